What follows belongs to an exercise in optimizing a design on an open flow for small area; a production flow would make more cautious choices.
RTL that was checked went through simulation tests only; none was proved equivalent to the original.
The runs stand in the order in which they began. Some may have run side by side, so a run need not build on the results above it, and the first need not be the original design.
Not every run is shown, and edits may drop behaviour that the tests do not exercise.
No functional check of the RTL was part of runs 20, 21 and 24.
Power and IR drop assume default switching activity.

==> flow/design.v <==
module KF6845_Bus_Control_Logic (
    input   logic           clock,
    input   logic           reset,
    input   logic           CS_N,
    input   logic           RS,
    input   logic           ENABLE,
    input   logic           R_OR_W,
    input   logic   [7:0]   D_IN,
    output  logic   [7:0]   internal_data_bus,
    output  logic           write_horizontal_total_register,
    output  logic           write_horizontal_displayed_register,
    output  logic           write_horizontal_sync_position_register,
    output  logic           write_horizontal_sync_width_register,
    output  logic           write_vertical_total_register,
    output  logic           write_vertical_total_adjust_register,
    output  logic           write_vertical_displayed_register,
    output  logic           write_vertical_sync_position_register,
    output  logic           write_interlace_mode_register,
    output  logic           write_maximum_scan_line_register,
    output  logic           write_cursor_start_register,
    output  logic           write_cursor_end_register,
    output  logic           write_start_address_h_register,
    output  logic           write_start_address_l_register,
    output  logic           write_cursor_h_register,
    output  logic           write_cursor_l_register,
    output  logic           write_light_pen_h_register,
    output  logic           write_light_pen_l_register,
    output  logic           read_cursor_h_register,
    output  logic           read_cursor_l_register,
    output  logic           read_light_pen_h_register,
    output  logic           read_light_pen_l_register
);
    logic           latch_chip_select_n;
    logic           latch_r_or_s;
    logic           latch_read_or_write;
    logic   [7:0]   latch_data;
    always_ff @(posedge clock, posedge reset) begin
        if (reset) begin
            latch_chip_select_n <= 1'b1;
            latch_r_or_s        <= 1'b1;
            latch_read_or_write <= 1'b1;
            latch_data          <= 8'hFF;
        end
        else begin
            latch_chip_select_n <= CS_N;
            latch_r_or_s        <= RS;
            latch_read_or_write <= R_OR_W;
            latch_data          <= D_IN;
        end
    end
    logic           prev_enable;
    logic           strobe;
    always_ff @(posedge clock, posedge reset) begin
        if (reset)
            prev_enable         <= 1'b0;
        else
            prev_enable         <= ENABLE;
    end
    assign  strobe  = prev_enable & ~ENABLE;
    wire    write   = strobe      & ~latch_chip_select_n & ~latch_read_or_write;
    wire    read    = prev_enable & ~latch_chip_select_n &  latch_read_or_write;
    logic   [4:0]   address;
    always_ff @(posedge clock, posedge reset) begin
        if (reset)
            address             <= 5'h00;
        else if (write & ~latch_r_or_s)
            address             <= latch_data;
        else
            address             <= address;
    end
    assign  internal_data_bus   =  latch_data;
    wire    write_register  = write & latch_r_or_s;
    assign  write_horizontal_total_register         = (write_register & (address == 5'h00));
    assign  write_horizontal_displayed_register     = (write_register & (address == 5'h01));
    assign  write_horizontal_sync_position_register = (write_register & (address == 5'h02));
    assign  write_horizontal_sync_width_register    = (write_register & (address == 5'h03));
    assign  write_vertical_total_register           = (write_register & (address == 5'h04));
    assign  write_vertical_total_adjust_register    = (write_register & (address == 5'h05));
    assign  write_vertical_displayed_register       = (write_register & (address == 5'h06));
    assign  write_vertical_sync_position_register   = (write_register & (address == 5'h07));
    assign  write_interlace_mode_register           = (write_register & (address == 5'h08));
    assign  write_maximum_scan_line_register        = (write_register & (address == 5'h09));
    assign  write_cursor_start_register             = (write_register & (address == 5'h0A));
    assign  write_cursor_end_register               = (write_register & (address == 5'h0B));
    assign  write_start_address_h_register          = (write_register & (address == 5'h0C));
    assign  write_start_address_l_register          = (write_register & (address == 5'h0D));
    assign  write_cursor_h_register                 = (write_register & (address == 5'h0E));
    assign  write_cursor_l_register                 = (write_register & (address == 5'h0F));
    assign  write_light_pen_h_register              = (write_register & (address == 5'h10));
    assign  write_light_pen_l_register              = (write_register & (address == 5'h11));
    wire    read_register   = read & latch_r_or_s;
    assign  read_cursor_h_register                  = (read_register  & (address == 5'h0E));
    assign  read_cursor_l_register                  = (read_register  & (address == 5'h0F));
    assign  read_light_pen_h_register               = (read_register  & (address == 5'h10));
    assign  read_light_pen_l_register               = (read_register  & (address == 5'h11));
endmodule
module KF6845_Horizontal_Control (
    input   logic           clock,
    input   logic           video_clock_enable,
    input   logic           reset,
    input   logic   [7:0]   internal_data_bus,
    input   logic           write_horizontal_total_register,
    input   logic           write_horizontal_displayed_register,
    input   logic           write_horizontal_sync_position_register,
    input   logic           write_horizontal_sync_width_register,
    output  logic           Horizontal,
    output  logic           Horizontal_Half,
    output  logic           Horizontal_End,
    output  logic           H_Display,
    output  logic           HSYNC
);
    logic   [7:0]   horizontal_total;
    always_ff @(posedge clock, posedge reset) begin
        if (reset)
            horizontal_total                    <= 8'h00;
        else if (write_horizontal_total_register)
            horizontal_total                    <= internal_data_bus;
        else
            horizontal_total                    <= horizontal_total;
    end
    logic   [7:0]   horizontal_displayed;
    always_ff @(posedge clock, posedge reset) begin
        if (reset)
            horizontal_displayed                <= 8'h00;
        else if (write_horizontal_displayed_register)
            horizontal_displayed                <= internal_data_bus;
        else
            horizontal_displayed                <= horizontal_displayed;
    end
    logic   [7:0]   horizontal_sync_position;
    always_ff @(posedge clock, posedge reset) begin
        if (reset)
            horizontal_sync_position            <= 8'h00;
        else if (write_horizontal_sync_position_register)
            horizontal_sync_position            <= internal_data_bus;
        else
            horizontal_sync_position            <= horizontal_sync_position;
    end
    logic   [3:0]   horizontal_sync_width;
    always_ff @(posedge clock, posedge reset) begin
        if (reset)
            horizontal_sync_width               <= 4'h0;
        else if (write_horizontal_sync_width_register)
            horizontal_sync_width               <= internal_data_bus;
        else
            horizontal_sync_width               <= horizontal_sync_width;
    end
    logic   [7:0]   horizontal_counter;
    logic   [7:0]   next_horizontal_counter;
    always_comb begin
        if (Horizontal)
            next_horizontal_counter             = 8'h00;
        else
            next_horizontal_counter             = horizontal_counter + 8'h01;
    end
    always_ff @(posedge clock, posedge reset) begin
        if (reset)
            horizontal_counter                  <= 8'hFF;
        else if (video_clock_enable)
            horizontal_counter                  <= next_horizontal_counter;
        else
            horizontal_counter                  <= horizontal_counter;
    end
    logic   [3:0]   horizontal_sync_width_counter;
    logic   [3:0]   next_horizontal_sync_width_counter;
    logic           wire_reset_horizontal_sync_width;
    logic           reset_horizontal_sync_width;
    always_comb begin
        if (reset_horizontal_sync_width)
            next_horizontal_sync_width_counter  = 4'h0;
        else if (HSYNC)
            next_horizontal_sync_width_counter  = horizontal_sync_width_counter + 4'h1;
        else
            next_horizontal_sync_width_counter  = horizontal_sync_width_counter;
    end
    always_ff @(posedge clock, posedge reset) begin
        if (reset)
            horizontal_sync_width_counter       <= 4'h0;
        else if (video_clock_enable)
            horizontal_sync_width_counter       <= next_horizontal_sync_width_counter;
        else
            horizontal_sync_width_counter       <= horizontal_sync_width_counter;
    end
    assign  wire_reset_horizontal_sync_width = (next_horizontal_sync_width_counter == horizontal_sync_width);
    always_ff @(posedge clock, posedge reset) begin
        if (reset)
            reset_horizontal_sync_width         <= 1'b0;
        else if (video_clock_enable)
            reset_horizontal_sync_width         <= wire_reset_horizontal_sync_width;
        else
            reset_horizontal_sync_width         <= reset_horizontal_sync_width;
    end
    wire    wire_Horizontal         = (next_horizontal_counter == horizontal_total);
    wire    wire_Horizontal_Half    = (next_horizontal_counter == {1'b0, horizontal_total[7:1]});
    wire    wire_Horizontal_End     = (next_horizontal_counter == horizontal_displayed);
    always_ff @(posedge clock, posedge reset) begin
        if (reset)
            Horizontal      <= 1'b0;
        else if (video_clock_enable)
            Horizontal      <= wire_Horizontal;
        else
            Horizontal      <= Horizontal;
    end
    always_ff @(posedge clock, posedge reset) begin
        if (reset)
            Horizontal_Half <= 1'b0;
        else if (video_clock_enable)
            Horizontal_Half <= wire_Horizontal_Half;
        else
            Horizontal_Half <= Horizontal_Half;
    end
    always_ff @(posedge clock, posedge reset) begin
        if (reset)
            Horizontal_End  <= 1'b0;
        else if (video_clock_enable)
            Horizontal_End  <= wire_Horizontal_End;
        else
            Horizontal_End  <= Horizontal_End;
    end
    always_ff @(posedge clock, posedge reset) begin
        if (reset)
            H_Display       <= 1'b0;
        else if ((video_clock_enable) && (wire_Horizontal_End))
            H_Display       <= 1'b0;
        else if ((video_clock_enable) && (wire_Horizontal))
            H_Display       <= 1'b1;
        else
            H_Display       <= H_Display;
    end
    always_ff @(posedge clock, posedge reset) begin
        if (reset)
            HSYNC           <= 1'b0;
        else if ((video_clock_enable) && (wire_reset_horizontal_sync_width))
            HSYNC           <= 1'b0;
        else if ((video_clock_enable) && (next_horizontal_counter == horizontal_sync_position))
            HSYNC           <= 1'b1;
        else
            HSYNC           <= HSYNC;
    end
endmodule
module KF6845_Vertical_Control (
    input   logic           clock,
    input   logic           video_clock_enable,
    input   logic           reset,
    input   logic   [7:0]   internal_data_bus,
    input   logic           write_vertical_total_register,
    input   logic           write_vertical_total_adjust_register,
    input   logic           write_vertical_displayed_register,
    input   logic           write_vertical_sync_position_register,
    input   logic           write_interlace_mode_register,
    input   logic           write_maximum_scan_line_register,
    input   logic           Horizontal,
    input   logic           Horizontal_Half,
    output  logic   [1:0]   interlace,
    output  logic           V_total,
    output  logic           V_Display,
    output  logic           Scanline_End,
    output  logic   [4:0]   RA,
    output  logic           VSYNC
);
    logic   [6:0]   vertical_total;
    always_ff @(posedge clock, posedge reset) begin
        if (reset)
            vertical_total              <= 7'h00;
        else if (write_vertical_total_register)
            vertical_total              <= internal_data_bus[6:0];
        else
            vertical_total              <= vertical_total;
    end
    logic   [4:0]   vertical_total_adjust;
    always_ff @(posedge clock, posedge reset) begin
        if (reset)
            vertical_total_adjust       <= 5'h00;
        else if (write_vertical_total_adjust_register)
            vertical_total_adjust       <= internal_data_bus[4:0];
        else
            vertical_total_adjust       <= vertical_total_adjust;
    end
    logic   [6:0]   vertical_displayed;
    always_ff @(posedge clock, posedge reset) begin
        if (reset)
            vertical_displayed          <= 7'h00;
        else if (write_vertical_displayed_register)
            vertical_displayed          <= internal_data_bus[6:0];
        else
            vertical_displayed          <= vertical_displayed;
    end
    logic   [6:0]   vertical_sync_position;
    always_ff @(posedge clock, posedge reset) begin
        if (reset)
            vertical_sync_position      <= 7'h3F;
        else if (write_vertical_sync_position_register)
            vertical_sync_position      <= internal_data_bus[6:0];
        else
            vertical_sync_position      <= vertical_sync_position;
    end
    logic   [1:0]   interlace_mode;
    always_ff @(posedge clock, posedge reset) begin
        if (reset)
            interlace_mode              <= 2'b00;
        else if (write_interlace_mode_register)
            interlace_mode              <= internal_data_bus[1:0];
        else
            interlace_mode              <= interlace_mode;
    end
    logic   [4:0]   maximum_scan_line;
    always_ff @(posedge clock, posedge reset) begin
        if (reset)
            maximum_scan_line           <= 5'h00;
        else if (write_maximum_scan_line_register)
            maximum_scan_line           <= internal_data_bus[4:0];
        else
            maximum_scan_line           <= maximum_scan_line;
    end
    logic   [4:0]   scan_line_counter;
    always_ff @(posedge clock, posedge reset) begin
        if (reset)
            scan_line_counter           <= 5'h00;
        else if ((video_clock_enable) && (Horizontal))
            if (V_total || Scanline_End)
                scan_line_counter       <= 5'h00;
            else
                scan_line_counter       <= scan_line_counter + 5'h01;
        else
            scan_line_counter           <= scan_line_counter;
    end
    assign  Scanline_End    = video_clock_enable & Horizontal & (scan_line_counter == maximum_scan_line);
    logic   [6:0]   next_character_row_counter;
    logic   [6:0]   character_row_counter;
    always_comb begin
        if (V_total)
            next_character_row_counter  = 8'h00;
        else if (Scanline_End)
            next_character_row_counter  = character_row_counter + 8'h01;
        else
            next_character_row_counter  = character_row_counter;
    end
    always_ff @(posedge clock, posedge reset) begin
        if (reset)
            character_row_counter       <= 8'h00;
        else
            character_row_counter       <= next_character_row_counter;
    end
    logic           odd_or_even;
    always_ff @(posedge clock, posedge reset) begin
        if (reset) begin
            interlace                   <= 2'b00;
            odd_or_even                 <= 1'b1;
        end
        else if (V_total) begin
            interlace                   <= interlace_mode[1:0];
            if (~interlace_mode[0])
                odd_or_even             <= 1'b1;
            else
                odd_or_even             <= ~odd_or_even;
        end
        else begin
            interlace                   <= interlace;
            odd_or_even                 <= odd_or_even;
        end
    end
    logic   Vadjust;
    always_ff @(posedge clock, posedge reset) begin
        if (reset)
            Vadjust                     <= 1'b0;
        else if (V_total)
            Vadjust                     <= 1'b0;
        else if (Scanline_End && (character_row_counter == vertical_total))
            Vadjust                     <= 1'b1;
        else
            Vadjust                     <= Vadjust;
    end
    always_comb begin
        if (odd_or_even)     
            if (~|vertical_total_adjust)     
                V_total = (character_row_counter == vertical_total);
            else                             
                V_total = (Vadjust & scan_line_counter == (vertical_total_adjust-5'h01));
        else                 
            V_total = (Vadjust & (scan_line_counter == vertical_total_adjust));
        V_total = video_clock_enable & Horizontal & V_total;
    end
    wire wire_Vertical_End  = (next_character_row_counter == vertical_displayed);
    always_ff @(posedge clock, posedge reset) begin
        if (reset)
            V_Display                   <= 1'b0;
        else if (wire_Vertical_End)
            V_Display                   <= 1'b0;
        else if (V_total)
            V_Display                   <= 1'b1;
        else
            V_Display                   <= V_Display;
    end
    wire    update_ra_timing = video_clock_enable & Horizontal;
    always_ff @(posedge clock, posedge reset) begin
        if (reset)
            RA                          <= 5'h00;
        else if (V_total || Scanline_End)
            if (~interlace[0] || ~interlace[1] || ~odd_or_even)  
                RA                      <= 5'h00;
            else                                                 
                RA                      <= 5'h01;
        else if (update_ra_timing)
            if (~interlace[0] || ~interlace[1])                  
                RA                      <= RA + 5'h01;
            else                                                 
                RA                      <= RA + 5'h02;
        else
            RA                          <= RA;
    end
    logic   [4:0]   Vsync_counter;
    logic   [4:0]   increment_Vsync_counter;
    logic           Vsync_odd;
    logic           Vsync_even;
    assign  increment_Vsync_counter = Vsync_counter + 5'h1;
    always_ff @(posedge clock, posedge reset) begin
        if (reset) begin
            Vsync_odd                   <= 1'b0;
            Vsync_counter               <= 5'h0;
        end
        else if (update_ra_timing)
            if ((Scanline_End) && (next_character_row_counter == vertical_sync_position)) begin
                Vsync_odd               <= 1'b1;
                Vsync_counter           <= 5'h0;
            end
            else if (increment_Vsync_counter == 5'h10) begin
                Vsync_odd               <= 1'b0;
                Vsync_counter           <= 5'h0;
            end
            else begin
                Vsync_odd               <= Vsync_odd;
                Vsync_counter           <= increment_Vsync_counter;
            end
        else begin
            Vsync_odd                   <= Vsync_odd;
            Vsync_counter               <= Vsync_counter;
        end
    end
    always_ff @(posedge clock, posedge reset) begin
        if (reset)
            Vsync_even                  <= 1'b0;
        else if (video_clock_enable & Horizontal_Half)
            Vsync_even                  <= Vsync_odd;
        else
            Vsync_even                  <= Vsync_even;
    end
    assign  VSYNC   = (odd_or_even) ? Vsync_odd : Vsync_even;
endmodule
module KF6845_Linear_Address_Generator (
    input   logic           clock,
    input   logic           video_clock_enable,
    input   logic           reset,
    input   logic   [7:0]   internal_data_bus,
    input   logic           write_start_address_h_register,
    input   logic           write_start_address_l_register,
    input   logic           Horizontal,
    input   logic           Horizontal_End,
    input   logic           V_total,
    input   logic           Scanline_End,
    output  logic   [13:0]  MA
);
    logic   [13:0]  start_address;
    always_ff @(posedge clock, posedge reset) begin
        if (reset)
            start_address   <= 14'h0;
        else if (write_start_address_h_register)
            start_address   <= {internal_data_bus[5:0], start_address[7:0]};
        else if (write_start_address_l_register)
            start_address   <= {start_address[13:8],    internal_data_bus };
        else
            start_address   <= start_address;
    end
    wire    [13:0]  increment_ma = MA + 14'h1;
    logic   [13:0]  retrace_ma;
    logic   [13:0]  next_line_ma;
    always_ff @(posedge clock, posedge reset) begin
        if (reset)
            retrace_ma      <= 14'h0;
        else if (video_clock_enable)
            if (V_total)
                retrace_ma  <= start_address;
            else if (Scanline_End)
                retrace_ma  <= next_line_ma;
            else
                retrace_ma  <= retrace_ma;
        else
            retrace_ma      <= retrace_ma;
    end
    always_ff @(posedge clock, posedge reset) begin
        if (reset)
            next_line_ma    <= 14'h0;
        else if (video_clock_enable && Horizontal_End)
            next_line_ma    <= increment_ma;
        else
            next_line_ma    <= next_line_ma;
    end
    always_ff @(posedge clock, posedge reset) begin
        if (reset)
            MA              <= 14'h0;
        else if (video_clock_enable)
            if (V_total)
                MA          <= start_address;
            else if (Scanline_End)
                MA          <= next_line_ma;
            else if (Horizontal)
                MA          <= retrace_ma;
            else
                MA          <= increment_ma;
        else
            MA              <= MA;
    end
endmodule
module KF6845_Cursor (
    input   logic           clock,
    input   logic           video_clock_enable,
    input   logic           reset,
    input   logic   [7:0]   internal_data_bus_in,
    output  logic   [7:0]   internal_data_bus_out,
    input   logic           write_cursor_start_register,
    input   logic           write_cursor_end_register,
    input   logic           write_cursor_h_register,
    input   logic           write_cursor_l_register,
    input   logic           read_cursor_h_register,
    input   logic           read_cursor_l_register,
    input   logic           V_total,
    input   logic   [4:0]   RA,
    input   logic   [13:0]  MA,
    output  logic           CURSOR
);
    logic   [1:0]   blink_config;
    logic   [4:0]   cursor_start;
    always_ff @(posedge clock, posedge reset) begin
        if (reset) begin
            blink_config            <= 2'h1;
            cursor_start            <= 5'h0;
        end
        else if (write_cursor_start_register) begin
            blink_config            <= internal_data_bus_in[6:5];
            cursor_start            <= internal_data_bus_in[4:0];
        end
        else begin
            blink_config            <= blink_config;
            cursor_start            <= cursor_start;
        end
    end
    logic   [4:0]   cursor_end;
    always_ff @(posedge clock, posedge reset) begin
        if (reset)
            cursor_end              <= 5'h0;
        else if (write_cursor_end_register)
            cursor_end              <= internal_data_bus_in[4:0];
        else
            cursor_end              <= cursor_end;
    end
    logic   [13:0]  cursor_address;
    always_ff @(posedge clock, posedge reset) begin
        if (reset)
            cursor_address          <= 14'h0;
        else if (write_cursor_h_register)
            cursor_address          <= {internal_data_bus_in[5:0], cursor_address[7:0]};
        else if (write_cursor_l_register)
            cursor_address          <= {cursor_address[13:8], internal_data_bus_in};
        else
            cursor_address          <= cursor_address;
    end
    always_comb begin
        if (read_cursor_h_register)
            internal_data_bus_out   = {2'b00, cursor_address[13:8]};
        else if (read_cursor_l_register)
            internal_data_bus_out   = cursor_address[7:0];
        else
            internal_data_bus_out   = 8'hFF;
    end
    logic   [4:0]   field_rate_counter;
    logic           cursor_on;
    always_ff @(posedge clock, posedge reset) begin
        if (reset)
            field_rate_counter      <= 5'h0;
        else if (V_total)
            field_rate_counter      <= field_rate_counter + 5'h1;
        else
            field_rate_counter      <= field_rate_counter;
    end
    always_ff @(posedge clock, posedge reset) begin
        if (reset)
            cursor_on               <= 1'b0;
        else
            casez (blink_config)
                2'b00:  cursor_on   <= 1'b1;
                2'b01:  cursor_on   <= 1'b0;
                2'b10:  if (V_total)
                            cursor_on   <= (~|field_rate_counter[3:0]) ? ~cursor_on : cursor_on;
                        else
                            cursor_on   <= cursor_on;
                2'b11:  if (V_total)
                            cursor_on   <= (~|field_rate_counter[4:0]) ? ~cursor_on : cursor_on;
                        else
                            cursor_on   <= cursor_on;
            endcase
    end
    wire    cursor_character = (cursor_address == MA);
    wire    cursor_scanline  = (cursor_start <= RA) && (RA <= cursor_end);
    assign  CURSOR  = cursor_character & cursor_scanline & cursor_on;
endmodule
module KF6845_Light_Pen (
    input   logic           clock,
    input   logic           video_clock_enable,
    input   logic           reset,
    output  logic   [7:0]   internal_data_bus_out,
    input   logic           read_light_pen_h_register,
    input   logic           read_light_pen_l_register,
    input   logic   [13:0]  MA,
    input   logic           LPSTB
);
    logic   prev_lpstb;
    always_ff @(posedge clock, posedge reset) begin
        if (reset)
            prev_lpstb              <= 1'b1;
        else if (video_clock_enable)
            prev_lpstb              <= LPSTB;
        else
            prev_lpstb              <= prev_lpstb;
    end
    wire    lpstb_edge  = ~prev_lpstb & LPSTB;
    logic   [13:0]  light_pen;
    always_ff @(posedge clock, posedge reset) begin
        if (reset)
            light_pen               <= 14'h0;
        else if (video_clock_enable & lpstb_edge)
            light_pen               <= MA;
        else
            light_pen               <= light_pen;
    end
    always_comb begin
        if (read_light_pen_h_register)
            internal_data_bus_out   = {2'b00, light_pen[13:8]};
        else if (read_light_pen_l_register)
            internal_data_bus_out   = light_pen[7:0];
        else
            internal_data_bus_out   = 8'hFF;
    end
endmodule
module KF6845 (
    input   logic           clock,
    input   logic           video_clock_enable,
    input   logic           reset,
    input   logic           CS_N,
    input   logic           RS,
    input   logic           ENABLE,
    input   logic           R_OR_W,
    input   logic   [7:0]   D_IN,
    output  logic   [7:0]   D_OUT,
    input   logic           LPSTB,
    output  logic           CURSOR,
    output  logic           HSYNC,
    output  logic           VSYNC,
    output  logic   [4:0]   RA,
    output  logic   [13:0]  MA,
    output  logic           DE
);
    logic   [7:0]   internal_data_bus;
    logic   [7:0]   internal_data_bus_out_cursor;
    logic   [7:0]   internal_data_bus_out_light_pen;
    logic           write_horizontal_total_register;
    logic           write_horizontal_displayed_register;
    logic           write_horizontal_sync_position_register;
    logic           write_horizontal_sync_width_register;
    logic           write_vertical_total_register;
    logic           write_vertical_total_adjust_register;
    logic           write_vertical_displayed_register;
    logic           write_vertical_sync_position_register;
    logic           write_interlace_mode_register;
    logic           write_maximum_scan_line_register;
    logic           write_cursor_start_register;
    logic           write_cursor_end_register;
    logic           write_start_address_h_register;
    logic           write_start_address_l_register;
    logic           write_cursor_h_register;
    logic           write_cursor_l_register;
    logic           write_light_pen_h_register;
    logic           write_light_pen_l_register;
    logic           read_cursor_h_register;
    logic           read_cursor_l_register;
    logic           read_light_pen_h_register;
    logic           read_light_pen_l_register;
    logic           Horizontal;
    logic           Horizontal_Half;
    logic           Horizontal_End;
    logic           H_Display;
    logic           V_Display;
    logic   [1:0]   interlace;
    logic           V_total;
    logic           Scanline_End;
    logic           CURSOR_Buffer;
    logic           HSYNC_Buffer;
    logic           VSYNC_Buffer;
    logic   [4:0]   RA_Buffer;
    logic   [13:0]  MA_Buffer;
    logic           DE_Buffer;
    KF6845_Bus_Control_Logic u_Bus_Control_Logic (
        .clock                                      (clock),
        .reset                                      (reset),
        .CS_N                                       (CS_N),
        .RS                                         (RS),
        .ENABLE                                     (ENABLE),
        .R_OR_W                                     (R_OR_W),
        .D_IN                                       (D_IN),
        .internal_data_bus                          (internal_data_bus),
        .write_horizontal_total_register            (write_horizontal_total_register),
        .write_horizontal_displayed_register        (write_horizontal_displayed_register),
        .write_horizontal_sync_position_register    (write_horizontal_sync_position_register),
        .write_horizontal_sync_width_register       (write_horizontal_sync_width_register),
        .write_vertical_total_register              (write_vertical_total_register),
        .write_vertical_total_adjust_register       (write_vertical_total_adjust_register),
        .write_vertical_displayed_register          (write_vertical_displayed_register),
        .write_vertical_sync_position_register      (write_vertical_sync_position_register),
        .write_interlace_mode_register              (write_interlace_mode_register),
        .write_maximum_scan_line_register           (write_maximum_scan_line_register),
        .write_cursor_start_register                (write_cursor_start_register),
        .write_cursor_end_register                  (write_cursor_end_register),
        .write_start_address_h_register             (write_start_address_h_register),
        .write_start_address_l_register             (write_start_address_l_register),
        .write_cursor_h_register                    (write_cursor_h_register),
        .write_cursor_l_register                    (write_cursor_l_register),
        .write_light_pen_h_register                 (write_light_pen_h_register),
        .write_light_pen_l_register                 (write_light_pen_l_register),
        .read_cursor_h_register                     (read_cursor_h_register),
        .read_cursor_l_register                     (read_cursor_l_register),
        .read_light_pen_h_register                  (read_light_pen_h_register),
        .read_light_pen_l_register                  (read_light_pen_l_register)
    );
    KF6845_Horizontal_Control u_Horizontal_Control (
        .clock                                      (clock),
        .video_clock_enable                         (video_clock_enable),
        .reset                                      (reset),
        .internal_data_bus                          (internal_data_bus),
        .write_horizontal_total_register            (write_horizontal_total_register),
        .write_horizontal_displayed_register        (write_horizontal_displayed_register),
        .write_horizontal_sync_position_register    (write_horizontal_sync_position_register),
        .write_horizontal_sync_width_register       (write_horizontal_sync_width_register),
        .Horizontal                                 (Horizontal),
        .Horizontal_Half                            (Horizontal_Half),
        .Horizontal_End                             (Horizontal_End),
        .H_Display                                  (H_Display),
        .HSYNC                                      (HSYNC_Buffer)
    );
    KF6845_Vertical_Control u_Vertical_Control (
        .clock                                      (clock),
        .video_clock_enable                         (video_clock_enable),
        .reset                                      (reset),
        .internal_data_bus                          (internal_data_bus),
        .write_vertical_total_register              (write_vertical_total_register),
        .write_vertical_total_adjust_register       (write_vertical_total_adjust_register),
        .write_vertical_displayed_register          (write_vertical_displayed_register),
        .write_vertical_sync_position_register      (write_vertical_sync_position_register),
        .write_interlace_mode_register              (write_interlace_mode_register),
        .write_maximum_scan_line_register           (write_maximum_scan_line_register),
        .Horizontal                                 (Horizontal),
        .Horizontal_Half                            (Horizontal_Half),
        .interlace                                  (interlace),
        .V_total                                    (V_total),
        .V_Display                                  (V_Display),
        .Scanline_End                               (Scanline_End),
        .RA                                         (RA_Buffer),
        .VSYNC                                      (VSYNC_Buffer)
    );
    assign  DE_Buffer   = H_Display & V_Display;
    KF6845_Linear_Address_Generator u_Linear_Address_Generator (
        .clock                                      (clock),
        .video_clock_enable                         (video_clock_enable),
        .reset                                      (reset),
        .internal_data_bus                          (internal_data_bus),
        .write_start_address_h_register             (write_start_address_h_register),
        .write_start_address_l_register             (write_start_address_l_register),
        .Horizontal                                 (Horizontal),
        .Horizontal_End                             (Horizontal_End),
        .V_total                                    (V_total),
        .Scanline_End                               (Scanline_End),
        .MA                                         (MA_Buffer)
    );
    KF6845_Cursor u_Cursor (
        .clock                                      (clock),
        .video_clock_enable                         (video_clock_enable),
        .reset                                      (reset),
        .internal_data_bus_in                       (internal_data_bus),
        .internal_data_bus_out                      (internal_data_bus_out_cursor),
        .write_cursor_start_register                (write_cursor_start_register),
        .write_cursor_end_register                  (write_cursor_end_register),
        .write_cursor_h_register                    (write_cursor_h_register),
        .write_cursor_l_register                    (write_cursor_l_register),
        .read_cursor_h_register                     (read_cursor_h_register),
        .read_cursor_l_register                     (read_cursor_l_register),
        .V_total                                    (V_total),
        .RA                                         (RA_Buffer),
        .MA                                         (MA_Buffer),
        .CURSOR                                     (CURSOR_Buffer)
    );
    KF6845_Light_Pen u_Light_Pen (
        .clock                                      (clock),
        .video_clock_enable                         (video_clock_enable),
        .reset                                      (reset),
        .internal_data_bus_out                      (internal_data_bus_out_light_pen),
        .read_light_pen_h_register                  (read_light_pen_h_register),
        .read_light_pen_l_register                  (read_light_pen_l_register),
        .MA                                         (MA),
        .LPSTB                                      (LPSTB)
    );
    always_comb begin
        if (read_cursor_h_register)
            D_OUT   = internal_data_bus_out_cursor;
        else if (read_cursor_l_register)
            D_OUT   = internal_data_bus_out_cursor;
        else if (read_light_pen_h_register)
            D_OUT   = internal_data_bus_out_light_pen;
        else if (read_light_pen_l_register)
            D_OUT   = internal_data_bus_out_light_pen;
        else
            D_OUT   = 8'hFF;
    end
    always_ff @(posedge clock, posedge reset) begin
        if (reset) begin
            CURSOR  <= 1'b0;
            HSYNC   <= 1'b0;
            VSYNC   <= 1'b0;
            RA      <= 5'h0;
            MA      <= 14'h0;
            DE      <= 1'b0;
        end
        else begin
            CURSOR  <= CURSOR_Buffer;
            HSYNC   <= HSYNC_Buffer;
            VSYNC   <= VSYNC_Buffer;
            RA      <= RA_Buffer;
            MA      <= MA_Buffer;
            DE      <= DE_Buffer;
        end
    end
endmodule
==> flow/run.sh <==
#!/bin/bash
# synth_recipe.tcl (not shown) runs the flow's synth.tcl, then flattens the netlist and writes it again
# the make line also repeats each setting of config.mk as NAME=value (left out here)
make -C /OpenROAD-flow-scripts/flow DESIGN_CONFIG=/design/flow/config.mk WORK_HOME=/design/flow/orfs CLKGATE_MAP_FILE= SYNTH_SCRIPT=/design/flow/synth_recipe.tcl finish
==> flow/config.mk <==
export PLATFORM = sky130hd
export DESIGN_NAME = KF6845
export DESIGN_NICKNAME = KF6845
export VERILOG_FILES = /design/flow/design.v
export SDC_FILE = /design/flow/constraint.sdc
export NUM_CORES = 4
export LEC_CHECK = 0
export CAP_MARGIN = 20
export CORE_MARGIN = 2
export CORE_UTILIZATION = 40
export SLEW_MARGIN = 20
==> flow/constraint.sdc <==
create_clock -name core_clock -period 5.0 [get_ports {clock}]
set_input_delay 1.0000 -clock core_clock [delete_from_list [all_inputs] [get_ports {clock}]]
set_output_delay 1.0000 -clock core_clock [all_outputs]
set_load 0.01 [all_outputs]
==> key figures, run 1 <==
Logic synthesis
  • Post-Synthesis Cells: 1080
  • Ys async rst share: 1.00
  • Synthesized flop and latch total: 251
  • Mapped Avg Cell Area: 11.1 um2
  • Sequential fraction of the synthesis area: 0.526
  • Yosys cell types: 64
  • Syn_nets: 1117
  • Mapped Area: 0.0120 mm2
  • Main synth FF type: dfrtp_1
  • Post-synth EDFFs: 0
  • YS warnings: 7

Worst setup path
  • Max Fanout on Critical Path: 12
  • Critical path startpoint: u_Bus_Control_Logic.address[1]
  • Critical path class: register to output port
  • CP Data Required Time: 4.00 ns
  • Reg2reg path depth: 10
  • Worst EP arrival: 2.82 ns
  • CP Launch Type: register
  • Reg2reg end: u_Linear_Address_Generator.MA[3]
  • Crit end category: output port
  • Reg-to-Reg Start: u_Vertical_Control.vertical_total_adjust[1]
  • CP endpoint: D_OUT[3]
  • Reg2Reg Setup Slack: 2.07 ns

Route
  • Final ANT Viol Nets: 0
  • Overall routed net length: 27.8 mm
  • Via density: 5.31
  • Via count: 8141
  • Drt first-iter violations: 444
  • DRC: 0
  • Wire length per cell: 18.1 um
  • 1st-pass router iterations: 4

Global routing
  • Total gr overflow: 0
  • Initial antenna violation count: 0
  • Gr usage total: 0.180
  • Global-route wire length before repair: 44.7 mm
  • Largest net degree at the start of global routing: 132
  • Vias in the first global route: 7976

Timing
  • Highest Clock Rate: 0.262 GHz
  • Setup-failing EPs final: 0
  • Final hold violation count: 0
  • Max-slew violations: 0
  • Clock Skews: 0.0222 ns
  • Min Tclk post-route: 3.82 ns
  • Crit share post-route: 0.764
  • Rel. slew slack: 0.348
  • Setup_tns: 0 ns
  • RSZ-0062 raised after global routing: false
  • Worst Max-Slew Pin Slew: 0.977 ns

Floorplan
  • Die span in y: 177 um
  • Ports: 47
  • Core Region: 0.0296 mm2
  • Die area: 0.0314 mm2
  • Starting density of the core: 0.406
  • Die width: 177 um
  • Rows: 63

Pwr
  • Total power: 7.14 mW
  • Peak VDD IR: 0.000327 V
  • Pleak: 6.41 nW
  • Power per cell area: 514 mW/mm2

Clock tree
  • CTS tree: built
  • H-tree levels: 1
  • CTS Buffer Depth: 3
  • Clock root cell: clkbuf_16
  • CTS buffer count: 28
  • CTS resizes: 0
  • Setup bufs post-CTS: 0
  • Clk sinks: 251
  • Clk slew on worst S/H paths: 0.05 ns
  • Hold Buf Count CTS: 0
  • Clock Latency Late Sink: 0.54 ns

Layout
  • Area Growth Syn to Fin: 15.7%
  • Final core utilization: 0.470
  • Nets@finish: 1157
  • Antenna cell count: 0
  • Fraction of layout cells with a size suffix above 1: 0.207
  • Design area: 0.0139 mm2

Place
  • Placed cell areas: 0.0128 mm2
  • GPL Wtd Cong: 0.823
  • HPWL after DPL: 18.0 mm
  • Port bufs: 46

Worst hold path
  • Hold crit path type: register to register

Job
  • Max-cap violations: 0

Run status
  • Status: finished clean
-- where the power goes --
group	total (mW)	internal (mW)	leakage, nW	switching [mW]
clock network	2.30	1.45	0.489	0.851
registers	3.01	2.52	3.27	0.492
logic	1.82	0.906	2.65	0.918
-- critical path, stage by stage (launching register included) --
cell             delay [ns]
dfrtp_1                0.51
nor4b_1                0.47
nand2_1                0.38
o221ai_1               0.27
o21ai_0                0.13
clkdlybuf4s50_1        0.53
-- how the worst min path moves through the flow --
stage                       end  cells past startpoint                     start  slack [ns]
after floorplan           RA[3]                      0  u_Vertical_Control.RA[3]        0.38
after global placement    RA[3]                      0  u_Vertical_Control.RA[3]        0.41
after detailed placement  RA[3]                      0  u_Vertical_Control.RA[3]        0.40
after CTS                 RA[3]                      0  u_Vertical_Control.RA[3]        0.42
after global routing      RA[3]                      0  u_Vertical_Control.RA[3]        0.44
final                     RA[3]                      0  u_Vertical_Control.RA[3]        0.42
-- logic make-up (layout without fill, tap and decap cells) --
| kind of cell | count (synthesis) | after routing | share of synthesized area |
|---|---|---|---|
| flip-flops | 251 | 251 | 0.526 |
| multiplexers | 133 | 133 | 0.125 |
| buffers and inverters | 83 | 145 | 0.0284 |
| XOR/XNOR | 109 | 109 | 0.0795 |
| AND/OR/NAND/NOR | 296 | 296 | 0.120 |
| adder cells (fa/ha/maj) | 21 | 21 | 0.0219 |
| AO/OA/AOI/OAI | 187 | 187 | 0.0985 |
-- cell type report --
class / count / area [um2]
inverters: 37 / 143
repair buffers: 56 / 548
clock inverters: 16 / 270
fillers: 2706 / 15700
well taps: 390 / 488
multi-input cells: 746 / 5350
flip-flops and latches: 251 / 6320
clock buffers: 36 / 772
-- through the flow --
step / setup WS (ns) / instances / hold slack (ns)
6_report: 1.18 / 1532 / 0.415
3_3_place_gp: 1.10 / 1480 / 0.410
3_5_place_dp: 1.06 / 1480 / 0.402
5_1_grt: 0.989 / 1532 / 0.438
2_1_floorplan: 0.721 / 1080 / 0.380
4_1_cts: 1.14 / 1532 / 0.415
-- synth_stat cells, types with 9 or more instances --
| master | instances | area, um2 |
|---|---|---|
| a21o_1 | 9 | 67.6 |
| a21oi_1 | 45 | 225 |
| a31oi_1 | 10 | 62.6 |
| and3_1 | 14 | 87.6 |
| buf_2 | 11 | 55.1 |
| clkbuf_1 | 31 | 116 |
| dfrtp_1 | 223 | 5580 |
| dfstp_2 | 28 | 736 |
| ha_1 | 21 | 263 |
| inv_1 | 37 | 139 |
| mux2_2 | 132 | 1490 |
| nand2_1 | 127 | 477 |
| nand3_1 | 30 | 150 |
| nand4_1 | 15 | 93.8 |
| nor2_1 | 50 | 188 |
| nor3_1 | 9 | 45.0 |
| nor4_1 | 9 | 56.3 |
| o21ai_0 | 59 | 295 |
| xnor2_1 | 55 | 482 |
| xor2_1 | 54 | 473 |
-- sequential cells by signal (all words and copies together) (netlist names), 8 cells and up --
name and count:
u_Light_Pen.light_pen 14, u_Linear_Address_Generator.retrace_ma 14, MA 14, u_Horizontal_Control.horizontal_displayed 8, u_Horizontal_Control.horizontal_counter 8, u_Cursor.cursor_address 14
u_Linear_Address_Generator.next_line_ma 14, u_Horizontal_Control.horizontal_sync_position 8, u_Linear_Address_Generator.start_address 14, u_Linear_Address_Generator.MA 14, u_Bus_Control_Logic.latch_data 8, u_Horizontal_Control.horizontal_total 8
-- cell usage in the layout, fill, tap and decap left out, types with 28 or more instances in the layout --
cell and n:
nand2_1 127, mux2_2 132, xor2_1 54, clkdlybuf4s50_1 46, xnor2_1 55, inv_1 36, a21oi_1 45, o21ai_0 59
nand3_1 30, clkbuf_16 29, dfrtp_1 223, dfstp_2 28, nor2_1 50
-- metal layers --
layer,up-vias,global-route usage,wire length [um]
met5,-,0,0
met2,149,0.288,12900
li1,3866,-,-
met3,29,0.0253,1210
met1,4097,0.263,13400
met4,0,0.0310,320
==> run 2, diff against run 1 <==
--- a/flow/config.mk
+++ b/flow/config.mk
@@ -7,2 +7,3 @@
 export LEC_CHECK = 0
+export ABC_AREA = 1
 export CAP_MARGIN = 20
@@ -10,2 +11,3 @@
 export CORE_UTILIZATION = 40
+export CTS_BUF_LIST = sky130_fd_sc_hd__clkbuf_4
 export SLEW_MARGIN = 20
==> run 2 against run 1 <==
Net effect:
- clock skew up 0.017 ns
- core utilization fell by 0.65 points
- non-clock buffer count decreased by 4
- cell count up 25%
- flip-flop and latch count stayed put
- area after synthesis decreased by 1.1%
- routed wire length increased by 3.6%
==> key figures, run 2 <==
Logic synthesis
  • Post-synth top cells: nand2_1 (366), dfrtp_1 (223), o21ai_0 (187)
  • Syn_nets: 1424
  • Sequential fraction of the synthesis area: 0.532
  • Main synth FF type: dfrtp_1
  • Synthesized flop and latch total: 251
  • Synth top area cells: dfrtp_1 (47%), nand2_1 (12%), o21ai_0 (7.9%)
  • Ys async rst share: 1.00
  • Post-Synthesis Cells: 1387
  • Top cell type's share of synthesized area: 0.470
  • Area leader, netlist: dfrtp_1
  • Cell with the most instances after synthesis: nand2_1
  • YS warnings: 7
  • Mapped Area: 0.0119 mm2
  • Post-synth EDFFs: 0
  • Mapped Avg Cell Area: 8.56 um2
  • Yosys cell types: 46

Clock tree
  • CTS buffer count: 68
  • Clock Latency Late Sink: 0.67 ns
  • Clk slew on worst S/H paths: 0.06 ns
  • CTS resizes: 0
  • CTS Buffer Depth: 3
  • Clk sinks: 251
  • CTS tree: built
  • Clock root cell: clkbuf_4
  • Setup bufs post-CTS: 0
  • H-tree levels: 3
  • Hold Buf Count CTS: 0

Pwr
  • Power per cell area: 466 mW/mm2
  • Sw Pwr: 2.15 mW
  • Switch share: 0.339
  • Total power: 6.35 mW
  • Clk network pwr share: 0.301
  • Seq pwr share: 0.451
  • Peak VDD IR: 0.000157 V
  • Combinational power share: 0.248
  • Pleak: 6.44 nW
  • Internal: 4.19 mW

Layout
  • Leading cell type in the layout, fill and taps excluded: nand2_1
  • Storage cell area: 0.00632 mm2
  • Nets@finish: 1502
  • Filler cells: 2853
  • Most frequent cells in the layout: nand2_1 (366), dfrtp_1 (223), o21ai_0 (187)
  • Area Growth Syn to Fin: 14.7%
  • Fraction of layout cells with a size suffix above 1: 0.123
  • Footprint of the multi-input gates: 0.00478 mm2

Floorplan
  • Core Region: 0.0294 mm2
  • Starting density of the core: 0.404
  • Die area: 0.0311 mm2
  • Ports: 47
  • Die span in y: 176 um
  • Rows: 63
  • Die width: 176 um

Worst setup path
  • Worst path bufs/invs: 5
  • CP Data Required Time: 4.00 ns
  • Crit end category: output port
  • Cell family with most CP delay: buffers and inverters
  • CP peak stage delay: 0.50 ns
  • Most frequent CP cell: inv_1
  • CP Launch Type: register
  • Critical path class: register to output port
  • Reg2Reg Setup Slack: 1.53 ns
  • Worst EP arrival: 3.13 ns
  • Crit-path cells: inv_1 > nor3_1 > inv_1 > nor2_1 > inv_1 > nor2_1 > inv_1 > o21ai_0 > o21ai_0 > clkdlybuf4s50_1
  • Slowest CP cell: clkdlybuf4s50_1
  • Max Fanout on Critical Path: 8

Global routing
  • Gr usage total: 0.192
  • Largest net degree at the start of global routing: 127
  • Initial antenna violation count: 1
  • Vias in the first global route: 9183
  • Total gr overflow: 0
  • Global-route wire length before repair: 47.5 mm

Route
  • DRC: 0
  • Via density: 4.94
  • 1st-pass router iterations: 7
  • Via count: 9432
  • Overall routed net length: 28.8 mm
  • Final ANT Viol Nets: 0
  • Wire length per cell: 15.1 um
  • Drt first-iter violations: 764

Place
  • Port bufs: 46
  • HPWL after DPL: 19.2 mm
  • GPL Wtd Cong: 0.849

Timing
  • Setup_tns: 0 ns
  • Rel. slew slack: 0.299
  • Final hold violation count: 0
  • Worst Max-Slew Pin Slew: 1.05 ns
  • Crit share post-route: 0.825
  • Setup-failing EPs final: 0
  • Max-slew violations: 0
  • Highest Clock Rate: 0.242 GHz
  • Min Tclk post-route: 4.13 ns
  • RSZ-0062 raised after global routing: false
  • Clock Skews: 0.0390 ns

Run status
  • Status: finished clean

Worst hold path
  • Hold crit path type: register to register

Job
  • Max-cap violations: 0
## run 2: per-layer routing
metal	part of all wire	global-route usage	routed length, um
met2	0.44	0.296	12600
met5	0	0	0
met4	0.028	0.0713	802
met1	0.49	0.271	14000
met3	0.046	0.0342	1320
## run 2: final timing paths
path	from	endpoint	cells past startpoint
max	u_Bus_Control_Logic.address[3]	D_OUT[2]	10
min	u_Vertical_Control.interlace_mode[1]	u_Vertical_Control.interlace[1]	2
max reg2reg	u_Horizontal_Control.Horizontal	u_Vertical_Control.Vsync_counter[3]	16
min reg2reg	u_Vertical_Control.interlace_mode[1]	u_Vertical_Control.interlace[1]	2
max in group asynchronous	reset	u_Horizontal_Control.horizontal_sync_width[3]	3
min in group asynchronous	reset	u_Vertical_Control.RA[0]	3
## run 2: layout make-up
| cell class | instances | area share |
|---|---|---|
| clock inverter | 12 | 0.00606 |
| timing repair buffer | 52 | 0.0389 |
| tap | 390 | 0.0358 |
| multi-input combinational | 934 | 0.351 |
| sequential | 251 | 0.464 |
| antenna | 1 | 0.000184 |
| inverter | 158 | 0.0438 |
| clock buffer | 110 | 0.0606 |
## run 2: metrics by stage
stage | instance area [um2] | util | worst slack (ns) | hold WS [ns] | instances
global route | 13600 | 0.463 | 0.609 | 0.471 | 1908
finish | 13600 | 0.463 | 0.875 | 0.461 | 1908
CTS | 13600 | 0.463 | 0.884 | 0.456 | 1907
floorplan | 11900 | - | 0.721 | 0.352 | 1387
global placement | 12700 | 0.432 | 0.985 | 0.441 | 1785
detailed placement | 12700 | 0.432 | 0.928 | 0.445 | 1785
## run 2: logic make-up after synthesis
group / share of synthesized area
AOI/OAI and AO/OA: 0.122
muxes: 0.00948
xor gates and xnor gates: 0.0529
DFF: 0.532
adders and majority gates: 0.0221
and+or+nand+nor: 0.195
buffers and inverters: 0.0663
## run 2: worst reg2reg max path: cells and delay by family (launching register included)
kind	cells	cell delay, ns
compound gates	2	0.32
buf+inv	3	0.84
simple gates	11	1.37
flops	1	0.84
## run 2: power by group through the flow
stage          Clock, mW  Combinational (mW)  Sequential, mW
4_1_cts             1.97                1.59            2.87
3_5_place_dp           0                1.58            2.90
6_report            1.91                1.58            2.86
5_1_grt             2.08                1.81            2.93
2_1_floorplan          0                1.14            2.79
3_3_place_gp           0                1.54            2.89
==> run 3, diff against run 2 <==
--- a/flow/config.mk
+++ b/flow/config.mk
@@ -10,4 +10,5 @@
 export CORE_MARGIN = 2
-export CORE_UTILIZATION = 40
-export CTS_BUF_LIST = sky130_fd_sc_hd__clkbuf_4
+export CORE_UTILIZATION = 60
+export CTS_BUF_LIST = sky130_fd_sc_hd__clkbuf_2
+export PLACE_DENSITY = 0.7
 export SLEW_MARGIN = 20
==> run 3 against run 2 <==
Net effect:
- die area down 33%
- global-route usage up 8.4 points
- cell count down 7.0%
- core utilization up 21 points
- final area down 3.8%
- flip-flop and latch count unchanged
- critical path depth unchanged
- combinational power about the same
- hold slack worse by 0.022 ns
- total power down 8.8%
==> key figures, run 3 <==
Clock tree
  • CTS tree: built
  • Setup bufs post-CTS: 0
  • Clock root cell: clkbuf_2
  • Clk sinks: 251
  • Hold Buf Count CTS: 0
  • Clock Latency Late Sink: 0.81 ns
  • CTS Buffer Depth: 3
  • CTS resizes: 0
  • Clk slew on worst S/H paths: 0.09 ns
  • CTS buffer count: 66
  • H-tree levels: 3

Worst setup path
  • Cell family with most CP delay: buffers and inverters
  • Worst path bufs/invs: 5
  • Crit end category: output port
  • Slowest CP cell: clkdlybuf4s50_1
  • CP Launch Type: register
  • Worst EP arrival: 3.16 ns
  • Max Fanout on Critical Path: 8
  • Most frequent CP cell: inv_1
  • Crit-path cells: inv_1 > nor3_1 > inv_1 > nor2_1 > inv_1 > nor2_1 > inv_1 > o21ai_0 > o21ai_0 > clkdlybuf4s50_1
  • CP peak stage delay: 0.51 ns
  • Critical path class: register to output port
  • CP Data Required Time: 4.00 ns

Place
  • HPWL after DPL: 18.3 mm
  • GPL Wtd Cong: 0.867
  • Placed cells: 1659
  • Port bufs: 46

Logic synthesis
  • Synth top area cells: dfrtp_1 (47%), nand2_1 (12%), o21ai_0 (7.9%)
  • Synthesized flop and latch total: 251
  • Syn_nets: 1424
  • Post-synth EDFFs: 0
  • Yosys cell types: 46
  • Top cell type's share of synthesized area: 0.470
  • Ys async rst share: 1.00
  • Cell with the most instances after synthesis: nand2_1
  • Sequential fraction of the synthesis area: 0.532
  • Main synth FF type: dfrtp_1
  • Mapped Area: 0.0119 mm2
  • Mapped Avg Cell Area: 8.56 um2
  • Area leader, netlist: dfrtp_1
  • Post-synth top cells: nand2_1 (366), dfrtp_1 (223), o21ai_0 (187)
  • YS warnings: 7
  • Post-Synthesis Cells: 1387

Layout
  • Leading cell type in the layout, fill and taps excluded: nand2_1
  • Filler cells: 1667
  • Footprint of the multi-input gates: 0.00477 mm2
  • Nets@finish: 1499
  • Final std cells w/o fill: 1775
  • Storage cell area: 0.00632 mm2
  • Fraction of layout cells with a size suffix above 1: 0.117
  • Most frequent cells in the layout: nand2_1 (366), dfrtp_1 (223), o21ai_0 (187)
  • Area Growth Syn to Fin: 10.4%

Route
  • Via density: 5.32
  • Overall routed net length: 27.4 mm
  • Via count: 9447
  • Drt first-iter violations: 656
  • DRC: 0
  • Final ANT Viol Nets: 0
  • 1st-pass router iterations: 7
  • Wire length per cell: 15.4 um

Timing
  • Setup_tns: 0 ns
  • Crit share post-route: 0.833
  • Highest Clock Rate: 0.240 GHz
  • Setup-failing EPs final: 0
  • Rel. slew slack: 0.358
  • Clock Skews: 0.0572 ns
  • RSZ-0062 raised after global routing: false
  • Final hold violation count: 0
  • Max-slew violations: 0
  • Worst Max-Slew Pin Slew: 0.960 ns
  • Min Tclk post-route: 4.16 ns

Pwr
  • Peak VDD IR: 0.000221 V
  • Pleak: 6.35 nW
  • Power per cell area: 442 mW/mm2

Job
  • Max-cap violations: 0

Global routing
  • Largest net degree at the start of global routing: 165
  • Gr usage total: 0.277
  • Vias in the first global route: 8967
  • Total gr overflow: 0
  • Global-route wire length before repair: 44.7 mm
  • Initial antenna violation count: 1

Run status
  • Status: finished clean

Floorplan
  • Rows: 51
  • Die area: 0.0209 mm2
  • Die width: 145 um
  • Starting density of the core: 0.610
  • Ports: 47
  • Die span in y: 145 um
  • Core Region: 0.0195 mm2

Worst hold path
  • Hold crit path type: register to register
-- run 3: changes by cell type in the layout (fill, tap and decap cells not counted), moves of 2 or more --
cell,change
clkbuf_4,-110
clkbuf_2,+105
clkinvlp_4,-3
clkinv_1,+2
clkinv_2,+2
inv_2,-2
-- run 3: through the flow --
step | instance area [um2] | hold WS [ns] | util | total power, mW | worst slack, ns
floorplan | 11900 | 0.352 | - | 3.93 | 0.721
global placement | 12500 | 0.428 | 0.644 | 4.42 | 1.07
detailed placement | 12500 | 0.436 | 0.644 | 4.46 | 0.944
CTS | 13100 | 0.443 | 0.673 | 5.84 | 0.765
global route | 13100 | 0.459 | 0.673 | 6.23 | 0.465
finish | 13100 | 0.440 | 0.673 | 5.79 | 0.837
-- run 3: path summary, 6_finish.rpt --
kind | startpoint | to | slack [ns] | cells after the start
setup / recovery | u_Bus_Control_Logic.address[3] | D_OUT[3] | 0.84 | 10
setup reg to reg | u_Horizontal_Control.Horizontal | u_Vertical_Control.Vsync_counter[1] | 1.46 | 16
hold / removal | u_Linear_Address_Generator.MA[3] | MA[3] | 0.44 | 0
max in group asynchronous | reset | MA[5] | 3.43 | 3
min in group asynchronous | reset | u_Vertical_Control.RA[1] | 0.71 | 3
hold reg to reg | u_Linear_Address_Generator.MA[3] | MA[3] | 0.44 | 0
-- run 3: cell type report --
class,count,share of cell area
Antenna cell,1,0.000191
Clock buffer,105,0.0401
Clock inverter,10,0.00305
Inverter,158,0.0455
Multi-Input combinational cell,934,0.364
Sequential cell,251,0.482
Tap cell,265,0.0253
Timing Repair Buffer,51,0.0399
-- run 3: cells by family after synthesis --
kind of cell,after synthesis,synth area share
buffers and inverters,202,0.0663
multiplexers,10,0.00948
XOR/XNOR,70,0.0529
AND/OR/NAND/NOR,563,0.195
adder cells (fa/ha/maj),21,0.0221
AO/OA/AOI/OAI,270,0.122
flip-flops,251,0.532
-- run 3: worst register-to-register path, cell delays in order, from the launching register on --
cell,delay [ns]
dfrtp_1,0.90
nand2_1,0.12
buf_4,0.23
inv_2,0.19
nand2_1,0.09
nor2_2,0.10
nand3_2,0.35
inv_2,0.41
nand2_1,0.08
o21ai_0,0.17
nand2_1,0.16
a21oi_1,0.19
nand2_1,0.10
nor2_1,0.12
nand2_2,0.11
nand2_1,0.08
nand2_1,0.05
-- run 3: where the power goes --
| group | switching, mW | internal [mW] |
|---|---|---|
| Clock | 0.811 | 0.546 |
| Sequential | 0.398 | 2.47 |
| Combinational | 0.889 | 0.678 |
| Total | 2.10 | 3.69 |
-- run 3: metal layers --
| layer | share of wire | GRT usage | vias to the layer above |
|---|---|---|---|
| li1 | - | - | 4679 |
| met1 | 0.46 | 0.387 | 4464 |
| met2 | 0.46 | 0.435 | 254 |
| met3 | 0.056 | 0.0586 | 50 |
| met4 | 0.019 | 0.0904 | 0 |
| met5 | 0 | 0 | - |
==> run 4, diff against run 3 <==
==> flow/design.v (replaced) <==
module KF6845 (
    input   logic           clock,
    input   logic           video_clock_enable,
    input   logic           reset,
    input   logic           CS_N,
    input   logic           RS,
    input   logic           ENABLE,
    input   logic           R_OR_W,
    input   logic   [7:0]   D_IN,
    output  logic   [7:0]   D_OUT,
    input   logic           LPSTB,
    output  logic           CURSOR,
    output  logic           HSYNC,
    output  logic           VSYNC,
    output  logic   [4:0]   RA,
    output  logic   [13:0]  MA,
    output  logic           DE
);
    logic   [1:0]   bus_state;
    logic           write_pending;
    logic           write_pending_rs;
    logic   [7:0]   bus_data;
    always_ff @(posedge clock, posedge reset) begin
        if (reset) begin
            bus_state       <= 2'b00;
            write_pending   <= 1'b0;
        end
        else begin
            bus_state[1]    <= ENABLE & ~CS_N & ~R_OR_W;
            bus_state[0]    <= ENABLE & ~CS_N & RS;
            write_pending   <= bus_state[1] & ~ENABLE;
        end
    end
    always_ff @(posedge clock) begin
        write_pending_rs    <= bus_state[0];
        if (ENABLE)
            bus_data        <= D_IN;
    end
    wire    read_cycle      = ~bus_state[1] & bus_state[0];
    logic           vce;
    always_ff @(posedge clock, posedge reset) begin
        if (reset)
            vce             <= 1'b0;
        else
            vce             <= video_clock_enable;
    end
    logic   [4:0]   address;
    always_ff @(posedge clock, posedge reset) begin
        if (reset)
            address         <= 5'h00;
        else if (write_pending & ~write_pending_rs)
            address         <= bus_data[4:0];
    end
    wire    write_register  = write_pending & write_pending_rs;
    wire    wr_h_total      = write_register & (address == 5'h00);
    wire    wr_h_disp       = write_register & (address == 5'h01);
    wire    wr_h_sync_pos   = write_register & (address == 5'h02);
    wire    wr_h_sync_width = write_register & (address == 5'h03);
    wire    wr_v_total      = write_register & (address == 5'h04);
    wire    wr_v_adjust     = write_register & (address == 5'h05);
    wire    wr_v_disp       = write_register & (address == 5'h06);
    wire    wr_v_sync_pos   = write_register & (address == 5'h07);
    wire    wr_interlace    = write_register & (address == 5'h08);
    wire    wr_max_scan     = write_register & (address == 5'h09);
    wire    wr_cursor_start = write_register & (address == 5'h0A);
    wire    wr_cursor_end   = write_register & (address == 5'h0B);
    wire    wr_start_h      = write_register & (address == 5'h0C);
    wire    wr_start_l      = write_register & (address == 5'h0D);
    wire    wr_cursor_h     = write_register & (address == 5'h0E);
    wire    wr_cursor_l     = write_register & (address == 5'h0F);
    logic   [7:0]   horizontal_total;
    logic   [7:0]   horizontal_displayed;
    logic   [7:0]   horizontal_sync_position;
    logic   [3:0]   horizontal_sync_width;
    logic   [6:0]   vertical_total;
    logic   [4:0]   vertical_total_adjust;
    logic   [6:0]   vertical_displayed;
    logic   [6:0]   vertical_sync_position;
    logic   [1:0]   interlace_mode;
    logic   [4:0]   maximum_scan_line;
    logic   [1:0]   blink_config;
    logic   [4:0]   cursor_start;
    logic   [4:0]   cursor_end;
    logic   [13:0]  start_address;
    logic   [13:0]  cursor_address;
    always_ff @(posedge clock, posedge reset) begin
        if (reset) begin
            horizontal_total            <= 8'h00;
            horizontal_displayed        <= 8'h00;
            horizontal_sync_position    <= 8'h00;
            horizontal_sync_width       <= 4'h0;
            vertical_total              <= 7'h00;
            vertical_total_adjust       <= 5'h00;
            vertical_displayed          <= 7'h00;
            vertical_sync_position      <= 7'h3F;
            interlace_mode              <= 2'b00;
            maximum_scan_line           <= 5'h00;
            blink_config                <= 2'h1;
            cursor_start                <= 5'h00;
            cursor_end                  <= 5'h00;
            start_address               <= 14'h0000;
            cursor_address              <= 14'h0000;
        end
        else begin
            if (wr_h_total)         horizontal_total            <= bus_data;
            if (wr_h_disp)          horizontal_displayed        <= bus_data;
            if (wr_h_sync_pos)      horizontal_sync_position    <= bus_data;
            if (wr_h_sync_width)    horizontal_sync_width       <= bus_data[3:0];
            if (wr_v_total)         vertical_total              <= bus_data[6:0];
            if (wr_v_adjust)        vertical_total_adjust       <= bus_data[4:0];
            if (wr_v_disp)          vertical_displayed          <= bus_data[6:0];
            if (wr_v_sync_pos)      vertical_sync_position      <= bus_data[6:0];
            if (wr_interlace)       interlace_mode              <= bus_data[1:0];
            if (wr_max_scan)        maximum_scan_line           <= bus_data[4:0];
            if (wr_cursor_start) begin
                blink_config        <= bus_data[6:5];
                cursor_start        <= bus_data[4:0];
            end
            if (wr_cursor_end)      cursor_end                  <= bus_data[4:0];
            if (wr_start_h)         start_address[13:8]         <= bus_data[5:0];
            if (wr_start_l)         start_address[7:0]          <= bus_data;
            if (wr_cursor_h)        cursor_address[13:8]        <= bus_data[5:0];
            if (wr_cursor_l)        cursor_address[7:0]         <= bus_data;
        end
    end
    logic   [7:0]   horizontal_counter;
    logic   [3:0]   horizontal_sync_width_counter;
    logic           reset_horizontal_sync_width;
    logic           Horizontal;
    logic           Horizontal_Half;
    logic           Horizontal_End;
    logic           H_Display;
    wire    [7:0]   next_horizontal_counter = Horizontal ? 8'h00 : horizontal_counter + 8'h01;
    wire    [3:0]   next_horizontal_sync_width_counter =
                        reset_horizontal_sync_width ? 4'h0 :
                        HSYNC ? horizontal_sync_width_counter + 4'h1 : horizontal_sync_width_counter;
    wire            wire_reset_horizontal_sync_width = (next_horizontal_sync_width_counter == horizontal_sync_width);
    wire            wire_Horizontal         = (next_horizontal_counter == horizontal_total);
    wire            wire_Horizontal_Half    = (next_horizontal_counter == {1'b0, horizontal_total[7:1]});
    wire            wire_Horizontal_End     = (next_horizontal_counter == horizontal_displayed);
    wire            wire_HSYNC_start        = (next_horizontal_counter == horizontal_sync_position);
    always_ff @(posedge clock, posedge reset) begin
        if (reset) begin
            horizontal_counter              <= 8'hFF;
            horizontal_sync_width_counter   <= 4'h0;
            reset_horizontal_sync_width     <= 1'b0;
            Horizontal                      <= 1'b0;
            Horizontal_Half                 <= 1'b0;
            Horizontal_End                  <= 1'b0;
            H_Display                       <= 1'b0;
            HSYNC                           <= 1'b0;
        end
        else if (vce) begin
            horizontal_counter              <= next_horizontal_counter;
            horizontal_sync_width_counter   <= next_horizontal_sync_width_counter;
            reset_horizontal_sync_width     <= wire_reset_horizontal_sync_width;
            Horizontal                      <= wire_Horizontal;
            Horizontal_Half                 <= wire_Horizontal_Half;
            Horizontal_End                  <= wire_Horizontal_End;
            if (wire_Horizontal_End)
                H_Display                   <= 1'b0;
            else if (wire_Horizontal)
                H_Display                   <= 1'b1;
            if (wire_reset_horizontal_sync_width)
                HSYNC                       <= 1'b0;
            else if (wire_HSYNC_start)
                HSYNC                       <= 1'b1;
        end
    end
    logic   [4:0]   scan_line_counter;
    logic   [6:0]   character_row_counter;
    logic           interlace_video;
    logic           odd_or_even;
    logic           Vadjust;
    logic           V_Display;
    logic   [3:0]   Vsync_counter;
    logic           Vsync_odd;
    logic           Vsync_even;
    logic           V_total;
    wire            line_end        = vce & Horizontal;
    wire    [4:0]   next_scan_line  = scan_line_counter + 5'h01;
    wire            Scanline_End    = line_end & (scan_line_counter == maximum_scan_line);
    always_comb begin
        if (odd_or_even)
            if (~|vertical_total_adjust)
                V_total = (character_row_counter == vertical_total);
            else
                V_total = Vadjust & (next_scan_line == vertical_total_adjust);
        else
            V_total = (Vadjust & (scan_line_counter == vertical_total_adjust));
        V_total = line_end & V_total;
    end
    wire    [6:0]   next_character_row_counter =
                        V_total ? 7'h00 : Scanline_End ? character_row_counter + 7'h01 : character_row_counter;
    always_ff @(posedge clock, posedge reset) begin
        if (reset) begin
            scan_line_counter       <= 5'h00;
            character_row_counter   <= 7'h00;
            interlace_video         <= 1'b0;
            odd_or_even             <= 1'b1;
            Vadjust                 <= 1'b0;
            V_Display               <= 1'b0;
            RA                      <= 5'h00;
            Vsync_odd               <= 1'b0;
            Vsync_even              <= 1'b0;
        end
        else begin
            if (line_end)
                scan_line_counter   <= (V_total | Scanline_End) ? 5'h00 : next_scan_line;
            character_row_counter   <= next_character_row_counter;
            if (V_total) begin
                interlace_video     <= &interlace_mode;
                odd_or_even         <= ~interlace_mode[0] | ~odd_or_even;
            end
            if (V_total)
                Vadjust             <= 1'b0;
            else if (Scanline_End && (character_row_counter == vertical_total))
                Vadjust             <= 1'b1;
            if (next_character_row_counter == vertical_displayed)
                V_Display           <= 1'b0;
            else if (V_total)
                V_Display           <= 1'b1;
            if (V_total | Scanline_End)
                RA                  <= {4'h0, interlace_video & odd_or_even};
            else if (line_end)
                RA                  <= RA + {3'h0, interlace_video, ~interlace_video};
            if (line_end) begin
                if (Scanline_End && (next_character_row_counter == vertical_sync_position))
                    Vsync_odd       <= 1'b1;
                else if (&Vsync_counter)
                    Vsync_odd       <= 1'b0;
            end
            if (vce & Horizontal_Half)
                Vsync_even          <= Vsync_odd;
        end
    end
    always_ff @(posedge clock) begin
        if (line_end)
            Vsync_counter   <= (Scanline_End && (next_character_row_counter == vertical_sync_position)) ? 4'h0 : Vsync_counter + 4'h1;
    end
    assign  VSYNC   = odd_or_even ? Vsync_odd : Vsync_even;
    assign  DE      = H_Display & V_Display;
    logic   [13:0]  retrace_ma;
    logic   [13:0]  next_line_ma;
    wire    [13:0]  increment_ma = MA + 14'h1;
    wire    [13:0]  next_retrace_ma = V_total ? start_address : Scanline_End ? next_line_ma : retrace_ma;
    always_ff @(posedge clock, posedge reset) begin
        if (reset) begin
            retrace_ma      <= 14'h0;
            next_line_ma    <= 14'h0;
            MA              <= 14'h0;
        end
        else if (vce) begin
            retrace_ma      <= next_retrace_ma;
            MA              <= Horizontal ? next_retrace_ma : increment_ma;
            if (Horizontal_End)
                next_line_ma <= increment_ma;
        end
    end
    logic   [4:0]   field_rate_counter;
    logic           cursor_on;
    always_ff @(posedge clock, posedge reset) begin
        if (reset) begin
            field_rate_counter      <= 5'h0;
            cursor_on               <= 1'b0;
        end
        else begin
            if (V_total)
                field_rate_counter  <= field_rate_counter + 5'h1;
            case (blink_config)
                2'b00:  cursor_on   <= 1'b1;
                2'b01:  cursor_on   <= 1'b0;
                2'b10:  if (V_total & ~|field_rate_counter[3:0]) cursor_on <= ~cursor_on;
                2'b11:  if (V_total & ~|field_rate_counter[4:0]) cursor_on <= ~cursor_on;
            endcase
        end
    end
    assign  CURSOR  = (cursor_address == MA) & (cursor_start <= RA) & (RA <= cursor_end) & cursor_on;
    logic           prev_lpstb;
    logic   [13:0]  light_pen;
    always_ff @(posedge clock, posedge reset) begin
        if (reset) begin
            prev_lpstb      <= 1'b1;
            light_pen       <= 14'h0;
        end
        else if (video_clock_enable) begin
            prev_lpstb      <= LPSTB;
            if (LPSTB & ~prev_lpstb)
                light_pen   <= MA;
        end
    end
    always_comb begin
        if (read_cycle && (address == 5'h0E))
            D_OUT   = {2'b00, cursor_address[13:8]};
        else if (read_cycle && (address == 5'h0F))
            D_OUT   = cursor_address[7:0];
        else if (read_cycle && (address == 5'h10))
            D_OUT   = {2'b00, light_pen[13:8]};
        else if (read_cycle && (address == 5'h11))
            D_OUT   = light_pen[7:0];
        else
            D_OUT   = 8'hFF;
    end
endmodule
--- a/flow/config.mk
+++ b/flow/config.mk
@@ -11,3 +11,5 @@
 export CORE_UTILIZATION = 60
-export CTS_BUF_LIST = sky130_fd_sc_hd__clkbuf_2
+export CTS_BUF_LIST = sky130_fd_sc_hd__clkbuf_4
+export CTS_CLUSTER_DIAMETER = 40
+export CTS_CLUSTER_SIZE = 10
 export PLACE_DENSITY = 0.7
==> run 4 against run 3 <==
Net effect:
- core utilization grew 0.22 points
- largest cell class unchanged
- highest routed layer unchanged
- maximum frequency rose by 6.1%
- critical path depth fell by 3
==> key figures, run 4 <==
Layout
  • Filler cells: 1540
  • Leading cell type in the layout, fill and taps excluded: nand2_1
  • Final core utilization: 0.676
  • Area Growth Syn to Fin: 10.7%
  • Final std cells w/o fill: 1581
  • Nets@finish: 1362
  • Most frequent cells in the layout: nand2_1 (322), dfrtp_1 (197), o21ai_0 (197)
  • Fraction of layout cells with a size suffix above 1: 0.0740

Global routing
  • Largest net degree at the start of global routing: 170
  • GR Layer Usage met3: 0.0435
  • Grt met1 use: 0.402
  • Met2 Resource Use GR: 0.442
  • Total gr overflow: 0
  • Global-route wire length before repair: 43.5 mm
  • Initial antenna violation count: 1
  • Vias in the first global route: 8313
  • Gr usage total: 0.282
  • Busiest layer in global routing: met2

Worst setup path
  • CP Data Required Time: 4.00 ns
  • Crit end category: output port
  • Most frequent CP cell: o22ai_1
  • Worst EP arrival: 2.92 ns
  • Max Fanout on Critical Path: 6
  • Crit-path cells: nor2_1 > nand2_1 > nor3_1 > inv_1 > o22ai_1 > o22ai_1 > clkdlybuf4s50_1
  • Critical path class: register to output port
  • CP peak stage delay: 0.50 ns
  • CP Launch Type: register
  • Slowest CP cell: clkdlybuf4s50_1

Clock tree
  • CTS buffer count: 35
  • CTS Buffer Depth: 3
  • Clk sinks: 227
  • Setup bufs post-CTS: 0
  • CTS tree: built
  • Clock Latency Late Sink: 0.64 ns
  • Clk slew on worst S/H paths: 0.11 ns
  • Hold Buf Count CTS: 0
  • H-tree levels: 2
  • Clock root cell: clkbuf_4
  • CTS resizes: 0

Route
  • Overall routed net length: 26.4 mm
  • DRC: 0
  • Via count: 8717
  • Wire length per cell: 16.7 um
  • Final ANT Viol Nets: 0
  • Drt first-iter violations: 648
  • Via density: 5.51
  • 1st-pass router iterations: 6

Floorplan
  • Die area: 0.0194 mm2
  • Rows: 49
  • Die width: 139 um
  • Ports: 47
  • Core Region: 0.0180 mm2
  • Die span in y: 139 um
  • Starting density of the core: 0.610

Logic synthesis
  • Mapped Avg Cell Area: 8.58 um2
  • Post-synth top cells: nand2_1 (322), dfrtp_1 (197), o21ai_0 (197)
  • Main synth FF type: dfrtp_1
  • Synthesized flop and latch total: 227
  • Mapped Area: 0.0110 mm2
  • Top cell type's share of synthesized area: 0.450
  • YS warnings: 1
  • Yosys cell types: 47
  • Sequential fraction of the synthesis area: 0.525
  • Ys async rst share: 0.943
  • Post-Synthesis Cells: 1277
  • Synth top area cells: dfrtp_1 (45%), nand2_1 (11%), o21ai_0 (9.0%)
  • Post-synth EDFFs: 12
  • Syn_nets: 1314
  • Cell with the most instances after synthesis: nand2_1
  • Area leader, netlist: dfrtp_1

Timing
  • Crit share post-route: 0.785
  • Rel. slew slack: 0.387
  • Min Tclk post-route: 3.92 ns
  • RSZ-0062 raised after global routing: false
  • Setup-failing EPs final: 0
  • Final hold violation count: 0
  • Highest Clock Rate: 0.255 GHz
  • Clock Skews: 0.0378 ns
  • Post-route setup slack: 1.08 ns
  • Worst Max-Slew Pin Slew: 0.920 ns
  • Worst-case hold slack: 0.434 ns
  • Max-slew violations: 0
  • Setup_tns: 0 ns

Place
  • Placed cells: 1517
  • Port bufs: 46
  • Pre-CTS WS: 1.40 ns
  • HPWL after DPL: 17.8 mm
  • GPL Wtd Cong: 0.910

Worst hold path
  • Hold crit path type: register to register

Job
  • Max-cap violations: 0

Pwr
  • Pleak: 5.62 nW
  • Power per cell area: 445 mW/mm2
  • Peak VDD IR: 0.000288 V

Run status
  • Status: finished clean
run 4: cell count changes in the layout (fill, tap and decap cells not counted), moves of 9 or more:
| cell | change |
|---|---|
| a21oi_1 | -16 |
| a31oi_1 | -12 |
| clkbuf_2 | -105 |
| clkbuf_4 | +42 |
| dfrtp_1 | -26 |
| dfstp_2 | -11 |
| edfxtp_1 | +12 |
| mux2_2 | -9 |
| nand2_1 | -44 |
| nor2_1 | -19 |
| o21ai_0 | +10 |
| o21ai_1 | +10 |
run 4: cell families (layout without fill, tap and decap cells):
logic type	Yosys count	after routing	synth area share
simple gates	503	503	0.193
mux	1	1	0.00103
xor+xnor	67	67	0.0535
fa+ha+maj	21	21	0.0247
flops	227	227	0.525
other cells	0	1	0
compound gates	273	273	0.135
buf+inv	185	259	0.0673
run 4: metal layers:
layer / vias to the layer above / routed length (um)
met4: 0 / 933
met3: 67 / 1620
met5: - / 0
li1: 4286 / -
met2: 272 / 11900
met1: 4092 / 12000
run 4: worst paths after layout:
path	cells after the start	slack (ns)	to	from
worst max-delay path	7	1.08	D_OUT[5]	address[0]
worst min-delay path	0	0.43	write_pending_rs	bus_state[0]
worst max register to register	15	1.37	Vsync_counter[0]	vce
worst min register to register	0	0.43	write_pending_rs	bus_state[0]
max in group asynchronous	3	3.33	HSYNC	reset
min in group asynchronous	3	0.91	light_pen[8]	reset
run 4: metrics by stage:
stage	total power [mW]	instance area [um2]
CTS	5.43	12100
global placement	3.97	11600
global route	5.74	12100
finish	5.40	12100
floorplan	3.45	11000
detailed placement	3.99	11600
run 4: where the power goes:
group	internal, mW	total (mW)	switching (mW)
clock network	0.726	1.42	0.698
registers	2.19	2.51	0.313
logic	0.581	1.47	0.887
total	3.50	5.40	1.90
run 4: final cells by class:
cell class                 instances  area, um2  share of cell area
sequential                       227       5760               0.474
multi-input combinational        865       4470               0.368
inverter                         147        557              0.0459
timing repair buffer              49        495              0.0408
clock buffer                      42        315              0.0260
tap                              229        287              0.0236
clock inverter                    21        256              0.0211
antenna                            1       2.50            0.000206
run 4: worst max-delay path, delay by kind of cell, from the launching register on:
family | cells | cell delay [ns]
buf+inv | 2 | 0.75
simple gates | 3 | 0.75
compound gates | 2 | 0.37
flops | 1 | 0.44
==> run 5, diff against run 4 <==
--- a/flow/config.mk
+++ b/flow/config.mk
@@ -11,5 +11,5 @@
 export CORE_UTILIZATION = 60
-export CTS_BUF_LIST = sky130_fd_sc_hd__clkbuf_4
-export CTS_CLUSTER_DIAMETER = 40
-export CTS_CLUSTER_SIZE = 10
+export CTS_BUF_LIST = sky130_fd_sc_hd__clkbuf_8
+export CTS_CLUSTER_DIAMETER = 60
+export CTS_CLUSTER_SIZE = 20
 export PLACE_DENSITY = 0.7
==> run 5 against run 4 <==
Net effect:
- routed wire length is 1.9% lower
- combinational power hardly changed
- die area stayed put
- maximum frequency is 3.2% higher
- setup slack better by 0.12 ns
- sequential power hardly changed
- largest cell class unchanged
==> key figures, run 5 <==
Route
  • Via density: 5.56
  • Drt first-iter violations: 640
  • Wire length per cell: 16.7 um
  • 1st-pass router iterations: 5
  • Via count: 8619
  • Final ANT Viol Nets: 0
  • Overall routed net length: 25.9 mm
  • DRC: 0

Logic synthesis
  • YS warnings: 1
  • Synthesized flop and latch total: 227
  • Ys async rst share: 0.943
  • Top cell type's share of synthesized area: 0.450
  • Area leader, netlist: dfrtp_1
  • Synth top area cells: dfrtp_1 (45%), nand2_1 (11%), o21ai_0 (9.0%)
  • Mapped Area: 0.0110 mm2
  • Post-Synthesis Cells: 1277
  • Post-synth EDFFs: 12
  • Sequential fraction of the synthesis area: 0.525
  • Post-synth top cells: nand2_1 (322), dfrtp_1 (197), o21ai_0 (197)
  • Yosys cell types: 47
  • Cell with the most instances after synthesis: nand2_1
  • Main synth FF type: dfrtp_1
  • Syn_nets: 1314
  • Mapped Avg Cell Area: 8.58 um2

Timing
  • Min Tclk post-route: 3.80 ns
  • Worst Max-Slew Pin Slew: 0.947 ns
  • Setup-failing EPs final: 0
  • Clock Skews: 0.0245 ns
  • Max-slew violations: 0
  • Rel. slew slack: 0.368
  • Setup_tns: 0 ns
  • Post-route setup slack: 1.20 ns
  • Crit share post-route: 0.760
  • Highest Clock Rate: 0.263 GHz
  • Final hold violation count: 0
  • RSZ-0062 raised after global routing: false
  • Worst-case hold slack: 0.434 ns

Pwr
  • Total power: 5.09 mW
  • Power per cell area: 426 mW/mm2
  • Pleak: 5.51 nW
  • Peak VDD IR: 0.000376 V

Worst setup path
  • Critical path class: register to output port
  • Worst path bufs/invs: 2
  • Cell family with most CP delay: simple AND/OR/NAND/NOR gates
  • Crit-path cells: nor2_1 > nand2_1 > nor3_1 > inv_1 > o22ai_1 > o21ai_0 > clkdlybuf4s50_1
  • Crit end category: output port
  • CP Launch Type: register
  • Critical path startpoint: address[0]
  • Slowest CP cell: clkdlybuf4s50_1
  • Worst EP arrival: 2.80 ns
  • Reg-to-Reg Start: vce
  • Max Fanout on Critical Path: 6
  • CP peak stage delay: 0.48 ns
  • CP Data Required Time: 4.00 ns

Layout
  • Antenna cell count: 0
  • Final std cells w/o fill: 1549
  • Nets@finish: 1345
  • Leading cell type in the layout, fill and taps excluded: nand2_1
  • Most frequent cells in the layout: nand2_1 (322), dfrtp_1 (197), o21ai_0 (197)
  • Area Growth Syn to Fin: 9.08%
  • Fraction of layout cells with a size suffix above 1: 0.0553
  • Final core utilization: 0.666
  • Design area: 0.0120 mm2

Clock tree
  • Hold Buf Count CTS: 0
  • H-tree levels: 1
  • Clk sinks: 227
  • CTS buffer count: 18
  • Clock root cell: clkbuf_8
  • Setup bufs post-CTS: 0
  • CTS Buffer Depth: 3
  • CTS resizes: 0
  • Clk slew on worst S/H paths: 0.11 ns
  • CTS tree: built
  • Clock Latency Late Sink: 0.53 ns

Floorplan
  • Starting density of the core: 0.610
  • Core Region: 0.0180 mm2
  • Ports: 47
  • Die span in y: 139 um
  • Rows: 49
  • Die width: 139 um
  • Die area: 0.0194 mm2

Run status
  • Status: finished clean

Global routing
  • Total gr overflow: 0
  • Met2 Resource Use GR: 0.438
  • Grt met1 use: 0.399
  • Vias in the first global route: 8137
  • Busiest layer in global routing: met2
  • Largest net degree at the start of global routing: 170
  • Global-route wire length before repair: 42.6 mm
  • GR Layer Usage met3: 0.0380
  • Initial antenna violation count: 0
  • Gr usage total: 0.275

Job
  • Max-cap violations: 0

Worst hold path
  • Hold Startpoint: bus_state[0]
  • Hold crit path type: register to register

Place
  • Pre-CTS WS: 1.40 ns
  • HPWL after DPL: 17.8 mm
  • GPL Wtd Cong: 0.910
  • Placed cells: 1517
  • Placed cell areas: 0.0116 mm2
  • Port bufs: 46
[run 5: worst register-to-register path, delay by kind of cell, from the launching register on]
| family | cells | cell delay [ns] |
|---|---|---|
| simple gates | 12 | 1.73 |
| buf+inv | 2 | 0.90 |
| flops | 1 | 0.63 |
| compound gates | 1 | 0.14 |
[run 5: cell families (layout without fill, tap and decap cells)]
group / count (synthesis) / count (layout) / synth area share
and+or+nand+nor: 503 / 503 / 0.193
AOI/OAI and AO/OA: 273 / 273 / 0.135
DFF: 227 / 227 / 0.525
buffers and inverters: 185 / 228 / 0.0673
xor gates and xnor gates: 67 / 67 / 0.0535
adders and majority gates: 21 / 21 / 0.0247
muxes: 1 / 1 / 0.00103
[run 5: metal layers]
layer | vias to the layer above | share of wire
li1 | 4230 | -
met1 | 4085 | 0.46
met2 | 257 | 0.45
met3 | 47 | 0.059
met4 | 0 | 0.028
met5 | - | 0
[run 5: cell type report]
cell class | count | area [um2]
multi-input cells | 865 | 4470
fillers | 1567 | 6000
clock inverters | 12 | 120
repair buffers | 49 | 495
flip-flops and latches | 227 | 5760
well taps | 229 | 287
clock buffers | 20 | 275
inverters | 147 | 557
[run 5: path summary, 6_finish.rpt]
kind,endpoint,slack [ns],cells after the start
worst max-delay path,D_OUT[3],1.20,7
worst min-delay path,write_pending_rs,0.43,0
worst max register to register,Vsync_counter[0],1.40,15
worst min register to register,write_pending_rs,0.43,0
max in group asynchronous,horizontal_total[4],3.22,3
min in group asynchronous,light_pen[2],1.02,3
[run 5: power breakdown]
group / switching (mW) / leakage [nW] / internal [mW] / total [mW]
sequential: 0.312 / 2.95 / 2.19 / 2.50
clock: 0.663 / 0.208 / 0.454 / 1.12
combinational: 0.886 / 2.36 / 0.581 / 1.47
==> run 6, diff against run 5 <==
==> flow/flow/run.sh (new file) <==
#!/bin/bash
# Own layout flow: the standard flow (standard.sh's make command and
# settings), with
#  - synthesis mapping the logic with an area-oriented abc script
#    (flow/abc_area.script, through flow/mysynth.tcl),
#  - the port buffers made of the smallest buffer cell,
#  - clock tree synthesis without dummy loads.
# Each step's full output is in orfs/logs/...; make's output is in make.log.
set -euo pipefail
HERE=$(pwd)
export MY_ABC_SCRIPT=$HERE/flow/abc_area.script
export BUFFER_PORTS_ARGS="-buffer_cell sky130_fd_sc_hd__buf_1"
export CTS_ARGS="-sink_clustering_enable -repair_clock_nets -sink_clustering_size 20 -sink_clustering_max_diameter 60 -buf_list sky130_fd_sc_hd__clkbuf_8 -dont_use_dummy_load"
sed "s#SYNTH_SCRIPT=[^ ]*#SYNTH_SCRIPT=$HERE/flow/mysynth.tcl#" standard.sh > my_standard.sh
grep -q "SYNTH_SCRIPT=$HERE/flow/mysynth.tcl" my_standard.sh
bash my_standard.sh finish > make.log 2>&1
test -f out/final.def
==> flow/flow/abc_area.script (new file) <==
strash
dch -f
amap
topo
==> flow/flow/mysynth.tcl (new file) <==
# The standard synthesis (synth_recipe.tcl), with one change: abc maps the
# combinational logic with the script in MY_ABC_SCRIPT instead of ORFS's.
# Flip-flop mapping, register names, flattening and renaming are unchanged.
proc synth {args} { yosys synth -nofsm -noshare {*}$args }
proc abc {args} {
  set i [lsearch -exact $args -script]
  if { $i >= 0 } { set args [lreplace $args $i [expr {$i+1}] -script $::env(MY_ABC_SCRIPT)] }
  set j [lsearch -exact $args -D]
  if { $j >= 0 } { set args [lreplace $args $j [expr {$j+1}]] }
  yosys abc {*}$args
}
source $::env(SCRIPTS_DIR)/synth.tcl
# left out here: clear keep_hierarchy, flatten, clean up, hide names made inside functions, write 1_2_yosys.v
==> flow/standard.sh (new file) <==
#!/bin/bash
# synth_recipe.tcl (not shown) runs the flow's synth.tcl, then flattens the netlist and writes it again
# the make line also repeats each setting of config.mk as NAME=value (left out here)
make -C /OpenROAD-flow-scripts/flow DESIGN_CONFIG=/design/flow/config.mk WORK_HOME=/design/flow/orfs CLKGATE_MAP_FILE= SYNTH_SCRIPT=/design/flow/synth_recipe.tcl "${@:-finish}"
--- a/flow/config.mk
+++ b/flow/config.mk
@@ -11,5 +11,2 @@
 export CORE_UTILIZATION = 60
-export CTS_BUF_LIST = sky130_fd_sc_hd__clkbuf_8
-export CTS_CLUSTER_DIAMETER = 60
-export CTS_CLUSTER_SIZE = 20
 export PLACE_DENSITY = 0.7
removed: flow/run.sh
==> run 6 against run 5 <==
Net effect:
- still clean
- clock power decreased by 25%
- die area decreased by 5.5%
- register-to-register slack got worse by 0.90 ns
- clock skew increased by 0.020 ns
- largest cell class unchanged
- highest routed layer is now met5
==> key figures, run 6 <==
Place
  • Port bufs: 46
  • HPWL after DPL: 17.6 mm
  • Pre-CTS WS: 0.423 ns
  • GPL Wtd Cong: 0.921

Worst setup path
  • Critical path class: register to register
  • Worst EP arrival: 4.89 ns
  • Reg2Reg Setup Slack: 0.50 ns
  • Max Fanout on Critical Path: 15
  • CP Data Required Time: 5.39 ns
  • CP Launch Type: register
  • Crit end category: register

Layout
  • Area Growth Syn to Fin: 8.05%
  • Leading cell type in the layout, fill and taps excluded: dfrtp_1
  • Nets@finish: 1179
  • Storage cell area: 0.00576 mm2
  • Fraction of layout cells with a size suffix above 1: 0.0491
  • Footprint of the multi-input gates: 0.00410 mm2
  • Final core utilization: 0.655
  • Filler cells: 1463
  • Most frequent cells in the layout: dfrtp_1 (196), nor2_1 (165), clkinv_1 (134)
  • Antenna cell count: 0

Logic synthesis
  • Mapped Area: 0.0103 mm2
  • Ys async rst share: 0.943
  • Syn_nets: 1099
  • Yosys cell types: 44
  • Post-Synthesis Cells: 1062
  • Mapped Avg Cell Area: 9.74 um2
  • Synth top area cells: dfrtp_1 (48%), o22a_1 (6.8%), nor2_1 (6.0%)
  • Post-synth top cells: dfrtp_1 (197), nor2_1 (166), clkinv_1 (136)
  • Sequential fraction of the synthesis area: 0.557
  • YS warnings: 1
  • Main synth FF type: dfrtp_1
  • Cell with the most instances after synthesis: dfrtp_1
  • Synthesized flop and latch total: 227
  • Area leader, netlist: dfrtp_1
  • Top cell type's share of synthesized area: 0.477
  • Post-synth EDFFs: 12

Global routing
  • Largest net degree at the start of global routing: 150
  • Busiest layer in global routing: met2
  • Global-route wire length before repair: 41.2 mm
  • Initial antenna violation count: 1
  • Vias in the first global route: 7733
  • Grt met1 use: 0.420
  • Gr usage total: 0.285
  • Total gr overflow: 0
  • GR Layer Usage met3: 0.0363
  • Met2 Resource Use GR: 0.452

Route
  • DRC: 0
  • Via count: 8390
  • Overall routed net length: 25.6 mm
  • 1st-pass router iterations: 4
  • Drt first-iter violations: 627
  • Wire length per cell: 18.8 um
  • Via density: 6.15
  • Final ANT Viol Nets: 0

Pwr
  • Peak VDD IR: 0.000257 V
  • Total power: 4.05 mW
  • Power per cell area: 362 mW/mm2
  • Pleak: 4.74 nW

Timing
  • Worst-case hold slack: 0.396 ns
  • Highest Clock Rate: 0.222 GHz
  • Worst Max-Slew Pin Slew: 1.06 ns
  • Setup_tns: 0 ns
  • Clock Skews: 0.0443 ns
  • Max-slew violations: 0
  • Rel. slew slack: 0.290
  • Setup-failing EPs final: 0
  • RSZ-0062 raised after global routing: false
  • Crit share post-route: 0.900
  • Final hold violation count: 0
  • Post-route setup slack: 0.499 ns
  • Min Tclk post-route: 4.50 ns

Clock tree
  • Clk sinks: 227
  • CTS buffer count: 16
  • CTS tree: built
  • Clk slew on worst S/H paths: 0.12 ns
  • H-tree levels: 1
  • Clock root cell: clkbuf_8
  • Clock Latency Late Sink: 0.52 ns
  • CTS Buffer Depth: 3
  • Setup bufs post-CTS: 0

Floorplan
  • Rows: 48
  • Die span in y: 135 um
  • Die area: 0.0183 mm2
  • Die width: 135 um
  • Core Region: 0.0171 mm2
  • Starting density of the core: 0.606
  • Ports: 47

Run status
  • Status: finished clean

Job
  • Max-cap violations: 0

Worst hold path
  • Hold crit path type: register to register
## run 6: changes by cell type in the layout (fill, tap and decap cells not counted), moves of 38 or more
| cell | before | now |
|---|---|---|
| nand2_1 | 322 | 75 |
| o21ai_0 | 197 | 34 |
| inv_1 | 143 | 0 |
| clkinv_1 | 1 | 134 |
| nor2_1 | 73 | 165 |
| a21oi_1 | 18 | 105 |
| o22a_1 | 0 | 80 |
| buf_1 | 0 | 46 |
| clkdlybuf4s50_1 | 46 | 0 |
| nand3_1 | 54 | 11 |
| o22ai_1 | 14 | 57 |
| xor2_1 | 42 | 4 |
## run 6: cells by family after synthesis
logic type	Yosys count	synth area share
fa+ha+maj	21	0.0261
simple gates	307	0.125
flops	227	0.557
buf+inv	136	0.0494
xor+xnor	5	0.00423
compound gates	366	0.239
## run 6: through the flow
stage / cell area (um2) / cells
after floorplan: 10400 / 1062
after global placement: 10900 / 1349
after detailed placement: 10900 / 1349
after CTS: 11200 / 1365
after global routing: 11200 / 1365
final: 11200 / 1365
## run 6: final cells by class
type | count | area share
sequential | 227 | 0.515
multi-input combinational | 699 | 0.367
inverter | 136 | 0.0469
timing repair buffer | 62 | 0.0262
tap | 225 | 0.0252
clock buffer | 16 | 0.0197
## run 6: metal layers
metal  wire length [um]  vias up
met5                 13        -
met3               1310       46
met4                608        2
li1                   -     4055
met2              11800      229
met1              11900     4058
## run 6: power breakdown
part | total (mW) | switching, mW | leakage, nW | internal (mW)
clock network | 0.841 | 0.550 | 0.115 | 0.291
registers | 2.30 | 0.207 | 2.96 | 2.09
logic | 0.907 | 0.556 | 1.66 | 0.351
## run 6: timing repair
item                       4_1_cts  5_1_grt
hold buffers                     0        0
resized for setup                0        2
setup endpoints to repair        0        5
## run 6: critical path, stage by stage (launching register included)
cell	delay (ns)
dfrtp_1	0.37
clkinv_1	0.12
nor2_4	0.37
clkinv_1	0.39
a2111oi_0	0.52
nand4_1	0.39
clkinv_1	0.14
nand2_1	0.10
nor4_1	0.39
nor2_1	0.10
a211oi_2	0.35
a21oi_1	0.13
a2111o_1	0.31
nor3_2	0.38
a31oi_1	0.06
o21ai_0	0.16
nand2b_1	0.08
## run 6: worst paths after layout
kind	start	end	cells after the start
hold reg to reg	bus_state[0]	write_pending_rs	0
setup / recovery	Horizontal	Vsync_odd	16
min in group asynchronous	reset	vertical_displayed[0]	2
setup reg to reg	Horizontal	Vsync_odd	16
hold / removal	bus_state[0]	write_pending_rs	0
max in group asynchronous	reset	prev_lpstb	3
==> run 7, diff against run 6 <==
--- a/flow/config.mk
+++ b/flow/config.mk
@@ -11,2 +11,3 @@
 export CORE_UTILIZATION = 60
+export GPL_TIMING_DRIVEN = 0
 export PLACE_DENSITY = 0.7
==> run 7 against run 6 <==
Net effect:
- largest power group unchanged
- clock skew rose by 0.0017 ns
- clock power is 3.3% higher
- still clean
- via count decreased by 0.88%
- combinational power grew 1%
- core utilization is 0.58 points higher
- routed wire length grew 1.2%
- hold slack worse by 0.019 ns
- critical path type unchanged
- highest routed layer is now met4
==> key figures, run 7 <==
Run status
  • Status: finished clean

Clock tree
  • CTS Buffer Depth: 3
  • Clk slew on worst S/H paths: 0.11 ns
  • H-tree levels: 1
  • Clock root cell: clkbuf_8
  • CTS buffer count: 17
  • Clock Latency Late Sink: 0.53 ns
  • CTS tree: built
  • Clk sinks: 227

Route
  • Via count: 8316
  • Final ANT Viol Nets: 0
  • Wire length per cell: 19.0 um
  • DRC: 0
  • Via density: 6.11
  • 1st-pass router iterations: 5
  • Overall routed net length: 25.9 mm
  • Drt first-iter violations: 551

Worst setup path
  • Worst path bufs/invs: 4
  • CP Launch Type: register
  • CP Data Required Time: 5.41 ns
  • Cell family with most CP delay: simple AND/OR/NAND/NOR gates
  • Worst EP arrival: 5.04 ns
  • Crit end category: register
  • CP Depth: 17
  • Max Fanout on Critical Path: 27
  • CP peak stage delay: 0.60 ns
  • Critical path class: register to register
  • Crit-path cells: clkinv_4 > nor2_4 > clkinvlp_4 > a2111oi_4 > nand4_1 > buf_4 > clkinv_2 > nand2_1 > nor4_1 > nor2_1 > a211oi_2 > a21oi_1 > a2111o_1 > nor3_4 > a31oi_1 > o21ai_0 > nand2b_1
  • Slowest CP cell: dfrtp_4
  • Reg2reg path depth: 17

Floorplan
  • Ports: 47
  • Die span in y: 135 um
  • Starting density of the core: 0.606
  • Die area: 0.0183 mm2
  • Rows: 48
  • Core Region: 0.0171 mm2
  • Die width: 135 um

Timing
  • RSZ-0062 raised after global routing: false
  • Clock Skews: 0.0460 ns
  • Crit share post-route: 0.926
  • Final hold violation count: 0
  • Highest Clock Rate: 0.216 GHz
  • Worst Max-Slew Pin Slew: 1.06 ns
  • Setup-failing EPs final: 0
  • Rel. slew slack: 0.295
  • Setup_tns: 0 ns
  • Min Tclk post-route: 4.63 ns
  • Max-slew violations: 0

Logic synthesis
  • Sequential fraction of the synthesis area: 0.557
  • Cell with the most instances after synthesis: dfrtp_1
  • Post-Synthesis Cells: 1062
  • Synth top area cells: dfrtp_1 (48%), o22a_1 (6.8%), nor2_1 (6.0%)
  • Synthesized flop and latch total: 227
  • Yosys cell types: 44
  • Main synth FF type: dfrtp_1
  • Ys async rst share: 0.943
  • Area leader, netlist: dfrtp_1
  • Post-synth top cells: dfrtp_1 (197), nor2_1 (166), clkinv_1 (136)
  • Top cell type's share of synthesized area: 0.477
  • Mapped Avg Cell Area: 9.74 um2
  • Post-synth EDFFs: 12
  • Syn_nets: 1099
  • YS warnings: 1
  • Mapped Area: 0.0103 mm2

Worst hold path
  • Hold path depth: 0
  • Hold crit path type: register to register

Global routing
  • Global-route wire length before repair: 41.2 mm
  • Vias in the first global route: 7833
  • Total gr overflow: 0
  • Gr usage total: 0.288
  • Initial antenna violation count: 0
  • Largest net degree at the start of global routing: 109

Place
  • Port bufs: 46
  • HPWL after DPL: 17.0 mm
  • GPL Wtd Cong: 0.822

Layout
  • Fraction of layout cells with a size suffix above 1: 0.0537
  • Final core utilization: 0.661
  • Nets@finish: 1175
  • Filler cells: 1418
  • Antenna cell count: 0
  • Leading cell type in the layout, fill and taps excluded: dfrtp_1
  • Area Growth Syn to Fin: 9.00%
  • Most frequent cells in the layout: dfrtp_1 (195), nor2_1 (163), clkinv_1 (131)

Pwr
  • Power per cell area: 363 mW/mm2
  • Peak VDD IR: 0.000363 V
  • Total power: 4.09 mW
  • Pleak: 4.74 nW

Job
  • Max-cap violations: 0
==> run 7: metal layers <==
metal,share of wire,wire [um],GRT usage,vias to the layer above
li1,-,-,-,4036
met4,0.023,595,0.0787,0
met5,0,0,0,-
met1,0.45,11600,0.406,3979
met2,0.47,12100,0.469,254
met3,0.064,1660,0.0468,47
==> run 7: repair_timing <==
action	in CTS	in global routing
gates cloned	1	0
setup buffers	5	1
pin swaps	2	0
resized for setup	10	5
hold buffers	0	0
setup endpoints to repair	53	5
==> run 7: cell families after synthesis <==
kind of cell / synth area share
AO/OA/AOI/OAI: 0.239
XOR/XNOR: 0.00423
buffers and inverters: 0.0494
flip-flops: 0.557
AND/OR/NAND/NOR: 0.125
adder cells (fa/ha/maj): 0.0261
==> run 7: metrics by stage <==
| stage | std cells | worst slack (ns) | hold slack [ns] | area (um2) |
|---|---|---|---|---|
| final | 1361 | 0.371 | 0.377 | 11300 |
| after global routing | 1361 | 0.00651 | 0.401 | 11300 |
| after CTS | 1359 | 0.00653 | 0.377 | 11200 |
| after detailed placement | 1336 | -2.57 | 0.352 | 10900 |
| after global placement | 1333 | -2.57 | 0.352 | 10800 |
| after floorplan | 1062 | 0.0436 | 0.347 | 10400 |
==> run 7: report_power, final <==
part / leakage (nW) / switching, mW / internal [mW]
sequential: 2.96 / 0.209 / 2.09
combinational: 1.66 / 0.565 / 0.352
clock: 0.122 / 0.561 / 0.308
==> run 7: final cells by class <==
| class | count | area (um2) | share of cell area |
|---|---|---|---|
| flip-flops and latches | 227 | 5760 | 0.511 |
| inverters | 136 | 538 | 0.0477 |
| well taps | 225 | 282 | 0.0250 |
| clock buffers | 17 | 234 | 0.0208 |
| multi-input cells | 700 | 4150 | 0.368 |
| repair buffers | 56 | 307 | 0.0272 |
==> run 7: path summary, 6_finish.rpt <==
| check | from | to | slack, ns |
|---|---|---|---|
| min | bus_state[0] | write_pending_rs | 0.38 |
| max in group asynchronous | reset | light_pen[7] | 3.50 |
| min in group asynchronous | reset | vertical_displayed[2] | 0.56 |
| max | vce | Vsync_odd | 0.37 |
| min reg2reg | bus_state[0] | write_pending_rs | 0.38 |
| max reg2reg | vce | Vsync_odd | 0.37 |
==> run 8, diff against run 7 <==
--- a/flow/config.mk
+++ b/flow/config.mk
@@ -10,5 +10,5 @@
 export CORE_MARGIN = 2
-export CORE_UTILIZATION = 60
+export CORE_UTILIZATION = 70
 export GPL_TIMING_DRIVEN = 0
-export PLACE_DENSITY = 0.7
+export PLACE_DENSITY = 0.8
 export SLEW_MARGIN = 20
==> run 8 against run 7 <==
Net effect:
- clock power fell by 3.6%
- global-route usage rose by 3.7 points
- clock skew rose by 0.0015 ns
- register-to-register slack barely moved
- critical path type unchanged
- largest cell class unchanged
- largest power group unchanged
==> key figures, run 8 <==
Worst setup path
  • CP peak stage delay: 0.62 ns
  • Critical path class: register to register
  • Worst path bufs/invs: 4
  • Most frequent CP cell: nand2_1
  • Slowest CP cell: dfrtp_4
  • CP endpoint: Vsync_odd
  • Reg2Reg Setup Slack: 0.36 ns
  • Crit end category: register
  • Reg-to-Reg Start: vce
  • Reg2reg path depth: 17
  • Max Fanout on Critical Path: 27
  • Cell family with most CP delay: compound AO/OA/AOI/OAI gates
  • CP Data Required Time: 5.40 ns
  • CP Depth: 17
  • CP Launch Type: register
  • Crit-path cells: clkinv_4 > nor2_4 > clkinv_2 > a2111oi_2 > nand4_1 > buf_4 > clkinvlp_4 > nand2_1 > nor2_1 > nand2_1 > a211oi_2 > a21oi_1 > a2111o_1 > nor3_2 > a31oi_1 > o21ai_0 > nand2b_1
  • Worst EP arrival: 5.04 ns
  • Critical path startpoint: vce
  • Reg2reg end: Vsync_odd

Clock tree
  • CTS buffer count: 16
  • Clk slew on worst S/H paths: 0.12 ns
  • Hold Buf Count CTS: 0
  • CTS tree: built
  • Clk sinks: 227
  • Clock root cell: clkbuf_8
  • Clock Latency Late Sink: 0.53 ns
  • CTS Buffer Depth: 3
  • H-tree levels: 1

Global routing
  • Gr usage total: 0.325
  • Global-route wire length before repair: 41.2 mm
  • Total gr overflow: 0
  • Vias in the first global route: 8199
  • Largest net degree at the start of global routing: 126
  • Initial antenna violation count: 0

Logic synthesis
  • Mapped Area: 0.0103 mm2
  • Synth top area cells: dfrtp_1 (48%), o22a_1 (6.8%), nor2_1 (6.0%)
  • Simple-gate share of the synthesized area: 0.125
  • Post-Synthesis Cells: 1062
  • Synthesized flop and latch total: 227
  • YS warnings: 1
  • Post-synth EDFFs: 12
  • Mapped Avg Cell Area: 9.74 um2
  • Main synth FF type: dfrtp_1
  • Yosys cell types: 44
  • Ys async rst share: 0.943
  • Syn_nets: 1099
  • Cell with the most instances after synthesis: dfrtp_1
  • Synth Area in Adders: 0.0261
  • Top cell type's share of synthesized area: 0.477
  • Area leader, netlist: dfrtp_1
  • Post-synth top cells: dfrtp_1 (197), nor2_1 (166), clkinv_1 (136)
  • Xor and xnor fraction of the mapped netlist area: 0.00423
  • Main combinational cell family by area after synthesis: compound AO/OA/AOI/OAI gates
  • Sequential fraction of the synthesis area: 0.557
  • Complex-gate fraction of the synthesized area: 0.239
  • Mux share of post-synthesis cell area: 0

Pwr
  • Power per cell area: 364 mW/mm2
  • Switch share: 0.326
  • Seq pwr share: 0.566
  • Pleak: 4.71 nW
  • Total power: 4.06 mW
  • Sw Pwr: 1.32 mW
  • Clk network pwr share: 0.207
  • Internal: 2.74 mW
  • Combinational power share: 0.227
  • Peak VDD IR: 0.000326 V

Floorplan
  • Die span in y: 126 um
  • Rows: 44
  • Core Region: 0.0145 mm2
  • Die width: 126 um
  • Starting density of the core: 0.714
  • Ports: 47
  • Die area: 0.0158 mm2

Place
  • GPL Wtd Cong: 0.949
  • Placed cell areas: 0.0108 mm2
  • HPWL after DPL: 16.5 mm
  • Placed cells: 1295
  • Pre-CTS WS: -2.55 ns
  • Port bufs: 46

Timing
  • Setup_tns: 0 ns
  • Worst Max-Slew Pin Slew: 1.04 ns
  • RSZ-0062 raised after global routing: false
  • Min Tclk post-route: 4.64 ns
  • Clock Skews: 0.0475 ns
  • Final hold violation count: 0
  • Max-slew violations: 0
  • Rel. slew slack: 0.306
  • Highest Clock Rate: 0.216 GHz
  • Setup-failing EPs final: 0
  • Crit share post-route: 0.928
  • Post-route setup slack: 0.362 ns

Layout
  • Fraction of layout cells with a size suffix above 1: 0.0521
  • Leading cell type in the layout, fill and taps excluded: dfrtp_1
  • Final std cells w/o fill: 1317
  • Filler cells: 1060
  • Area Growth Syn to Fin: 7.88%
  • Nets@finish: 1172
  • Antenna cell count: 0
  • Most frequent cells in the layout: dfrtp_1 (195), nor2_1 (163), clkinv_1 (131)
  • Design area: 0.0112 mm2

Route
  • Met2 wire length: 11.7 mm
  • Metal-1 WL: 11.0 mm
  • Wire length per cell: 19.3 um
  • Via count: 8545
  • DRC: 0
  • Final ANT Viol Nets: 0
  • DR top layer: met4
  • Drt first-iter violations: 807
  • Routed wl met3: 1.80 mm
  • 1st-pass router iterations: 5
  • Overall routed net length: 25.4 mm
  • Via density: 6.49

Run status
  • Status: finished clean

Job
  • Max-cap violations: 0

Worst hold path
  • Hold crit path type: register to register
[run 8: cell counts after synthesis]
No cell type changed its count.
[run 8: logic make-up after synthesis]
group | Yosys count
compound gates | 366
xor+xnor | 5
fa+ha+maj | 21
buf+inv | 136
flops | 227
simple gates | 307
[run 8: worst reg2reg max path, stage by stage (launching register included)]
cell and delay (ns):
dfrtp_4 0.62, clkinv_4 0.29, nor2_4 0.24, clkinv_2 0.20, a2111oi_2 0.45, nand4_1 0.14
buf_4 0.18, clkinvlp_4 0.30, nand2_1 0.17, nor2_1 0.15, nand2_1 0.11, a211oi_2 0.42
a21oi_1 0.15, a2111o_1 0.38, nor3_2 0.39, a31oi_1 0.07, o21ai_0 0.16, nand2b_1 0.07
[run 8: area by class of cell]
class	count	area (um2)	area share
clock buffer	16	220	0.0197
sequential	227	5760	0.517
tap	184	230	0.0206
inverter	136	538	0.0482
multi-input combinational	700	4140	0.371
timing repair buffer	54	268	0.0240
[run 8: worst min-delay path by stage]
stage	end	cells past startpoint	startpoint
3_3_place_gp	write_pending_rs	0	bus_state[0]
6_report	write_pending_rs	0	bus_state[0]
5_1_grt	write_pending_rs	0	bus_state[0]
3_5_place_dp	write_pending_rs	0	bus_state[0]
4_1_cts	write_pending_rs	0	bus_state[0]
2_1_floorplan	write_pending_rs	0	bus_state[0]
[run 8: what timing repair did]
action,CTS,global route
endpoints found under the setup margin,51,5
cloned,1,0
pin swaps,2,0
gates resized for setup,11,3
setup buffers,4,1
[run 8: power by group through the flow]
stage | sequential (mW) | combinational [mW] | clock (mW)
after floorplan | 2.28 | 0.665 | 0
after global placement | 2.32 | 0.858 | 0
after detailed placement | 2.33 | 0.894 | 0
after CTS | 2.29 | 0.908 | 0.853
after global routing | 2.33 | 1.03 | 0.908
final | 2.30 | 0.922 | 0.838
[run 8: metal layers]
metal / vias up / track usage
li1: 4027 / -
met1: 4114 / 0.473
met2: 342 / 0.503
met3: 62 / 0.0501
met4: 0 / 0.120
met5: - / 0
[run 8: per-stage QoR]
step / hold slack [ns] / util
finish: 0.379 / 0.771
global route: 0.411 / 0.771
CTS: 0.380 / 0.768
detailed placement: 0.354 / 0.748
global placement: 0.353 / 0.743
floorplan: 0.347 / -
==> run 9, diff against run 8 <==
--- a/flow/flow/run.sh
+++ b/flow/flow/run.sh
@@ -12,3 +12,3 @@
 export BUFFER_PORTS_ARGS="-buffer_cell sky130_fd_sc_hd__buf_1"
-export CTS_ARGS="-sink_clustering_enable -repair_clock_nets -sink_clustering_size 20 -sink_clustering_max_diameter 60 -buf_list sky130_fd_sc_hd__clkbuf_8 -dont_use_dummy_load"
+export CTS_ARGS="-sink_clustering_enable -repair_clock_nets -sink_clustering_size 30 -sink_clustering_max_diameter 80 -buf_list sky130_fd_sc_hd__clkbuf_16 -dont_use_dummy_load"
 sed "s#SYNTH_SCRIPT=[^ ]*#SYNTH_SCRIPT=$HERE/flow/mysynth.tcl#" standard.sh > my_standard.sh
==> flow/flow/abc_area.script (replaced) <==
strash
dc2
dch -f
amap
strash
dc2
dch -f
amap
topo
--- a/flow/config.mk
+++ b/flow/config.mk
@@ -10,5 +10,4 @@
 export CORE_MARGIN = 2
-export CORE_UTILIZATION = 70
-export GPL_TIMING_DRIVEN = 0
-export PLACE_DENSITY = 0.8
+export CORE_UTILIZATION = 60
+export PLACE_DENSITY = 0.7
 export SLEW_MARGIN = 20
==> run 9 against run 8 <==
Net effect:
- still clean
- total power grew 6.1%
- die area increased by 14%
- global-route usage down 2.6 points
- register-to-register slack better by 0.11 ns
- via count shrank 2.7%
- maximum frequency is 2.4% higher
- cell count up 2.1%
- hold slack improved by 0.0075 ns
- critical path type unchanged
- highest routed layer unchanged
==> key figures, run 9 <==
Route
  • Drt first-iter violations: 740
  • Via count: 8311
  • Wire length per cell: 19.2 um
  • Via density: 6.18
  • 1st-pass router iterations: 8
  • Final ANT Viol Nets: 0
  • Overall routed net length: 25.8 mm
  • DRC: 0

Clock tree
  • Setup bufs post-CTS: 0
  • Clk sinks: 227
  • CTS buffer count: 13
  • Clock root cell: clkbuf_16
  • CTS tree: built
  • H-tree levels: 1
  • Clk slew on worst S/H paths: 0.11 ns
  • CTS Buffer Depth: 3
  • Hold Buf Count CTS: 0
  • CTS resizes: 0
  • Clock Latency Late Sink: 0.48 ns

Pwr
  • Power per cell area: 388 mW/mm2
  • Peak VDD IR: 0.000264 V
  • Pleak: 4.49 nW

Global routing
  • Vias in the first global route: 7965
  • Gr usage total: 0.298
  • Total gr overflow: 0
  • Initial antenna violation count: 0
  • Global-route wire length before repair: 42.5 mm
  • Largest net degree at the start of global routing: 145

Logic synthesis
  • Post-synth top cells: dfrtp_1 (197), clkinv_1 (196), o22ai_1 (161)
  • Mapped Area: 0.0102 mm2
  • Sequential fraction of the synthesis area: 0.565
  • Post-synth EDFFs: 12
  • Synth Area in Adders: 0.0265
  • Top cell type's share of synthesized area: 0.484
  • Simple-gate share of the synthesized area: 0.0968
  • Cell with the most instances after synthesis: dfrtp_1
  • Synthesized flop and latch total: 227
  • YS warnings: 1
  • Yosys cell types: 42
  • Synth top area cells: dfrtp_1 (48%), o22ai_1 (9.9%), clkinv_1 (7.2%)
  • Xor and xnor fraction of the mapped netlist area: 0.000860
  • Area leader, netlist: dfrtp_1
  • Main synth FF type: dfrtp_1
  • Post-Synthesis Cells: 1053
  • Main combinational cell family by area after synthesis: compound AO/OA/AOI/OAI gates
  • Syn_nets: 1090
  • Complex-gate fraction of the synthesized area: 0.238
  • Mapped Avg Cell Area: 9.67 um2
  • Mux share of post-synthesis cell area: 0
  • Ys async rst share: 0.943

Timing
  • RSZ-0062 raised after global routing: false
  • Final hold violation count: 0
  • Worst-case hold slack: 0.387 ns
  • Worst Max-Slew Pin Slew: 0.900 ns
  • Highest Clock Rate: 0.221 GHz
  • Clock Skews: 0.0501 ns
  • Rel. slew slack: 0.396
  • Post-route setup slack: 0.470 ns
  • Min Tclk post-route: 4.53 ns
  • Setup-failing EPs final: 0
  • Crit share post-route: 0.906
  • Max-slew violations: 0

Place
  • GPL Wtd Cong: 0.936
  • Pre-CTS WS: 0.582 ns
  • Port bufs: 46
  • Placed cells: 1331
  • HPWL after DPL: 18.1 mm

Worst setup path
  • Worst EP arrival: 4.77 ns
  • Crit end category: register
  • CP Data Required Time: 5.24 ns
  • Critical path class: register to register
  • Max Fanout on Critical Path: 21
  • CP Launch Type: register

Floorplan
  • Die span in y: 134 um
  • Ports: 47
  • Die area: 0.0180 mm2
  • Die width: 134 um
  • Rows: 47
  • Core Region: 0.0166 mm2
  • Starting density of the core: 0.614

Layout
  • Fraction of layout cells with a size suffix above 1: 0.0409
  • Final std cells w/o fill: 1345
  • Area Growth Syn to Fin: 8.92%
  • Nets@finish: 1164
  • Antenna cell count: 0
  • Most frequent cells in the layout: dfrtp_1 (197), clkinv_1 (194), o22ai_1 (161)
  • Storage cell area: 0.00576 mm2
  • Filler cells: 1380
  • Footprint of the multi-input gates: 0.00370 mm2
  • Leading cell type in the layout, fill and taps excluded: dfrtp_1

Worst hold path
  • Hold crit path type: register to register

Job
  • Max-cap violations: 0

Run status
  • Status: finished clean
## run 9: routing by layer
metal | vias to the layer above | wire length, um | track usage | part of all wire
li1 | 3983 | - | - | -
met1 | 4019 | 11600 | 0.438 | 0.45
met2 | 275 | 12000 | 0.472 | 0.46
met3 | 34 | 1530 | 0.0423 | 0.059
met4 | 0 | 700 | 0.0807 | 0.027
met5 | - | 0 | 0 | 0
## run 9: cell families after synthesis
family,after synthesis
AOI/OAI and AO/OA,376
DFF,227
xor gates and xnor gates,1
and+or+nand+nor,232
buffers and inverters,196
adders and majority gates,21
## run 9: report_power, final
group | switching (mW) | internal, mW | total (mW)
Combinational | 0.658 | 0.361 | 1.02
Clock | 0.565 | 0.468 | 1.03
Sequential | 0.184 | 2.07 | 2.26
## run 9: cell type report
| class | instances | share of cell area |
|---|---|---|
| Sequential cell | 227 | 0.519 |
| Multi-Input combinational cell | 630 | 0.334 |
| Inverter | 196 | 0.0671 |
| Clock buffer | 13 | 0.0293 |
| Timing Repair Buffer | 59 | 0.0262 |
| Tap cell | 220 | 0.0248 |
## run 9: per-stage QoR
step	utilization	total power [mW]	instance area [um2]	setup TNS [ns]
2_1_floorplan	-	2.95	10200	-0.608
3_3_place_gp	0.648	3.26	10700	0
3_5_place_dp	0.648	3.29	10700	0
4_1_cts	0.667	4.32	11100	0
5_1_grt	0.669	4.55	11100	0
6_report	0.669	4.31	11100	0
## run 9: critical path: stages (launching register included)
cell	delay, ns
dfrtp_1	0.41
clkinv_1	0.33
nor2_4	0.23
o21ai_0	0.11
a221oi_1	0.25
nand3_1	0.12
buf_4	0.22
clkinv_1	0.06
buf_4	0.27
nand4_1	0.16
a211oi_1	0.39
clkinv_1	0.21
a2111oi_0	0.45
o221ai_1	0.18
or3_1	0.35
a2111oi_1	0.30
buf_4	0.21
a211oi_1	0.04
## run 9: worst paths after layout
path	from	endpoint	slack, ns	cells after the start
setup / recovery	Horizontal	Vsync_counter[2]	0.47	17
hold / removal	bus_state[0]	write_pending_rs	0.39	0
setup reg to reg	Horizontal	Vsync_counter[2]	0.47	17
hold reg to reg	bus_state[0]	write_pending_rs	0.39	0
max in group asynchronous	reset	scan_line_counter[2]	3.62	3
min in group asynchronous	reset	vertical_displayed[5]	0.50	2
==> run 10, diff against run 9 <==
--- a/flow/flow/run.sh
+++ b/flow/flow/run.sh
@@ -12,3 +12,3 @@
 export BUFFER_PORTS_ARGS="-buffer_cell sky130_fd_sc_hd__buf_1"
-export CTS_ARGS="-sink_clustering_enable -repair_clock_nets -sink_clustering_size 30 -sink_clustering_max_diameter 80 -buf_list sky130_fd_sc_hd__clkbuf_16 -dont_use_dummy_load"
+export CTS_ARGS="-sink_clustering_enable -repair_clock_nets -sink_clustering_size 20 -sink_clustering_max_diameter 60 -buf_list sky130_fd_sc_hd__clkbuf_8 -dont_use_dummy_load"
 sed "s#SYNTH_SCRIPT=[^ ]*#SYNTH_SCRIPT=$HERE/flow/mysynth.tcl#" standard.sh > my_standard.sh
==> run 10 against run 9 <==
Net effect:
- maximum frequency about the same
- sequential power about the same
- setup slack worse by 0.0026 ns
- still clean on timing, DRC and antenna
- highest routed layer unchanged
- flip-flop and latch count unchanged
- first-iteration DRC count fell by 7.4%
- routed wire length decreased by 0.24%
==> key figures, run 10 <==
Layout
  • Most frequent cells in the layout: dfrtp_1 (197), clkinv_1 (194), o22ai_1 (161)
  • Storage cell area: 0.00576 mm2
  • Antenna cell count: 0
  • Footprint of the multi-input gates: 0.00370 mm2
  • Area Growth Syn to Fin: 8.02%
  • Leading cell type in the layout, fill and taps excluded: dfrtp_1
  • Design area: 0.0110 mm2
  • Final core utilization: 0.663
  • Fraction of layout cells with a size suffix above 1: 0.0443
  • Filler cells: 1406
  • Nets@finish: 1168

Logic synthesis
  • Synthesized flop and latch total: 227
  • Post-Synthesis Cells: 1053
  • Post-synth EDFFs: 12
  • Syn_nets: 1090
  • YS warnings: 1
  • Mapped Area: 0.0102 mm2
  • Ys async rst share: 0.943
  • Main synth FF type: dfrtp_1
  • Sequential fraction of the synthesis area: 0.565
  • Mapped Avg Cell Area: 9.67 um2
  • Post-synth top cells: dfrtp_1 (197), clkinv_1 (196), o22ai_1 (161)
  • Area leader, netlist: dfrtp_1
  • Top cell type's share of synthesized area: 0.484
  • Yosys cell types: 42
  • Synth top area cells: dfrtp_1 (48%), o22ai_1 (9.9%), clkinv_1 (7.2%)
  • Cell with the most instances after synthesis: dfrtp_1

Worst setup path
  • Reg-to-Reg Start: Horizontal
  • Critical path class: register to register
  • Critical path startpoint: Horizontal
  • CP Data Required Time: 5.23 ns
  • CP Launch Type: register
  • Max Fanout on Critical Path: 21
  • Crit end category: register
  • Worst EP arrival: 4.76 ns

Timing
  • Rel. slew slack: 0.397
  • Min Tclk post-route: 4.53 ns
  • Worst Max-Slew Pin Slew: 0.899 ns
  • Clock Skews: 0.0475 ns
  • Final hold violation count: 0
  • Setup-failing EPs final: 0
  • Setup_tns: 0 ns
  • RSZ-0062 raised after global routing: false
  • Max-slew violations: 0
  • Highest Clock Rate: 0.221 GHz
  • Crit share post-route: 0.907

Pwr
  • Peak VDD IR: 0.000279 V
  • Pleak: 4.45 nW
  • Power per cell area: 376 mW/mm2

Clock tree
  • CTS Buffer Depth: 3
  • Clock root cell: clkbuf_8
  • CTS resizes: 0
  • Setup bufs post-CTS: 0
  • H-tree levels: 1
  • CTS tree: built
  • Clock Latency Late Sink: 0.52 ns
  • Clk slew on worst S/H paths: 0.12 ns
  • Hold Buf Count CTS: 0
  • Clk sinks: 227
  • CTS buffer count: 17

Global routing
  • Gr usage total: 0.297
  • Global-route wire length before repair: 42.2 mm
  • Total gr overflow: 0
  • Largest net degree at the start of global routing: 145
  • Initial antenna violation count: 0
  • Vias in the first global route: 7974

Place
  • Placed cell areas: 0.0107 mm2
  • HPWL after DPL: 18.1 mm
  • Port bufs: 46
  • GPL Wtd Cong: 0.936

Route
  • DRC: 0
  • Via density: 6.14
  • Drt first-iter violations: 685
  • Wire length per cell: 19.1 um
  • Via count: 8284
  • Final ANT Viol Nets: 0
  • Overall routed net length: 25.8 mm
  • 1st-pass router iterations: 7

Worst hold path
  • Hold Startpoint: bus_state[0]
  • Hold crit path type: register to register

Floorplan
  • Die span in y: 134 um
  • Rows: 47
  • Ports: 47
  • Die width: 134 um
  • Starting density of the core: 0.614
  • Core Region: 0.0166 mm2
  • Die area: 0.0180 mm2

Run status
  • Status: finished clean

Job
  • Max-cap violations: 0
[run 10: final timing paths]
kind / endpoint / cells after the start / slack (ns)
setup / recovery: Vsync_counter[2] / 17 / 0.47
hold / removal: write_pending_rs / 0 / 0.39
setup reg to reg: Vsync_counter[2] / 17 / 0.47
hold reg to reg: write_pending_rs / 0 / 0.39
max in group asynchronous: cursor_start[4] / 3 / 3.67
min in group asynchronous: V_Display / 2 / 0.47
[run 10: area by class of cell]
| cell class | count | area share |
|---|---|---|
| inverter | 196 | 0.0677 |
| multi-input combinational | 630 | 0.336 |
| clock buffer | 17 | 0.0213 |
| sequential | 227 | 0.523 |
| timing repair buffer | 59 | 0.0264 |
| tap | 220 | 0.0250 |
[run 10: where the power goes]
group          total [mW]  switching [mW]  internal [mW]
clock               0.865           0.557          0.308
sequential           2.26           0.183           2.07
combinational        1.02           0.656          0.361
total                4.14            1.40           2.74
[run 10: cells by family after synthesis]
| family | Yosys count | share of synthesized area |
|---|---|---|
| AO/OA/AOI/OAI | 376 | 0.238 |
| XOR/XNOR | 1 | 0.000860 |
| adder cells (fa/ha/maj) | 21 | 0.0265 |
| buffers and inverters | 196 | 0.0722 |
| flip-flops | 227 | 0.565 |
| AND/OR/NAND/NOR | 232 | 0.0968 |
[run 10: per-stage QoR]
| stage | instances | worst slack, ns | power [mW] | hold slack, ns |
|---|---|---|---|---|
| floorplan | 1053 | -0.164 | 2.95 | 0.347 |
| global placement | 1331 | 0.753 | 3.26 | 0.355 |
| detailed placement | 1331 | 0.582 | 3.29 | 0.360 |
| CTS | 1348 | 0.509 | 4.15 | 0.386 |
| global route | 1349 | 0.0932 | 4.38 | 0.407 |
| finish | 1349 | 0.467 | 4.14 | 0.385 |
[run 10: critical path, cell delays in order, from the launching register on]
cell and delay, ns:
dfrtp_1 0.42, clkinv_1 0.33, nor2_4 0.22, o21ai_0 0.11, a221oi_1 0.25, nand3_1 0.12, buf_4 0.22, clkinv_1 0.06
buf_4 0.26, nand4_1 0.16, a211oi_1 0.38, clkinv_1 0.20, a2111oi_0 0.45, o221ai_1 0.18, or3_1 0.34, a2111oi_1 0.29
buf_4 0.20, a211oi_1 0.04
[run 10: per-layer routing]
layer	vias to the layer above	wire length, um	GRT usage
met5	-	0	0
met3	38	1550	0.0450
li1	3987	-	-
met2	259	11900	0.469
met4	0	695	0.0860
met1	4000	11600	0.433
==> run 11, diff against run 10 <==
--- a/flow/design.v
+++ b/flow/design.v
@@ -125,3 +125,4 @@
     end
-    logic   [7:0]   horizontal_counter;
+    logic   [7:0]   horizontal_counter_n;
+    wire    [7:0]   horizontal_counter = ~horizontal_counter_n;
     logic   [3:0]   horizontal_sync_width_counter;
@@ -143,7 +144,5 @@
         if (reset) begin
-            horizontal_counter              <= 8'hFF;
+            horizontal_counter_n            <= 8'h00;
             horizontal_sync_width_counter   <= 4'h0;
-            reset_horizontal_sync_width     <= 1'b0;
             Horizontal                      <= 1'b0;
-            Horizontal_Half                 <= 1'b0;
             Horizontal_End                  <= 1'b0;
@@ -153,7 +152,5 @@
         else if (vce) begin
-            horizontal_counter              <= next_horizontal_counter;
+            horizontal_counter_n            <= ~next_horizontal_counter;
             horizontal_sync_width_counter   <= next_horizontal_sync_width_counter;
-            reset_horizontal_sync_width     <= wire_reset_horizontal_sync_width;
             Horizontal                      <= wire_Horizontal;
-            Horizontal_Half                 <= wire_Horizontal_Half;
             Horizontal_End                  <= wire_Horizontal_End;
@@ -168,2 +165,8 @@
         end
+    end
+    always_ff @(posedge clock) begin
+        if (vce) begin
+            reset_horizontal_sync_width     <= wire_reset_horizontal_sync_width;
+            Horizontal_Half                 <= wire_Horizontal_Half;
+        end
     end
--- a/flow/flow/run.sh
+++ b/flow/flow/run.sh
@@ -12,3 +12,3 @@
 export BUFFER_PORTS_ARGS="-buffer_cell sky130_fd_sc_hd__buf_1"
-export CTS_ARGS="-sink_clustering_enable -repair_clock_nets -sink_clustering_size 20 -sink_clustering_max_diameter 60 -buf_list sky130_fd_sc_hd__clkbuf_8 -dont_use_dummy_load"
+export CTS_ARGS="-sink_clustering_enable -repair_clock_nets -sink_clustering_size 16 -sink_clustering_max_diameter 50 -buf_list sky130_fd_sc_hd__clkbuf_8 -dont_use_dummy_load"
 sed "s#SYNTH_SCRIPT=[^ ]*#SYNTH_SCRIPT=$HERE/flow/mysynth.tcl#" standard.sh > my_standard.sh
==> run 11 against run 10 <==
Net effect:
- register-to-register slack better by 0.17 ns
- total power is 7.8% lower
- highest routed layer unchanged
- flip-flop and latch count stayed put
- sequential share of layout area is 0.15 points lower
- global-route usage is 0.39 points lower
==> key figures, run 11 <==
Place
  • Pre-CTS WS: 0.666 ns
  • GPL Wtd Cong: 0.862
  • HPWL after DPL: 17.5 mm
  • Port bufs: 46

Floorplan
  • Core Region: 0.0166 mm2
  • Die span in y: 134 um
  • Rows: 47
  • Starting density of the core: 0.612
  • Die area: 0.0180 mm2
  • Ports: 47
  • Die width: 134 um

Logic synthesis
  • Simple-gate share of the synthesized area: 0.0930
  • Complex-gate fraction of the synthesized area: 0.237
  • Post-synth top cells: clkinv_1 (204), dfrtp_1 (203), o22ai_1 (173)
  • Post-Synthesis Cells: 1044
  • Mapped Avg Cell Area: 9.73 um2
  • Post-synth EDFFs: 14
  • Syn_nets: 1081
  • Xor and xnor fraction of the mapped netlist area: 0.000862
  • Sequential fraction of the synthesis area: 0.567
  • Main combinational cell family by area after synthesis: compound AO/OA/AOI/OAI gates
  • Cell with the most instances after synthesis: clkinv_1
  • Mux share of post-synthesis cell area: 0
  • Top cell type's share of synthesized area: 0.500
  • Synthesized flop and latch total: 227
  • Mapped Area: 0.0102 mm2
  • YS warnings: 1
  • Area leader, netlist: dfrtp_1
  • Synth top area cells: dfrtp_1 (50%), o22ai_1 (11%), clkinv_1 (7.5%)
  • Synth Area in Adders: 0.0266
  • Main synth FF type: dfrtp_1
  • Ys async rst share: 0.934
  • Yosys cell types: 42

Clock tree
  • H-tree levels: 1
  • Hold Buf Count CTS: 0
  • Clock Latency Late Sink: 0.56 ns
  • Setup bufs post-CTS: 0
  • Clk sinks: 227
  • CTS tree: built
  • Clock root cell: clkbuf_8
  • CTS Buffer Depth: 3
  • CTS resizes: 0
  • CTS buffer count: 23
  • Clk slew on worst S/H paths: 0.10 ns

Worst setup path
  • Critical path class: register to register
  • Max Fanout on Critical Path: 12
  • Reg-to-Reg Start: Horizontal
  • CP Launch Type: register
  • Reg2reg end: Vsync_counter[3]
  • Reg2reg path depth: 17
  • Crit-path cells: clkinv_1 > nor2_4 > clkinv_1 > a221oi_1 > o2111ai_1 > clkinv_1 > nand2_1 > nor2_1 > nand2_1 > nor3_1 > o21ai_0 > a21oi_1 > o22ai_1 > a221oi_1 > o21ai_0 > a2111oi_1 > nor2_1
  • CP Data Required Time: 5.25 ns
  • Slowest CP cell: a2111oi_1
  • Worst EP arrival: 4.61 ns
  • Most frequent CP cell: clkinv_1
  • Reg2Reg Setup Slack: 0.64 ns
  • Crit end category: register
  • CP peak stage delay: 0.77 ns

Worst hold path
  • Hold path depth: 0
  • Hold Startpoint: bus_state[0]
  • WHS Endpoint: write_pending_rs
  • Hold crit path type: register to register

Timing
  • RSZ-0062 raised after global routing: false
  • Highest Clock Rate: 0.229 GHz
  • Clock Skews: 0.0615 ns
  • Rel. slew slack: 0.363
  • Post-route setup slack: 0.639 ns
  • Worst Max-Slew Pin Slew: 0.950 ns
  • Crit share post-route: 0.872
  • Max-slew violations: 0
  • Final hold violation count: 0
  • Min Tclk post-route: 4.36 ns
  • Setup-failing EPs final: 0

Pwr
  • Total power: 3.82 mW
  • Pleak: 4.49 nW
  • Peak VDD IR: 0.000240 V
  • Power per cell area: 346 mW/mm2

Route
  • DRC: 0
  • Drt first-iter violations: 545
  • DR top layer: met4
  • 1st-pass router iterations: 5
  • Via count: 8349
  • Wire length per cell: 19.0 um
  • Routed wl met3: 1.37 mm
  • Via density: 6.20
  • Metal-1 WL: 11.7 mm
  • Overall routed net length: 25.5 mm
  • Final ANT Viol Nets: 0
  • Met2 wire length: 11.8 mm

Global routing
  • Largest net degree at the start of global routing: 121
  • Gr usage total: 0.293
  • Total gr overflow: 0
  • Vias in the first global route: 8080
  • Global-route wire length before repair: 41.8 mm
  • Initial antenna violation count: 0

Layout
  • Storage cell area: 0.00576 mm2
  • Footprint of the multi-input gates: 0.00364 mm2
  • Area Growth Syn to Fin: 8.67%
  • Most frequent cells in the layout: dfrtp_1 (202), clkinv_1 (202), o22ai_1 (173)
  • Filler cells: 1384
  • Antenna cell count: 0
  • Nets@finish: 1165
  • Fraction of layout cells with a size suffix above 1: 0.0435

Run status
  • Status: finished clean

Job
  • Max-cap violations: 0
run 11: power by group:
group          internal, mW  leakage (nW)  switching (mW)  total, mW
clock network         0.410         0.165           0.585      0.995
registers              1.98          2.98           0.105       2.09
logic                 0.241          1.34           0.493      0.733
run 11: per-stage QoR:
stage                     std cells  hold WS (ns)   util  instance area (um2)  setup TNS [ns]
final                          1346         0.421  0.666                11000               0
after CTS                      1346         0.414  0.666                11000               0
after global routing           1346         0.437  0.666                11000               0
after floorplan                1044         0.367      -                10200        -0.00291
after detailed placement       1323         0.393  0.647                10700               0
after global placement         1323         0.385  0.647                10700               0
run 11: routing by layer:
metal	global-route usage	up-vias
met4	0.0877	0
met2	0.455	269
met5	0	-
met1	0.441	4043
li1	-	3994
met3	0.0359	43
run 11: logic make-up (layout without fill, tap and decap cells):
group | count (synthesis) | after routing
compound gates | 372 | 372
buf+inv | 204 | 286
fa+ha+maj | 21 | 21
simple gates | 219 | 219
xor+xnor | 1 | 1
flops | 227 | 227
run 11: critical path: cells and delay by family (launching register included):
| kind | cells | cell delay (ns) |
|---|---|---|
| buf+inv | 3 | 0.68 |
| flops | 1 | 0.40 |
| compound gates | 8 | 2.08 |
| simple gates | 6 | 0.90 |
run 11: cell type report:
type / instances / area share
sequential: 227 / 0.522
multi-input combinational: 613 / 0.330
inverter: 204 / 0.0702
clock buffer: 23 / 0.0287
tap: 220 / 0.0249
timing repair buffer: 59 / 0.0245
run 11: worst max-delay path by stage:
stage	from	end	slack, ns	depth (start not counted)
5_1_grt	Horizontal	Vsync_counter[3]	0.16	17
3_3_place_gp	Horizontal	Vsync_counter[3]	0.81	14
2_1_floorplan	scan_line_counter[3]	Vsync_counter[3]	-0.003	11
4_1_cts	Horizontal	Vsync_counter[3]	0.60	14
6_report	Horizontal	Vsync_counter[3]	0.64	17
3_5_place_dp	Horizontal	Vsync_counter[3]	0.67	14
==> run 12, diff against run 11 <==
--- a/flow/flow/run.sh
+++ b/flow/flow/run.sh
@@ -12,3 +12,3 @@
 export BUFFER_PORTS_ARGS="-buffer_cell sky130_fd_sc_hd__buf_1"
-export CTS_ARGS="-sink_clustering_enable -repair_clock_nets -sink_clustering_size 16 -sink_clustering_max_diameter 50 -buf_list sky130_fd_sc_hd__clkbuf_8 -dont_use_dummy_load"
+export CTS_ARGS="-sink_clustering_enable -repair_clock_nets -sink_clustering_size 20 -sink_clustering_max_diameter 45 -buf_list sky130_fd_sc_hd__clkbuf_8 -dont_use_dummy_load"
 sed "s#SYNTH_SCRIPT=[^ ]*#SYNTH_SCRIPT=$HERE/flow/mysynth.tcl#" standard.sh > my_standard.sh
==> run 12 against run 11 <==
Net effect:
- still clean
- clock power up 7%
- first-iteration DRC count up 1.7%
- routed wire length about the same
- maximum frequency up 0.76%
- global-route usage down 0.12 points
- register-to-register slack better by 0.03 ns
- via count down 0.61%
- critical path depth down 3
- sequential power about the same
- largest cell class unchanged
- largest power group unchanged
==> key figures, run 12 <==
Run status
  • Status: finished clean

Logic synthesis
  • Cell with the most instances after synthesis: clkinv_1
  • Post-synth top cells: clkinv_1 (204), dfrtp_1 (203), o22ai_1 (173)
  • Synth Area in Adders: 0.0266
  • Mapped Area: 0.0102 mm2
  • Synthesized flop and latch total: 227
  • Main synth FF type: dfrtp_1
  • Xor and xnor fraction of the mapped netlist area: 0.000862
  • Post-Synthesis Cells: 1044
  • Sequential fraction of the synthesis area: 0.567
  • Post-synth EDFFs: 14
  • Syn_nets: 1081
  • Ys async rst share: 0.934
  • Mapped Avg Cell Area: 9.73 um2
  • Simple-gate share of the synthesized area: 0.0930
  • Mux share of post-synthesis cell area: 0
  • Yosys cell types: 42
  • Area leader, netlist: dfrtp_1
  • Complex-gate fraction of the synthesized area: 0.237
  • Top cell type's share of synthesized area: 0.500
  • Synth top area cells: dfrtp_1 (50%), o22ai_1 (11%), clkinv_1 (7.5%)
  • YS warnings: 1
  • Main combinational cell family by area after synthesis: compound AO/OA/AOI/OAI gates

Worst setup path
  • Reg-to-Reg Start: Horizontal
  • Max Fanout on Critical Path: 12
  • CP Data Required Time: 5.26 ns
  • Worst EP arrival: 4.59 ns
  • CP Launch Type: register
  • Reg2reg end: Vsync_counter[1]
  • Critical path class: register to register
  • Reg2reg path depth: 14
  • Crit end category: register
  • Reg2Reg Setup Slack: 0.67 ns
  • Critical path startpoint: Horizontal
  • CP endpoint: Vsync_counter[1]

Timing
  • Worst-case hold slack: 0.411 ns
  • Rel. slew slack: 0.348
  • Post-route setup slack: 0.672 ns
  • Worst Max-Slew Pin Slew: 0.976 ns
  • RSZ-0062 raised after global routing: false
  • Min Tclk post-route: 4.33 ns
  • Crit share post-route: 0.866
  • Setup_tns: 0 ns
  • Setup-failing EPs final: 0
  • Clock Skews: 0.0673 ns
  • Max-slew violations: 0
  • Final hold violation count: 0
  • Highest Clock Rate: 0.231 GHz

Clock tree
  • CTS Buffer Depth: 3
  • Setup bufs post-CTS: 0
  • CTS resizes: 0
  • CTS tree: built
  • Clock Latency Late Sink: 0.58 ns
  • Hold Buf Count CTS: 0
  • H-tree levels: 1
  • CTS buffer count: 26
  • Clk sinks: 227
  • Clk slew on worst S/H paths: 0.07 ns
  • Clock root cell: clkbuf_8

Global routing
  • Initial antenna violation count: 0
  • Gr usage total: 0.292
  • Largest net degree at the start of global routing: 121
  • Total gr overflow: 0
  • Global-route wire length before repair: 41.6 mm
  • Vias in the first global route: 8086

Place
  • GPL Wtd Cong: 0.862
  • Pre-CTS WS: 0.666 ns
  • HPWL after DPL: 17.5 mm
  • Port bufs: 46

Route
  • Metal-1 WL: 11.9 mm
  • DRC: 0
  • 1st-pass router iterations: 5
  • Overall routed net length: 25.5 mm
  • Final ANT Viol Nets: 0
  • Wire length per cell: 18.9 um
  • Met2 wire length: 11.5 mm
  • Via count: 8298
  • DR top layer: met4
  • Drt first-iter violations: 554
  • Via density: 6.15
  • Routed wl met3: 1.26 mm

Layout
  • Nets@finish: 1168
  • Fraction of layout cells with a size suffix above 1: 0.0461
  • Final core utilization: 0.668
  • Area Growth Syn to Fin: 9.08%
  • Antenna cell count: 0
  • Filler cells: 1380
  • Most frequent cells in the layout: dfrtp_1 (202), clkinv_1 (202), o22ai_1 (173)

Floorplan
  • Die span in y: 134 um
  • Rows: 47
  • Starting density of the core: 0.612
  • Die width: 134 um
  • Die area: 0.0180 mm2
  • Ports: 47
  • Core Region: 0.0166 mm2

Worst hold path
  • Hold crit path type: register to register

Pwr
  • Peak VDD IR: 0.000271 V
  • Total power: 3.88 mW
  • Pleak: 4.51 nW
  • Power per cell area: 350 mW/mm2

Job
  • Max-cap violations: 0
run 12: cell counts after synthesis:
Identical to the previous run, type by type.
run 12: per-stage QoR:
| stage | std cells | cell area (um2) |
|---|---|---|
| after global placement | 1323 | 10700 |
| after floorplan | 1044 | 10200 |
| after detailed placement | 1323 | 10700 |
| after CTS | 1349 | 11100 |
| final | 1349 | 11100 |
| after global routing | 1349 | 11100 |
run 12: logic make-up after synthesis:
kind of cell    after synthesis
compound gates              372
xor+xnor                      1
fa+ha+maj                    21
buf+inv                     204
flops                       227
simple gates                219
run 12: power by group:
part / total (mW) / internal (mW) / switching (mW) / leakage (nW)
clock: 1.06 / 0.461 / 0.598 / 0.187
combinational: 0.733 / 0.241 / 0.493 / 1.34
sequential: 2.09 / 1.98 / 0.105 / 2.98
run 12: final cells by class:
class / count / area, um2 / share of cell area
sequential: 227 / 5760 / 0.520
inverter: 204 / 774 / 0.0699
multi-input combinational: 613 / 3640 / 0.329
clock buffer: 26 / 358 / 0.0323
timing repair buffer: 59 / 270 / 0.0244
tap: 220 / 275 / 0.0248
run 12: worst min path at each step:
stage                             from                to  slack (ns)  cells past startpoint
after global routing      bus_state[0]  write_pending_rs        0.43                      0
after detailed placement  bus_state[0]  write_pending_rs        0.39                      0
after global placement    bus_state[0]  write_pending_rs        0.39                      0
final                     bus_state[0]  write_pending_rs        0.41                      0
after CTS                 bus_state[0]  write_pending_rs        0.41                      0
after floorplan           bus_state[0]  write_pending_rs        0.37                      0
run 12: per-layer routing:
layer	GRT usage	up-vias
met2	0.450	236
met4	0.0959	0
li1	-	3993
met3	0.0393	54
met1	0.436	4015
met5	0	-
run 12: critical path, stage by stage, from the launching register on:
cell and delay, ns:
dfrtp_1 0.39, clkinv_1 0.30, nor2_4 0.23, clkinv_1 0.22, a221oi_1 0.28, o2111ai_1 0.19
clkinv_1 0.15, nand4_1 0.13, nor2_1 0.20, a21oi_1 0.09, a311oi_1 0.42, o22ai_1 0.16
a2111o_1 0.35, a2111oi_1 0.84, nor2b_1 0.10
==> run 13, diff against run 12 <==
--- a/flow/flow/run.sh
+++ b/flow/flow/run.sh
@@ -12,3 +12,3 @@
 export BUFFER_PORTS_ARGS="-buffer_cell sky130_fd_sc_hd__buf_1"
-export CTS_ARGS="-sink_clustering_enable -repair_clock_nets -sink_clustering_size 20 -sink_clustering_max_diameter 45 -buf_list sky130_fd_sc_hd__clkbuf_8 -dont_use_dummy_load"
+export CTS_ARGS="-sink_clustering_enable -repair_clock_nets -sink_clustering_size 18 -sink_clustering_max_diameter 55 -buf_list sky130_fd_sc_hd__clkbuf_8 -dont_use_dummy_load"
 sed "s#SYNTH_SCRIPT=[^ ]*#SYNTH_SCRIPT=$HERE/flow/mysynth.tcl#" standard.sh > my_standard.sh
==> run 13 against run 12 <==
Net effect:
- cell count fell by 0.59%
- clock power fell by 17%
- routed wire length fell by 0.50%
- core utilization fell by 0.66 points
- critical endpoint is now Vsync_counter[3]
- first-iteration DRC count rose by 14%
- critical path depth rose by 3
- flip-flop and latch count did not move
- combinational power barely moved
- die area did not move
==> key figures, run 13 <==
Logic synthesis
  • Cell with the most instances after synthesis: clkinv_1
  • Area leader, netlist: dfrtp_1
  • Mapped Area: 0.0102 mm2
  • Post-synth top cells: clkinv_1 (204), dfrtp_1 (203), o22ai_1 (173)
  • YS warnings: 1
  • Post-Synthesis Cells: 1044
  • Mapped Avg Cell Area: 9.73 um2
  • Top cell type's share of synthesized area: 0.500
  • Synth top area cells: dfrtp_1 (50%), o22ai_1 (11%), clkinv_1 (7.5%)
  • Post-synth EDFFs: 14
  • Yosys cell types: 42
  • Ys async rst share: 0.934
  • Synthesized flop and latch total: 227
  • Syn_nets: 1081
  • Main synth FF type: dfrtp_1
  • Sequential fraction of the synthesis area: 0.567

Clock tree
  • Clock Latency Late Sink: 0.53 ns
  • Setup bufs post-CTS: 0
  • CTS resizes: 0
  • CTS buffer count: 18
  • H-tree levels: 1
  • Clk slew on worst S/H paths: 0.11 ns
  • Clock root cell: clkbuf_8
  • CTS tree: built
  • Hold Buf Count CTS: 0
  • CTS Buffer Depth: 3
  • Clk sinks: 227

Place
  • HPWL after DPL: 17.5 mm
  • Pre-CTS WS: 0.666 ns
  • GPL Wtd Cong: 0.862
  • Placed cell areas: 0.0107 mm2
  • Port bufs: 46

Layout
  • Fraction of layout cells with a size suffix above 1: 0.0393
  • Most frequent cells in the layout: dfrtp_1 (202), clkinv_1 (202), o22ai_1 (173)
  • Area Growth Syn to Fin: 7.99%
  • Final core utilization: 0.661
  • Nets@finish: 1160
  • Design area: 0.0110 mm2
  • Antenna cell count: 0

Timing
  • Setup-failing EPs final: 0
  • Crit share post-route: 0.873
  • Worst Max-Slew Pin Slew: 0.963 ns
  • Clock Skews: 0.0349 ns
  • Rel. slew slack: 0.357
  • Setup_tns: 0 ns
  • Highest Clock Rate: 0.229 GHz
  • Final hold violation count: 0
  • Max-slew violations: 0
  • Min Tclk post-route: 4.37 ns
  • Post-route setup slack: 0.634 ns
  • RSZ-0062 raised after global routing: false

Pwr
  • Peak VDD IR: 0.000294 V
  • Pleak: 4.45 nW
  • Internal: 2.55 mW
  • Seq pwr share: 0.564
  • Power per cell area: 338 mW/mm2
  • Clk network pwr share: 0.238
  • Sw Pwr: 1.16 mW
  • Combinational power share: 0.198
  • Switch share: 0.312

Worst setup path
  • Most frequent CP cell: clkinv_1
  • Critical path class: register to register
  • CP peak stage delay: 0.78 ns
  • Crit-path cells: clkinv_1 > nor2_4 > clkinv_1 > a221oi_1 > o2111ai_1 > clkinv_1 > nand2_1 > nor2_1 > nand2_1 > nor3_1 > o21ai_0 > a21oi_1 > o22ai_1 > a221oi_1 > o21ai_0 > a2111oi_1 > nor2_1
  • CP Launch Type: register
  • Slowest CP cell: a2111oi_1
  • Reg2reg end: Vsync_counter[3]
  • Max Fanout on Critical Path: 12
  • Reg2Reg Setup Slack: 0.63 ns
  • Reg2reg path depth: 17
  • CP Data Required Time: 5.24 ns
  • Reg-to-Reg Start: Horizontal
  • Worst EP arrival: 4.61 ns
  • Crit end category: register

Job
  • Max-cap violations: 0

Worst hold path
  • Hold path depth: 0
  • WHS Endpoint: write_pending_rs
  • Hold Startpoint: bus_state[0]
  • Hold crit path type: register to register

Global routing
  • Global-route wire length before repair: 41.4 mm
  • Vias in the first global route: 8015
  • Largest net degree at the start of global routing: 121
  • Initial antenna violation count: 0
  • Gr usage total: 0.291
  • Total gr overflow: 0

Route
  • Wire length per cell: 18.9 um
  • Final ANT Viol Nets: 0
  • Overall routed net length: 25.4 mm
  • Via count: 8360
  • DRC: 0
  • 1st-pass router iterations: 5
  • Via density: 6.23
  • Drt first-iter violations: 634

Floorplan
  • Rows: 47
  • Core Region: 0.0166 mm2
  • Die span in y: 134 um
  • Starting density of the core: 0.612
  • Die area: 0.0180 mm2
  • Die width: 134 um
  • Ports: 47

Run status
  • Status: finished clean
-- run 13: cell types whose count changed in the layout (fill, tap and decap cells not counted), sizes merged --
cell	delta
clkbuf	-8
-- run 13: worst max-delay path, delay by kind of cell, from the launching register on --
family | cells | cell delay [ns]
AOI/OAI and AO/OA | 8 | 2.09
and+or+nand+nor | 6 | 0.89
buffers and inverters | 3 | 0.68
DFF | 1 | 0.40
-- run 13: power by group through the flow --
stage	sequential, mW	clock (mW)	combinational, mW
final	2.09	0.883	0.733
after global routing	2.10	0.969	0.822
after CTS	2.09	0.908	0.727
after detailed placement	2.12	0	0.724
after global placement	2.12	0	0.716
after floorplan	2.11	0	0.507
-- run 13: stage by stage --
stage                     hold WS [ns]  power [mW]  instances
after floorplan                  0.367        2.62       1044
after global placement           0.385        2.84       1323
after detailed placement         0.393        2.85       1323
after CTS                        0.418        3.72       1341
after global routing             0.446        3.90       1341
final                            0.425        3.70       1341
-- run 13: metal layers --
layer / wire, um / up-vias / GRT usage / part of all wire
met1: 11800 / 4079 / 0.436 / 0.46
li1: - / 3984 / - / -
met4: 696 / 0 / 0.0830 / 0.027
met3: 1270 / 45 / 0.0382 / 0.050
met2: 11600 / 252 / 0.452 / 0.46
met5: 0 / - / 0 / 0
-- run 13: kinds of logic after synthesis --
logic type                 share of synthesized area
adders and majority gates                     0.0266
xor gates and xnor gates                    0.000862
AOI/OAI and AO/OA                              0.237
and+or+nand+nor                               0.0930
DFF                                            0.567
buffers and inverters                         0.0754
-- run 13: how the worst max path moves through the flow --
stage,from,end,slack [ns],cells after the start
floorplan,scan_line_counter[3],Vsync_counter[3],-0.003,11
global placement,Horizontal,Vsync_counter[3],0.81,14
detailed placement,Horizontal,Vsync_counter[3],0.67,14
CTS,Horizontal,Vsync_counter[3],0.61,14
global route,Horizontal,Vsync_counter[3],0.17,17
finish,Horizontal,Vsync_counter[3],0.63,17
-- run 13: cell type report --
cell class | instances | area, um2
sequential | 227 | 5760
fill | 1400 | 5610
multi-input combinational | 613 | 3640
inverter | 204 | 774
tap | 220 | 275
timing repair buffer | 59 | 270
clock buffer | 18 | 248
==> run 14, diff against run 13 <==
--- a/flow/flow/run.sh
+++ b/flow/flow/run.sh
@@ -12,3 +12,3 @@
 export BUFFER_PORTS_ARGS="-buffer_cell sky130_fd_sc_hd__buf_1"
-export CTS_ARGS="-sink_clustering_enable -repair_clock_nets -sink_clustering_size 18 -sink_clustering_max_diameter 55 -buf_list sky130_fd_sc_hd__clkbuf_8 -dont_use_dummy_load"
+export CTS_ARGS="-sink_clustering_enable -repair_clock_nets -sink_clustering_size 20 -sink_clustering_max_diameter 60 -buf_list sky130_fd_sc_hd__clkbuf_8 -dont_use_dummy_load"
 sed "s#SYNTH_SCRIPT=[^ ]*#SYNTH_SCRIPT=$HERE/flow/mysynth.tcl#" standard.sh > my_standard.sh
--- a/flow/config.mk
+++ b/flow/config.mk
@@ -10,4 +10,4 @@
 export CORE_MARGIN = 2
-export CORE_UTILIZATION = 60
-export PLACE_DENSITY = 0.7
+export CORE_UTILIZATION = 70
+export PLACE_DENSITY = 0.85
 export SLEW_MARGIN = 20
==> run 14 against run 13 <==
Net effect:
- sequential share of layout area increased by 0.40 points
- hold slack improved by 0.021 ns
- sequential power about the same
- maximum frequency increased by 0.97%
- combinational power increased by 2.9%
- synthesized cell count unchanged
- setup slack improved by 0.042 ns
- core utilization increased by 9.6 points
- non-clock buffer count decreased by 2
- final area decreased by 0.75%
- die area decreased by 14%
- critical path type unchanged
- largest cell class unchanged
==> key figures, run 14 <==
Timing
  • Setup_tns: 0 ns
  • Worst-case hold slack: 0.446 ns
  • Setup-failing EPs final: 0
  • Min Tclk post-route: 4.32 ns
  • Rel. slew slack: 0.363
  • Max-slew violations: 0
  • RSZ-0062 raised after global routing: false
  • Highest Clock Rate: 0.231 GHz
  • Clock Skews: 0.0516 ns
  • Worst Max-Slew Pin Slew: 0.955 ns
  • Final hold violation count: 0
  • Crit share post-route: 0.865

Worst setup path
  • CP Launch Type: register
  • Worst path bufs/invs: 4
  • Crit-path cells: clkinv_1 > nor2_4 > clkinv_1 > a221oi_1 > o2111ai_1 > buf_4 > clkinv_1 > nand4_1 > nor2_1 > a21oi_1 > a311oi_1 > o22ai_1 > a2111o_1 > a2111oi_2 > a211oi_1
  • CP Data Required Time: 5.21 ns
  • Slowest CP cell: a2111oi_2
  • Critical path class: register to register
  • Crit end category: register
  • CP peak stage delay: 0.55 ns
  • Worst EP arrival: 4.53 ns
  • Most frequent CP cell: clkinv_1
  • Max Fanout on Critical Path: 17
  • Cell family with most CP delay: compound AO/OA/AOI/OAI gates

Job
  • Max-cap violations: 0

Layout
  • Storage cell area: 0.00576 mm2
  • Final core utilization: 0.758
  • Area Growth Syn to Fin: 7.18%
  • Most frequent cells in the layout: dfrtp_1 (202), clkinv_1 (202), o22ai_1 (173)
  • Footprint of the multi-input gates: 0.00365 mm2
  • Design area: 0.0109 mm2
  • Fraction of layout cells with a size suffix above 1: 0.0367
  • Antenna cell count: 0
  • Nets@finish: 1156
  • Filler cells: 1023

Global routing
  • Vias in the first global route: 8237
  • Largest net degree at the start of global routing: 144
  • Initial antenna violation count: 0
  • Gr usage total: 0.328
  • Total gr overflow: 0
  • Global-route wire length before repair: 41.2 mm

Worst hold path
  • Hold crit path type: register to register

Logic synthesis
  • Top cell type's share of synthesized area: 0.500
  • Ys async rst share: 0.934
  • Post-synth top cells: clkinv_1 (204), dfrtp_1 (203), o22ai_1 (173)
  • Synth top area cells: dfrtp_1 (50%), o22ai_1 (11%), clkinv_1 (7.5%)
  • Post-synth EDFFs: 14
  • Post-Synthesis Cells: 1044
  • Mapped Area: 0.0102 mm2
  • Main synth FF type: dfrtp_1
  • Syn_nets: 1081
  • Synthesized flop and latch total: 227
  • Mapped Avg Cell Area: 9.73 um2
  • Sequential fraction of the synthesis area: 0.567
  • Yosys cell types: 42
  • Cell with the most instances after synthesis: clkinv_1
  • Area leader, netlist: dfrtp_1
  • YS warnings: 1

Route
  • Via count: 8499
  • Wire length per cell: 19.2 um
  • Via density: 6.53
  • DRC: 0
  • Final ANT Viol Nets: 0
  • Drt first-iter violations: 882
  • Overall routed net length: 25.0 mm
  • 1st-pass router iterations: 5

Pwr
  • Sw Pwr: 1.17 mW
  • Pleak: 4.43 nW
  • Combinational power share: 0.205
  • Switch share: 0.317
  • Internal: 2.51 mW
  • Clk network pwr share: 0.228
  • Seq pwr share: 0.568
  • Power per cell area: 338 mW/mm2
  • Peak VDD IR: 0.000298 V

Place
  • Port bufs: 46
  • HPWL after DPL: 17.1 mm
  • Placed cell areas: 0.0107 mm2
  • GPL Wtd Cong: 0.928

Clock tree
  • Clk sinks: 227
  • Clk slew on worst S/H paths: 0.11 ns
  • CTS resizes: 0
  • CTS Buffer Depth: 3
  • Setup bufs post-CTS: 0
  • CTS buffer count: 16
  • Hold Buf Count CTS: 0
  • CTS tree: built
  • H-tree levels: 1
  • Clock Latency Late Sink: 0.52 ns
  • Clock root cell: clkbuf_8

Floorplan
  • Die area: 0.0155 mm2
  • Core Region: 0.0144 mm2
  • Starting density of the core: 0.707
  • Die width: 124 um
  • Rows: 44
  • Die span in y: 124 um
  • Ports: 47

Run status
  • Status: finished clean
run 14: cell counts after synthesis:
No cell type changed its count.
run 14: power groups by stage:
stage	Clock [mW]	Combinational, mW	Sequential [mW]
6_report	0.838	0.754	2.09
5_1_grt	0.907	0.837	2.10
4_1_cts	0.845	0.736	2.08
3_5_place_dp	0	0.733	2.12
3_3_place_gp	0	0.712	2.12
2_1_floorplan	0	0.507	2.11
run 14: area by class of cell:
| type | instances | area share |
|---|---|---|
| Clock buffer | 16 | 0.0202 |
| Inverter | 204 | 0.0711 |
| Sequential cell | 227 | 0.529 |
| Timing Repair Buffer | 57 | 0.0234 |
| Multi-Input combinational cell | 613 | 0.335 |
| Tap cell | 184 | 0.0211 |
run 14: cell families (layout without fill, tap and decap cells):
kind of cell,after synthesis,in the layout,share of synthesized area
buf+inv,204,277,0.0754
xor+xnor,1,1,0.000862
compound gates,372,372,0.237
simple gates,219,219,0.0930
fa+ha+maj,21,21,0.0266
flops,227,227,0.567
run 14: layer usage:
metal  up-vias  part of all wire  global-route usage
li1       3975                 -                   -
met3        74             0.073              0.0490
met2       405              0.47               0.514
met5         -                 0                   0
met4         0             0.030               0.112
met1      4045              0.42               0.478
run 14: worst paths after layout:
check / startpoint / endpoint / slack, ns / cells past startpoint
setup / recovery: Horizontal / Vsync_counter[2] / 0.68 / 15
max in group asynchronous: reset / blink_config[0] / 3.21 / 3
setup reg to reg: Horizontal / Vsync_counter[2] / 0.68 / 15
min in group asynchronous: reset / scan_line_counter[0] / 0.72 / 2
hold reg to reg: bus_state[0] / write_pending_rs / 0.45 / 0
hold / removal: bus_state[0] / write_pending_rs / 0.45 / 0
run 14: stage by stage:
step / std cells / setup slack (ns) / power (mW)
after global routing: 1301 / 0.282 / 3.85
after floorplan: 1044 / -0.00291 / 2.62
after global placement: 1285 / 0.707 / 2.83
after detailed placement: 1285 / 0.498 / 2.85
after CTS: 1301 / 0.445 / 3.67
final: 1301 / 0.676 / 3.68
==> run 15, diff against run 14 <==
--- a/flow/design.v
+++ b/flow/design.v
@@ -133,6 +133,6 @@
     logic           H_Display;
-    wire    [7:0]   next_horizontal_counter = Horizontal ? 8'h00 : horizontal_counter + 8'h01;
+    wire    [7:0]   next_horizontal_counter = (vce & Horizontal) ? 8'h00 : horizontal_counter + {7'h00, vce};
     wire    [3:0]   next_horizontal_sync_width_counter =
-                        reset_horizontal_sync_width ? 4'h0 :
-                        HSYNC ? horizontal_sync_width_counter + 4'h1 : horizontal_sync_width_counter;
+                        (vce & reset_horizontal_sync_width) ? 4'h0 :
+                        horizontal_sync_width_counter + {3'h0, vce & HSYNC};
     wire            wire_reset_horizontal_sync_width = (next_horizontal_sync_width_counter == horizontal_sync_width);
@@ -144,4 +144,2 @@
         if (reset) begin
-            horizontal_counter_n            <= 8'h00;
-            horizontal_sync_width_counter   <= 4'h0;
             Horizontal                      <= 1'b0;
@@ -152,4 +150,2 @@
         else if (vce) begin
-            horizontal_counter_n            <= ~next_horizontal_counter;
-            horizontal_sync_width_counter   <= next_horizontal_sync_width_counter;
             Horizontal                      <= wire_Horizontal;
@@ -166,2 +162,12 @@
     end
+    always_ff @(posedge clock, posedge reset) begin
+        if (reset) begin
+            horizontal_counter_n            <= 8'h00;
+            horizontal_sync_width_counter   <= 4'h0;
+        end
+        else begin
+            horizontal_counter_n            <= ~next_horizontal_counter;
+            horizontal_sync_width_counter   <= next_horizontal_sync_width_counter;
+        end
+    end
     always_ff @(posedge clock) begin
@@ -183,3 +189,3 @@
     wire            line_end        = vce & Horizontal;
-    wire    [4:0]   next_scan_line  = scan_line_counter + 5'h01;
+    wire    [4:0]   next_scan_line  = scan_line_counter + {4'h0, line_end};
     wire            Scanline_End    = line_end & (scan_line_counter == maximum_scan_line);
@@ -196,3 +202,3 @@
     wire    [6:0]   next_character_row_counter =
-                        V_total ? 7'h00 : Scanline_End ? character_row_counter + 7'h01 : character_row_counter;
+                        V_total ? 7'h00 : character_row_counter + {6'h00, Scanline_End};
     always_ff @(posedge clock, posedge reset) begin
@@ -210,4 +216,3 @@
         else begin
-            if (line_end)
-                scan_line_counter   <= (V_total | Scanline_End) ? 5'h00 : next_scan_line;
+            scan_line_counter       <= (V_total | Scanline_End) ? 5'h00 : next_scan_line;
             character_row_counter   <= next_character_row_counter;
@@ -227,4 +232,4 @@
                 RA                  <= {4'h0, interlace_video & odd_or_even};
-            else if (line_end)
-                RA                  <= RA + {3'h0, interlace_video, ~interlace_video};
+            else
+                RA                  <= RA + {3'h0, line_end & interlace_video, line_end & ~interlace_video};
             if (line_end) begin
@@ -240,4 +245,3 @@
     always_ff @(posedge clock) begin
-        if (line_end)
-            Vsync_counter   <= (Scanline_End && (next_character_row_counter == vertical_sync_position)) ? 4'h0 : Vsync_counter + 4'h1;
+        Vsync_counter   <= (Scanline_End && (next_character_row_counter == vertical_sync_position)) ? 4'h0 : Vsync_counter + {3'h0, line_end};
     end
@@ -247,3 +251,3 @@
     logic   [13:0]  next_line_ma;
-    wire    [13:0]  increment_ma = MA + 14'h1;
+    wire    [13:0]  increment_ma = MA + {13'h0, vce};
     wire    [13:0]  next_retrace_ma = V_total ? start_address : Scanline_End ? next_line_ma : retrace_ma;
@@ -255,6 +259,6 @@
         end
-        else if (vce) begin
+        else begin
+            MA              <= (vce & Horizontal) ? next_retrace_ma : increment_ma;
             retrace_ma      <= next_retrace_ma;
-            MA              <= Horizontal ? next_retrace_ma : increment_ma;
-            if (Horizontal_End)
+            if (vce & Horizontal_End)
                 next_line_ma <= increment_ma;
@@ -270,4 +274,3 @@
         else begin
-            if (V_total)
-                field_rate_counter  <= field_rate_counter + 5'h1;
+            field_rate_counter      <= field_rate_counter + {4'h0, V_total};
             case (blink_config)
--- a/flow/flow/run.sh
+++ b/flow/flow/run.sh
@@ -12,3 +12,3 @@
 export BUFFER_PORTS_ARGS="-buffer_cell sky130_fd_sc_hd__buf_1"
-export CTS_ARGS="-sink_clustering_enable -repair_clock_nets -sink_clustering_size 20 -sink_clustering_max_diameter 60 -buf_list sky130_fd_sc_hd__clkbuf_8 -dont_use_dummy_load"
+export CTS_ARGS="-sink_clustering_enable -repair_clock_nets -sink_clustering_size 16 -sink_clustering_max_diameter 50 -buf_list sky130_fd_sc_hd__clkbuf_8 -dont_use_dummy_load"
 sed "s#SYNTH_SCRIPT=[^ ]*#SYNTH_SCRIPT=$HERE/flow/mysynth.tcl#" standard.sh > my_standard.sh
==> run 15 against run 14 <==
Net effect:
- sequential power grew 7%
- setup slack improved by 0.056 ns
- sequential share of layout area grew 0.13 points
- synthesized cell count decreased by 3.2%
==> key figures, run 15 <==
Layout
  • Filler cells: 923
  • Design area: 0.0108 mm2
  • Final std cells w/o fill: 1268
  • Leading cell type in the layout, fill and taps excluded: dfrtp_1
  • Most frequent cells in the layout: dfrtp_1 (203), clkinv_1 (191), o22ai_1 (162)
  • Area Growth Syn to Fin: 8.08%
  • Fraction of layout cells with a size suffix above 1: 0.0396
  • Nets@finish: 1132

Place
  • Placed cells: 1246
  • HPWL after DPL: 17.3 mm
  • Port bufs: 46
  • Placed cell areas: 0.0105 mm2
  • GPL Wtd Cong: 0.998

Global routing
  • Gr usage total: 0.343
  • Vias in the first global route: 7958
  • Global-route wire length before repair: 39.9 mm
  • Initial antenna violation count: 0
  • Largest net degree at the start of global routing: 150
  • Total gr overflow: 0

Clock tree
  • Clk slew on worst S/H paths: 0.10 ns
  • H-tree levels: 1
  • CTS Buffer Depth: 3
  • Clock Latency Late Sink: 0.54 ns
  • Hold Buf Count CTS: 0
  • CTS tree: built
  • Setup bufs post-CTS: 0
  • CTS resizes: 0
  • CTS buffer count: 20
  • Clock root cell: clkbuf_8
  • Clk sinks: 227

Worst setup path
  • Crit-path cells: clkinv_1 > nor2_4 > ha_1 > ha_1 > clkinv_1 > nor3_1 > nor2_1 > a21oi_1 > nand2_1 > o2111ai_1 > a31oi_1 > o21ai_1 > clkinv_2 > a211oi_1 > nor2_1 > nor3_1 > o221ai_1 > nor3b_1 > nor2b_1
  • Critical path class: register to register
  • CP peak stage delay: 0.57 ns
  • CP Launch Type: register
  • Max Fanout on Critical Path: 6
  • Crit end category: register
  • Slowest CP cell: a211oi_1
  • Worst EP arrival: 4.67 ns
  • CP Data Required Time: 5.40 ns

Floorplan
  • Die span in y: 123 um
  • Die width: 123 um
  • Ports: 47
  • Core Region: 0.0139 mm2
  • Rows: 43
  • Starting density of the core: 0.719
  • Die area: 0.0152 mm2

Route
  • Via count: 8298
  • Final ANT Viol Nets: 0
  • Drt first-iter violations: 898
  • Via density: 6.54
  • Overall routed net length: 25.3 mm
  • 1st-pass router iterations: 6
  • DRC: 0
  • Wire length per cell: 20.0 um

Logic synthesis
  • Mapped Area: 0.00998 mm2
  • Post-synth top cells: dfrtp_1 (203), clkinv_1 (193), o22ai_1 (162)
  • Area leader, netlist: dfrtp_1
  • Yosys cell types: 42
  • Synthesized flop and latch total: 227
  • Post-Synthesis Cells: 1011
  • Sequential fraction of the synthesis area: 0.573
  • Main synth FF type: dfrtp_1
  • Post-synth EDFFs: 10
  • YS warnings: 1
  • Synth top area cells: dfrtp_1 (51%), o22ai_1 (10%), clkinv_1 (7.3%)
  • Cell with the most instances after synthesis: dfrtp_1
  • Mapped Avg Cell Area: 9.87 um2
  • Top cell type's share of synthesized area: 0.509
  • Ys async rst share: 0.934
  • Syn_nets: 1054

Timing
  • RSZ-0062 raised after global routing: false
  • Max-slew violations: 0
  • Worst-case hold slack: 0.451 ns
  • Setup-failing EPs final: 0
  • Setup_tns: 0 ns
  • Highest Clock Rate: 0.234 GHz
  • Crit share post-route: 0.854
  • Final hold violation count: 0
  • Rel. slew slack: 0.282
  • Worst Max-Slew Pin Slew: 1.07 ns
  • Clock Skews: 0.0589 ns
  • Min Tclk post-route: 4.27 ns

Run status
  • Status: finished clean

Job
  • Max-cap violations: 0

Pwr
  • Pleak: 4.54 nW
  • Power per cell area: 371 mW/mm2
  • Peak VDD IR: 0.000317 V

Worst hold path
  • Hold crit path type: register to register
## run 15: cell types whose count changed after synthesis, sizes merged, moves of 5 or more
cell    delta
a22oi      -8
a21oi      +5
nor3       +7
clkinv    -11
o22a       +5
o21ai      -8
ha         +6
nor2       +6
o221ai    -16
o22ai     -11
nand2     -19
## run 15: metal layers
metal / track usage / vias to the layer above / routed length, um
li1: - / 3827 / -
met1: 0.489 / 3977 / 10600
met2: 0.531 / 425 / 11600
met3: 0.0720 / 69 / 2370
met4: 0.116 / 0 / 748
met5: 0 / - / 0
## run 15: final cells by class
cell class / count / area [um2] / area share
antenna: 1 / 2.50 / 0.000232
multi-input combinational: 591 / 3560 / 0.330
sequential: 227 / 5720 / 0.530
timing repair buffer: 56 / 268 / 0.0248
clock buffer: 20 / 275 / 0.0255
tap: 180 / 225 / 0.0209
inverter: 193 / 733 / 0.0680
## run 15: report_power, final
group          internal [mW]  total (mW)  leakage, nW  switching (mW)
Sequential              2.06        2.23         2.97           0.166
Clock                  0.359       0.917        0.144           0.558
Combinational          0.308       0.855         1.42           0.547
## run 15: worst paths after layout
check                      slack [ns]         start                    to  cells after the start
setup / recovery                 0.73           vce      Vsync_counter[1]                     19
hold / removal                   0.45  bus_state[0]      write_pending_rs                      0
setup reg to reg                 0.73           vce      Vsync_counter[1]                     19
hold reg to reg                  0.45  bus_state[0]      write_pending_rs                      0
max in group asynchronous        3.20         reset  maximum_scan_line[1]                      4
min in group asynchronous        0.52         reset  scan_line_counter[3]                      2
## run 15: through the flow
step,worst slack [ns],utilization,power [mW]
after global routing,0.313,0.777,4.19
after global placement,0.956,0.755,3.06
after detailed placement,0.846,0.755,3.09
after floorplan,0.159,-,2.82
after CTS,0.760,0.775,3.99
final,0.731,0.777,4.00
## run 15: worst max-delay path, delay by kind of cell (launching register included)
| family | cells | cell delay (ns) |
|---|---|---|
| simple gates | 8 | 1.52 |
| compound gates | 6 | 1.45 |
| buf+inv | 3 | 0.44 |
| flops | 1 | 0.36 |
| fa+ha+maj | 2 | 0.35 |
## run 15: cell families (layout without fill, tap and decap cells)
logic type | count (synthesis) | count (layout) | share of synthesized area
flops | 227 | 227 | 0.573
buf+inv | 193 | 269 | 0.0726
compound gates | 342 | 342 | 0.220
fa+ha+maj | 27 | 27 | 0.0346
simple gates | 222 | 222 | 0.0996
other cells | 0 | 1 | 0
==> run 16, diff against run 15 <==
--- a/flow/flow/run.sh
+++ b/flow/flow/run.sh
@@ -12,3 +12,3 @@
 export BUFFER_PORTS_ARGS="-buffer_cell sky130_fd_sc_hd__buf_1"
-export CTS_ARGS="-sink_clustering_enable -repair_clock_nets -sink_clustering_size 16 -sink_clustering_max_diameter 50 -buf_list sky130_fd_sc_hd__clkbuf_8 -dont_use_dummy_load"
+export CTS_ARGS="-sink_clustering_enable -repair_clock_nets -sink_clustering_size 18 -sink_clustering_max_diameter 55 -buf_list sky130_fd_sc_hd__clkbuf_8 -dont_use_dummy_load"
 sed "s#SYNTH_SCRIPT=[^ ]*#SYNTH_SCRIPT=$HERE/flow/mysynth.tcl#" standard.sh > my_standard.sh
==> run 16 against run 15 <==
Net effect:
- highest routed layer unchanged
- count of clock-buffer cells in the layout fell by 3
- core utilization shrank 0.46 points
- cell count decreased by 0.32%
- via count is 0.40% lower
- register-to-register slack got worse by 0.02 ns
- clock power down 7.0%
- critical path depth down 2
- sequential share of layout area up 0.32 points
- non-clock buffer count decreased by 1
- still clean
- synthesized cell count stayed put
- largest power group unchanged
- hold slack worse by 0.012 ns
==> key figures, run 16 <==
Run status
  • Status: finished clean

Layout
  • Leading cell type in the layout, fill and taps excluded: dfrtp_1
  • Storage cell area: 0.00572 mm2
  • Nets@finish: 1128
  • Footprint of the multi-input gates: 0.00356 mm2
  • Final std cells w/o fill: 1264
  • Filler cells: 926
  • Area Growth Syn to Fin: 7.44%
  • Most frequent cells in the layout: dfrtp_1 (203), clkinv_1 (191), o22ai_1 (162)
  • Fraction of layout cells with a size suffix above 1: 0.0360
  • Final core utilization: 0.772

Worst setup path
  • CP peak stage delay: 0.59 ns
  • Reg-to-Reg Start: scan_line_counter[0]
  • Worst path bufs/invs: 3
  • Reg2reg end: Vsync_counter[1]
  • Worst EP arrival: 4.66 ns
  • Max Fanout on Critical Path: 5
  • Slowest CP cell: nor3b_1
  • Crit end category: register
  • CP Launch Type: register
  • Reg2reg path depth: 17
  • CP Data Required Time: 5.37 ns
  • Crit-path cells: clkinv_1 > a222oi_1 > o2111ai_1 > a2111oi_4 > ha_1 > ha_1 > clkinv_1 > nor3_1 > clkinv_1 > nor3_1 > nor2_1 > a211oi_1 > a22oi_1 > nor3_1 > o221ai_1 > nor3b_1 > nor2b_1
  • Cell family with most CP delay: compound AO/OA/AOI/OAI gates
  • Reg2Reg Setup Slack: 0.72 ns
  • Critical path class: register to register

Route
  • Overall routed net length: 25.3 mm
  • 1st-pass router iterations: 7
  • DRC: 0
  • Drt first-iter violations: 839
  • Via density: 6.54
  • Final ANT Viol Nets: 0
  • Via count: 8265
  • Wire length per cell: 20.0 um

Global routing
  • Total gr overflow: 0
  • Largest net degree at the start of global routing: 150
  • Vias in the first global route: 7949
  • Gr usage total: 0.342
  • Global-route wire length before repair: 39.8 mm
  • Initial antenna violation count: 0

Clock tree
  • Setup bufs post-CTS: 0
  • H-tree levels: 1
  • Hold Buf Count CTS: 0
  • Clk sinks: 227
  • CTS Buffer Depth: 3
  • Clock Latency Late Sink: 0.51 ns
  • Clock root cell: clkbuf_8
  • CTS buffer count: 17
  • CTS tree: built
  • CTS resizes: 0
  • Clk slew on worst S/H paths: 0.10 ns

Logic synthesis
  • Mapped Area: 0.00998 mm2
  • Synthesized flop and latch total: 227
  • Area leader, netlist: dfrtp_1
  • Mapped Avg Cell Area: 9.87 um2
  • Synth top area cells: dfrtp_1 (51%), o22ai_1 (10%), clkinv_1 (7.3%)
  • Ys async rst share: 0.934
  • Main synth FF type: dfrtp_1
  • Post-synth EDFFs: 10
  • Cell with the most instances after synthesis: dfrtp_1
  • YS warnings: 1
  • Syn_nets: 1054
  • Post-Synthesis Cells: 1011
  • Top cell type's share of synthesized area: 0.509
  • Yosys cell types: 42
  • Post-synth top cells: dfrtp_1 (203), clkinv_1 (193), o22ai_1 (162)
  • Sequential fraction of the synthesis area: 0.573

Timing
  • Min Tclk post-route: 4.28 ns
  • Clock Skews: 0.0310 ns
  • Setup-failing EPs final: 0
  • Worst-case hold slack: 0.439 ns
  • Highest Clock Rate: 0.233 GHz
  • Post-route setup slack: 0.716 ns
  • Crit share post-route: 0.857
  • Rel. slew slack: 0.296
  • RSZ-0062 raised after global routing: false
  • Final hold violation count: 0
  • Setup_tns: 0 ns
  • Worst Max-Slew Pin Slew: 1.05 ns
  • Max-slew violations: 0

Place
  • HPWL after DPL: 17.3 mm
  • Pre-CTS WS: 0.846 ns
  • Placed cells: 1246
  • GPL Wtd Cong: 0.998
  • Port bufs: 46

Pwr
  • Peak VDD IR: 0.000338 V
  • Power per cell area: 367 mW/mm2
  • Pleak: 4.51 nW

Floorplan
  • Starting density of the core: 0.719
  • Die area: 0.0152 mm2
  • Die width: 123 um
  • Rows: 43
  • Ports: 47
  • Die span in y: 123 um
  • Core Region: 0.0139 mm2

Worst hold path
  • Hold path depth: 0
  • Hold crit path type: register to register
  • WHS Endpoint: write_pending_rs
  • Hold Startpoint: bus_state[0]

Job
  • Max-cap violations: 0
==> run 16: per-stage QoR <==
| stage | power (mW) | cell area, um2 |
|---|---|---|
| final | 3.94 | 10700 |
| after global routing | 4.13 | 10700 |
| after CTS | 3.92 | 10700 |
| after detailed placement | 3.09 | 10500 |
| after global placement | 3.06 | 10500 |
| after floorplan | 2.82 | 9990 |
==> run 16: cells by family after synthesis <==
logic type,share of synthesized area
AOI/OAI and AO/OA,0.220
DFF,0.573
and+or+nand+nor,0.0996
buffers and inverters,0.0726
adders and majority gates,0.0346
==> run 16: per-layer routing <==
| layer | vias up | track usage | part of all wire |
|---|---|---|---|
| met1 | 3973 | 0.485 | 0.41 |
| met5 | - | 0 | 0 |
| met4 | 0 | 0.104 | 0.026 |
| met2 | 414 | 0.531 | 0.46 |
| li1 | 3813 | - | - |
| met3 | 65 | 0.0798 | 0.097 |
==> run 16: cell type report <==
| cell class | count | share of cell area |
|---|---|---|
| inverter | 193 | 0.0689 |
| multi-input combinational | 591 | 0.332 |
| tap | 180 | 0.0210 |
| sequential | 227 | 0.533 |
| antenna | 1 | 0.000233 |
| timing repair buffer | 55 | 0.0224 |
| clock buffer | 17 | 0.0218 |
==> run 16: worst max-delay path by stage <==
stage	slack, ns	cells after the start	to	startpoint
2_1_floorplan	0.16	1	HSYNC	reset
3_3_place_gp	0.96	17	Vsync_counter[0]	maximum_scan_line[3]
3_5_place_dp	0.85	18	Vsync_counter[1]	vce
4_1_cts	0.70	17	Vsync_counter[1]	scan_line_counter[0]
5_1_grt	0.28	17	Vsync_counter[2]	scan_line_counter[0]
6_report	0.72	17	Vsync_counter[1]	scan_line_counter[0]
==> run 16: report_power, final <==
group,switching (mW),total [mW],internal [mW]
sequential,0.165,2.22,2.06
combinational,0.553,0.860,0.306
clock,0.545,0.853,0.308
total,1.26,3.94,2.67
==> run 16: worst reg2reg max path, stage by stage (launching register included) <==
cell,delay (ns)
dfrtp_1,0.41
clkinv_1,0.10
a222oi_1,0.30
o2111ai_1,0.21
a2111oi_4,0.27
ha_1,0.24
ha_1,0.18
clkinv_1,0.08
nor3_1,0.24
clkinv_1,0.12
nor3_1,0.25
nor2_1,0.07
a211oi_1,0.45
a22oi_1,0.19
nor3_1,0.19
o221ai_1,0.14
nor3b_1,0.59
nor2b_1,0.12
==> run 17, diff against run 16 <==
--- a/flow/flow/run.sh
+++ b/flow/flow/run.sh
@@ -12,3 +12,3 @@
 export BUFFER_PORTS_ARGS="-buffer_cell sky130_fd_sc_hd__buf_1"
-export CTS_ARGS="-sink_clustering_enable -repair_clock_nets -sink_clustering_size 18 -sink_clustering_max_diameter 55 -buf_list sky130_fd_sc_hd__clkbuf_8 -dont_use_dummy_load"
+export CTS_ARGS="-sink_clustering_enable -repair_clock_nets -sink_clustering_size 10 -sink_clustering_max_diameter 40 -buf_list sky130_fd_sc_hd__clkbuf_4 -dont_use_dummy_load"
 sed "s#SYNTH_SCRIPT=[^ ]*#SYNTH_SCRIPT=$HERE/flow/mysynth.tcl#" standard.sh > my_standard.sh
==> run 17 against run 16 <==
Net effect:
- still clean on timing, DRC and antenna
- maximum frequency rose by 1.1%
- clock skew rose by 0.051 ns
- sequential share of layout area barely moved
- largest power group unchanged
==> key figures, run 17 <==
Route
  • Via count: 8397
  • Drt first-iter violations: 885
  • Overall routed net length: 25.1 mm
  • Final ANT Viol Nets: 0
  • Via density: 6.58
  • Wire length per cell: 19.7 um
  • 1st-pass router iterations: 5
  • DRC: 0

Clock tree
  • CTS resizes: 0
  • Clock root cell: clkbuf_4
  • CTS tree: built
  • H-tree levels: 1
  • CTS buffer count: 30
  • Hold Buf Count CTS: 0
  • Clk sinks: 227
  • CTS Buffer Depth: 3
  • Clock Latency Late Sink: 0.72 ns
  • Clk slew on worst S/H paths: 0.10 ns
  • Setup bufs post-CTS: 0

Worst setup path
  • CP Launch Type: register
  • Worst EP arrival: 3.24 ns
  • Max Fanout on Critical Path: 7
  • Crit end category: output port
  • CP Data Required Time: 4.00 ns
  • Critical path class: register to output port

Logic synthesis
  • Top cell type's share of synthesized area: 0.509
  • Main synth FF type: dfrtp_1
  • Synthesized flop and latch total: 227
  • Mapped Avg Cell Area: 9.87 um2
  • Sequential fraction of the synthesis area: 0.573
  • Synth top area cells: dfrtp_1 (51%), o22ai_1 (10%), clkinv_1 (7.3%)
  • Area leader, netlist: dfrtp_1
  • Syn_nets: 1054
  • Cell with the most instances after synthesis: dfrtp_1
  • Yosys cell types: 42
  • Post-synth top cells: dfrtp_1 (203), clkinv_1 (193), o22ai_1 (162)
  • Mapped Area: 0.00998 mm2
  • YS warnings: 1
  • Post-synth EDFFs: 10
  • Post-Synthesis Cells: 1011
  • Ys async rst share: 0.934

Floorplan
  • Core Region: 0.0139 mm2
  • Rows: 43
  • Die area: 0.0152 mm2
  • Die span in y: 123 um
  • Die width: 123 um
  • Starting density of the core: 0.719
  • Ports: 47

Pwr
  • Internal: 2.64 mW
  • Total power: 3.92 mW
  • Power per cell area: 366 mW/mm2
  • Clk network pwr share: 0.216
  • Peak VDD IR: 0.000298 V
  • Combinational power share: 0.217
  • Sw Pwr: 1.28 mW
  • Seq pwr share: 0.567
  • Pleak: 4.52 nW
  • Switch share: 0.327

Timing
  • Clock Skews: 0.0816 ns
  • Crit share post-route: 0.847
  • Post-route setup slack: 0.763 ns
  • Rel. slew slack: 0.247
  • Setup_tns: 0 ns
  • RSZ-0062 raised after global routing: false
  • Worst-case hold slack: 0.425 ns
  • Final hold violation count: 0
  • Setup-failing EPs final: 0
  • Max-slew violations: 0
  • Worst Max-Slew Pin Slew: 1.12 ns
  • Highest Clock Rate: 0.236 GHz
  • Min Tclk post-route: 4.24 ns

Global routing
  • Global-route wire length before repair: 39.9 mm
  • Gr usage total: 0.343
  • Largest net degree at the start of global routing: 150
  • Initial antenna violation count: 1
  • Vias in the first global route: 7962
  • Total gr overflow: 0

Layout
  • Fraction of layout cells with a size suffix above 1: 0.0474
  • Filler cells: 947
  • Leading cell type in the layout, fill and taps excluded: dfrtp_1
  • Design area: 0.0107 mm2
  • Nets@finish: 1141
  • Most frequent cells in the layout: dfrtp_1 (203), clkinv_1 (191), o22ai_1 (162)
  • Area Growth Syn to Fin: 7.35%
  • Final core utilization: 0.772
  • Final std cells w/o fill: 1277

Place
  • GPL Wtd Cong: 0.998
  • Placed cells: 1246
  • Pre-CTS WS: 0.846 ns
  • Placed cell areas: 0.0105 mm2
  • Port bufs: 46
  • HPWL after DPL: 17.3 mm

Worst hold path
  • Hold crit path type: register to register

Job
  • Max-cap violations: 0

Run status
  • Status: finished clean
run 17: cell count changes in the layout (fill, tap and decap cells not counted), sizes merged:
cell    previous run  this run
clkbuf            17        30
run 17: per-layer routing:
layer / up-vias / global-route usage / wire, um
met3: 86 / 0.0821 / 2380
met5: - / 0 / 0
li1: 3859 / - / -
met1: 4002 / 0.488 / 10600
met2: 450 / 0.523 / 11200
met4: 0 / 0.119 / 859
run 17: cell families (layout without fill, tap and decap cells):
group,Yosys count,in the layout,share of synthesized area
compound gates,342,342,0.220
flops,227,227,0.573
simple gates,222,222,0.0996
buf+inv,193,278,0.0726
fa+ha+maj,27,27,0.0346
other cells,0,1,0
run 17: worst paths after layout:
check / startpoint / endpoint / slack (ns) / depth (start not counted)
setup / recovery: address[2] / D_OUT[6] / 0.76 / 8
hold / removal: bus_state[0] / write_pending_rs / 0.43 / 0
setup reg to reg: vce / Vsync_counter[1] / 0.79 / 18
hold reg to reg: bus_state[0] / write_pending_rs / 0.43 / 0
max in group asynchronous: reset / maximum_scan_line[3] / 3.50 / 3
min in group asynchronous: reset / horizontal_sync_width_counter[1] / 0.48 / 2
run 17: area by class of cell:
type / count / area [um2] / area share
diodes: 1 / 2.50 / 0.000234
clock buffers: 30 / 225 / 0.0210
inverters: 193 / 738 / 0.0689
multi-input cells: 591 / 3560 / 0.333
flip-flops and latches: 227 / 5720 / 0.534
well taps: 180 / 225 / 0.0210
repair buffers: 55 / 240 / 0.0224
run 17: critical path: stages, from the launching register on:
cell	delay, ns
dfrtp_1	0.40
nand2_1	0.19
nor2_1	0.15
nand3_1	0.11
nor3_1	0.79
clkinv_1	0.31
o21a_1	0.27
nor2_1	0.12
buf_1	0.18
run 17: power groups by stage:
stage | combinational, mW | clock (mW) | sequential [mW]
after floorplan | 0.594 | 0 | 2.22
after global placement | 0.815 | 0 | 2.25
after detailed placement | 0.837 | 0 | 2.25
after CTS | 0.842 | 0.849 | 2.22
after global routing | 0.950 | 0.943 | 2.24
final | 0.851 | 0.846 | 2.22
==> run 18, diff against run 17 <==
--- a/flow/flow/run.sh
+++ b/flow/flow/run.sh
@@ -12,3 +12,3 @@
 export BUFFER_PORTS_ARGS="-buffer_cell sky130_fd_sc_hd__buf_1"
-export CTS_ARGS="-sink_clustering_enable -repair_clock_nets -sink_clustering_size 10 -sink_clustering_max_diameter 40 -buf_list sky130_fd_sc_hd__clkbuf_4 -dont_use_dummy_load"
+export CTS_ARGS="-sink_clustering_enable -repair_clock_nets -sink_clustering_size 18 -sink_clustering_max_diameter 55 -buf_list sky130_fd_sc_hd__clkbuf_8 -dont_use_dummy_load"
 sed "s#SYNTH_SCRIPT=[^ ]*#SYNTH_SCRIPT=$HERE/flow/mysynth.tcl#" standard.sh > my_standard.sh
--- a/flow/config.mk
+++ b/flow/config.mk
@@ -10,4 +10,4 @@
 export CORE_MARGIN = 2
-export CORE_UTILIZATION = 70
-export PLACE_DENSITY = 0.85
+export CORE_UTILIZATION = 80
+export PLACE_DENSITY = 0.92
 export SLEW_MARGIN = 20
==> run 18 against run 17 <==
Net effect:
- sequential share of layout area is 0.093 points lower
- highest routed layer unchanged
- die area is 12% lower
- critical path type is now register to register
- via count is 4.7% higher
- synthesized cell count stayed put
- count of clock-buffer cells in the layout is 13 lower
- critical endpoint is now Vsync_counter[0]
==> key figures, run 18 <==
Clock tree
  • CTS buffer count: 17
  • CTS resizes: 0
  • H-tree levels: 1
  • Hold Buf Count CTS: 0
  • Setup bufs post-CTS: 0
  • Clock Latency Late Sink: 0.51 ns
  • CTS tree: built
  • CTS Buffer Depth: 3
  • Clk slew on worst S/H paths: 0.12 ns
  • Clock root cell: clkbuf_8
  • Clk sinks: 227

Worst setup path
  • Reg-to-Reg Start: scan_line_counter[0]
  • Max Fanout on Critical Path: 5
  • Worst EP arrival: 4.71 ns
  • CP Launch Type: register
  • Crit-path cells: clkinv_1 > a222oi_1 > o2111ai_1 > a2111oi_4 > ha_1 > ha_1 > clkinv_1 > nor3_1 > clkinv_1 > nor3_1 > nor2_1 > a211oi_1 > a22oi_1 > nor3_1 > o221ai_1 > nor3b_1 > nor2b_1
  • Cell family with most CP delay: compound AO/OA/AOI/OAI gates
  • Reg2reg path depth: 17
  • CP Depth: 17
  • Reg2Reg Setup Slack: 0.67 ns
  • Worst path bufs/invs: 3
  • Slowest CP cell: nor3b_1
  • CP Data Required Time: 5.38 ns
  • CP peak stage delay: 0.51 ns
  • Crit end category: register
  • Reg2reg end: Vsync_counter[0]
  • Critical path class: register to register

Pwr
  • Seq pwr share: 0.558
  • Total power: 3.99 mW
  • Peak VDD IR: 0.000308 V
  • Pleak: 4.52 nW
  • Sw Pwr: 1.31 mW
  • Clk network pwr share: 0.215
  • Switch share: 0.329
  • Power per cell area: 372 mW/mm2
  • Combinational power share: 0.226
  • Internal: 2.68 mW

Timing
  • RSZ-0062 raised after global routing: false
  • Min Tclk post-route: 4.33 ns
  • Final hold violation count: 0
  • Clock Skews: 0.0492 ns
  • Setup-failing EPs final: 0
  • Post-route setup slack: 0.669 ns
  • Highest Clock Rate: 0.231 GHz
  • Rel. slew slack: 0.206
  • Setup_tns: 0 ns
  • Max-slew violations: 0
  • Crit share post-route: 0.866
  • Worst Max-Slew Pin Slew: 1.18 ns

Layout
  • Area Growth Syn to Fin: 7.54%
  • Nets@finish: 1128
  • Antenna cell count: 0
  • Fraction of layout cells with a size suffix above 1: 0.0360
  • Final core utilization: 0.886
  • Filler cells: 605
  • Most frequent cells in the layout: dfrtp_1 (203), clkinv_1 (191), o22ai_1 (162)
  • Leading cell type in the layout, fill and taps excluded: dfrtp_1
  • Design area: 0.0107 mm2

Worst hold path
  • WHS Endpoint: write_pending_rs
  • Hold path depth: 0
  • Hold Startpoint: bus_state[0]
  • Hold crit path type: register to register

Logic synthesis
  • Top cell type's share of synthesized area: 0.509
  • YS warnings: 1
  • Post-synth EDFFs: 10
  • Post-Synthesis Cells: 1011
  • Post-synth top cells: dfrtp_1 (203), clkinv_1 (193), o22ai_1 (162)
  • Cell with the most instances after synthesis: dfrtp_1
  • Yosys cell types: 42
  • Sequential fraction of the synthesis area: 0.573
  • Synth top area cells: dfrtp_1 (51%), o22ai_1 (10%), clkinv_1 (7.3%)
  • Mapped Area: 0.00998 mm2
  • Syn_nets: 1054
  • Area leader, netlist: dfrtp_1
  • Ys async rst share: 0.934
  • Mapped Avg Cell Area: 9.87 um2
  • Synthesized flop and latch total: 227
  • Main synth FF type: dfrtp_1

Floorplan
  • Ports: 47
  • Die area: 0.0134 mm2
  • Rows: 40
  • Starting density of the core: 0.824
  • Die span in y: 116 um
  • Core Region: 0.0121 mm2
  • Die width: 116 um

Route
  • Final ANT Viol Nets: 0
  • Via density: 7.03
  • Drt first-iter violations: 1160
  • Via count: 8791
  • Overall routed net length: 27.2 mm
  • 1st-pass router iterations: 5
  • Wire length per cell: 21.7 um
  • DRC: 0

Place
  • HPWL after DPL: 17.8 mm
  • GPL Wtd Cong: 0.958
  • Pre-CTS WS: 0.752 ns
  • Port bufs: 46
  • Placed cell areas: 0.0105 mm2

Global routing
  • Gr usage total: 0.414
  • Largest net degree at the start of global routing: 151
  • Global-route wire length before repair: 42.8 mm
  • Initial antenna violation count: 0
  • Total gr overflow: 0
  • Vias in the first global route: 8564

Job
  • Max-cap violations: 0

Run status
  • Status: finished clean
run 18: cell types whose count changed in the layout (fill, tap and decap cells not counted):
cell	previous run	this run
buf_16	0	1
clkbuf_8	0	17
diode_2	1	0
clkbuf_4	30	0
buf_12	0	1
inv_8	0	1
clkinv_8	1	0
buf_4	9	7
run 18: power groups by stage:
stage	Combinational (mW)	Sequential [mW]	Clock (mW)
6_report	0.903	2.23	0.860
5_1_grt	0.995	2.25	0.909
3_5_place_dp	0.857	2.25	0
4_1_cts	0.877	2.22	0.846
2_1_floorplan	0.594	2.22	0
3_3_place_gp	0.814	2.24	0
run 18: kinds of logic (layout without fill, tap and decap cells):
kind of cell,Yosys count,in the layout,synth area share
compound gates,342,342,0.220
flops,227,227,0.573
simple gates,222,222,0.0996
buf+inv,193,265,0.0726
fa+ha+maj,27,27,0.0346
run 18: layer usage:
layer / wire [um] / track usage / up-vias / part of all wire
li1: - / - / 3802 / -
met1: 10000 / 0.556 / 4207 / 0.37
met2: 12800 / 0.653 / 632 / 0.47
met3: 2940 / 0.0994 / 150 / 0.11
met4: 1430 / 0.191 / 0 / 0.053
met5: 0 / 0 / - / 0
run 18: final cells by class:
type	count	area, um2	share of cell area
Multi-Input combinational cell	591	3560	0.332
Sequential cell	227	5720	0.533
Inverter	193	733	0.0683
Clock buffer	17	234	0.0218
Timing Repair Buffer	55	273	0.0254
Tap cell	168	210	0.0196
run 18: worst register-to-register path: stages (launching register included):
cell,delay (ns)
dfrtp_1,0.43
clkinv_1,0.13
a222oi_1,0.34
o2111ai_1,0.22
a2111oi_4,0.27
ha_1,0.23
ha_1,0.18
clkinv_1,0.10
nor3_1,0.24
clkinv_1,0.12
nor3_1,0.26
nor2_1,0.09
a211oi_1,0.47
a22oi_1,0.19
nor3_1,0.16
o221ai_1,0.15
nor3b_1,0.51
nor2b_1,0.10
run 18: worst max-delay path by stage:
| stage | startpoint | end | slack [ns] |
|---|---|---|---|
| after floorplan | reset | HSYNC | 0.16 |
| after global placement | vce | Vsync_counter[1] | 0.94 |
| after detailed placement | vce | Vsync_counter[0] | 0.75 |
| after CTS | scan_line_counter[0] | Vsync_counter[0] | 0.75 |
| after global routing | vce | Vsync_counter[2] | 0.30 |
| final | scan_line_counter[0] | Vsync_counter[0] | 0.67 |
run 18: metrics by stage:
stage	instances	hold slack [ns]
floorplan	1011	0.367
global placement	1233	0.376
detailed placement	1233	0.377
CTS	1250	0.414
global route	1251	0.421
finish	1251	0.418
==> run 19, diff against run 18 <==
--- a/flow/config.mk
+++ b/flow/config.mk
@@ -8,6 +8,6 @@
 export ABC_AREA = 1
-export CAP_MARGIN = 20
+export CAP_MARGIN = 5
 export CORE_MARGIN = 2
-export CORE_UTILIZATION = 80
-export PLACE_DENSITY = 0.92
-export SLEW_MARGIN = 20
+export CORE_UTILIZATION = 70
+export PLACE_DENSITY = 0.85
+export SLEW_MARGIN = 5
==> run 19 against run 18 <==
Net effect:
- hold slack improved by 0.023 ns
- clock power decreased by 0.5%
- first-iteration DRC count decreased by 27%
- sequential share of layout area increased by 0.075 points
- via count decreased by 5.6%
- flip-flop and latch count unchanged
- area after synthesis unchanged
- cell count increased by 1.0%
- core utilization decreased by 11 points
- critical path depth unchanged
- non-clock buffer count unchanged
- highest routed layer unchanged
==> key figures, run 19 <==
Run status
  • Status: finished clean

Floorplan
  • Rows: 43
  • Ports: 47
  • Die width: 123 um
  • Die span in y: 123 um
  • Die area: 0.0152 mm2
  • Starting density of the core: 0.719
  • Core Region: 0.0139 mm2

Worst setup path
  • Worst path bufs/invs: 3
  • Reg-to-Reg Start: scan_line_counter[0]
  • Reg2reg end: Vsync_counter[1]
  • CP Data Required Time: 5.37 ns
  • Crit-path cells: clkinv_1 > a222oi_1 > o2111ai_1 > a2111oi_4 > ha_1 > ha_1 > clkinv_1 > nor3_1 > clkinv_1 > nor3_1 > nor2_1 > a211oi_1 > a22oi_1 > nor3_1 > o221ai_1 > nor3b_1 > nor2b_1
  • Critical path startpoint: scan_line_counter[0]
  • Reg2Reg Setup Slack: 0.70 ns
  • CP Launch Type: register
  • Reg2reg path depth: 17
  • Slowest CP cell: nor3b_1
  • Cell family with most CP delay: compound AO/OA/AOI/OAI gates
  • CP peak stage delay: 0.59 ns
  • CP endpoint: Vsync_counter[1]
  • CP Depth: 17
  • Max Fanout on Critical Path: 5
  • Worst EP arrival: 4.67 ns
  • Critical path class: register to register
  • Crit end category: register

Pwr
  • Power per cell area: 368 mW/mm2
  • Peak VDD IR: 0.000346 V
  • Pleak: 4.50 nW

Logic synthesis
  • Synth top area cells: dfrtp_1 (51%), o22ai_1 (10%), clkinv_1 (7.3%)
  • Cell with the most instances after synthesis: dfrtp_1
  • YS warnings: 1
  • Yosys cell types: 42
  • Xor and xnor fraction of the mapped netlist area: 0
  • Post-synth EDFFs: 10
  • Sequential fraction of the synthesis area: 0.573
  • Ys async rst share: 0.934
  • Synth Area in Adders: 0.0346
  • Mapped Avg Cell Area: 9.87 um2
  • Post-Synthesis Cells: 1011
  • Mapped Area: 0.00998 mm2
  • Main synth FF type: dfrtp_1
  • Synthesized flop and latch total: 227
  • Area leader, netlist: dfrtp_1
  • Main combinational cell family by area after synthesis: compound AO/OA/AOI/OAI gates
  • Top cell type's share of synthesized area: 0.509
  • Post-synth top cells: dfrtp_1 (203), clkinv_1 (193), o22ai_1 (162)
  • Complex-gate fraction of the synthesized area: 0.220
  • Simple-gate share of the synthesized area: 0.0996
  • Mux share of post-synthesis cell area: 0
  • Syn_nets: 1054

Layout
  • Storage cell area: 0.00572 mm2
  • Nets@finish: 1128
  • Filler cells: 926
  • Leading cell type in the layout, fill and taps excluded: dfrtp_1
  • Fraction of layout cells with a size suffix above 1: 0.0360
  • Final std cells w/o fill: 1264
  • Footprint of the multi-input gates: 0.00356 mm2
  • Area Growth Syn to Fin: 7.39%
  • Most frequent cells in the layout: dfrtp_1 (203), clkinv_1 (191), o22ai_1 (162)

Worst hold path
  • Hold crit path type: register to register

Place
  • Placed cells: 1246
  • HPWL after DPL: 17.3 mm
  • Port bufs: 46
  • GPL Wtd Cong: 0.998

Global routing
  • Total gr overflow: 0
  • Initial antenna violation count: 0
  • Largest net degree at the start of global routing: 150
  • Global-route wire length before repair: 39.8 mm
  • Gr usage total: 0.342
  • Vias in the first global route: 7949

Timing
  • Crit share post-route: 0.860
  • RSZ-0062 raised after global routing: false
  • Final hold violation count: 0
  • Highest Clock Rate: 0.233 GHz
  • Rel. slew slack: 0.283
  • Max-slew violations: 0
  • Setup-failing EPs final: 0
  • Clock Skews: 0.0302 ns
  • Min Tclk post-route: 4.30 ns
  • Worst-case hold slack: 0.441 ns
  • Worst Max-Slew Pin Slew: 1.07 ns
  • Setup_tns: 0 ns

Route
  • Via count: 8298
  • Overall routed net length: 25.3 mm
  • 1st-pass router iterations: 5
  • Wire length per cell: 20.0 um
  • Drt first-iter violations: 842
  • DRC: 0
  • Via density: 6.56
  • Final ANT Viol Nets: 0

Clock tree
  • H-tree levels: 1
  • Setup bufs post-CTS: 0
  • Clk sinks: 227
  • Clock Latency Late Sink: 0.51 ns
  • CTS buffer count: 17
  • Hold Buf Count CTS: 0
  • Clock root cell: clkbuf_8
  • CTS tree: built
  • Clk slew on worst S/H paths: 0.10 ns
  • CTS resizes: 0
  • CTS Buffer Depth: 3

Job
  • Max-cap violations: 0
## run 19: cell count changes in the layout (fill, tap and decap cells not counted)
cell and change:
diode_2 +1, buf_4 +2, buf_12 -1, buf_16 -1
## run 19: where the power goes
group | internal (mW) | switching [mW] | total, mW
Combinational | 0.306 | 0.553 | 0.859
Clock | 0.308 | 0.548 | 0.856
Sequential | 2.06 | 0.165 | 2.22
## run 19: how the worst min path moves through the flow
stage | to | cells past startpoint | slack (ns) | startpoint
global route | write_pending_rs | 0 | 0.44 | bus_state[0]
detailed placement | write_pending_rs | 0 | 0.39 | bus_state[0]
CTS | write_pending_rs | 0 | 0.42 | bus_state[0]
floorplan | write_pending_rs | 0 | 0.37 | bus_state[0]
global placement | write_pending_rs | 0 | 0.39 | bus_state[0]
finish | write_pending_rs | 0 | 0.44 | bus_state[0]
## run 19: worst reg2reg max path, stage by stage (launching register included)
cell	delay, ns
dfrtp_1	0.41
clkinv_1	0.10
a222oi_1	0.31
o2111ai_1	0.21
a2111oi_4	0.28
ha_1	0.24
ha_1	0.18
clkinv_1	0.08
nor3_1	0.24
clkinv_1	0.12
nor3_1	0.25
nor2_1	0.07
a211oi_1	0.44
a22oi_1	0.19
nor3_1	0.19
o221ai_1	0.14
nor3b_1	0.59
nor2b_1	0.12
## run 19: cell type report
class,instances,area share
well taps,180,0.0210
clock buffers,17,0.0218
multi-input cells,591,0.332
inverters,193,0.0684
diodes,1,0.000234
repair buffers,55,0.0224
flip-flops and latches,227,0.534
## run 19: cell families after synthesis
family / count (synthesis)
AO/OA/AOI/OAI: 342
flip-flops: 227
AND/OR/NAND/NOR: 222
buffers and inverters: 193
adder cells (fa/ha/maj): 27
## run 19: through the flow
step | utilization | worst slack, ns | cell area (um2) | total power [mW]
after floorplan | - | 0.159 | 9990 | 2.82
after global placement | 0.755 | 0.956 | 10500 | 3.06
after detailed placement | 0.755 | 0.846 | 10500 | 3.09
after CTS | 0.772 | 0.698 | 10700 | 3.92
after global routing | 0.772 | 0.276 | 10700 | 4.13
final | 0.772 | 0.700 | 10700 | 3.94
## run 19: per-layer routing
metal,up-vias,share of wire,GRT usage
met5,-,0,0
met4,0,0.029,0.104
met3,74,0.098,0.0798
met2,420,0.46,0.531
met1,3985,0.42,0.485
li1,3819,-,-
==> run 20, diff against run 19 <==
--- a/flow/design.v
+++ b/flow/design.v
@@ -20,3 +20,2 @@
     logic           write_pending;
-    logic           write_pending_rs;
     logic   [7:0]   bus_data;
@@ -30,3 +29,3 @@
             bus_state[0]    <= ENABLE & ~CS_N & RS;
-            write_pending   <= bus_state[1] & ~ENABLE;
+            write_pending   <= bus_state[1] & bus_state[0] & ~ENABLE;
         end
@@ -34,3 +33,2 @@
     always_ff @(posedge clock) begin
-        write_pending_rs    <= bus_state[0];
         if (ENABLE)
@@ -50,6 +48,6 @@
             address         <= 5'h00;
-        else if (write_pending & ~write_pending_rs)
+        else if (bus_state[1] & ~bus_state[0] & ~ENABLE)
             address         <= bus_data[4:0];
     end
-    wire    write_register  = write_pending & write_pending_rs;
+    wire    write_register  = write_pending;
     wire    wr_h_total      = write_register & (address == 5'h00);
--- a/flow/config.mk
+++ b/flow/config.mk
@@ -8,3 +8,3 @@
 export ABC_AREA = 1
-export CAP_MARGIN = 5
+export CAP_MARGIN = 20
 export CORE_MARGIN = 2
@@ -12,2 +12,2 @@
 export PLACE_DENSITY = 0.85
-export SLEW_MARGIN = 5
+export SLEW_MARGIN = 20
==> run 20 against run 19 <==
Net effect:
- combinational power grew 0.5%
- final area grew 0.11%
- highest routed layer unchanged
- clock skew grew 0.0064 ns
- still clean on timing, DRC and antenna
- sequential power is essentially flat
- routed wire length shrank 1.6%
- count of clock-buffer cells in the layout shrank 1
- largest cell class unchanged
==> key figures, run 20 <==
Run status
  • Status: finished clean

Timing
  • RSZ-0062 raised after global routing: false
  • Post-route setup slack: 0.432 ns
  • Crit share post-route: 0.914
  • Rel. slew slack: 0.409
  • Min Tclk post-route: 4.57 ns
  • Worst Max-Slew Pin Slew: 0.881 ns
  • Max-slew violations: 0
  • Clock Skews: 0.0366 ns
  • Highest Clock Rate: 0.219 GHz
  • Setup_tns: 0 ns
  • Setup-failing EPs final: 0
  • Final hold violation count: 0

Logic synthesis
  • Synth Area in Adders: 0.0345
  • YS warnings: 1
  • Synth top area cells: dfrtp_1 (51%), o22ai_1 (9.4%), clkinv_1 (7.2%)
  • Top cell type's share of synthesized area: 0.508
  • Main synth FF type: dfrtp_1
  • Xor and xnor fraction of the mapped netlist area: 0
  • Simple-gate share of the synthesized area: 0.101
  • Complex-gate fraction of the synthesized area: 0.222
  • Yosys cell types: 45
  • Sequential fraction of the synthesis area: 0.570
  • Post-synth EDFFs: 10
  • Mux share of post-synthesis cell area: 0
  • Mapped Avg Cell Area: 9.87 um2
  • Area leader, netlist: dfrtp_1
  • Cell with the most instances after synthesis: dfrtp_1
  • Ys async rst share: 0.938
  • Post-Synthesis Cells: 1013
  • Syn_nets: 1056
  • Post-synth top cells: dfrtp_1 (203), clkinv_1 (192), o22ai_1 (150)
  • Mapped Area: 0.0100 mm2
  • Synthesized flop and latch total: 226
  • Main combinational cell family by area after synthesis: compound AO/OA/AOI/OAI gates

Clock tree
  • CTS tree: built
  • H-tree levels: 1
  • Clk sinks: 226
  • CTS buffer count: 16
  • Setup bufs post-CTS: 0
  • Clock Latency Late Sink: 0.53 ns
  • Clock root cell: clkbuf_8
  • Hold Buf Count CTS: 0
  • Clk slew on worst S/H paths: 0.11 ns
  • CTS Buffer Depth: 3

Worst hold path
  • Hold crit path type: register to register

Floorplan
  • Die span in y: 124 um
  • Starting density of the core: 0.718
  • Die area: 0.0153 mm2
  • Die width: 124 um
  • Core Region: 0.0139 mm2
  • Ports: 47
  • Rows: 43

Layout
  • Most frequent cells in the layout: dfrtp_1 (203), clkinv_1 (191), o22ai_1 (150)
  • Final core utilization: 0.770
  • Area Growth Syn to Fin: 7.26%
  • Leading cell type in the layout, fill and taps excluded: dfrtp_1
  • Nets@finish: 1129
  • Antenna cell count: 0
  • Fraction of layout cells with a size suffix above 1: 0.0351

Global routing
  • Total gr overflow: 0
  • Largest net degree at the start of global routing: 110
  • Global-route wire length before repair: 40.1 mm
  • Vias in the first global route: 7854
  • Initial antenna violation count: 0
  • Gr usage total: 0.342

Worst setup path
  • CP Launch Type: register
  • Crit end category: register
  • Worst EP arrival: 4.97 ns
  • CP Data Required Time: 5.40 ns
  • Critical path class: register to register
  • Max Fanout on Critical Path: 31

Place
  • Port bufs: 46
  • GPL Wtd Cong: 0.919
  • HPWL after DPL: 17.2 mm
  • Pre-CTS WS: 0.347 ns

Pwr
  • Sw Pwr: 1.26 mW
  • Seq pwr share: 0.566
  • Combinational power share: 0.221
  • Peak VDD IR: 0.000251 V
  • Power per cell area: 365 mW/mm2
  • Clk network pwr share: 0.213
  • Total power: 3.91 mW
  • Switch share: 0.323
  • Pleak: 4.54 nW
  • Internal: 2.65 mW

Route
  • DRC: 0
  • 1st-pass router iterations: 5
  • Via count: 8263
  • Overall routed net length: 24.9 mm
  • Wire length per cell: 19.7 um
  • Final ANT Viol Nets: 0
  • Via density: 6.54
  • Drt first-iter violations: 756

Job
  • Max-cap violations: 0
## run 20: cell types whose count changed after synthesis, moves of 3 or more
cell and change:
nand4_1 +5, nor3_1 -4, or4_1 -3, nor2_1 +11, a21oi_1 -3, o221ai_1 +6, o22ai_1 -12, o21ai_0 -3
or3_1 -3, nand2_1 +3, nand3_1 -3
## run 20: worst max-delay path, stage by stage (launching register included)
cell and delay, ns:
dfrtp_1 0.56, clkinv_1 0.34, nor2_4 0.20, buf_4 0.35
o211ai_1 0.15, a2111oi_0 0.42, ha_1 0.28, ha_1 0.19
clkinv_1 0.08, nor3_1 0.24, clkinv_1 0.12, nor3_1 0.30
nor2_1 0.09, a211oi_2 0.35, o22ai_1 0.12, a2111oi_1 0.39
buf_4 0.21, a211oi_1 0.05
## run 20: area by class of cell
type	instances	area, um2
flip-flops and latches	226	5700
multi-input cells	595	3600
fillers	957	3210
inverters	192	728
repair buffers	55	253
well taps	180	225
clock buffers	16	220
## run 20: path summary, 6_finish.rpt
kind,startpoint,endpoint,slack [ns],cells after the start
worst max-delay path,vce,Vsync_counter[2],0.43,17
worst min-delay path,Vsync_counter[2],Vsync_counter[2],0.46,1
worst max register to register,vce,Vsync_counter[2],0.43,17
worst min register to register,Vsync_counter[2],Vsync_counter[2],0.46,1
max in group asynchronous,reset,next_line_ma[0],3.35,3
min in group asynchronous,reset,vertical_total[0],0.64,2
## run 20: per-layer routing
layer | routed length (um) | vias up | share of wire | GRT usage
li1 | - | 3822 | - | -
met1 | 10600 | 3981 | 0.43 | 0.491
met2 | 11700 | 390 | 0.47 | 0.538
met3 | 1800 | 70 | 0.072 | 0.0595
met4 | 765 | 0 | 0.031 | 0.109
met5 | 0 | - | 0 | 0
## run 20: power by group through the flow
| stage | clock, mW | sequential (mW) | combinational (mW) |
|---|---|---|---|
| after floorplan | 0 | 2.21 | 0.602 |
| after global placement | 0 | 2.23 | 0.827 |
| after detailed placement | 0 | 2.24 | 0.850 |
| after CTS | 0.849 | 2.21 | 0.853 |
| after global routing | 0.905 | 2.23 | 0.967 |
| final | 0.835 | 2.21 | 0.863 |
## run 20: repair_timing
action | in CTS | in global routing
endpoints found under the hold margin | 0 | 0
setup endpoints to repair | 0 | 5
gates resized for setup | 0 | 1
## run 20: cell families (layout without fill, tap and decap cells)
family | count (synthesis) | after routing
buffers and inverters | 192 | 263
AO/OA/AOI/OAI | 339 | 339
AND/OR/NAND/NOR | 229 | 229
flip-flops | 226 | 226
adder cells (fa/ha/maj) | 27 | 27
## run 20: per-stage QoR
step / cell area [um2] / hold slack (ns) / std cells
floorplan: 10000 / 0.433 / 1013
global placement: 10500 / 0.445 / 1248
detailed placement: 10500 / 0.451 / 1248
CTS: 10700 / 0.468 / 1264
global route: 10700 / 0.492 / 1264
finish: 10700 / 0.463 / 1264
==> run 21, diff against run 20 <==
--- a/flow/flow/run.sh
+++ b/flow/flow/run.sh
@@ -7,2 +7,3 @@
 #  - clock tree synthesis without dummy loads.
+#  - non-critical gates downsized after global routing (RECOVER_POWER).
 # Each step's full output is in orfs/logs/...; make's output is in make.log.
@@ -12,2 +13,3 @@
 export BUFFER_PORTS_ARGS="-buffer_cell sky130_fd_sc_hd__buf_1"
+export RECOVER_POWER=100
 export CTS_ARGS="-sink_clustering_enable -repair_clock_nets -sink_clustering_size 18 -sink_clustering_max_diameter 55 -buf_list sky130_fd_sc_hd__clkbuf_8 -dont_use_dummy_load"
==> run 21 against run 20 <==
Net effect:
- die area stayed put
- the layout now fails its checks (capacitance limit, slew limit)
- total power is essentially flat
- area after synthesis is the same
- largest power group unchanged
- critical path type unchanged
==> key figures, run 21 <==
Run status
  • Layout check fault list: capacitance limit, slew limit
  • Status: complete, but fails checks

Pwr
  • Total power: 3.91 mW
  • Sw Pwr: 1.26 mW
  • Clk network pwr share: 0.214
  • Seq pwr share: 0.566
  • Pleak: 4.52 nW
  • Switch share: 0.323
  • Power per cell area: 366 mW/mm2
  • Peak VDD IR: 0.000249 V
  • Combinational power share: 0.220
  • Internal: 2.65 mW

Timing
  • Min Tclk post-route: 4.57 ns
  • Post-route setup slack: 0.426 ns
  • Clock Skews: 0.0347 ns
  • Highest Clock Rate: 0.219 GHz
  • Rel. slew slack: -0.514
  • RSZ-0062 raised after global routing: false
  • Worst Max-Slew Pin Slew: 2.27 ns
  • Setup_tns: 0 ns
  • Final hold violation count: 0
  • Max-slew violations: 217
  • Crit share post-route: 0.915
  • Setup-failing EPs final: 0

Worst setup path
  • CP Launch Type: register
  • Critical path class: register to register
  • Reg2Reg Setup Slack: 0.43 ns
  • CP Data Required Time: 5.41 ns
  • Crit-path cells: clkinv_1 > nor2_4 > buf_4 > o211ai_1 > a2111oi_0 > ha_1 > ha_1 > clkinv_1 > nor3_1 > clkinv_1 > nor3_1 > nor2_1 > a211oi_2 > o22ai_1 > a2111oi_1 > buf_4 > a211oi_1
  • Crit end category: register
  • CP peak stage delay: 0.56 ns
  • Reg2reg path depth: 17
  • Max Fanout on Critical Path: 31
  • Slowest CP cell: dfrtp_1
  • Worst EP arrival: 4.98 ns
  • Most frequent CP cell: clkinv_1

Job
  • Max-cap violations: 3

Layout
  • Filler cells: 965
  • Design area: 0.0107 mm2
  • Final core utilization: 0.767
  • Area Growth Syn to Fin: 6.89%
  • Leading cell type in the layout, fill and taps excluded: dfrtp_1
  • Most frequent cells in the layout: dfrtp_1 (203), clkinv_1 (191), o22ai_1 (150)
  • Antenna cell count: 0
  • Fraction of layout cells with a size suffix above 1: 0.0304
  • Nets@finish: 1129

Worst hold path
  • Hold crit path type: register to register
  • Hold path depth: 1

Clock tree
  • Setup bufs post-CTS: 0
  • Clock Latency Late Sink: 0.53 ns
  • CTS tree: built
  • Clock root cell: clkbuf_8
  • Clk slew on worst S/H paths: 0.11 ns
  • CTS buffer count: 16
  • CTS Buffer Depth: 3
  • H-tree levels: 1
  • Clk sinks: 226
  • Hold Buf Count CTS: 0

Global routing
  • Vias in the first global route: 7854
  • Total gr overflow: 0
  • Largest net degree at the start of global routing: 110
  • Gr usage total: 0.342
  • Global-route wire length before repair: 40.1 mm
  • Initial antenna violation count: 0

Route
  • Via count: 8291
  • Wire length per cell: 19.7 um
  • DRC: 0
  • Drt first-iter violations: 832
  • Via density: 6.56
  • 1st-pass router iterations: 7
  • Overall routed net length: 24.9 mm
  • Final ANT Viol Nets: 0

Logic synthesis
  • YS warnings: 1
  • Synth top area cells: dfrtp_1 (51%), o22ai_1 (9.4%), clkinv_1 (7.2%)
  • Top cell type's share of synthesized area: 0.508
  • Area leader, netlist: dfrtp_1
  • Yosys cell types: 45
  • Ys async rst share: 0.938
  • Sequential fraction of the synthesis area: 0.570
  • Post-synth EDFFs: 10
  • Mapped Area: 0.0100 mm2
  • Synthesized flop and latch total: 226
  • Main synth FF type: dfrtp_1
  • Post-Synthesis Cells: 1013
  • Syn_nets: 1056
  • Cell with the most instances after synthesis: dfrtp_1
  • Mapped Avg Cell Area: 9.87 um2
  • Post-synth top cells: dfrtp_1 (203), clkinv_1 (192), o22ai_1 (150)

Place
  • Pre-CTS WS: 0.347 ns
  • GPL Wtd Cong: 0.919
  • Port bufs: 46
  • HPWL after DPL: 17.2 mm
  • Placed cell areas: 0.0105 mm2

Floorplan
  • Die width: 124 um
  • Ports: 47
  • Rows: 43
  • Core Region: 0.0139 mm2
  • Die span in y: 124 um
  • Starting density of the core: 0.718
  • Die area: 0.0153 mm2
## run 21: stage by stage
| step | cells | hold WS [ns] |
|---|---|---|
| after global routing | 1264 | 0.492 |
| after detailed placement | 1248 | 0.451 |
| after global placement | 1248 | 0.445 |
| after CTS | 1264 | 0.468 |
| final | 1264 | 0.463 |
| after floorplan | 1013 | 0.433 |
## run 21: layout make-up
type	instances	area, um2	share of cell area
multi-input combinational	595	3600	0.336
clock buffer	16	220	0.0206
inverter	192	724	0.0678
sequential	226	5700	0.533
timing repair buffer	55	226	0.0212
tap	180	225	0.0211
## run 21: critical path, delay by kind of cell (launching register included)
family	cells	cell delay, ns
adder cells (fa/ha/maj)	2	0.47
flip-flops	1	0.56
AND/OR/NAND/NOR	4	0.84
buffers and inverters	5	1.09
AO/OA/AOI/OAI	6	1.50
## run 21: metal layers
layer	wire length, um	GRT usage	vias to the layer above
li1	-	-	3826
met1	10500	0.491	3953
met2	11600	0.538	429
met3	1990	0.0595	83
met4	830	0.109	0
met5	0	0	-
## run 21: kinds of logic after synthesis
kind of cell	after synthesis	share of synthesized area
buffers and inverters	192	0.0721
AND/OR/NAND/NOR	229	0.101
flip-flops	226	0.570
AO/OA/AOI/OAI	339	0.222
adder cells (fa/ha/maj)	27	0.0345
## run 21: worst paths after layout
path / startpoint / to
worst max-delay path: vce / Vsync_counter[2]
max in group asynchronous: reset / next_line_ma[0]
worst min-delay path: Vsync_counter[2] / Vsync_counter[2]
min in group asynchronous: reset / vertical_total[5]
worst min register to register: Vsync_counter[2] / Vsync_counter[2]
worst max register to register: vce / Vsync_counter[2]
## run 21: repair_timing
| item | CTS | global route |
|---|---|---|
| endpoints found under the setup margin | 0 | 5 |
| hold endpoints to repair | 0 | 0 |
| gates resized for setup | 0 | 1 |
## run 21: power by group through the flow
stage	clock [mW]	sequential [mW]	combinational, mW
6_report	0.836	2.21	0.861
3_3_place_gp	0	2.23	0.827
4_1_cts	0.849	2.21	0.853
3_5_place_dp	0	2.24	0.850
5_1_grt	0.905	2.24	0.963
2_1_floorplan	0	2.21	0.602
==> run 22, diff against run 21 <==
--- a/flow/design.v
+++ b/flow/design.v
@@ -186,2 +186,3 @@
     logic           V_total;
+    logic           RA_start;
     wire            line_end        = vce & Horizontal;
@@ -209,3 +210,3 @@
             V_Display               <= 1'b0;
-            RA                      <= 5'h00;
+            RA_start                <= 1'b0;
             Vsync_odd               <= 1'b0;
@@ -229,5 +230,3 @@
             if (V_total | Scanline_End)
-                RA                  <= {4'h0, interlace_video & odd_or_even};
-            else
-                RA                  <= RA + {3'h0, line_end & interlace_video, line_end & ~interlace_video};
+                RA_start            <= interlace_video & odd_or_even;
             if (line_end) begin
@@ -245,2 +244,4 @@
     end
+    assign  RA      = interlace_video ? {scan_line_counter[3:0], RA_start}
+                                      : scan_line_counter + {4'h0, RA_start};
     assign  VSYNC   = odd_or_even ? Vsync_odd : Vsync_even;
--- a/flow/flow/run.sh
+++ b/flow/flow/run.sh
@@ -7,3 +7,2 @@
 #  - clock tree synthesis without dummy loads.
-#  - non-critical gates downsized after global routing (RECOVER_POWER).
 # Each step's full output is in orfs/logs/...; make's output is in make.log.
@@ -13,3 +12,2 @@
 export BUFFER_PORTS_ARGS="-buffer_cell sky130_fd_sc_hd__buf_1"
-export RECOVER_POWER=100
 export CTS_ARGS="-sink_clustering_enable -repair_clock_nets -sink_clustering_size 18 -sink_clustering_max_diameter 55 -buf_list sky130_fd_sc_hd__clkbuf_8 -dont_use_dummy_load"
==> run 22 against run 21 <==
Net effect:
- maximum frequency up 1.7%
- the run now finishes clean
- area after synthesis is 1.7% lower
- hold slack better by 0.00057 ns
- die area is 1.6% lower
- critical path depth shrank 6
- register-to-register slack better by 0.11 ns
- count of clock-buffer cells in the layout is 1 higher
- critical endpoint is now CURSOR
- setup slack improved by 0.079 ns
- total power is 1.9% lower
- largest power group unchanged
- global-route usage fell by 0.20 points
- combinational power shrank 3.7%
- core utilization decreased by 0.20 points
==> key figures, run 22 <==
Logic synthesis
  • Synthesized flop and latch total: 222
  • Post-Synthesis Cells: 994
  • Syn_nets: 1036
  • Mapped Avg Cell Area: 9.89 um2
  • Synth top area cells: dfrtp_1 (51%), o22ai_1 (9.6%), clkinv_1 (7.4%)
  • Ys async rst share: 0.937
  • Cell with the most instances after synthesis: dfrtp_1
  • Post-synth EDFFs: 10
  • YS warnings: 1
  • Area leader, netlist: dfrtp_1
  • Top cell type's share of synthesized area: 0.506
  • Post-synth top cells: dfrtp_1 (199), clkinv_1 (193), o22ai_1 (151)
  • Mapped Area: 0.00983 mm2
  • Yosys cell types: 44
  • Main synth FF type: dfrtp_1
  • Sequential fraction of the synthesis area: 0.569

Layout
  • Storage cell area: 0.00560 mm2
  • Antenna cell count: 0
  • Leading cell type in the layout, fill and taps excluded: dfrtp_1
  • Final std cells w/o fill: 1250
  • Design area: 0.0106 mm2
  • Final core utilization: 0.765
  • Footprint of the multi-input gates: 0.00352 mm2
  • Nets@finish: 1114
  • Fraction of layout cells with a size suffix above 1: 0.0393
  • Area Growth Syn to Fin: 7.58%
  • Most frequent cells in the layout: dfrtp_1 (199), clkinv_1 (191), o22ai_1 (151)
  • Filler cells: 938

Pwr
  • Pleak: 4.47 nW
  • Peak VDD IR: 0.000270 V
  • Clk network pwr share: 0.221
  • Switch share: 0.321
  • Sw Pwr: 1.23 mW
  • Total power: 3.84 mW
  • Combinational power share: 0.216
  • Internal: 2.61 mW
  • Power per cell area: 363 mW/mm2
  • Seq pwr share: 0.563

Clock tree
  • Hold Buf Count CTS: 0
  • Setup bufs post-CTS: 0
  • CTS tree: built
  • CTS resizes: 0
  • Clk slew on worst S/H paths: 0.10 ns
  • Clock Latency Late Sink: 0.52 ns
  • Clk sinks: 222
  • CTS buffer count: 17
  • H-tree levels: 1
  • CTS Buffer Depth: 3
  • Clock root cell: clkbuf_8

Place
  • Placed cell areas: 0.0103 mm2
  • Port bufs: 46
  • GPL Wtd Cong: 0.967
  • Pre-CTS WS: 0.711 ns
  • Placed cells: 1233
  • HPWL after DPL: 16.8 mm

Global routing
  • Total gr overflow: 0
  • Largest net degree at the start of global routing: 136
  • Global-route wire length before repair: 39.3 mm
  • Gr usage total: 0.340
  • Vias in the first global route: 7759
  • Initial antenna violation count: 0

Floorplan
  • Die span in y: 123 um
  • Starting density of the core: 0.711
  • Core Region: 0.0138 mm2
  • Ports: 47
  • Die area: 0.0150 mm2
  • Die width: 123 um
  • Rows: 43

Timing
  • Max-slew violations: 0
  • RSZ-0062 raised after global routing: false
  • Crit share post-route: 0.899
  • Post-route setup slack: 0.505 ns
  • Worst-case hold slack: 0.463 ns
  • Setup-failing EPs final: 0
  • Min Tclk post-route: 4.50 ns
  • Clock Skews: 0.0626 ns
  • Highest Clock Rate: 0.222 GHz
  • Setup_tns: 0 ns
  • Final hold violation count: 0
  • Rel. slew slack: 0.227
  • Worst Max-Slew Pin Slew: 1.15 ns

Worst setup path
  • Reg2Reg Setup Slack: 0.54 ns
  • Cell family with most CP delay: compound AO/OA/AOI/OAI gates
  • Reg2reg end: Vsync_counter[0]
  • Critical path class: register to output port
  • Max Fanout on Critical Path: 7
  • CP Launch Type: register
  • CP Data Required Time: 4.00 ns
  • Crit end category: output port
  • Crit-path cells: ha_1 > ha_1 > a21oi_1 > nor2_1 > o31ai_1 > ha_1 > and2_0 > a221oi_1 > a41oi_1 > nor4_1 > buf_1
  • Worst EP arrival: 3.50 ns
  • Worst path bufs/invs: 1
  • CP peak stage delay: 0.47 ns
  • Reg-to-Reg Start: vce
  • Slowest CP cell: dfrtp_1
  • Most frequent CP cell: ha_1
  • Reg2reg path depth: 20

Worst hold path
  • Hold path depth: 1
  • Hold crit path type: register to register
  • WHS Endpoint: Vsync_counter[2]
  • Hold Startpoint: Vsync_counter[2]

Route
  • Drt first-iter violations: 834
  • 1st-pass router iterations: 6
  • Via count: 8190
  • Wire length per cell: 19.5 um
  • Via density: 6.55
  • DRC: 0
  • Overall routed net length: 24.3 mm
  • Final ANT Viol Nets: 0

Run status
  • Status: finished clean

Job
  • Max-cap violations: 0
## run 22: changes by cell type after synthesis, moves of 2 or more
cell / delta
dfrtp_1: -4
or3_1: +4
o22a_1: +2
nor4b_1: -2
a21oi_1: +3
a221oi_1: +3
o2111ai_1: +2
nand4_1: -4
a2111oi_0: -3
nand4b_1: -2
nand3_1: +3
nor2_1: -18
nand2_1: -3
## run 22: worst register-to-register path, cell delays in order, from the launching register on
cell      delay (ns)
dfrtp_1         0.36
clkinv_1        0.11
nor2_4          0.13
ha_1            0.18
ha_1            0.21
clkinv_1        0.10
nor3_1          0.22
clkinv_1        0.15
nor2_1          0.12
a21oi_1         0.05
a211oi_1        0.27
nand4_1         0.17
a31oi_1         0.25
o21ai_1         0.11
buf_4           0.24
clkinv_2        0.08
buf_4           0.27
a211oi_1        0.15
a2111o_1        0.44
nor4_1          0.56
nor2b_1         0.11
## run 22: worst max-delay path by stage
stage	from	to	slack, ns	cells after the start
4_1_cts	scan_line_counter[0]	CURSOR	0.54	11
2_1_floorplan	vce	Vsync_counter[0]	0.11	18
3_3_place_gp	Horizontal	Vsync_counter[1]	0.88	20
5_1_grt	vce	Vsync_counter[0]	0.20	20
6_report	scan_line_counter[0]	CURSOR	0.50	11
3_5_place_dp	Horizontal	Vsync_counter[0]	0.71	20
## run 22: power by group through the flow
stage                     Combinational [mW]  Sequential, mW  Clock (mW)
after floorplan                        0.568            2.16           0
after global placement                 0.792            2.18           0
after detailed placement               0.815            2.19           0
after CTS                              0.818            2.15       0.851
after global routing                   0.911            2.18       0.921
final                                  0.829            2.16       0.850
## run 22: cell families after synthesis
| family | synth area share |
|---|---|
| buffers and inverters | 0.0737 |
| AOI/OAI and AO/OA | 0.232 |
| xor gates and xnor gates | 0.000891 |
| adders and majority gates | 0.0331 |
| DFF | 0.569 |
| and+or+nand+nor | 0.0916 |
## run 22: routing by layer
layer | vias to the layer above | part of all wire | GRT usage
met5 | - | 0 | 0
met4 | 0 | 0.038 | 0.136
met3 | 72 | 0.087 | 0.0590
met2 | 416 | 0.46 | 0.539
met1 | 3912 | 0.41 | 0.474
li1 | 3790 | - | -
## run 22: area by class of cell
cell class | instances | share of cell area
Multi-Input combinational cell | 579 | 0.333
Timing Repair Buffer | 59 | 0.0255
Sequential cell | 222 | 0.529
Inverter | 193 | 0.0693
Tap cell | 180 | 0.0213
Clock buffer | 17 | 0.0221
==> run 23, diff against run 22 <==
--- a/flow/config.mk
+++ b/flow/config.mk
@@ -10,4 +10,4 @@
 export CORE_MARGIN = 2
-export CORE_UTILIZATION = 70
-export PLACE_DENSITY = 0.85
+export CORE_UTILIZATION = 75
+export PLACE_DENSITY = 0.88
 export SLEW_MARGIN = 20
==> run 23 against run 22 <==
Net effect:
- critical endpoint unchanged
- largest power group unchanged
- area after synthesis did not move
- routed wire length rose by 3.7%
- first-iteration DRC count shrank 3.5%
- total power grew 0.34%
- via count up 2.9%
- count of clock-buffer cells in the layout unchanged
- still clean on timing, DRC and antenna
==> key figures, run 23 <==
Worst hold path
  • Hold crit path type: register to register
  • WHS Endpoint: cursor_on
  • Hold Startpoint: blink_config[1]
  • Hold path depth: 1

Route
  • Final ANT Viol Nets: 0
  • Overall routed net length: 25.2 mm
  • Wire length per cell: 20.3 um
  • Via density: 6.79
  • Drt first-iter violations: 805
  • Via count: 8429
  • 1st-pass router iterations: 7
  • DRC: 0

Layout
  • Nets@finish: 1113
  • Filler cells: 798
  • Final std cells w/o fill: 1242
  • Leading cell type in the layout, fill and taps excluded: dfrtp_1
  • Fraction of layout cells with a size suffix above 1: 0.0393
  • Final core utilization: 0.831
  • Area Growth Syn to Fin: 7.49%
  • Most frequent cells in the layout: dfrtp_1 (199), clkinv_1 (191), o22ai_1 (151)

Logic synthesis
  • Area leader, netlist: dfrtp_1
  • Yosys cell types: 44
  • Main synth FF type: dfrtp_1
  • Post-synth EDFFs: 10
  • Syn_nets: 1036
  • Cell with the most instances after synthesis: dfrtp_1
  • Ys async rst share: 0.937
  • Top cell type's share of synthesized area: 0.506
  • Post-synth top cells: dfrtp_1 (199), clkinv_1 (193), o22ai_1 (151)
  • Mapped Area: 0.00983 mm2
  • Sequential fraction of the synthesis area: 0.569
  • Mapped Avg Cell Area: 9.89 um2
  • YS warnings: 1
  • Synthesized flop and latch total: 222
  • Synth top area cells: dfrtp_1 (51%), o22ai_1 (9.6%), clkinv_1 (7.4%)
  • Post-Synthesis Cells: 994

Timing
  • Setup-failing EPs final: 0
  • Highest Clock Rate: 0.223 GHz
  • RSZ-0062 raised after global routing: false
  • Final hold violation count: 0
  • Min Tclk post-route: 4.49 ns
  • Crit share post-route: 0.898
  • Max-slew violations: 0
  • Rel. slew slack: 0.220
  • Clock Skews: 0.0429 ns
  • Worst Max-Slew Pin Slew: 1.16 ns
  • Setup_tns: 0 ns

Worst setup path
  • Reg2reg end: Vsync_counter[0]
  • Reg2Reg Setup Slack: 0.67 ns
  • Critical path class: register to output port
  • Crit end category: output port
  • CP Data Required Time: 4.00 ns
  • Reg2reg path depth: 18
  • Cell family with most CP delay: compound AO/OA/AOI/OAI gates
  • Slowest CP cell: dfrtp_1
  • Max Fanout on Critical Path: 7
  • Most frequent CP cell: ha_1
  • Crit-path cells: ha_1 > ha_1 > a21oi_1 > nor2_1 > o31ai_1 > ha_1 > and2_0 > a221oi_1 > a41oi_1 > nor4_1 > buf_1
  • CP peak stage delay: 0.48 ns
  • Worst path bufs/invs: 1
  • CP Launch Type: register
  • Worst EP arrival: 3.49 ns
  • Reg-to-Reg Start: vce

Clock tree
  • Clk sinks: 222
  • Clk slew on worst S/H paths: 0.11 ns
  • H-tree levels: 1
  • CTS buffer count: 17
  • Clock root cell: clkbuf_8
  • CTS tree: built
  • CTS Buffer Depth: 3
  • Clock Latency Late Sink: 0.52 ns
  • Hold Buf Count CTS: 0

Floorplan
  • Rows: 41
  • Die width: 119 um
  • Die span in y: 119 um
  • Die area: 0.0140 mm2
  • Starting density of the core: 0.773
  • Core Region: 0.0127 mm2
  • Ports: 47

Job
  • Max-cap violations: 0

Place
  • GPL Wtd Cong: 0.953
  • Placed cells: 1224
  • HPWL after DPL: 17.2 mm
  • Port bufs: 46

Global routing
  • Largest net degree at the start of global routing: 133
  • Initial antenna violation count: 1
  • Vias in the first global route: 8345
  • Total gr overflow: 0
  • Gr usage total: 0.366
  • Global-route wire length before repair: 40.9 mm

Run status
  • Status: finished clean

Pwr
  • Power per cell area: 364 mW/mm2
  • Total power: 3.85 mW
  • Pleak: 4.46 nW
  • Peak VDD IR: 0.000338 V
[run 23: cell counts after synthesis]
No cell type changed its count.
[run 23: how the worst max path moves through the flow]
| stage | startpoint | depth (start not counted) | to | slack [ns] |
|---|---|---|---|---|
| 6_report | scan_line_counter[0] | 11 | CURSOR | 0.51 |
| 2_1_floorplan | vce | 18 | Vsync_counter[0] | 0.11 |
| 4_1_cts | vce | 18 | Vsync_counter[0] | 0.53 |
| 3_5_place_dp | vce | 18 | Vsync_counter[0] | 0.52 |
| 5_1_grt | scan_line_counter[0] | 11 | CURSOR | 0.19 |
| 3_3_place_gp | vce | 18 | Vsync_counter[0] | 0.79 |
[run 23: power breakdown]
part	internal, mW	switching [mW]	total, mW
clock	0.308	0.547	0.855
sequential	2.01	0.159	2.17
combinational	0.288	0.539	0.828
[run 23: repair_timing]
action                     CTS  global route
buffers inserted             0             0
gates resized for setup      0             1
setup endpoints to repair    0             3
[run 23: worst reg2reg max path: stages, from the launching register on]
cell	delay (ns)
dfrtp_1	0.36
clkinv_1	0.26
nor2_4	0.21
clkinv_1	0.11
a211oi_1	0.22
nand3_1	0.15
clkinv_1	0.10
ha_1	0.17
ha_1	0.18
clkinv_1	0.08
nor3_1	0.28
clkinv_1	0.16
nor3_1	0.29
nor2_1	0.08
a211oi_1	0.55
a22oi_1	0.19
a2111o_1	0.33
nor4_2	0.39
nor2b_1	0.12
[run 23: logic make-up (layout without fill, tap and decap cells)]
logic type,after synthesis,after routing,synth area share
compound gates,347,347,0.232
xor+xnor,1,1,0.000891
fa+ha+maj,26,26,0.0331
buf+inv,193,268,0.0737
flops,222,222,0.569
other cells,0,1,0
simple gates,205,205,0.0916
[run 23: cell type report]
cell class	instances	area [um2]	area share
antenna	1	2.50	0.000237
clock buffer	17	234	0.0221
inverter	193	733	0.0694
multi-input combinational	579	3530	0.334
sequential	222	5600	0.529
tap	172	215	0.0204
timing repair buffer	58	263	0.0249
[run 23: layer usage]
layer / part of all wire / vias up / global-route usage
met1: 0.38 / 4021 / 0.489
li1: - / 3787 / -
met3: 0.098 / 104 / 0.0598
met4: 0.045 / 0 / 0.179
met5: 0 / - / 0
met2: 0.47 / 517 / 0.591
[run 23: stage by stage]
step / cell area, um2 / worst slack (ns) / hold slack, ns
2_1_floorplan: 9840 / 0.113 / 0.430
3_3_place_gp: 10300 / 0.795 / 0.446
3_5_place_dp: 10300 / 0.519 / 0.458
4_1_cts: 10600 / 0.525 / 0.466
5_1_grt: 10600 / 0.191 / 0.487
6_report: 10600 / 0.509 / 0.472
==> run 24, diff against run 23 <==
--- a/flow/design.v
+++ b/flow/design.v
@@ -296,14 +296,5 @@
     end
-    always_comb begin
-        if (read_cycle && (address == 5'h0E))
-            D_OUT   = {2'b00, cursor_address[13:8]};
-        else if (read_cycle && (address == 5'h0F))
-            D_OUT   = cursor_address[7:0];
-        else if (read_cycle && (address == 5'h10))
-            D_OUT   = {2'b00, light_pen[13:8]};
-        else if (read_cycle && (address == 5'h11))
-            D_OUT   = light_pen[7:0];
-        else
-            D_OUT   = 8'hFF;
-    end
+    wire            read_valid  = read_cycle & ((address[4:1] == 4'b0111) | (address[4:1] == 4'b1000));
+    wire    [13:0]  read_source = address[4] ? light_pen : cursor_address;
+    assign  D_OUT   = ~read_valid ? 8'hFF : address[0] ? read_source[7:0] : {2'b00, read_source[13:8]};
 endmodule
--- a/flow/config.mk
+++ b/flow/config.mk
@@ -10,4 +10,4 @@
 export CORE_MARGIN = 2
-export CORE_UTILIZATION = 75
-export PLACE_DENSITY = 0.88
+export CORE_UTILIZATION = 70
+export PLACE_DENSITY = 0.85
 export SLEW_MARGIN = 20
==> run 24 against run 23 <==
Net effect:
- maximum frequency is 2.8% higher
- sequential share of layout area hardly changed
- non-clock buffer count is 3 lower
- synthesized cell count is 0.20% lower
- core utilization is 6.3 points lower
- via count is 0.66% lower
- clock power is 0.8% lower
- critical endpoint is now Vsync_counter[2]
- total power is 1.5% higher
- routed wire length is 2.4% lower
- critical path type is now register to register
- setup slack better by 0.12 ns
- first-iteration DRC count is 6.7% higher
- combinational power is 6.0% higher
==> key figures, run 24 <==
Logic synthesis
  • Mapped Area: 0.00983 mm2
  • Yosys cell types: 41
  • Post-Synthesis Cells: 992
  • Post-synth top cells: dfrtp_1 (199), clkinv_1 (187), o22ai_1 (142)
  • Synth top area cells: dfrtp_1 (51%), o22ai_1 (9.0%), clkinv_1 (7.1%)
  • Sequential fraction of the synthesis area: 0.569
  • Area leader, netlist: dfrtp_1
  • YS warnings: 1
  • Ys async rst share: 0.937
  • Main synth FF type: dfrtp_1
  • Post-synth EDFFs: 10
  • Synthesized flop and latch total: 222
  • Mapped Avg Cell Area: 9.91 um2
  • Cell with the most instances after synthesis: dfrtp_1
  • Top cell type's share of synthesized area: 0.506
  • Syn_nets: 1034

Timing
  • Highest Clock Rate: 0.229 GHz
  • Setup_tns: 0 ns
  • Setup-failing EPs final: 0
  • RSZ-0062 raised after global routing: false
  • Clock Skews: 0.0648 ns
  • Min Tclk post-route: 4.37 ns
  • Crit share post-route: 0.873
  • Worst Max-Slew Pin Slew: 1.00 ns
  • Max-slew violations: 0
  • Rel. slew slack: 0.331
  • Final hold violation count: 0

Route
  • Drt first-iter violations: 859
  • Final ANT Viol Nets: 0
  • Via density: 6.73
  • DRC: 0
  • Via count: 8373
  • 1st-pass router iterations: 6
  • Overall routed net length: 24.6 mm
  • Wire length per cell: 19.8 um

Place
  • Port bufs: 46
  • GPL Wtd Cong: 0.952
  • HPWL after DPL: 17.0 mm

Floorplan
  • Core Region: 0.0138 mm2
  • Die area: 0.0150 mm2
  • Ports: 47
  • Die span in y: 123 um
  • Rows: 43
  • Die width: 123 um
  • Starting density of the core: 0.714

Clock tree
  • Clock Latency Late Sink: 0.53 ns
  • CTS tree: built
  • CTS Buffer Depth: 3
  • H-tree levels: 1
  • Hold Buf Count CTS: 0
  • Clk slew on worst S/H paths: 0.11 ns
  • CTS resizes: 0
  • Clk sinks: 222
  • CTS buffer count: 17
  • Setup bufs post-CTS: 0
  • Clock root cell: clkbuf_8

Worst setup path
  • Worst path bufs/invs: 5
  • Cell family with most CP delay: simple AND/OR/NAND/NOR gates
  • Critical path class: register to register
  • Max Fanout on Critical Path: 29
  • CP Data Required Time: 5.34 ns
  • Crit-path cells: clkinv_1 > buf_4 > nor2_4 > buf_4 > o221ai_1 > a2111oi_4 > ha_1 > ha_1 > clkinv_1 > nor3_1 > clkinv_1 > nor3_1 > nor2_1 > a211oi_1 > a22oi_1 > nor4_1 > a211oi_1
  • CP peak stage delay: 0.72 ns
  • Crit end category: register
  • Worst EP arrival: 4.71 ns
  • CP Launch Type: register
  • Most frequent CP cell: clkinv_1
  • Slowest CP cell: nor4_1

Pwr
  • Power per cell area: 369 mW/mm2
  • Internal: 2.63 mW
  • Combinational power share: 0.225
  • Total power: 3.91 mW
  • Clk network pwr share: 0.217
  • Seq pwr share: 0.558
  • Switch share: 0.328
  • Peak VDD IR: 0.000336 V
  • Pleak: 4.45 nW
  • Sw Pwr: 1.28 mW

Global routing
  • Vias in the first global route: 7909
  • Gr usage total: 0.343
  • Initial antenna violation count: 0
  • Global-route wire length before repair: 40.0 mm
  • Largest net degree at the start of global routing: 145
  • Total gr overflow: 0

Layout
  • Area Growth Syn to Fin: 7.60%
  • Filler cells: 963
  • Fraction of layout cells with a size suffix above 1: 0.0367
  • Leading cell type in the layout, fill and taps excluded: dfrtp_1
  • Antenna cell count: 0
  • Nets@finish: 1108
  • Most frequent cells in the layout: dfrtp_1 (199), clkinv_1 (185), o22ai_1 (142)

Worst hold path
  • Hold crit path type: register to register

Job
  • Max-cap violations: 0

Run status
  • Status: finished clean
## run 24: power by group through the flow
| stage | Combinational (mW) | Clock, mW | Sequential (mW) |
|---|---|---|---|
| after floorplan | 0.612 | 0 | 2.17 |
| after global placement | 0.832 | 0 | 2.20 |
| after detailed placement | 0.858 | 0 | 2.21 |
| after CTS | 0.863 | 0.854 | 2.18 |
| after global routing | 0.967 | 0.915 | 2.21 |
| final | 0.878 | 0.848 | 2.18 |
## run 24: cells by family after synthesis
group	Yosys count	share of synthesized area
flip-flops	222	0.569
XOR/XNOR	1	0.000891
adder cells (fa/ha/maj)	26	0.0331
AO/OA/AOI/OAI	352	0.234
AND/OR/NAND/NOR	204	0.0915
buffers and inverters	187	0.0714
## run 24: routing by layer
layer / track usage / vias up / part of all wire
met3: 0.0530 / 72 / 0.094
met5: 0 / - / 0
li1: - / 3770 / -
met1: 0.505 / 4057 / 0.41
met4: 0.108 / 0 / 0.032
met2: 0.534 / 474 / 0.46
## run 24: path summary, 6_finish.rpt
| check | start | endpoint | slack [ns] | cells after the start |
|---|---|---|---|---|
| worst max register to register | vce | Vsync_counter[2] | 0.63 | 17 |
| worst max-delay path | vce | Vsync_counter[2] | 0.63 | 17 |
| worst min register to register | Horizontal_Half | Vsync_even | 0.48 | 1 |
| max in group asynchronous | reset | vertical_sync_position[5] | 3.37 | 3 |
| min in group asynchronous | reset | field_rate_counter[2] | 0.71 | 2 |
| worst min-delay path | Horizontal_Half | Vsync_even | 0.48 | 1 |
## run 24: metrics by stage
step	hold slack (ns)	setup slack, ns	area [um2]	cells	utilization
finish	0.477	0.633	10600	1244	0.768
global placement	0.452	0.777	10300	1227	0.751
CTS	0.481	0.669	10600	1244	0.768
floorplan	0.430	0.0435	9850	992	-
detailed placement	0.466	0.719	10300	1227	0.751
global route	0.504	0.131	10600	1244	0.768
## run 24: final cells by class
type	instances	area (um2)	area share
sequential	222	5600	0.529
multi-input combinational	583	3560	0.336
inverter	187	711	0.0672
timing repair buffer	55	253	0.0239
clock buffer	17	234	0.0221
tap	180	225	0.0213

==> static timing again, ports no longer ideal <==
The results above use ideal ports. As a check the final layouts listed here were re-extracted and re-timed, cells and wires unchanged. Step 1, drivers: a clkbuf_16 drives clock and a buf_2 each remaining input, both assumed. Step 2, shift: input delay + t, output delay - t, t = (earliest + latest rising clock arrival at the registers) / 2. This alone moves slack from input paths to output paths. Three values: ideal, step 1, step 2; two values: the first two.
| run | t (ns) | slack for setup (ns) | worst hold slack (ns) | pins driven straight from the clock port |
|---|---|---|---|---|
| run 1 | 0.573 | 1.179 / 1.134 / 1.028 | 0.415 / 0.415 / 0.415 | 1 |
| run 2 | 0.695 | 0.875 / 0.829 / 0.884 | 0.461 / 0.461 / 0.461 | 1 |
| run 3 | 0.831 | 0.837 / 0.792 / 0.894 | 0.440 / 0.440 / 0.440 | 1 |
| run 4 | 0.659 | 1.075 / 1.034 / 1.366 | 0.434 / 0.434 / 0.434 | 1 |
| run 5 | 0.559 | 1.199 / 1.159 / 1.399 | 0.434 / 0.434 / 0.434 | 1 |
| run 6 | 0.538 | 0.499 / 0.499 / 0.499 | 0.396 / 0.396 / 0.396 | 1 |
| run 7 | 0.545 | 0.371 / 0.371 / 0.371 | 0.377 / 0.377 / 0.377 | 1 |
| run 8 | 0.544 | 0.362 / 0.362 / 0.362 | 0.379 / 0.379 / 0.379 | 1 |
| run 9 | 0.504 | 0.470 / 0.470 / 0.470 | 0.387 / 0.387 / 0.387 | 1 |
| run 10 | 0.539 | 0.467 / 0.467 / 0.467 | 0.385 / 0.385 / 0.385 | 1 |
| run 11 | 0.566 | 0.639 / 0.639 / 0.639 | 0.421 / 0.421 / 0.421 | 1 |
| run 12 | 0.587 | 0.672 / 0.672 / 0.672 | 0.411 / 0.411 / 0.411 | 1 |
| run 13 | 0.550 | 0.634 / 0.634 / 0.634 | 0.425 / 0.425 / 0.425 | 1 |
| run 14 | 0.532 | 0.676 / 0.676 / 0.676 | 0.446 / 0.446 / 0.446 | 1 |
| run 15 | 0.553 | 0.731 / 0.731 / 0.731 | 0.451 / 0.451 / 0.451 | 1 |
| run 16 | 0.538 | 0.716 / 0.716 / 0.716 | 0.439 / 0.439 / 0.439 | 1 |
| run 17 | 0.718 | 0.763 / 0.721 / 0.786 | 0.425 / 0.410 / 0.425 | 1 |
| run 18 | 0.524 | 0.669 / 0.669 / 0.669 | 0.418 / 0.418 / 0.418 | 1 |
| run 19 | 0.536 | 0.700 / 0.700 / 0.700 | 0.441 / 0.441 / 0.441 | 1 |
| run 20 | 0.549 | 0.432 / 0.432 / 0.432 | 0.463 / 0.463 / 0.463 | 1 |
| run 21 | 0.551 | 0.426 / 0.426 / 0.426 | 0.463 / 0.463 / 0.463 | 1 |
| run 22 | 0.531 | 0.505 / 0.465 / 0.539 | 0.463 / 0.463 / 0.463 | 1 |
| run 23 | 0.536 | 0.509 / 0.472 / 0.674 | 0.472 / 0.472 / 0.472 | 1 |
| run 24 | 0.536 | 0.633 / 0.630 / 0.633 | 0.477 / 0.477 / 0.477 | 1 |
For run 1, which loses most, drivers alone change the setup slack by -0.045 ns; drivers and shift together by -0.151 ns.
